From an optimization exercise on the open Yosys and OpenROAD flow, aimed at small area and a short achievable clock period; shortcuts taken in it are not production practice.
Where RTL was checked, it was by simulation tests only, not by an equivalence proof against the original.
The runs stand in the order in which they began. Some may have run side by side, so a run need not build on the results above it, and the first need not be the original design.
The series may have gaps, and a smaller design here may also do less where the tests do not look.
Function not checked in run 2: the RTL went through the layout flow alone.

**design/flow/run.sh**
```bash
#!/bin/bash
# synth_recipe.tcl (not shown) runs the flow's synth.tcl, then flattens the netlist and writes it again
# the make line also repeats each setting of config.mk as NAME=value (left out here)
make -C /OpenROAD-flow-scripts/flow DESIGN_CONFIG=/design/flow/config.mk WORK_HOME=/design/flow/orfs CLKGATE_MAP_FILE= SYNTH_SCRIPT=/design/flow/synth_recipe.tcl finish
```
**design/flow/config.mk**
```make
export PLATFORM = sky130hd
export DESIGN_NAME = sym4_dec_fir_fp32
export DESIGN_NICKNAME = sym4_dec_fir_fp32
export VERILOG_FILES = /design/flow/design.v
export SDC_FILE = /design/flow/constraint.sdc
export NUM_CORES = 4
export LEC_CHECK = 0
export CAP_MARGIN = 20
export CORE_MARGIN = 2
export CORE_UTILIZATION = 30
export PLACE_DENSITY = 0.42
export SLEW_MARGIN = 20
```
**design/flow/constraint.sdc**
```tcl
create_clock -name core_clock -period 10.0 [get_ports {clk}]
set_input_delay 2.0000 -clock core_clock [delete_from_list [all_inputs] [get_ports {clk}]]
set_output_delay 2.0000 -clock core_clock [all_outputs]
set_load 0.01 [all_outputs]
```
**design/flow/design.v**
```verilog
module fp32_mult(
    input clk,
    input rstn,
    input [31:0] dina,
    input [31:0] dinb,
    input valid_din,
    output [31:0] result,
    output valid_out
);
    reg [31:0] dina_r1, dinb_r1;
    reg valid_r1;
    reg sign_a1, sign_b1;
    reg signed [8:0] exp_a1, exp_b1;
    reg [23:0] man_a1, man_b1;
    always @(posedge clk or negedge rstn) begin
        if (!rstn) begin
            valid_r1 <= 1'b0;
        end else begin
            valid_r1 <= valid_din;
            dina_r1 <= dina; dinb_r1 <= dinb;
            sign_a1 <= dina[31]; sign_b1 <= dinb[31];
            exp_a1  <= {1'b0,dina[30:23]}; exp_b1  <= {1'b0,dinb[30:23]};
            man_a1  <= (dina[30:23] == 8'h0) ? {1'b0,dina[22:0]} : {1'b1, dina[22:0]};
            man_b1  <= (dinb[30:23] == 8'h0) ? {1'b0,dinb[22:0]} : {1'b1, dinb[22:0]};
        end
    end
    reg valid_r2;
    reg sign_r2;
    reg signed [9:0] exp_sum2;
    reg [47:0] man_prod2;
    reg [31:0] dina_r2, dinb_r2;
    always @(posedge clk or negedge rstn) begin
        if (!rstn) valid_r2 <= 1'b0;
        else begin
            valid_r2  <= valid_r1;
            sign_r2   <= sign_a1 ^ sign_b1;
            exp_sum2  <= exp_a1 + exp_b1 - 8'd127;
            man_prod2 <= man_a1 * man_b1;
            dina_r2   <= dina_r1; dinb_r2 <= dinb_r1;
        end
    end
    reg valid_r3;
    reg sign_r3;
    reg signed[9:0] exp_norm3;
    reg [23:0] man_norm3;  
    reg sticky3;
    reg round3;
    reg [31:0] dina_r3, dinb_r3;
    always @(posedge clk or negedge rstn) begin
        if (!rstn) valid_r3 <= 1'b0;
        else begin
            valid_r3 <= valid_r2;
            sign_r3  <= sign_r2;
            dina_r3  <= dina_r2; dinb_r3 <= dinb_r2;
            if (man_prod2[47]) begin
                exp_norm3 <= exp_sum2 + 1'b1;
                man_norm3 <= man_prod2[47:24];
                round3    <= man_prod2[23];
                sticky3   <= |man_prod2[22:0];
            end else begin
                exp_norm3 <= exp_sum2;
                man_norm3 <= man_prod2[46:23];
                round3    <= man_prod2[22];
                sticky3   <= |man_prod2[21:0];
            end
        end
    end
    reg valid_r4;
    reg [31:0] result_pre4;
    reg signed [9:0] exp_final4;
    reg sign_r4;
    reg [31:0] dina_r4, dinb_r4;
    wire round_en = sticky3 && (round3);  
    always @(posedge clk or negedge rstn) begin
        if (!rstn) valid_r4 <= 1'b0;
        else begin
            valid_r4 <= valid_r3;
            sign_r4  <= sign_r3;
            dina_r4  <= dina_r3; dinb_r4 <= dinb_r3;
            if (round_en) begin
                if (man_norm3 == 24'hFFFFFF) begin  
                    result_pre4[22:0] <= 23'h0; 
                    exp_final4 <= exp_norm3 + 1'b1;
                end else begin
                    result_pre4[22:0] <= man_norm3[22:0] + 1'b1;
                    exp_final4 <= exp_norm3;
                end
            end else begin
                result_pre4[22:0] <= man_norm3[22:0];
                exp_final4 <= exp_norm3;
            end
        end
    end
    reg [31:0] final_result;
    reg final_valid;
    wire is_zero=(~|dina_r4[30:0]) || (~|dinb_r4[30:0]);
    wire is_inf=(&dina_r4[30:23] && ~|dina_r4[22:0]) || (&dinb_r4[30:23] && ~|dinb_r4[22:0]);
    wire is_nan=(&dina_r4[30:23] && |dina_r4[22:0]) || (&dinb_r4[30:23] && |dinb_r4[22:0]);
    always @(posedge clk or negedge rstn) 
        if (!rstn) begin
            final_result <= 32'h0;
            final_valid  <= 1'b0;
        end else begin
            final_valid <= valid_r4;
            if(is_nan) begin
                final_result <= 32'h7fc00000;  
            end else if(is_inf) begin
                if(is_zero)  
                    final_result <= 32'h7fc00000;  
                else
                    final_result <= {sign_r4, 8'hff, 23'h0};  
            end
            else if(is_zero) begin
                final_result <= {sign_r4, 31'h0};  
            end
            else if (exp_final4>= 255) begin
                final_result <= {sign_r4, 8'hFF, 23'h0};  
            end else if(exp_final4 <= 0) begin
                final_result <= {sign_r4, 31'h0};  
            end else
            begin
                final_result <= {sign_r4, exp_final4[7:0], result_pre4[22:0]};
            end
        end
    assign result = final_result;
    assign valid_out = final_valid;
endmodule
module fp32_add_sub (
    input clk,
    input rstn,
    input [31:0]dina,
    input [31:0]dinb,
    input op,          
    input valid_in,
    output [31:0]result,
    output valid_out
);
    reg [31:0] dina_r1, dinb_r1;
    reg op_r1, valid_r1;
    reg sign_a1, sign_b1;
    reg [7:0] exp_a1, exp_b1;
    reg [23:0] man_a1, man_b1;   
    reg is_zero_a1, is_zero_b1;
    reg is_inf_a1, is_inf_b1;
    reg is_nan_a1, is_nan_b1;
    always @(posedge clk or negedge rstn) begin
        if (!rstn) begin
            is_zero_a1 <= 1'b0;
            is_zero_b1 <= 1'b0;
            is_inf_a1 <= 1'b0;
            is_inf_b1 <= 1'b0;
            is_nan_a1 <= 1'b0;
            is_nan_b1 <= 1'b0;
            dina_r1 <= 32'h0;
            dinb_r1 <= 32'h0;
            op_r1 <= 1'b0;
            valid_r1 <= 1'b0;
            sign_a1 <= 1'b0;
            exp_a1 <= 8'h0;
            man_a1 <= 24'h0;
            sign_b1 <= 1'b0;
            exp_b1 <= 8'h0;
            man_b1 <= 24'h0;
        end else begin
            dina_r1 <= dina;
            dinb_r1 <= dinb;
            op_r1 <= op;
            valid_r1 <= valid_in;
            sign_a1 <= dina[31];
            exp_a1 <= dina[30:23];
            man_a1 <= {(dina[30:23] != 8'h0), dina[22:0]};   
            sign_b1 <= dinb[31];
            exp_b1 <= dinb[30:23];
            man_b1 <= {(dinb[30:23] != 8'h0), dinb[22:0]};   
            is_zero_a1 <= (dina[30:0] == 31'h0);
            is_zero_b1 <= (dinb[30:0] == 31'h0);
            is_inf_a1 <= (dina[30:23] == 8'hFF) && (dina[22:0] == 23'h0);
            is_inf_b1 <= (dinb[30:23] == 8'hFF) && (dinb[22:0] == 23'h0);
            is_nan_a1 <= (dina[30:23] == 8'hFF) && (dina[22:0] != 23'h0);
            is_nan_b1 <= (dinb[30:23] == 8'hFF) && (dinb[22:0] != 23'h0);
        end
    end
    reg [7:0] exp_aligned2;
    reg [47:0] man_a2, man_b2;
    reg sign_a2, sign_b2_adj;
    reg [31:0] dina_r2, dinb_r2;
    reg valid_r2;
    reg is_zero_a2, is_zero_b2;
    reg is_inf_a2, is_inf_b2;
    reg is_nan_a2,is_nan_b2;
    always @(posedge clk or negedge rstn) begin
        if (!rstn) begin
            exp_aligned2 <= 8'h0;
            man_a2 <= 48'h0;
            man_b2 <= 48'h0;
            sign_a2 <= 1'b0;
            sign_b2_adj <= 1'b0;
            dina_r2 <= 32'h0;
            dinb_r2 <= 32'h0;
            valid_r2 <= 1'b0;
            is_zero_a2 <= 1'b0;
            is_zero_b2 <= 1'b0;
            is_inf_a2 <= 1'b0;
            is_inf_b2 <= 1'b0;
            is_nan_a2 <= 1'b0;
            is_nan_b2 <= 1'b0;
        end else begin
            is_zero_a2 <= is_zero_a1;
            is_zero_b2 <= is_zero_b1;
            is_inf_a2 <= is_inf_a1;
            is_inf_b2 <= is_inf_b1;
            is_nan_a2 <= is_nan_a1;
            is_nan_b2 <= is_nan_b1;
            dina_r2 <= dina_r1;
            dinb_r2 <= dinb_r1;
            valid_r2 <= valid_r1;
            sign_b2_adj <= (op_r1) ? ~sign_b1 : sign_b1;
            sign_a2 <= sign_a1;
            if (exp_a1 >= exp_b1) begin
                exp_aligned2 <= exp_a1;
                man_a2 <= {man_a1, 24'h0};
                man_b2 <= {man_b1, 24'h0} >> (exp_a1 - exp_b1);
            end else begin
                exp_aligned2 <= exp_b1;
                man_b2 <= {man_b1, 24'h0};
                man_a2 <= {man_a1, 24'h0} >> (exp_b1 - exp_a1);
            end
        end
    end
    reg [48:0] man_result3;
    reg [7:0] exp_result3;
    reg sign_result3;
    reg valid_r3;
    reg sign_a3, sign_b3_adj;
    reg is_zero_a3, is_zero_b3;
    reg is_inf_a3, is_inf_b3;
    reg is_nan_a3, is_nan_b3;
        always @(posedge clk or negedge rstn) begin
            if (!rstn) begin
                is_zero_a3 <= 1'b0;
                is_zero_b3 <= 1'b0;
                is_inf_a3 <= 1'b0;
                is_inf_b3 <= 1'b0;
                is_nan_a3 <= 1'b0;
                is_nan_b3 <= 1'b0;
                sign_a3 <= 1'b0;
                sign_b3_adj <= 1'b0;
            end else begin
                is_zero_a3 <= is_zero_a2;
                is_zero_b3 <= is_zero_b2;
                is_inf_a3 <= is_inf_a2;
                is_inf_b3 <= is_inf_b2;
                is_nan_a3 <= is_nan_a2;
                is_nan_b3 <= is_nan_b2;
                sign_a3 <= sign_a2;
                sign_b3_adj <= sign_b2_adj;
            end
        end
    always @(posedge clk or negedge rstn) begin
        if (!rstn) begin
            man_result3 <= 49'h0;
            exp_result3 <= 8'h0;
            sign_result3 <= 1'b0;
            valid_r3 <= 1'b0;
        end else begin
            exp_result3 <= exp_aligned2;
            valid_r3 <= valid_r2;
            if (sign_a2 == sign_b2_adj) begin
                man_result3 <= {1'b0, man_a2} + {1'b0, man_b2};
                sign_result3 <= sign_a2;
            end else begin
                if (man_a2 >= man_b2) begin
                    man_result3 <= {1'b0, man_a2} - {1'b0, man_b2};
                    sign_result3 <= sign_a2;
                end else begin
                    man_result3 <= {1'b0, man_b2} - {1'b0, man_a2};
                    sign_result3 <= sign_b2_adj;
                end
            end
        end
    end
    wire [5:0] clz;   
    assign clz = 
        (man_result3[48]) ? 6'd0  :
        (man_result3[47]) ? 6'd1  :
        (man_result3[46]) ? 6'd2  :
        (man_result3[45]) ? 6'd3  :
        (man_result3[44]) ? 6'd4  :
        (man_result3[43]) ? 6'd5  :
        (man_result3[42]) ? 6'd6  :
        (man_result3[41]) ? 6'd7  :
        (man_result3[40]) ? 6'd8  :
        (man_result3[39]) ? 6'd9  :
        (man_result3[38]) ? 6'd10 :
        (man_result3[37]) ? 6'd11 :
        (man_result3[36]) ? 6'd12 :
        (man_result3[35]) ? 6'd13 :
        (man_result3[34]) ? 6'd14 :
        (man_result3[33]) ? 6'd15 :
        (man_result3[32]) ? 6'd16 :
        (man_result3[31]) ? 6'd17 :
        (man_result3[30]) ? 6'd18 :
        (man_result3[29]) ? 6'd19 :
        (man_result3[28]) ? 6'd20 :
        (man_result3[27]) ? 6'd21 :
        (man_result3[26]) ? 6'd22 :
        (man_result3[25]) ? 6'd23 :
        (man_result3[24]) ? 6'd24 :
        (man_result3[23]) ? 6'd25 :
        (man_result3[22]) ? 6'd26 :
        (man_result3[21]) ? 6'd27 :
        (man_result3[20]) ? 6'd28 :
        (man_result3[19]) ? 6'd29 :
        (man_result3[18]) ? 6'd30 :
        (man_result3[17]) ? 6'd31 :
        (man_result3[16]) ? 6'd32 :
        (man_result3[15]) ? 6'd33 :
        (man_result3[14]) ? 6'd34 :
        (man_result3[13]) ? 6'd35 :
        (man_result3[12]) ? 6'd36 :
        (man_result3[11]) ? 6'd37 :
        (man_result3[10]) ? 6'd38 :
        (man_result3[9])  ? 6'd39 :
        (man_result3[8])  ? 6'd40 :
        (man_result3[7])  ? 6'd41 :
        (man_result3[6])  ? 6'd42 :
        (man_result3[5])  ? 6'd43 :
        (man_result3[4])  ? 6'd44 :
        (man_result3[3])  ? 6'd45 :
        (man_result3[2])  ? 6'd46 :
        (man_result3[1])  ? 6'd47 :
        (man_result3[0])  ? 6'd48 :
        6'd49;   
    wire [7:0] shift_amount;
    wire signed [8:0] exp_adjusted;
    wire [23:0] mantissa_normalized;
    assign shift_amount = (clz == 6'd0) ? 6'd0 : (clz - 6'd1);
    assign exp_adjusted = (clz == 6'd0) ? (exp_result3 + 8'd1) : (exp_result3 - {{2{shift_amount[5]}},shift_amount[5:0]});
    assign mantissa_normalized =
        (clz == 6'd0)  ? man_result3[47:25] :    
        (clz == 6'd1)  ? man_result3[46:24] :    
        (clz == 6'd2)  ? man_result3[45:23] :    
        (clz == 6'd3)  ? man_result3[44:22] :    
        (clz == 6'd4)  ? man_result3[43:21] :    
        (clz == 6'd5)  ? man_result3[42:20] :    
        (clz == 6'd6)  ? man_result3[41:19] :    
        (clz == 6'd7)  ? man_result3[40:18] :
        (clz == 6'd8)  ? man_result3[39:17] :
        (clz == 6'd9)  ? man_result3[38:16] :
        (clz == 6'd10) ? man_result3[37:15] :
        (clz == 6'd11) ? man_result3[36:14] :
        (clz == 6'd12) ? man_result3[35:13] :
        (clz == 6'd13) ? man_result3[34:12] :
        (clz == 6'd14) ? man_result3[33:11] :
        (clz == 6'd15) ? man_result3[32:10] :
        (clz == 6'd16) ? man_result3[31:9]  :
        (clz == 6'd17) ? man_result3[30:8]  :
        (clz == 6'd18) ? man_result3[29:7]  :
        (clz == 6'd19) ? man_result3[28:6]  :
        (clz == 6'd20) ? man_result3[27:5]  :
        (clz == 6'd21) ? man_result3[26:4]  :
        (clz == 6'd22) ? man_result3[25:3]  :
        (clz == 6'd23) ? man_result3[24:2]  :
        (clz == 6'd24) ? man_result3[23:1]  :
        24'h0;   
    reg [31:0] result_r4;
    reg valid_r4;
always @(posedge clk or negedge rstn) begin
        if (!rstn) begin
            result_r4 <= 32'h0;
            valid_r4 <= 1'b0;
        end else begin
            valid_r4 <= valid_r3;
            if(is_nan_a3 || is_nan_b3) begin
                result_r4 <= 32'h7FC00000;
            end 
            else if (is_inf_a3 || is_inf_b3) begin
                if (is_inf_a3 && is_inf_b3) begin
                    result_r4 <= (sign_a3 == sign_b3_adj) ? {sign_a3, 8'hFF, 23'h0} : 32'h7FC00000;
                end else if (is_inf_a3) begin
                    result_r4 <= {sign_a3, 8'hFF, 23'h0};
                end else begin
                    result_r4 <= {sign_b3_adj, 8'hFF, 23'h0};
                end
            end
            else if (is_zero_a3 && is_zero_b3) begin
                result_r4 <= (op_r1) ? {sign_a3 & sign_b3_adj, 31'h0} : {sign_a3 | sign_b3_adj, 31'h0};
            end 
            else begin
                if (man_result3 == 49'h0 || clz > 6'd24) begin
                    result_r4 <= 32'h0;  
                end else if (exp_adjusted <= 8'd0) begin
                    result_r4 <= 32'h0;  
                end else if (exp_adjusted >= 9'd255) begin
                    result_r4 <= {sign_result3, 8'hFF, 23'h0};  
                end else begin
                    result_r4 <= {sign_result3, exp_adjusted[7:0], mantissa_normalized[22:0]};
                end
            end
        end
    end
    assign result = result_r4;
    assign valid_out = valid_r4;
endmodule
module sym4_dec_fir_fp32 #(
    parameter [31:0] DEC_H0 = 32'hbd9b2b0e,  
    parameter [31:0] DEC_H1 = 32'hbcf2c635,  
    parameter [31:0] DEC_H2 = 32'h3efec7e0,  
    parameter [31:0] DEC_H3 = 32'h3f4dc1d3,  
    parameter [31:0] DEC_H4 = 32'h3e9880d1,  
    parameter [31:0] DEC_H5 = 32'hbdcb339e,  
    parameter [31:0] DEC_H6 = 32'hbc4e80df,  
    parameter [31:0] DEC_H7 = 32'h3d03fc5f   
)(
    input             clk,
    input             rstn,
    input             din_valid,
    input      [31:0] din,
    output reg        dout_valid,
    output reg [31:0] dout
);
reg [31:0] x_hist_temp [0:6];
reg        phase;
always @(posedge clk or negedge rstn) begin
    if (!rstn) begin
        x_hist_temp[0] <= 32'h0; x_hist_temp[1] <= 32'h0;
        x_hist_temp[2] <= 32'h0; x_hist_temp[3] <= 32'h0;
        x_hist_temp[4] <= 32'h0; x_hist_temp[5] <= 32'h0;
        x_hist_temp[6] <= 32'h0;
        phase <= 1'b0;
    end else if (din_valid) begin
        x_hist_temp[0] <= din;
        x_hist_temp[1] <= x_hist_temp[0];
        x_hist_temp[2] <= x_hist_temp[1];
        x_hist_temp[3] <= x_hist_temp[2];
        x_hist_temp[4] <= x_hist_temp[3];
        x_hist_temp[5] <= x_hist_temp[4];
        x_hist_temp[6] <= x_hist_temp[5];
        phase <= ~phase;
    end
end
reg        mult_valid_in;
reg [31:0] curr_din;
reg [31:0] x_hist [0:6];
integer i, j;
always @(posedge clk or negedge rstn) begin
    if (!rstn)
        mult_valid_in <= 1'b0;
    else
        mult_valid_in <= din_valid & phase;
end
always @(posedge clk) begin
    curr_din <= din;
    for (i = 0; i < 7; i = i + 1)
        x_hist[i] <= x_hist_temp[i];
end
wire [31:0] product [0:7];
wire mult_valid_out;
fp32_mult fp32_mult_0(clk, rstn, curr_din,  DEC_H0, mult_valid_in, product[0], mult_valid_out);
fp32_mult fp32_mult_1(clk, rstn, x_hist[0], DEC_H1, mult_valid_in, product[1], );
fp32_mult fp32_mult_2(clk, rstn, x_hist[1], DEC_H2, mult_valid_in, product[2], );
fp32_mult fp32_mult_3(clk, rstn, x_hist[2], DEC_H3, mult_valid_in, product[3], );
fp32_mult fp32_mult_4(clk, rstn, x_hist[3], DEC_H4, mult_valid_in, product[4], );
fp32_mult fp32_mult_5(clk, rstn, x_hist[4], DEC_H5, mult_valid_in, product[5], );
fp32_mult fp32_mult_6(clk, rstn, x_hist[5], DEC_H6, mult_valid_in, product[6], );
fp32_mult fp32_mult_7(clk, rstn, x_hist[6], DEC_H7, mult_valid_in, product[7], );
reg        mult_valid_out_d1;
reg [31:0] product_d1 [0:7];
always @(posedge clk or negedge rstn) begin
    if (!rstn) mult_valid_out_d1 <= 1'b0;
    else       mult_valid_out_d1 <= mult_valid_out;
end
always @(posedge clk)
    for (j = 0; j < 8; j = j + 1)
        product_d1[j] <= product[j];
wire        add_valid_out_0;
wire [31:0] sum0 [0:3];
fp32_add_sub fp32_add_0_0(clk, rstn, product_d1[0], product_d1[1], 1'b0, mult_valid_out_d1, sum0[0], add_valid_out_0);
fp32_add_sub fp32_add_0_1(clk, rstn, product_d1[2], product_d1[3], 1'b0, mult_valid_out_d1, sum0[1], );
fp32_add_sub fp32_add_0_2(clk, rstn, product_d1[4], product_d1[5], 1'b0, mult_valid_out_d1, sum0[2], );
fp32_add_sub fp32_add_0_3(clk, rstn, product_d1[6], product_d1[7], 1'b0, mult_valid_out_d1, sum0[3], );
reg        add_valid_out_0_d1;
reg [31:0] sum0_d1 [0:3];
always @(posedge clk or negedge rstn) begin
    if (!rstn) add_valid_out_0_d1 <= 1'b0;
    else       add_valid_out_0_d1 <= add_valid_out_0;
end
always @(posedge clk)
    for (j = 0; j < 4; j = j + 1)
        sum0_d1[j] <= sum0[j];
wire        add_valid_out_1;
wire [31:0] sum1 [0:1];
fp32_add_sub fp32_add_1_0(clk, rstn, sum0_d1[0], sum0_d1[1], 1'b0, add_valid_out_0_d1, sum1[0], add_valid_out_1);
fp32_add_sub fp32_add_1_1(clk, rstn, sum0_d1[2], sum0_d1[3], 1'b0, add_valid_out_0_d1, sum1[1], );
reg        add_valid_out_1_d1;
reg [31:0] sum1_d1 [0:1];
always @(posedge clk or negedge rstn) begin
    if (!rstn) add_valid_out_1_d1 <= 1'b0;
    else       add_valid_out_1_d1 <= add_valid_out_1;
end
always @(posedge clk) begin
    sum1_d1[0] <= sum1[0];
    sum1_d1[1] <= sum1[1];
end
wire        add_valid_out_2;
wire [31:0] sum2;
fp32_add_sub fp32_add_2_0(clk, rstn, sum1_d1[0], sum1_d1[1], 1'b0, add_valid_out_1_d1, sum2, add_valid_out_2);
always @(posedge clk or negedge rstn) begin
    if (!rstn) dout_valid <= 1'b0;
    else       dout_valid <= add_valid_out_2;
end
always @(posedge clk)
    dout <= sum2;
endmodule
```
==> results of run 1 <==
[cells by family (layout without fill, tap and decap cells)]
group,Yosys count,after routing
xor gates and xnor gates,1247,1247
adders and majority gates,4783,4783
DFF,5237,5237
AOI/OAI and AO/OA,10100,10100
other,0,20
buffers and inverters,5990,5824
muxes,1087,1087
and+or+nand+nor,9583,9583
[registers in the layout, summed over array words and instances (netlist names), 49 cells and up]
signal / cells
fp32_add_1_1.man_result3: 49
sum1_d1: 64
x_hist: 224
fp32_add_0_2.man_result3: 49
x_hist_temp: 224
fp32_add_2_0.man_result3: 49
fp32_add_0_3.man_result3: 49
fp32_add_0_1.man_result3: 49
sum0_d1: 128
fp32_add_1_0.man_result3: 49
product_d1: 256
fp32_add_0_0.man_result3: 49
[final cells by class]
class / count / area, um^2 / share of cell area (%)
multi-input combinational: 26800 / 207000 / 50.9
sequential: 5237 / 137000 / 33.8
antenna: 20 / 50.0 / 0.0123
clock inverter: 312 / 3520 / 0.866
tap: 16100 / 20100 / 4.94
clock buffer: 851 / 18000 / 4.42
timing repair buffer: 720 / 5840 / 1.44
inverter: 3941 / 14800 / 3.63
[cell usage in the layout, fill, tap and decap left out, types with 159 or more instances in the layout]
cell and n:
dfxtp_1 736, o22ai_1 351, a211oi_1 444, o221ai_1 251, edfxtp_1 2024, o21bai_1 467, nand2_1 2670, nand2b_1 171
a221o_1 201, o21ai_0 2202, nor2b_1 159, clkbuf_16 653, mux2_2 572, nor4_1 448, nand3_1 665, nor3_1 853
mux2i_1 394, xor2_1 324, buf_4 630, o211ai_1 269, nor2_1 2976, a21oi_1 2933, o31ai_1 169, a21o_1 479
and2_1 296, ha_1 3088, o21a_1 179, nand4_1 505, dfrtp_1 2477, a22oi_1 206, inv_1 3924, a221oi_1 422
xnor2_1 845, fa_1 1688, a31oi_1 327, and3_1 229
[through the flow]
stage	instances	hold slack, ns	worst slack [ns]	utilization (%)	cell area [um^2]
finish	53900	0.294	1.49	33.5	407000
global route	53900	0.290	1.00	33.5	407000
CTS	53900	0.275	1.49	33.5	407000
detailed placement	52800	0.320	1.46	31.7	385000
global placement	52800	0.322	1.23	31.7	385000
floorplan	38000	0.316	2.82	-	366000
[worst max-delay path: cells and delay by family, from the launching register on]
| family | cells | cell delay, ns |
|---|---|---|
| AO/OA/AOI/OAI | 9 | 3.44 |
| AND/OR/NAND/NOR | 3 | 0.61 |
| XOR/XNOR | 1 | 0.15 |
| buffers and inverters | 6 | 0.35 |
| adder cells (fa/ha/maj) | 8 | 3.24 |
| flip-flops | 1 | 0.49 |
[metal layers]
layer	vias up	share of wire, %
met5	-	0.0026
met4	6	3.1
met3	1961	5.4
met2	10400	44
met1	144000	47
li1	134000	-
[how the worst max path moves through the flow]
stage                                                     end  cells past startpoint                              from  slack (ns)
final                     fp32_mult_5.man_prod2[46]$_DFFE_PP_                     27  fp32_mult_5.dina_r1[6]$_DFFE_PP_        1.49
after CTS                 fp32_mult_5.man_prod2[46]$_DFFE_PP_                     27  fp32_mult_5.dina_r1[7]$_DFFE_PP_        1.49
after floorplan           fp32_mult_5.man_prod2[46]$_DFFE_PP_                     27  fp32_mult_5.dina_r1[6]$_DFFE_PP_        2.82
after global placement    fp32_mult_5.man_prod2[46]$_DFFE_PP_                     27  fp32_mult_5.dina_r1[7]$_DFFE_PP_        1.23
after global routing      fp32_mult_5.man_prod2[46]$_DFFE_PP_                     27  fp32_mult_5.dina_r1[7]$_DFFE_PP_         1.0
after detailed placement  fp32_mult_5.man_prod2[46]$_DFFE_PP_                     27  fp32_mult_5.dina_r1[7]$_DFFE_PP_        1.46
==> impl_metrics.env, run 1 <==
export IMPL_final_nets=42100
export IMPL_drt_iter0_drc=27000
export IMPL_ys_ff_latch=5237
export IMPL_crit_type="reg -> reg"
export IMPL_antenna_found_initial=79
export IMPL_reg2reg_depth=27
export IMPL_r2r_end="fp32_mult_5.man_prod2[46]$_DFFE_PP_"
export IMPL_synth_top_family_by_area="adder cells"
export IMPL_synth_cell_types=102
export IMPL_yosys_warnings=13
export IMPL_synth_compound_area_share_pct=17.8
export IMPL_slew_violations=0
export IMPL_outcome="complete, no violations"
export IMPL_hpwlAfterDp_um=1000000
export IMPL_met2_usage_pct=32.0
export IMPL_avgRoutedWirePerCell_um=24.3
export IMPL_syn_area_mm2=0.366
export IMPL_synthTopCellsByArea="dfrtp_1, edfxtp_1, ha_1, fa_1, dfxtp_1"
export IMPL_io_pins=68
export IMPL_grt_overflow_total=0
export IMPL_worst_pin_slew_ns=1.28
export IMPL_cts_tree="done"
export IMPL_synth_fa_ha_area_share_pct=19.8
export IMPL_synth_ff_type="dfrtp_1"
export IMPL_slew_limit_headroom_pct=14.0
export IMPL_firstDrtPassIters=9
export IMPL_numCtsBuffers=628
export IMPL_cp_slowest_cell="a2111oi_0"
export IMPL_cts_sinks=5237
export IMPL_path_max_fanout=5
export IMPL_cts_path_max_buffers=5
export IMPL_wirelength_um=1310000
export IMPL_ant_nets=0
export IMPL_io_buffers=67
export IMPL_r2r_start="fp32_mult_5.dina_r1[6]$_DFFE_PP_"
export IMPL_synth_top_area_share_pct=16.9
export IMPL_synth_most_common_cell="inv_1"
export IMPL_critPathMaxStageDelay_ns=1.02
export IMPL_grt_pass1_vias=290000
export IMPL_synth_xor_area_share_pct=2.98
export IMPL_synth_edf_count=2024
export IMPL_grt_max_degree=179
export IMPL_syn_inst=38000
export IMPL_layout_worst_path_cycle_share_pct=85.1
export IMPL_r2r_setup_slack_ns=1.49
export IMPL_required_ns=10.87
export IMPL_insertion_delay_ns=1.11
export IMPL_cts_hold_buf=0
export IMPL_die_x_um=1110
export IMPL_arrival_ns=9.38
export IMPL_grt_use_met1_pct=30.3
export IMPL_holdPathStages=0
export IMPL_critPathLaunchType="flop"
export IMPL_post_cts_buffers=0
export IMPL_finalSetupViolCount=0
export IMPL_met3_usage_pct=2.23
export IMPL_drcViolationCount=0
export IMPL_async_flop_share_pct=47.3
export IMPL_start_util_pct=30.1
export IMPL_rsz0062_at_grt="no"
export IMPL_via_per_inst=5.38
export IMPL_hp_class="reg -> reg"
export IMPL_path_clk_slew_ns=0.06
export IMPL_synthMuxAreaShare_pct=3.58
export IMPL_grt_use_total_pct=20.6
export IMPL_skew_ns=0.0861
export IMPL_die_h_um=1110
export IMPL_ctsResizeCount=0
export IMPL_gr_max_usage_layer="met2"
export IMPL_finalHoldViolCount=0
export IMPL_max_freq_mhz=117
export IMPL_ys_top_cells_by_count="inv_1, ha_1, nor2_1"
export IMPL_htreeDepth=6
export IMPL_die_area_mm2=1.23
export IMPL_fillerInstances=124000
export IMPL_cap_violations=0
export IMPL_min_to="product_d1[3][11]$_DFF_P_"
export IMPL_period_needed_ns=8.51
export IMPL_synth_simple_area_share_pct=12.1
export IMPL_cp_common_cell="inv_1"
export IMPL_min_delay_start="fp32_mult_3.final_result[11]$_DFF_PN0_"
export IMPL_syn_to_final_growth_pct=11.2
export IMPL_drive_above_1_share_pct=7.29
export IMPL_root_buffer="clkbuf_16"
export IMPL_rows=405
export IMPL_place_congestion=0.923
export IMPL_core_area_mm2=1.22
export IMPL_finalSetupTns_ns=0
export IMPL_synth_fp_nets=42800
export IMPL_vias=290000
export IMPL_critPathCaptureType="flop"
export IMPL_grt_pass1_wl_um=1960000
export IMPL_yosys_area_top_type="dfrtp_1"
export IMPL_seq_area_frac_synth_pct=37.6
export IMPL_syn_avg_cell_area_um2=9.63
Power of run 1 is not shown: default switching activity piles up to over one toggle a cycle in this logic, so the estimate is an artifact.
==> inputs of run 2 (changes only) <==
==> design/flow/design.v (replaced) <==
module mulc0 #(parameter R1 = 1, parameter R2 = 1) (
    input         clk,
    input  [31:0] x,
    input         sel,
    output [31:0] y
);
    wire [23:0] m  = {(x[30:23] != 8'h0), x[22:0]};
    wire [23:0] mn = ~m;
    wire [23:0] z  = 24'h0;
    wire [47:0] r0 = {24'h0, (mn & {24{~sel}})} << 0;
    wire [47:0] r1 = {24'h0, m} << 1;
    wire [47:0] r2 = {24'h0, (sel ? mn : m)} << 2;
    wire [47:0] r3 = {24'h0, m} << 4;
    wire [47:0] r4 = {24'h0, (m & {24{~sel}})} << 5;
    wire [47:0] r5 = {24'h0, (m & {24{sel}})} << 8;
    wire [47:0] r6 = {24'h0, (sel ? m : mn)} << 9;
    wire [47:0] r7 = {24'h0, m} << 11;
    wire [47:0] r8 = {24'h0, (m & {24{sel}})} << 13;
    wire [47:0] r9 = {24'h0, (mn & {24{~sel}})} << 14;
    wire [47:0] r10 = {24'h0, m} << 16;
    wire [47:0] r11 = {24'h0, m} << 17;
    wire [47:0] r12 = {24'h0, (m & {24{sel}})} << 19;
    wire [47:0] r13 = {24'h0, (sel ? m : mn)} << 20;
    wire [47:0] r14 = {24'h0, (mn & {24{sel}})} << 23;
    wire [47:0] r15 = {24'h0, m} << 24;
    wire [47:0] kc = {~sel, 1'b1, 1'b1, sel, 1'b1, 1'b1, 1'b1, 1'b1, 1'b1, sel, 1'b1, 1'b1, 1'b1, 1'b1, sel, 1'b1, 1'b1, 1'b1, 1'b1, 1'b1, 1'b1, 1'b1, ~sel, ~sel, sel, 1'b0, 1'b0, ~sel, 1'b0, 1'b0, 1'b0, 1'b0, 1'b0, ~sel, 1'b0, 1'b0, 1'b0, 1'b0, ~sel, 1'b0, 1'b0, 1'b0, 1'b0, 1'b0, 1'b0, sel, 1'b0, ~sel};
    wire [47:0] p = r0 + r1 + r2 + r3 + r4 + r5 + r6 + r7 + r8 + r9 + r10 + r11 + r12 + r13 + r14 + r15 + kc;
    wire st47 = sel ? (|m[21:0]) : (|m[22:0]);
    wire st46 = sel ? (|m[20:0]) : (|m[21:0]);
    wire [9:0] eh = sel ? 10'd123 : 10'd121;
    wire sgn = x[31] ^ (sel ? 1'b1 : 1'b1);
    wire nan  = (&x[30:23]) & (|x[22:0]);
    wire inf  = (&x[30:23]) & ~(|x[22:0]);
    wire zero = ~(|x[30:0]);
    wire [9:0] es = {2'b0, x[30:23]} + eh - 10'd127;
    wire [25:0] p1; wire s47_1, s46_1, sgn1, nan1, inf1, zero1; wire [9:0] es1;
    pipe #(.W(26+6+10), .EN(R1)) u_p1(clk, {p[47:22], st47, st46, sgn, nan, inf, zero, es},
                                        {p1, s47_1, s46_1, sgn1, nan1, inf1, zero1, es1});
    wire        hi  = p1[25];
    wire [23:0] mn3 = hi ? p1[25:2] : p1[24:1];
    wire        rnd = hi ? (p1[1] & s47_1) : (p1[0] & s46_1);
    wire [24:0] mr  = {1'b0, mn3} + rnd;
    wire [9:0]  ef  = es1 + hi + mr[24];
    wire [31:0] res = nan1 ? 32'h7fc00000 :
                      inf1 ? {sgn1, 8'hff, 23'h0} :
                      zero1 ? {sgn1, 31'h0} :
                      ($signed(ef) >= 255) ? {sgn1, 8'hff, 23'h0} :
                      ($signed(ef) <= 0) ? {sgn1, 31'h0} :
                      {sgn1, ef[7:0], mr[22:0]};
    pipe #(.W(32), .EN(R2)) u_p2(clk, res, y);
endmodule
module mulc1 #(parameter R1 = 1, parameter R2 = 1) (
    input         clk,
    input  [31:0] x,
    input         sel,
    output [31:0] y
);
    wire [23:0] m  = {(x[30:23] != 8'h0), x[22:0]};
    wire [23:0] mn = ~m;
    wire [23:0] z  = 24'h0;
    wire [47:0] r0 = {24'h0, (m & {24{~sel}})} << 0;
    wire [47:0] r1 = {24'h0, (m & {24{~sel}})} << 1;
    wire [47:0] r2 = {24'h0, (mn & {24{~sel}})} << 4;
    wire [47:0] r3 = {24'h0, mn} << 5;
    wire [47:0] r4 = {24'h0, (m & {24{~sel}})} << 9;
    wire [47:0] r5 = {24'h0, (m & {24{sel}})} << 11;
    wire [47:0] r6 = {24'h0, m} << 14;
    wire [47:0] r7 = {24'h0, (sel ? m : mn)} << 15;
    wire [47:0] r8 = {24'h0, mn} << 17;
    wire [47:0] r9 = {24'h0, (m & {24{~sel}})} << 20;
    wire [47:0] r10 = {24'h0, (mn & {24{~sel}})} << 22;
    wire [47:0] r11 = {24'h0, m} << 24;
    wire [47:0] kc = {1'b1, sel, 1'b1, 1'b1, 1'b1, 1'b1, 1'b0, 1'b1, sel, 1'b1, 1'b1, 1'b1, 1'b1, 1'b1, 1'b1, 1'b1, 1'b1, 1'b1, sel, ~sel, 1'b0, 1'b0, 1'b0, 1'b0, 1'b0, ~sel, 1'b0, 1'b0, 1'b0, 1'b0, 1'b1, 1'b0, ~sel, 1'b0, 1'b0, 1'b0, 1'b0, 1'b0, 1'b0, 1'b0, 1'b0, 1'b0, 1'b1, ~sel, 1'b0, 1'b0, 1'b0, 1'b0};
    wire [47:0] p = r0 + r1 + r2 + r3 + r4 + r5 + r6 + r7 + r8 + r9 + r10 + r11 + kc;
    wire st47 = sel ? (|m[17:0]) : (|m[22:0]);
    wire st46 = sel ? (|m[16:0]) : (|m[21:0]);
    wire [9:0] eh = sel ? 10'd125 : 10'd126;
    wire sgn = x[31] ^ (sel ? 1'b0 : 1'b0);
    wire nan  = (&x[30:23]) & (|x[22:0]);
    wire inf  = (&x[30:23]) & ~(|x[22:0]);
    wire zero = ~(|x[30:0]);
    wire [9:0] es = {2'b0, x[30:23]} + eh - 10'd127;
    wire [25:0] p1; wire s47_1, s46_1, sgn1, nan1, inf1, zero1; wire [9:0] es1;
    pipe #(.W(26+6+10), .EN(R1)) u_p1(clk, {p[47:22], st47, st46, sgn, nan, inf, zero, es},
                                        {p1, s47_1, s46_1, sgn1, nan1, inf1, zero1, es1});
    wire        hi  = p1[25];
    wire [23:0] mn3 = hi ? p1[25:2] : p1[24:1];
    wire        rnd = hi ? (p1[1] & s47_1) : (p1[0] & s46_1);
    wire [24:0] mr  = {1'b0, mn3} + rnd;
    wire [9:0]  ef  = es1 + hi + mr[24];
    wire [31:0] res = nan1 ? 32'h7fc00000 :
                      inf1 ? {sgn1, 8'hff, 23'h0} :
                      zero1 ? {sgn1, 31'h0} :
                      ($signed(ef) >= 255) ? {sgn1, 8'hff, 23'h0} :
                      ($signed(ef) <= 0) ? {sgn1, 31'h0} :
                      {sgn1, ef[7:0], mr[22:0]};
    pipe #(.W(32), .EN(R2)) u_p2(clk, res, y);
endmodule
module mulc2 #(parameter R1 = 1, parameter R2 = 1) (
    input         clk,
    input  [31:0] x,
    input         sel,
    output [31:0] y
);
    wire [23:0] m  = {(x[30:23] != 8'h0), x[22:0]};
    wire [23:0] mn = ~m;
    wire [23:0] z  = 24'h0;
    wire [47:0] r0 = {24'h0, (m & {24{sel}})} << 0;
    wire [47:0] r1 = {24'h0, (mn & {24{~sel}})} << 1;
    wire [47:0] r2 = {24'h0, (m & {24{sel}})} << 4;
    wire [47:0] r3 = {24'h0, (mn & {24{~sel}})} << 5;
    wire [47:0] r4 = {24'h0, m} << 6;
    wire [47:0] r5 = {24'h0, (sel ? m : mn)} << 7;
    wire [47:0] r6 = {24'h0, (m & {24{~sel}})} << 10;
    wire [47:0] r7 = {24'h0, (mn & {24{~sel}})} << 12;
    wire [47:0] r8 = {24'h0, (mn & {24{~sel}})} << 14;
    wire [47:0] r9 = {24'h0, (sel ? m : mn)} << 15;
    wire [47:0] r10 = {24'h0, (m & {24{~sel}})} << 18;
    wire [47:0] r11 = {24'h0, m} << 19;
    wire [47:0] r12 = {24'h0, (m & {24{sel}})} << 20;
    wire [47:0] r13 = {24'h0, (m & {24{~sel}})} << 22;
    wire [47:0] r14 = {24'h0, m} << 23;
    wire [47:0] kc = {~sel, ~sel, ~sel, ~sel, ~sel, ~sel, ~sel, ~sel, 1'b0, 1'b0, ~sel, 1'b0, ~sel, ~sel, ~sel, ~sel, 1'b0, ~sel, 1'b0, ~sel, ~sel, ~sel, ~sel, 1'b0, 1'b0, 1'b0, 1'b0, 1'b0, 1'b0, 1'b0, 1'b0, 1'b0, ~sel, ~sel, 1'b0, ~sel, 1'b0, 1'b0, 1'b0, 1'b0, ~sel, 1'b0, ~sel, 1'b0, 1'b0, 1'b0, ~sel, 1'b0};
    wire [47:0] p = r0 + r1 + r2 + r3 + r4 + r5 + r6 + r7 + r8 + r9 + r10 + r11 + r12 + r13 + r14 + kc;
    wire st47 = sel ? (|m[22:0]) : (|m[21:0]);
    wire st46 = sel ? (|m[21:0]) : (|m[20:0]);
    wire [9:0] eh = sel ? 10'd125 : 10'd123;
    wire sgn = x[31] ^ (sel ? 1'b0 : 1'b1);
    wire nan  = (&x[30:23]) & (|x[22:0]);
    wire inf  = (&x[30:23]) & ~(|x[22:0]);
    wire zero = ~(|x[30:0]);
    wire [9:0] es = {2'b0, x[30:23]} + eh - 10'd127;
    wire [25:0] p1; wire s47_1, s46_1, sgn1, nan1, inf1, zero1; wire [9:0] es1;
    pipe #(.W(26+6+10), .EN(R1)) u_p1(clk, {p[47:22], st47, st46, sgn, nan, inf, zero, es},
                                        {p1, s47_1, s46_1, sgn1, nan1, inf1, zero1, es1});
    wire        hi  = p1[25];
    wire [23:0] mn3 = hi ? p1[25:2] : p1[24:1];
    wire        rnd = hi ? (p1[1] & s47_1) : (p1[0] & s46_1);
    wire [24:0] mr  = {1'b0, mn3} + rnd;
    wire [9:0]  ef  = es1 + hi + mr[24];
    wire [31:0] res = nan1 ? 32'h7fc00000 :
                      inf1 ? {sgn1, 8'hff, 23'h0} :
                      zero1 ? {sgn1, 31'h0} :
                      ($signed(ef) >= 255) ? {sgn1, 8'hff, 23'h0} :
                      ($signed(ef) <= 0) ? {sgn1, 31'h0} :
                      {sgn1, ef[7:0], mr[22:0]};
    pipe #(.W(32), .EN(R2)) u_p2(clk, res, y);
endmodule
module mulc3 #(parameter R1 = 1, parameter R2 = 1) (
    input         clk,
    input  [31:0] x,
    input         sel,
    output [31:0] y
);
    wire [23:0] m  = {(x[30:23] != 8'h0), x[22:0]};
    wire [23:0] mn = ~m;
    wire [23:0] z  = 24'h0;
    wire [47:0] r0 = {24'h0, mn} << 0;
    wire [47:0] r1 = {24'h0, m} << 5;
    wire [47:0] r2 = {24'h0, m} << 6;
    wire [47:0] r3 = {24'h0, (m & {24{sel}})} << 7;
    wire [47:0] r4 = {24'h0, (mn & {24{~sel}})} << 10;
    wire [47:0] r5 = {24'h0, (m & {24{sel}})} << 15;
    wire [47:0] r6 = {24'h0, (m & {24{sel}})} << 17;
    wire [47:0] r7 = {24'h0, m} << 18;
    wire [47:0] r8 = {24'h0, (m & {24{sel}})} << 19;
    wire [47:0] r9 = {24'h0, (m & {24{sel}})} << 22;
    wire [47:0] r10 = {24'h0, m} << 23;
    wire [47:0] kc = {1'b1, 1'b1, 1'b1, 1'b1, 1'b1, 1'b1, 1'b1, 1'b1, 1'b1, 1'b1, 1'b1, 1'b1, 1'b1, sel, 1'b1, 1'b1, 1'b1, 1'b1, 1'b1, 1'b1, 1'b1, 1'b1, 1'b1, 1'b1, 1'b0, 1'b0, 1'b0, 1'b0, 1'b0, 1'b0, 1'b0, 1'b0, 1'b0, 1'b0, 1'b0, 1'b0, 1'b0, ~sel, 1'b0, 1'b0, 1'b0, 1'b0, 1'b0, 1'b0, 1'b0, 1'b0, 1'b0, 1'b1};
    wire [47:0] p = r0 + r1 + r2 + r3 + r4 + r5 + r6 + r7 + r8 + r9 + r10 + kc;
    wire st47 = sel ? (|m[22:0]) : (|m[22:0]);
    wire st46 = sel ? (|m[21:0]) : (|m[21:0]);
    wire [9:0] eh = sel ? 10'd120 : 10'd122;
    wire sgn = x[31] ^ (sel ? 1'b1 : 1'b0);
    wire nan  = (&x[30:23]) & (|x[22:0]);
    wire inf  = (&x[30:23]) & ~(|x[22:0]);
    wire zero = ~(|x[30:0]);
    wire [9:0] es = {2'b0, x[30:23]} + eh - 10'd127;
    wire [25:0] p1; wire s47_1, s46_1, sgn1, nan1, inf1, zero1; wire [9:0] es1;
    pipe #(.W(26+6+10), .EN(R1)) u_p1(clk, {p[47:22], st47, st46, sgn, nan, inf, zero, es},
                                        {p1, s47_1, s46_1, sgn1, nan1, inf1, zero1, es1});
    wire        hi  = p1[25];
    wire [23:0] mn3 = hi ? p1[25:2] : p1[24:1];
    wire        rnd = hi ? (p1[1] & s47_1) : (p1[0] & s46_1);
    wire [24:0] mr  = {1'b0, mn3} + rnd;
    wire [9:0]  ef  = es1 + hi + mr[24];
    wire [31:0] res = nan1 ? 32'h7fc00000 :
                      inf1 ? {sgn1, 8'hff, 23'h0} :
                      zero1 ? {sgn1, 31'h0} :
                      ($signed(ef) >= 255) ? {sgn1, 8'hff, 23'h0} :
                      ($signed(ef) <= 0) ? {sgn1, 31'h0} :
                      {sgn1, ef[7:0], mr[22:0]};
    pipe #(.W(32), .EN(R2)) u_p2(clk, res, y);
endmodule
module pipe #(parameter W = 1, parameter EN = 1) (
    input          clk,
    input  [W-1:0] d,
    output [W-1:0] q
);
    generate
        if (EN) begin : g_reg
            reg [W-1:0] r;
            always @(posedge clk) r <= d;
            assign q = r;
        end else begin : g_wire
            assign q = d;
        end
    endgenerate
endmodule
module fadd #(parameter R1 = 1, parameter R2 = 1, parameter R3 = 1) (
    input         clk,
    input  [31:0] a,
    input  [31:0] b,
    output [31:0] y
);
    wire        swap = a[30:0] < b[30:0];
    wire [31:0] big  = swap ? b : a;
    wire [31:0] sml  = swap ? a : b;
    wire [7:0]  eb   = big[30:23];
    wire [7:0]  es   = sml[30:23];
    wire [23:0] mb   = {(eb != 8'h0), big[22:0]};
    wire [23:0] ms   = {(es != 8'h0), sml[22:0]};
    wire [7:0]  sh   = eb - es;
    wire [25:0] t    = {ms, 2'b00} >> sh;
    reg st;
    integer j;
    always @* begin
        st = 1'b0;
        for (j = 0; j < 24; j = j + 1)
            if (ms[j] && sh >= j + 3 && sh <= j + 24) st = 1'b1;
    end
    wire        sub  = a[31] ^ b[31];
    wire nan_a = (&a[30:23]) & (|a[22:0]);
    wire nan_b = (&b[30:23]) & (|b[22:0]);
    wire inf_a = (&a[30:23]) & ~(|a[22:0]);
    wire inf_b = (&b[30:23]) & ~(|b[22:0]);
    wire zz    = ~(|a[30:0]) & ~(|b[30:0]);
    wire nanr  = nan_a | nan_b | (inf_a & inf_b & (a[31] ^ b[31]));
    wire infr  = inf_a | inf_b;
    wire sgn   = zz ? (a[31] | b[31]) : big[31];
    wire [23:0] mb1; wire [25:0] t1; wire st1, sub1, sgn1, nan1, inf1, zz1; wire [7:0] eb1;
    pipe #(.W(24+26+6+8), .EN(R1)) u_p1(clk, {mb, t, st, sub, sgn, nanr, infr, zz, eb},
                                        {mb1, t1, st1, sub1, sgn1, nan1, inf1, zz1, eb1});
    wire [26:0] r = sub1 ? ({1'b0, mb1, 2'b00} - {1'b0, t1} - st1)
                         : ({1'b0, mb1, 2'b00} + {1'b0, t1});
    wire [26:0] r2; wire sgn2, nan2, inf2, zz2; wire [7:0] eb2;
    pipe #(.W(27+4+8), .EN(R2)) u_p2(clk, {r, sgn1, nan1, inf1, zz1, eb1}, {r2, sgn2, nan2, inf2, zz2, eb2});
    reg [4:0] lz;
    integer i;
    always @* begin
        lz = 5'd26;
        for (i = 0; i <= 26; i = i + 1)
            if (r2[i]) lz = 26 - i;
    end
    wire [26:0] rn   = r2 << lz;
    wire        zr   = (r2[26:2] == 25'h0);             
    wire [8:0]  e9   = {1'b0, eb2} + 9'd1 - {4'h0, lz};    
    wire [31:0] res  = nan2 ? 32'h7fc00000 :
                       inf2 ? {sgn2, 8'hff, 23'h0} :
                       zz2 ? {sgn2, 31'h0} :
                       zr ? 32'h0 :
                       (e9 == 9'd0) ? 32'h0 :
                       (e9 >= 9'd255) ? {sgn2, 8'hff, 23'h0} :
                       {sgn2, e9[7:0], rn[25:3]};
    pipe #(.W(32), .EN(R3)) u_p3(clk, res, y);
endmodule
module sym4_dec_fir_fp32 #(
    parameter [31:0] DEC_H0 = 32'hbd9b2b0e,  
    parameter [31:0] DEC_H1 = 32'hbcf2c635,  
    parameter [31:0] DEC_H2 = 32'h3efec7e0,  
    parameter [31:0] DEC_H3 = 32'h3f4dc1d3,  
    parameter [31:0] DEC_H4 = 32'h3e9880d1,  
    parameter [31:0] DEC_H5 = 32'hbdcb339e,  
    parameter [31:0] DEC_H6 = 32'hbc4e80df,  
    parameter [31:0] DEC_H7 = 32'h3d03fc5f   
)(
    input         clk,
    input         rstn,
    input         din_valid,
    input  [31:0] din,
    output        dout_valid,
    output [31:0] dout
);
localparam M1 = 1, M2 = 1;                
localparam A1 = 1, A2 = 1, A3 = 1;        
localparam LM = M1 + M2;
localparam LA = A1 + A2 + A3;
localparam [31:0] P1_INIT  = 32'h00000000;    
localparam [31:0] P3_INIT  = 32'h80000000;    
localparam [31:0] S23_INIT = 32'h80000000;    
reg        phase;
reg        v0;
reg        par0;
reg [31:0] x0;
always @(posedge clk or negedge rstn) begin
    if (!rstn) begin
        phase <= 1'b0;
        v0    <= 1'b0;
    end else begin
        v0 <= din_valid;
        if (din_valid) phase <= ~phase;
    end
end
always @(posedge clk) begin
    x0   <= din;
    par0 <= phase;
end
wire [31:0] q0, q1, q2, q3;
mulc0 #(.R1(M1), .R2(M2)) u_m0(clk, x0, par0, q0);
mulc1 #(.R1(M1), .R2(M2)) u_m1(clk, x0, par0, q1);
mulc2 #(.R1(M1), .R2(M2)) u_m2(clk, x0, par0, q2);
mulc3 #(.R1(M1), .R2(M2)) u_m3(clk, x0, par0, q3);
wire vm, pm;
vdelay #(.N(LM)) u_vm(clk, rstn, v0 & par0, vm);       
wire ve;
vdelay #(.N(LM)) u_ve(clk, rstn, v0 & ~par0, ve);      
reg [31:0] e0, e1, e2, e3;
always @(posedge clk)
    if (ve) begin
        e0 <= q0; e1 <= q1; e2 <= q2; e3 <= q3;
    end
wire [31:0] pr0, pr1, pr2, pr3;
fadd #(.R1(A1), .R2(A2), .R3(A3)) u_a0(clk, q0, e0, pr0);
fadd #(.R1(A1), .R2(A2), .R3(A3)) u_a1(clk, q1, e1, pr1);
fadd #(.R1(A1), .R2(A2), .R3(A3)) u_a2(clk, q2, e2, pr2);
fadd #(.R1(A1), .R2(A2), .R3(A3)) u_a3(clk, q3, e3, pr3);
wire va;
vdelay #(.N(LA)) u_va(clk, rstn, vm, va);
reg [31:0] p1h, p3h;
always @(posedge clk or negedge rstn)
    if (!rstn) begin
        p1h <= P1_INIT;
        p3h <= P3_INIT;
    end else if (va) begin
        p1h <= pr1;
        p3h <= pr3;
    end
wire [31:0] s01, s23;
fadd #(.R1(A1), .R2(A2), .R3(A3)) u_b0(clk, pr0, p1h, s01);
fadd #(.R1(A1), .R2(A2), .R3(A3)) u_b1(clk, pr2, p3h, s23);
wire vb;
vdelay #(.N(LA)) u_vb(clk, rstn, va, vb);
reg [31:0] s23a, s23b;
always @(posedge clk or negedge rstn)
    if (!rstn) begin
        s23a <= S23_INIT;
        s23b <= S23_INIT;
    end else if (vb) begin
        s23a <= s23;
        s23b <= s23a;
    end
fadd #(.R1(A1), .R2(A2), .R3(A3)) u_c0(clk, s01, s23b, dout);
vdelay #(.N(LA)) u_vc(clk, rstn, vb, dout_valid);
endmodule
module vdelay #(parameter N = 1) (
    input  clk,
    input  rstn,
    input  d,
    output q
);
    generate
        if (N == 0) begin : g_wire
            assign q = d;
        end else begin : g_reg
            reg [N-1:0] r;
            always @(posedge clk or negedge rstn)
                if (!rstn) r <= {N{1'b0}};
                else       r <= (r << 1) | d;
            assign q = r[N-1];
        end
    endgenerate
endmodule
==> run 2 against run 1 <==
Effect of this change: clock-buffer cell count is 596 lower; clock skew up 0.042 ns; largest cell class unchanged; critical path depth rose by 11; worst hold slack gained 0.013 ns; highest routed layer unchanged; cell count shrank 59%; core utilization rose by 0.32 points.
==> impl_metrics.env, run 2 <==
export IMPL_drive_above_1_share_pct=7.43
export IMPL_rsz0062_at_grt="yes"
export IMPL_die_h_um=680
export IMPL_rows=248
export IMPL_yosys_warnings=8
export IMPL_max_freq_mhz=102
export IMPL_period_needed_ns=9.76
export IMPL_setup_ws_ns=0.243
export IMPL_antenna_found_initial=14
export IMPL_path_max_fanout=7
export IMPL_ys_top_cells_by_count="inv_1, ha_1, nor2_1"
export IMPL_mostFrequentLayoutCells="inv_1, ha_1, nor2_1"
export IMPL_syn_to_final_growth_pct=12.2
export IMPL_seq_area_frac_synth_pct=23.8
export IMPL_via_per_inst=5.06
export IMPL_root_buffer="clkbuf_16"
export IMPL_die_x_um=680
export IMPL_grt_use_total_pct=20.7
export IMPL_grt_pass1_vias=113000
export IMPL_skew_ns=0.128
export IMPL_synth_top_area_share_pct=18.4
export IMPL_io_pins=68
export IMPL_vias=112000
export IMPL_die_area_mm2=0.463
export IMPL_synth_cell_types=113
export IMPL_grt_max_degree=90
export IMPL_cap_violations=0
export IMPL_grt_overflow_total=0
export IMPL_place_congestion=0.958
export IMPL_synth_most_common_cell="inv_1"
export IMPL_finalSetupTns_ns=0
export IMPL_wirelength_um=488000
export IMPL_synthTopCellsByArea="dfxtp_1, ha_1, fa_1, inv_1, mux2i_1"
export IMPL_arrival_ns=10.57
export IMPL_fin_hold_ws_ns=0.307
export IMPL_dp_slack_ns=0.0906
export IMPL_ant_nets=0
export IMPL_cts_tree="done"
export IMPL_crit_type="reg -> reg"
export IMPL_final_util_pct=33.8
export IMPL_drt_iter0_drc=7297
export IMPL_layout_worst_path_cycle_share_pct=97.6
export IMPL_hpwlAfterDp_um=395000
export IMPL_final_nets=18500
export IMPL_syn_avg_cell_area_um2=8.67
export IMPL_syn_area_mm2=0.137
export IMPL_synth_fp_nets=18400
export IMPL_worst_pin_slew_ns=1.09
export IMPL_cts_path_max_buffers=4
export IMPL_required_ns=10.81
export IMPL_drcViolationCount=0
export IMPL_cp_slowest_cell="fa_2"
export IMPL_grt_pass1_wl_um=736000
export IMPL_ys_ff_latch=1535
export IMPL_cts_sinks=1535
export IMPL_path_clk_slew_ns=0.07
export IMPL_critPathMaxStageDelay_ns=0.55
export IMPL_yosys_area_top_type="dfxtp_1"
export IMPL_slew_violations=0
export IMPL_firstDrtPassIters=7
export IMPL_avgRoutedWirePerCell_um=22.0
export IMPL_critPathCaptureType="flop"
export IMPL_async_flop_share_pct=9.32
export IMPL_outcome="complete, no violations"
export IMPL_synth_ff_type="dfxtp_1"
export IMPL_slew_limit_headroom_pct=25.0
export IMPL_critPathLaunchType="flop"
export IMPL_syn_inst=15800
export IMPL_core_area_mm2=0.456
export IMPL_numCtsBuffers=193
export IMPL_start_util_pct=30.1
export IMPL_finalSetupViolCount=0
export IMPL_insertion_delay_ns=0.98
export IMPL_finalHoldViolCount=0
export IMPL_synth_edf_count=128
export IMPL_final_common_cell="inv_1"
export IMPL_io_buffers=67
export IMPL_fillerInstances=47700
export IMPL_htreeDepth=4
export IMPL_hp_class="reg -> reg"
-- run 2: cell count changes after synthesis, moves of 1439 or more --
cell,delta
inv_1,-1950
nor2_1,-1690
clkbuf_1,-1451
dfrtp_1,-2337
a21oi_1,-1882
ha_1,-1464
edfxtp_1,-1896
nand2_1,-1439
-- run 2: path summary, 6_finish.rpt --
| kind | startpoint | endpoint | slack, ns | cells past startpoint |
|---|---|---|---|---|
| max in group asynchronous | rstn | p1h[7]$_DFFE_PN0P_ | 7.61 | 2 |
| worst min register to register | u_ve.g_reg.r[0]$_DFF_PN0_ | u_ve.g_reg.r[1]$_DFF_PN0_ | 0.31 | 0 |
| worst min-delay path | u_ve.g_reg.r[0]$_DFF_PN0_ | u_ve.g_reg.r[1]$_DFF_PN0_ | 0.31 | 0 |
| min in group asynchronous | rstn | u_vc.g_reg.r[2]$_DFF_PN0_ | 0.98 | 1 |
| worst max-delay path | par0$_DFF_P_ | u_m1.u_p1.g_reg.r[39]$_DFF_P_ | 0.24 | 38 |
| worst max register to register | par0$_DFF_P_ | u_m1.u_p1.g_reg.r[39]$_DFF_P_ | 0.24 | 38 |
-- run 2: worst max-delay path, delay by kind of cell (launching register included) --
family	cells	cell delay, ns
buffers and inverters	4	0.40
and+or+nand+nor	4	0.90
DFF	1	0.40
xor gates and xnor gates	2	0.25
AOI/OAI and AO/OA	20	4.62
adders and majority gates	8	3.10
-- run 2: cells by family (layout without fill, tap and decap cells) --
| kind of cell | Yosys count | in the layout | synth area share [%] |
|---|---|---|---|
| simple gates | 4256 | 4256 | 14.3 |
| compound gates | 3442 | 3442 | 15.8 |
| fa+ha+maj | 2510 | 2510 | 27.7 |
| buf+inv | 2507 | 2785 | 6.91 |
| flops | 1535 | 1535 | 23.8 |
| mux | 869 | 869 | 6.99 |
| xor+xnor | 705 | 705 | 4.51 |
| other cells | 0 | 26 | 0 |
-- run 2: final cells by class --
type                            instances  area [um^2]  share of cell area, %
Timing Repair Buffer                  440         3570                   2.32
Inverter                             1988         7470                   4.85
Clock buffer                          255         5530                   3.59
Clock inverter                        102         1220                  0.792
Multi-Input combinational cell      11800        95900                   62.3
Antenna cell                           26         65.1                 0.0422
Tap cell                             6000         7510                   4.87
Sequential cell                      1535        32800                   21.3
-- run 2: timing repair --
| action | CTS | global route |
|---|---|---|
| endpoints found under the hold margin | 0 | 0 |
| setup buffers | 0 | 22 |
| endpoints found under the setup margin | 0 | 24 |
| hold buffers | 0 | 0 |
| gates resized for setup | 0 | 66 |
-- run 2: stage by stage --
step | instance area (um^2) | instances
after floorplan | 138000 | 15800
after global placement | 147000 | 21700
after detailed placement | 147000 | 21700
after CTS | 153000 | 22100
after global routing | 154000 | 22100
final | 154000 | 22100
-- run 2: routing by layer --
metal	GRT usage, %	share of wire [%]
met1	27.9	46
met2	34.6	46
met3	2.18	4.3
met4	6.62	3.7
met5	0	0.0027
Power of run 2 is left out for the same reason.
## Run 3: large edit since run 2, in outline
design/flow/design.v: 372 -> 1463 lines; modules unchanged: 2
  mulc0: edited, 51 -> 375 lines, shown in part
  mulc1: edited, 47 -> 341 lines, not shown
  mulc2: edited, 50 -> 257 lines, not shown
  mulc3: edited, 46 -> 285 lines
  fadd: edited, 57 -> 66 lines
  sym4_dec_fir_fp32: edited, 88 -> 106 lines
==> module mulc0, changes in run 3, first 33 of 407 lines <==
@@ -1,51 +1,375 @@
-module mulc0 #(parameter R1 = 1, parameter R2 = 1) (
+module mulc0 #(parameter R0 = 0, parameter R1 = 1, parameter R2 = 1) (
     input         clk,
     input  [31:0] x,
+    input  [25:0] m3,
     input         sel,
     output [31:0] y
 );
-    wire [23:0] m  = {(x[30:23] != 8'h0), x[22:0]};
-    wire [23:0] mn = ~m;
-    wire [23:0] z  = 24'h0;
-    wire [47:0] r0 = {24'h0, (mn & {24{~sel}})} << 0;
-    wire [47:0] r1 = {24'h0, m} << 1;
-    wire [47:0] r2 = {24'h0, (sel ? mn : m)} << 2;
-    wire [47:0] r3 = {24'h0, m} << 4;
-    wire [47:0] r4 = {24'h0, (m & {24{~sel}})} << 5;
-    wire [47:0] r5 = {24'h0, (m & {24{sel}})} << 8;
-    wire [47:0] r6 = {24'h0, (sel ? m : mn)} << 9;
-    wire [47:0] r7 = {24'h0, m} << 11;
-    wire [47:0] r8 = {24'h0, (m & {24{sel}})} << 13;
-    wire [47:0] r9 = {24'h0, (mn & {24{~sel}})} << 14;
-    wire [47:0] r10 = {24'h0, m} << 16;
-    wire [47:0] r11 = {24'h0, m} << 17;
-    wire [47:0] r12 = {24'h0, (m & {24{sel}})} << 19;
-    wire [47:0] r13 = {24'h0, (sel ? m : mn)} << 20;
-    wire [47:0] r14 = {24'h0, (mn & {24{sel}})} << 23;
-    wire [47:0] r15 = {24'h0, m} << 24;
-    wire [47:0] kc = {~sel, 1'b1, 1'b1, sel, 1'b1, 1'b1, 1'b1, 1'b1, 1'b1, sel, 1'b1, 1'b1, 1'b1, 1'b1, sel, 1'b1, 1'b1, 1'b1, 1'b1, 1'b1, 1'b1, 1'b1, ~sel, ~sel, sel, 1'b0, 1'b0, ~sel, 1'b0, 1'b0, 1'b0, 1'b0, 1'b0, ~sel, 1'b0, 1'b0, 1'b0, 1'b0, ~sel, 1'b0, 1'b0, 1'b0, 1'b0, 1'b0, 1'b0, sel, 1'b0, ~sel};
-    wire [47:0] p = r0 + r1 + r2 + r3 + r4 + r5 + r6 + r7 + r8 + r9 + r10 + r11 + r12 + r13 + r14 + r15 + kc;
+    wire [23:0] m = {(x[30:23] != 8'h0), x[22:0]};
+    wire t1 = (sel ? m[14] : m[15]) ^ (sel ? m3[13] : m[13]);
+    wire t2 = (sel ? m[14] : m[15]) & (sel ? m3[13] : m[13]);
==> module mulc3 as of run 3 <==
module mulc3 #(parameter R0 = 0, parameter R1 = 1, parameter R2 = 1) (
    input         clk,
    input  [31:0] x,
    input  [25:0] m3,
    input         sel,
    output [31:0] y
);
    wire [23:0] m = {(x[30:23] != 8'h0), x[22:0]};
    wire t1 = ~m[15] ^ (sel ? m[10] : m3[10]);
    wire t2 = ~m[15] & (sel ? m[10] : m3[10]);
    wire t3 = ~m[16] ^ (sel ? m[11] : m3[11]);
    wire t4 = ~m[16] & (sel ? m[11] : m3[11]);
    wire t5 = ~m[17] ^ (sel ? m[12] : m3[12]);
    wire t6 = ~m[17] & (sel ? m[12] : m3[12]);
    wire t7 = ~m[18] ^ (sel ? m[13] : m3[13]);
    wire t8 = ~m[18] & (sel ? m[13] : m3[13]);
    wire t9 = ~m[19] ^ (sel ? m[14] : m3[14]);
    wire t10 = ~m[19] & (sel ? m[14] : m3[14]);
    wire t11 = ~m[20] ^ (sel ? m[15] : m3[15]) ^ (sel ? m3[14] : ~m[10]);
    wire t12 = (~m[20] & (sel ? m[15] : m3[15])) | (~m[20] & (sel ? m3[14] : ~m[10])) | ((sel ? m[15] : m3[15]) & (sel ? m3[14] : ~m[10]));
    wire t13 = ~m[21] ^ (sel ? m[16] : m3[16]) ^ (sel ? m3[15] : ~m[11]);
    wire t14 = (~m[21] & (sel ? m[16] : m3[16])) | (~m[21] & (sel ? m3[15] : ~m[11])) | ((sel ? m[16] : m3[16]) & (sel ? m3[15] : ~m[11]));
    wire t15 = ~m[22] ^ (sel ? m[17] : m3[17]) ^ (sel ? m3[16] : ~m[12]);
    wire t16 = (~m[22] & (sel ? m[17] : m3[17])) | (~m[22] & (sel ? m3[16] : ~m[12])) | ((sel ? m[17] : m3[17]) & (sel ? m3[16] : ~m[12]));
    wire t17 = (sel ? ~m3[7] : m[4]) ^ (sel & m[2]);
    wire t18 = (sel ? ~m3[7] : m[4]) & (sel & m[2]);
    wire t19 = ~m[23] ^ (sel ? m[18] : m3[18]) ^ (sel ? m3[17] : ~m[13]);
    wire t20 = (~m[23] & (sel ? m[18] : m3[18])) | (~m[23] & (sel ? m3[17] : ~m[13])) | ((sel ? m[18] : m3[18]) & (sel ? m3[17] : ~m[13]));
    wire t21 = (sel ? ~m3[8] : m[5]) ^ (sel ? m[3] : m[0]) ^ (sel & m3[1]);
    wire t22 = ((sel ? ~m3[8] : m[5]) & (sel ? m[3] : m[0])) | ((sel ? ~m3[8] : m[5]) & (sel & m3[1])) | ((sel ? m[3] : m[0]) & (sel & m3[1]));
    wire t23 = (sel ? m[19] : m3[19]) ^ (sel ? m3[18] : ~m[14]) ^ (sel ? ~m3[9] : m[6]);
    wire t24 = ((sel ? m[19] : m3[19]) & (sel ? m3[18] : ~m[14])) | ((sel ? m[19] : m3[19]) & (sel ? ~m3[9] : m[6])) | ((sel ? m3[18] : ~m[14]) & (sel ? ~m3[9] : m[6]));
    wire t25 = (sel ? m[4] : m[1]) ^ (sel & m3[2]) ^ 1'b1;
    wire t26 = ((sel ? m[4] : m[1]) & (sel & m3[2])) | ((sel ? m[4] : m[1]) & 1'b1) | ((sel & m3[2]) & 1'b1);
    wire t27 = (sel ? m[20] : m3[20]) ^ (sel ? m3[19] : ~m[15]) ^ (sel ? ~m3[10] : m[7]);
    wire t28 = ((sel ? m[20] : m3[20]) & (sel ? m3[19] : ~m[15])) | ((sel ? m[20] : m3[20]) & (sel ? ~m3[10] : m[7])) | ((sel ? m3[19] : ~m[15]) & (sel ? ~m3[10] : m[7]));
    wire t29 = (sel ? m[5] : m[2]) ^ (sel & m3[3]) ^ 1'b1;
    wire t30 = ((sel ? m[5] : m[2]) & (sel & m3[3])) | ((sel ? m[5] : m[2]) & 1'b1) | ((sel & m3[3]) & 1'b1);
    wire t31 = (sel ? m[21] : m3[21]) ^ (sel ? m3[20] : ~m[16]) ^ (sel ? ~m3[11] : m[8]);
    wire t32 = ((sel ? m[21] : m3[21]) & (sel ? m3[20] : ~m[16])) | ((sel ? m[21] : m3[21]) & (sel ? ~m3[11] : m[8])) | ((sel ? m3[20] : ~m[16]) & (sel ? ~m3[11] : m[8]));
    wire t33 = (sel ? m[6] : m[3]) ^ (sel & m3[4]) ^ 1'b1;
    wire t34 = ((sel ? m[6] : m[3]) & (sel & m3[4])) | ((sel ? m[6] : m[3]) & 1'b1) | ((sel & m3[4]) & 1'b1);
    wire t35 = (sel ? m[22] : m3[22]) ^ (sel ? m3[21] : ~m[17]) ^ (sel ? ~m3[12] : m[9]);
    wire t36 = ((sel ? m[22] : m3[22]) & (sel ? m3[21] : ~m[17])) | ((sel ? m[22] : m3[22]) & (sel ? ~m3[12] : m[9])) | ((sel ? m3[21] : ~m[17]) & (sel ? ~m3[12] : m[9]));
    wire t37 = (sel ? m[7] : m[4]) ^ (sel & m3[5]) ^ 1'b1;
    wire t38 = ((sel ? m[7] : m[4]) & (sel & m3[5])) | ((sel ? m[7] : m[4]) & 1'b1) | ((sel & m3[5]) & 1'b1);
    wire t39 = (sel ? m[23] : m3[23]) ^ (sel ? m3[22] : ~m[18]) ^ (sel ? ~m3[13] : m[10]);
    wire t40 = ((sel ? m[23] : m3[23]) & (sel ? m3[22] : ~m[18])) | ((sel ? m[23] : m3[23]) & (sel ? ~m3[13] : m[10])) | ((sel ? m3[22] : ~m[18]) & (sel ? ~m3[13] : m[10]));
    wire t41 = (sel ? m[8] : m[5]) ^ (sel & m3[6]) ^ 1'b1;
    wire t42 = ((sel ? m[8] : m[5]) & (sel & m3[6])) | ((sel ? m[8] : m[5]) & 1'b1) | ((sel & m3[6]) & 1'b1);
    wire t43 = (~sel & m3[24]) ^ (sel ? m3[23] : ~m[19]) ^ (sel ? ~m3[14] : m[11]);
    wire t44 = ((~sel & m3[24]) & (sel ? m3[23] : ~m[19])) | ((~sel & m3[24]) & (sel ? ~m3[14] : m[11])) | ((sel ? m3[23] : ~m[19]) & (sel ? ~m3[14] : m[11]));
    wire t45 = (sel ? m[9] : m[6]) ^ (sel & m3[7]) ^ 1'b1;
    wire t46 = ((sel ? m[9] : m[6]) & (sel & m3[7])) | ((sel ? m[9] : m[6]) & 1'b1) | ((sel & m3[7]) & 1'b1);
    wire t47 = (~sel & m3[25]) ^ (sel ? m3[24] : ~m[20]) ^ (sel ? ~m3[15] : m[12]);
    wire t48 = ((~sel & m3[25]) & (sel ? m3[24] : ~m[20])) | ((~sel & m3[25]) & (sel ? ~m3[15] : m[12])) | ((sel ? m3[24] : ~m[20]) & (sel ? ~m3[15] : m[12]));
    wire t49 = (sel ? m[10] : m[7]) ^ (sel & m3[8]) ^ 1'b1;
    wire t50 = ((sel ? m[10] : m[7]) & (sel & m3[8])) | ((sel ? m[10] : m[7]) & 1'b1) | ((sel & m3[8]) & 1'b1);
    wire t51 = (sel ? m3[25] : ~m[21]) ^ (sel ? ~m3[16] : m[13]) ^ (sel ? m[11] : m[8]);
    wire t52 = ((sel ? m3[25] : ~m[21]) & (sel ? ~m3[16] : m[13])) | ((sel ? m3[25] : ~m[21]) & (sel ? m[11] : m[8])) | ((sel ? ~m3[16] : m[13]) & (sel ? m[11] : m[8]));
    wire t53 = (sel & m3[9]) ^ 1'b1;
    wire t54 = (sel & m3[9]) & 1'b1;
    wire t55 = (~sel & ~m[22]) ^ (sel ? ~m3[17] : m[14]) ^ (sel ? m[12] : m[9]);
    wire t56 = ((~sel & ~m[22]) & (sel ? ~m3[17] : m[14])) | ((~sel & ~m[22]) & (sel ? m[12] : m[9])) | ((sel ? ~m3[17] : m[14]) & (sel ? m[12] : m[9]));
    wire t57 = (sel & m3[10]) ^ 1'b1;
    wire t58 = (sel & m3[10]) & 1'b1;
    wire t59 = (~sel & ~m[23]) ^ (sel ? ~m3[18] : m[15]) ^ (sel ? m[13] : m[10]);
    wire t60 = ((~sel & ~m[23]) & (sel ? ~m3[18] : m[15])) | ((~sel & ~m[23]) & (sel ? m[13] : m[10])) | ((sel ? ~m3[18] : m[15]) & (sel ? m[13] : m[10]));
    wire t61 = (sel & m3[11]) ^ 1'b1;
    wire t62 = (sel & m3[11]) & 1'b1;
    wire t63 = (sel ? ~m3[19] : m[16]) ^ (sel ? m[14] : m[11]) ^ (sel & m3[12]);
    wire t64 = ((sel ? ~m3[19] : m[16]) & (sel ? m[14] : m[11])) | ((sel ? ~m3[19] : m[16]) & (sel & m3[12])) | ((sel ? m[14] : m[11]) & (sel & m3[12]));
    wire t65 = (sel ? ~m3[20] : m[17]) ^ (sel ? m[15] : m[12]);
    wire t66 = (sel ? ~m3[20] : m[17]) & (sel ? m[15] : m[12]);
    wire t67 = (sel ? ~m3[21] : m[18]) ^ (sel ? m[16] : m[13]);
    wire t68 = (sel ? ~m3[21] : m[18]) & (sel ? m[16] : m[13]);
    wire t69 = (sel ? ~m3[22] : m[19]) ^ (sel ? m[17] : m[14]);
    wire t70 = (sel ? ~m3[22] : m[19]) & (sel ? m[17] : m[14]);
    wire t71 = (sel ? ~m3[23] : m[20]) ^ (sel ? m[18] : m[15]);
    wire t72 = (sel ? ~m3[23] : m[20]) & (sel ? m[18] : m[15]);
    wire t73 = (sel ? ~m3[24] : m[21]) ^ (sel ? m[19] : m[16]);
    wire t74 = (sel ? ~m3[24] : m[21]) & (sel ? m[19] : m[16]);
    wire t75 = (sel ? ~m3[25] : m[22]) ^ (sel ? m[20] : m[17]);
    wire t76 = (sel ? ~m3[25] : m[22]) & (sel ? m[20] : m[17]);
    wire t77 = (~sel & m[23]) ^ (sel ? m[21] : m[18]);
    wire t78 = (~sel & m[23]) & (sel ? m[21] : m[18]);
    wire t79 = ~m[10] ^ (sel ? m[5] : m3[5]);
    wire t80 = ~m[10] & (sel ? m[5] : m3[5]);
    wire t81 = ~m[11] ^ (sel ? m[6] : m3[6]);
    wire t82 = ~m[11] & (sel ? m[6] : m3[6]);
    wire t83 = ~m[12] ^ (sel ? m[7] : m3[7]);
    wire t84 = ~m[12] & (sel ? m[7] : m3[7]);
    wire t85 = ~m[13] ^ (sel ? m[8] : m3[8]);
    wire t86 = ~m[13] & (sel ? m[8] : m3[8]);
    wire t87 = ~m[14] ^ (sel ? m[9] : m3[9]);
    wire t88 = ~m[14] & (sel ? m[9] : m3[9]);
    wire t89 = t1 ^ (sel ? m3[9] : ~m[5]) ^ (sel & ~m3[0]);
    wire t90 = (t1 & (sel ? m3[9] : ~m[5])) | (t1 & (sel & ~m3[0])) | ((sel ? m3[9] : ~m[5]) & (sel & ~m3[0]));
    wire t91 = t2 ^ t3 ^ (sel ? m3[10] : ~m[6]);
    wire t92 = (t2 & t3) | (t2 & (sel ? m3[10] : ~m[6])) | (t3 & (sel ? m3[10] : ~m[6]));
    wire t93 = t4 ^ t5 ^ (sel ? m3[11] : ~m[7]);
    wire t94 = (t4 & t5) | (t4 & (sel ? m3[11] : ~m[7])) | (t5 & (sel ? m3[11] : ~m[7]));
    wire t95 = t6 ^ t7 ^ (sel ? m3[12] : ~m[8]);
    wire t96 = (t6 & t7) | (t6 & (sel ? m3[12] : ~m[8])) | (t7 & (sel ? m3[12] : ~m[8]));
    wire t97 = t8 ^ t9 ^ (sel ? m3[13] : ~m[9]);
    wire t98 = (t8 & t9) | (t8 & (sel ? m3[13] : ~m[9])) | (t9 & (sel ? m3[13] : ~m[9]));
    wire t99 = t10 ^ t11 ^ (sel ? ~m3[5] : m[2]);
    wire t100 = (t10 & t11) | (t10 & (sel ? ~m3[5] : m[2])) | (t11 & (sel ? ~m3[5] : m[2]));
    wire t101 = t12 ^ t13 ^ (sel ? ~m3[6] : m[3]);
    wire t102 = (t12 & t13) | (t12 & (sel ? ~m3[6] : m[3])) | (t13 & (sel ? ~m3[6] : m[3]));
    wire t103 = t14 ^ t15 ^ t17;
    wire t104 = (t14 & t15) | (t14 & t17) | (t15 & t17);
    wire t105 = t16 ^ t18 ^ t19;
    wire t106 = (t16 & t18) | (t16 & t19) | (t18 & t19);
    wire t107 = t20 ^ t22 ^ t23;
    wire t108 = (t20 & t22) | (t20 & t23) | (t22 & t23);
    wire t109 = t24 ^ t26 ^ t27;
    wire t110 = (t24 & t26) | (t24 & t27) | (t26 & t27);
    wire t111 = t28 ^ t30 ^ t31;
    wire t112 = (t28 & t30) | (t28 & t31) | (t30 & t31);
    wire t113 = t32 ^ t34 ^ t35;
    wire t114 = (t32 & t34) | (t32 & t35) | (t34 & t35);
    wire t115 = t36 ^ t38 ^ t39;
    wire t116 = (t36 & t38) | (t36 & t39) | (t38 & t39);
    wire t117 = t40 ^ t42 ^ t43;
    wire t118 = (t40 & t42) | (t40 & t43) | (t42 & t43);
    wire t119 = t44 ^ t46 ^ t47;
    wire t120 = (t44 & t46) | (t44 & t47) | (t46 & t47);
    wire t121 = t48 ^ t50 ^ t51;
    wire t122 = (t48 & t50) | (t48 & t51) | (t50 & t51);
    wire t123 = t52 ^ t54 ^ t55;
    wire t124 = (t52 & t54) | (t52 & t55) | (t54 & t55);
    wire t125 = t56 ^ t58 ^ t59;
    wire t126 = (t56 & t58) | (t56 & t59) | (t58 & t59);
    wire t127 = t60 ^ t62 ^ t63;
    wire t128 = (t60 & t62) | (t60 & t63) | (t62 & t63);
    wire t129 = t64 ^ t65 ^ (sel & m3[13]);
    wire t130 = (t64 & t65) | (t64 & (sel & m3[13])) | (t65 & (sel & m3[13]));
    wire t131 = t66 ^ t67 ^ (sel & m3[14]);
    wire t132 = (t66 & t67) | (t66 & (sel & m3[14])) | (t67 & (sel & m3[14]));
    wire t133 = t68 ^ t69 ^ (sel & m3[15]);
    wire t134 = (t68 & t69) | (t68 & (sel & m3[15])) | (t69 & (sel & m3[15]));
    wire t135 = t70 ^ t71 ^ (sel & m3[16]);
    wire t136 = (t70 & t71) | (t70 & (sel & m3[16])) | (t71 & (sel & m3[16]));
    wire t137 = t72 ^ t73 ^ (sel & m3[17]);
    wire t138 = (t72 & t73) | (t72 & (sel & m3[17])) | (t73 & (sel & m3[17]));
    wire t139 = t74 ^ t75 ^ (sel & m3[18]);
    wire t140 = (t74 & t75) | (t74 & (sel & m3[18])) | (t75 & (sel & m3[18]));
    wire t141 = t76 ^ t77 ^ (sel & m3[19]);
    wire t142 = (t76 & t77) | (t76 & (sel & m3[19])) | (t77 & (sel & m3[19]));
    wire t143 = t78 ^ (sel ? m[22] : m[19]) ^ (sel & m3[20]);
    wire t144 = (t78 & (sel ? m[22] : m[19])) | (t78 & (sel & m3[20])) | ((sel ? m[22] : m[19]) & (sel & m3[20]));
    wire t145 = (sel ? m[23] : m[20]) ^ (sel & m3[21]);
    wire t146 = (sel ? m[23] : m[20]) & (sel & m3[21]);
    wire t147 = (~sel & m[21]) ^ (sel & m3[22]);
    wire t148 = (~sel & m[21]) & (sel & m3[22]);
    wire t149 = (~sel & m[22]) ^ (sel & m3[23]);
    wire t150 = (~sel & m[22]) & (sel & m3[23]);
    wire t151 = (~sel & m[23]) ^ (sel & m3[24]);
    wire t152 = (~sel & m[23]) & (sel & m3[24]);
    wire t153 = ~m[6] ^ (sel ? m[1] : m3[1]);
    wire t154 = ~m[6] & (sel ? m[1] : m3[1]);
    wire t155 = ~m[7] ^ (sel ? m[2] : m3[2]) ^ (sel & m3[1]);
    wire t156 = (~m[7] & (sel ? m[2] : m3[2])) | (~m[7] & (sel & m3[1])) | ((sel ? m[2] : m3[2]) & (sel & m3[1]));
    wire t157 = ~m[8] ^ (sel ? m[3] : m3[3]) ^ (sel & m3[2]);
    wire t158 = (~m[8] & (sel ? m[3] : m3[3])) | (~m[8] & (sel & m3[2])) | ((sel ? m[3] : m3[3]) & (sel & m3[2]));
    wire t159 = ~m[9] ^ (sel ? m[4] : m3[4]) ^ (sel & m3[3]);
    wire t160 = (~m[9] & (sel ? m[4] : m3[4])) | (~m[9] & (sel & m3[3])) | ((sel ? m[4] : m3[4]) & (sel & m3[3]));
    wire t161 = t79 ^ (sel ? m3[4] : ~m[0]) ^ ~sel;
    wire t162 = (t79 & (sel ? m3[4] : ~m[0])) | (t79 & ~sel) | ((sel ? m3[4] : ~m[0]) & ~sel);
    wire t163 = t80 ^ t81 ^ (sel ? m3[5] : ~m[1]);
    wire t164 = (t80 & t81) | (t80 & (sel ? m3[5] : ~m[1])) | (t81 & (sel ? m3[5] : ~m[1]));
    wire t165 = t82 ^ t83 ^ (sel ? m3[6] : ~m[2]);
    wire t166 = (t82 & t83) | (t82 & (sel ? m3[6] : ~m[2])) | (t83 & (sel ? m3[6] : ~m[2]));
    wire t167 = t84 ^ t85 ^ (sel ? m3[7] : ~m[3]);
    wire t168 = (t84 & t85) | (t84 & (sel ? m3[7] : ~m[3])) | (t85 & (sel ? m3[7] : ~m[3]));
    wire t169 = t86 ^ t87 ^ (sel ? m3[8] : ~m[4]);
    wire t170 = (t86 & t87) | (t86 & (sel ? m3[8] : ~m[4])) | (t87 & (sel ? m3[8] : ~m[4]));
    wire t171 = t88 ^ t89 ^ sel;
    wire t172 = (t88 & t89) | (t88 & sel) | (t89 & sel);
    wire t173 = t90 ^ t91 ^ (sel & ~m3[1]);
    wire t174 = (t90 & t91) | (t90 & (sel & ~m3[1])) | (t91 & (sel & ~m3[1]));
    wire t175 = t92 ^ t93 ^ (sel & ~m3[2]);
    wire t176 = (t92 & t93) | (t92 & (sel & ~m3[2])) | (t93 & (sel & ~m3[2]));
    wire t177 = t94 ^ t95 ^ (sel ? ~m3[3] : m[0]);
    wire t178 = (t94 & t95) | (t94 & (sel ? ~m3[3] : m[0])) | (t95 & (sel ? ~m3[3] : m[0]));
    wire t179 = t96 ^ t97 ^ (sel ? ~m3[4] : m[1]);
    wire t180 = (t96 & t97) | (t96 & (sel ? ~m3[4] : m[1])) | (t97 & (sel ? ~m3[4] : m[1]));
    wire t181 = t98 ^ t99 ^ (sel & m[0]);
    wire t182 = (t98 & t99) | (t98 & (sel & m[0])) | (t99 & (sel & m[0]));
    wire t183 = t100 ^ t101 ^ (sel & m[1]);
    wire t184 = (t100 & t101) | (t100 & (sel & m[1])) | (t101 & (sel & m[1]));
    wire t185 = t102 ^ t103 ^ (sel & m3[0]);
    wire t186 = (t102 & t103) | (t102 & (sel & m3[0])) | (t103 & (sel & m3[0]));
    wire t187 = t104 ^ t105 ^ t21;
    wire t188 = (t104 & t105) | (t104 & t21) | (t105 & t21);
    wire t189 = t106 ^ t107 ^ t25;
    wire t190 = (t106 & t107) | (t106 & t25) | (t107 & t25);
    wire t191 = t108 ^ t109 ^ t29;
    wire t192 = (t108 & t109) | (t108 & t29) | (t109 & t29);
    wire t193 = t110 ^ t111 ^ t33;
    wire t194 = (t110 & t111) | (t110 & t33) | (t111 & t33);
    wire t195 = t112 ^ t113 ^ t37;
    wire t196 = (t112 & t113) | (t112 & t37) | (t113 & t37);
    wire t197 = t114 ^ t115 ^ t41;
    wire t198 = (t114 & t115) | (t114 & t41) | (t115 & t41);
    wire t199 = t116 ^ t117 ^ t45;
    wire t200 = (t116 & t117) | (t116 & t45) | (t117 & t45);
    wire t201 = t118 ^ t119 ^ t49;
    wire t202 = (t118 & t119) | (t118 & t49) | (t119 & t49);
    wire t203 = t120 ^ t121 ^ t53;
    wire t204 = (t120 & t121) | (t120 & t53) | (t121 & t53);
    wire t205 = t122 ^ t123 ^ t57;
    wire t206 = (t122 & t123) | (t122 & t57) | (t123 & t57);
    wire t207 = t124 ^ t125 ^ t61;
    wire t208 = (t124 & t125) | (t124 & t61) | (t125 & t61);
    wire t209 = t126 ^ t127 ^ sel;
    wire t210 = (t126 & t127) | (t126 & sel) | (t127 & sel);
    wire t211 = t128 ^ t129 ^ 1'b1;
    wire t212 = (t128 & t129) | (t128 & 1'b1) | (t129 & 1'b1);
    wire t213 = t130 ^ t131 ^ 1'b1;
    wire t214 = (t130 & t131) | (t130 & 1'b1) | (t131 & 1'b1);
    wire t215 = t132 ^ t133 ^ 1'b1;
    wire t216 = (t132 & t133) | (t132 & 1'b1) | (t133 & 1'b1);
    wire t217 = t134 ^ t135 ^ 1'b1;
    wire t218 = (t134 & t135) | (t134 & 1'b1) | (t135 & 1'b1);
    wire t219 = t136 ^ t137 ^ 1'b1;
    wire t220 = (t136 & t137) | (t136 & 1'b1) | (t137 & 1'b1);
    wire t221 = t138 ^ t139 ^ 1'b1;
    wire t222 = (t138 & t139) | (t138 & 1'b1) | (t139 & 1'b1);
    wire t223 = t140 ^ t141 ^ ~sel;
    wire t224 = (t140 & t141) | (t140 & ~sel) | (t141 & ~sel);
    wire t225 = t142 ^ t143 ^ 1'b1;
    wire t226 = (t142 & t143) | (t142 & 1'b1) | (t143 & 1'b1);
    wire t227 = t144 ^ t145 ^ 1'b1;
    wire t228 = (t144 & t145) | (t144 & 1'b1) | (t145 & 1'b1);
    wire t229 = t146 ^ t147 ^ 1'b1;
    wire t230 = (t146 & t147) | (t146 & 1'b1) | (t147 & 1'b1);
    wire t231 = t148 ^ t149 ^ 1'b1;
    wire t232 = (t148 & t149) | (t148 & 1'b1) | (t149 & 1'b1);
    wire t233 = t150 ^ t151 ^ 1'b1;
    wire t234 = (t150 & t151) | (t150 & 1'b1) | (t151 & 1'b1);
    wire t235 = t152 ^ (sel & m3[25]) ^ 1'b1;
    wire t236 = (t152 & (sel & m3[25])) | (t152 & 1'b1) | ((sel & m3[25]) & 1'b1);
    wire [47:0] px = {t234, t232, t230, t228, t226, t224, t222, t220, t218, t216, t214, t212, t210, t208, t206, t204, t202, t200, t198, t196, t194, t192, t190, t188, t186, t184, t182, t180, t178, t176, t174, t172, t170, t168, t166, t164, t162, t160, t158, t156, t154, t153, ~m[5], ~m[4], ~m[3], ~m[2], ~m[1], ~m[0]};
    wire [47:0] py = {t235, t233, t231, t229, t227, t225, t223, t221, t219, t217, t215, t213, t211, t209, t207, t205, t203, t201, t199, t197, t195, t193, t191, t189, t187, t185, t183, t181, t179, t177, t175, t173, t171, t169, t167, t165, t163, t161, t159, t157, t155, (sel & m3[0]), (sel ? m[0] : m3[0]), 1'b0, 1'b0, 1'b0, 1'b0, 1'b1};
    wire st47 = sel ? (|m[22:0]) : (|m[22:0]);
    wire st46 = sel ? (|m[21:0]) : (|m[21:0]);
    wire [9:0] eh = sel ? 10'd1017 : 10'd1019;    
    wire sgn = x[31] ^ (sel ? 1'b1 : 1'b0);
    wire nan  = (&x[30:23]) & (|x[22:0]);
    wire inf  = (&x[30:23]) & ~(|x[22:0]);
    wire zero = ~(|x[30:0]);
    wire [9:0] es  = {2'b0, x[30:23]} + eh;
    wire [9:0] es1 = es + 10'd1;
    wire [9:0] es2 = es + 10'd2;
    wire [5:0] rng = {(~es2[9] & (es2[8:0] >= 9'd255)), (es2[9] | (es2 == 10'd0)),
                      (~es1[9] & (es1[8:0] >= 9'd255)), (es1[9] | (es1 == 10'd0)),
                      (~es[9]  & (es[8:0]  >= 9'd255)), (es[9]  | (es  == 10'd0))};
    localparam FW = 6 + 8 + 6;
    wire [FW-1:0] fl = {st47, st46, sgn, nan, inf, zero, es[7:0], rng};
    wire [47:0] px0, py0; wire [FW-1:0] fl0;
    pipe #(.W(96+FW), .EN(R0)) u_p0(clk, {px, py, fl}, {px0, py0, fl0});
    wire [47:0] p = px0 + py0;
    wire [25:0] p1; wire [FW-1:0] fl1;
    pipe #(.W(26+FW), .EN(R1)) u_p1(clk, {p[47:22], fl0}, {p1, fl1});
    wire s47_1 = fl1[19], s46_1 = fl1[18], sgn1 = fl1[17], nan1 = fl1[16], inf1 = fl1[15], zero1 = fl1[14];
    wire [7:0] e8 = fl1[13:6];
    wire [5:0] rg = fl1[5:0];
    wire        hi  = p1[25];
    wire [23:0] mn3 = hi ? p1[25:2] : p1[24:1];
    wire        rnd = hi ? (p1[1] & s47_1) : (p1[0] & s46_1);
    wire [24:0] mr  = {1'b0, mn3} + rnd;
    wire [1:0]  inc = {1'b0, hi} + {1'b0, mr[24]};
    wire [7:0]  ef  = e8 + {6'h0, inc};
    wire        ovf = inc[1] ? rg[5] : inc[0] ? rg[3] : rg[1];
    wire        unf = inc[1] ? rg[4] : inc[0] ? rg[2] : rg[0];
    wire [31:0] res = nan1 ? 32'h7fc00000 :
                      inf1 ? {sgn1, 8'hff, 23'h0} :
                      zero1 ? {sgn1, 31'h0} :
                      ovf ? {sgn1, 8'hff, 23'h0} :
                      unf ? {sgn1, 31'h0} :
                      {sgn1, ef, mr[22:0]};
    pipe #(.W(32), .EN(R2)) u_p2(clk, res, y);
endmodule
==> module fadd as of run 3 <==
module fadd #(parameter R1 = 1, parameter R2 = 1, parameter R3 = 1) (
    input         clk,
    input  [31:0] a,
    input  [31:0] b,
    output [31:0] y
);
    wire        swap = a[30:0] < b[30:0];
    wire [7:0]  dab  = a[30:23] - b[30:23];
    wire [7:0]  dba  = b[30:23] - a[30:23];
    wire [31:0] big  = swap ? b : a;
    wire [31:0] sml  = swap ? a : b;
    wire [7:0]  sh   = swap ? dba : dab;
    wire [7:0]  eb   = big[30:23];
    wire [23:0] mb   = {(eb != 8'h0), big[22:0]};
    wire [23:0] ms   = {(sml[30:23] != 8'h0), sml[22:0]};
    wire [25:0] t    = {ms, 2'b00} >> sh;
    reg st;
    integer j;
    always @* begin
        st = 1'b0;
        for (j = 0; j < 24; j = j + 1)
            if (ms[j] && sh >= j + 3 && sh <= j + 24) st = 1'b1;
    end
    wire        sub  = a[31] ^ b[31];
    wire nan_a = (&a[30:23]) & (|a[22:0]);
    wire nan_b = (&b[30:23]) & (|b[22:0]);
    wire inf_a = (&a[30:23]) & ~(|a[22:0]);
    wire inf_b = (&b[30:23]) & ~(|b[22:0]);
    wire zz    = ~(|a[30:0]) & ~(|b[30:0]);
    wire nanr  = nan_a | nan_b | (inf_a & inf_b & (a[31] ^ b[31]));
    wire infr  = inf_a | inf_b;
    wire sgn   = zz ? (a[31] | b[31]) : big[31];
    wire [25:0] tt   = sub ? ~t : t;
    wire        ci   = sub & ~st;
    wire [23:0] mb1; wire [25:0] tt1; wire ci1, sub1, sgn1, nan1, inf1, zz1; wire [7:0] eb1;
    pipe #(.W(24+26+6+8), .EN(R1)) u_p1(clk, {mb, tt, ci, sub, sgn, nanr, infr, zz, eb},
                                        {mb1, tt1, ci1, sub1, sgn1, nan1, inf1, zz1, eb1});
    wire [27:0] rs = {1'b0, mb1, 2'b00, ci1} + {1'b0, {1'b0, tt1} | {sub1, 26'h0}, ci1};
    wire [26:0] r  = rs[27:1];
    wire [8:0]  ep = {1'b0, eb1} + 9'd1;
    wire [26:0] r2; wire sgn2, nan2, inf2, zz2; wire [8:0] ep2;
    pipe #(.W(27+4+9), .EN(R2)) u_p2(clk, {r, sgn1, nan1, inf1, zz1, ep}, {r2, sgn2, nan2, inf2, zz2, ep2});
    wire        z4 = ~(|r2[26:11]);
    wire [26:0] n4 = z4 ? {r2[10:0], 16'h0} : r2;
    wire        z3 = ~(|n4[26:19]);
    wire [26:0] n3 = z3 ? {n4[18:0], 8'h0} : n4;
    wire        z2 = ~(|n3[26:23]);
    wire [26:0] n2 = z2 ? {n3[22:0], 4'h0} : n3;
    wire        z1 = ~(|n2[26:25]);
    wire [26:0] n1 = z1 ? {n2[24:0], 2'h0} : n2;
    wire        z0 = ~n1[26];
    wire [26:0] rn = z0 ? {n1[25:0], 1'h0} : n1;
    wire [4:0]  lz = {z4, z3, z2, z1, z0};
    wire        zr = (r2[26:2] == 25'h0);               
    wire [7:0]  e8   = ep2[7:0] - {3'h0, lz};
    wire        ez   = (ep2 == {4'h0, lz});
    wire        eo   = ({4'h0, lz} > ep2) | ((ep2 == 9'd255) & (lz == 5'd0));
    wire [31:0] res  = nan2 ? 32'h7fc00000 :
                       inf2 ? {sgn2, 8'hff, 23'h0} :
                       zz2 ? {sgn2, 31'h0} :
                       zr ? 32'h0 :
                       ez ? 32'h0 :
                       eo ? {sgn2, 8'hff, 23'h0} :
                       {sgn2, e8, rn[25:3]};
    pipe #(.W(32), .EN(R3)) u_p3(clk, res, y);
endmodule
==> module sym4_dec_fir_fp32 as of run 3 <==
module sym4_dec_fir_fp32 #(
    parameter [31:0] DEC_H0 = 32'hbd9b2b0e,  
    parameter [31:0] DEC_H1 = 32'hbcf2c635,  
    parameter [31:0] DEC_H2 = 32'h3efec7e0,  
    parameter [31:0] DEC_H3 = 32'h3f4dc1d3,  
    parameter [31:0] DEC_H4 = 32'h3e9880d1,  
    parameter [31:0] DEC_H5 = 32'hbdcb339e,  
    parameter [31:0] DEC_H6 = 32'hbc4e80df,  
    parameter [31:0] DEC_H7 = 32'h3d03fc5f   
)(
    input         clk,
    input         rstn,
    input         din_valid,
    input  [31:0] din,
    output        dout_valid,
    output [31:0] dout
);
localparam M0 = 1, M1 = 1, M2 = 1;        
localparam A1 = 1, A2 = 1, A3 = 1;        
localparam LM = M0 + M1 + M2;
localparam LA = A1 + A2 + A3;
localparam [31:0] P1_INIT  = 32'h00000000;    
localparam [31:0] P2_INIT  = 32'h80000000;    
localparam [31:0] P3_INIT  = 32'h80000000;    
localparam [31:0] S23_INIT = 32'h80000000;    
reg        phase;
reg        v0;
reg        par0;
reg [31:0] x0;
reg [25:0] m30;                            
wire [23:0] din_m = {(din[30:23] != 8'h0), din[22:0]};
always @(posedge clk or negedge rstn) begin
    if (!rstn) begin
        phase <= 1'b0;
        v0    <= 1'b0;
    end else begin
        v0 <= din_valid;
        if (din_valid) phase <= ~phase;
    end
end
reg [3:0] sel0;                            
always @(posedge clk) begin
    sel0 <= {4{phase}};
    x0   <= din;
    m30  <= {2'b00, din_m} + {1'b0, din_m, 1'b0};
    par0 <= phase;
end
wire [31:0] q0, q1, q2, q3;
mulc0 #(.R0(M0), .R1(M1), .R2(M2)) u_m0(clk, x0, m30, sel0[0], q0);
mulc1 #(.R0(M0), .R1(M1), .R2(M2)) u_m1(clk, x0, m30, sel0[1], q1);
mulc2 #(.R0(M0), .R1(M1), .R2(M2)) u_m2(clk, x0, m30, sel0[2], q2);
mulc3 #(.R0(M0), .R1(M1), .R2(M2)) u_m3(clk, x0, m30, sel0[3], q3);
wire vm, pm;
vdelay #(.N(LM)) u_vm(clk, rstn, v0 & par0, vm);       
wire ve;
vdelay #(.N(LM)) u_ve(clk, rstn, v0 & ~par0, ve);      
reg [31:0] e0, e1, e2, e3;
always @(posedge clk)
    if (ve) begin
        e0 <= q0; e1 <= q1; e2 <= q2; e3 <= q3;
    end
wire [31:0] pr0, pr1, pr2, pr3;
fadd #(.R1(A1), .R2(A2), .R3(A3)) u_a0(clk, q0, e0, pr0);
fadd #(.R1(A1), .R2(A2), .R3(A3)) u_a1(clk, q1, e1, pr1);
fadd #(.R1(A1), .R2(A2), .R3(0))  u_a2(clk, q2, e2, pr2);
fadd #(.R1(A1), .R2(A2), .R3(0))  u_a3(clk, q3, e3, pr3);
wire va, vap;
vdelay #(.N(LA)) u_va(clk, rstn, vm, va);
vdelay #(.N(LA-A3)) u_vap(clk, rstn, vm, vap);
reg [31:0] p1h, p2h, p3h, p3hh;
always @(posedge clk or negedge rstn)
    if (!rstn)
        p1h <= P1_INIT;
    else if (va)
        p1h <= pr1;
always @(posedge clk or negedge rstn)
    if (!rstn) begin
        p2h  <= P2_INIT;
        p3h  <= P3_INIT;
        p3hh <= P3_INIT;
    end else if (vap) begin
        p2h  <= pr2;
        p3h  <= pr3;
        p3hh <= p3h;
    end
wire vs;                                      
vdelay #(.N(LA-1)) u_vs(clk, rstn, vm, vs);
wire [31:0] b_a = vs ? p2h  : pr0;
wire [31:0] b_b = vs ? p3hh : p1h;
wire [31:0] bs;
fadd #(.R1(A1), .R2(A2), .R3(A3)) u_b0(clk, b_a, b_b, bs);
wire vs23, vb;
vdelay #(.N(LA)) u_vs23(clk, rstn, vs, vs23);    
vdelay #(.N(LA)) u_vb(clk, rstn, va, vb);        
reg [31:0] s23a, s23b;
always @(posedge clk or negedge rstn)
    if (!rstn) begin
        s23a <= S23_INIT;
        s23b <= S23_INIT;
    end else if (vs23) begin
        s23a <= bs;
        s23b <= s23a;
    end
fadd #(.R1(A1), .R2(A2), .R3(A3)) u_c0(clk, bs, s23b, dout);
vdelay #(.N(LA)) u_vc(clk, rstn, vb, dout_valid);
endmodule
--- a/design/flow/config.mk
+++ b/design/flow/config.mk
@@ -7,6 +7,7 @@
 export LEC_CHECK = 0
 export CAP_MARGIN = 20
 export CORE_MARGIN = 2
-export CORE_UTILIZATION = 30
-export PLACE_DENSITY = 0.42
+export CORE_UTILIZATION = 40
+export PLACE_DENSITY = 0.55
+export SETUP_SLACK_MARGIN = 5
 export SLEW_MARGIN = 20
==> run 3 against run 2 <==
Effect of this change: clock-buffer cell count up 42; worst hold slack better by 0.0082 ns; cell count down 23%; worst setup slack better by 4.8 ns; sequential share of layout area up 8.9 points; synthesized cell count down 18%; clock skew down 0.057 ns; still clean; largest cell class unchanged.
==> impl_metrics.env, run 3 <==
export IMPL_outcome="complete, no violations"
export IMPL_io_buffers=67
export IMPL_critPathCaptureType="flop"
export IMPL_synthTopCellsByArea="dfxtp_1, ha_1, fa_1, mux2i_1, dfrtp_1"
export IMPL_critPathLaunchType="flop"
export IMPL_seqCellArea_mm2=0.0400
export IMPL_avgRoutedWirePerCell_um=24.4
export IMPL_grt_use_total_pct=27.3
export IMPL_firstDrtPassIters=8
export IMPL_via_per_inst=5.69
export IMPL_grt_pass1_wl_um=615000
export IMPL_slew_limit_headroom_pct=20.3
export IMPL_cap_violations=0
export IMPL_period_needed_ns=4.98
export IMPL_hp_class="reg -> reg"
export IMPL_syn_inst=12900
export IMPL_synth_most_common_cell="dfxtp_1"
export IMPL_die_h_um=541
export IMPL_async_flop_share_pct=11.1
export IMPL_required_ns=10.76
export IMPL_path_max_fanout=12
export IMPL_cts_tree="done"
export IMPL_finalHoldViolCount=0
export IMPL_syn_avg_cell_area_um2=8.95
export IMPL_max_freq_mhz=201
export IMPL_rows=197
export IMPL_yosys_area_top_type="dfxtp_1"
export IMPL_fillerInstances=27600
export IMPL_hpwlAfterDp_um=320000
export IMPL_drcViolationCount=0
export IMPL_ys_ff_latch=1878
export IMPL_ant_nets=0
export IMPL_multiInputGateArea_mm2=0.0717
export IMPL_syn_area_mm2=0.116
export IMPL_arrival_ns=5.74
export IMPL_finalSetupViolCount=0
export IMPL_drive_above_1_share_pct=11.7
export IMPL_largest_reg_flops=111
export IMPL_final_common_cell="dfxtp_1"
export IMPL_io_pins=68
export IMPL_die_x_um=541
export IMPL_dp_slack_ns=2.02
export IMPL_grt_pass1_vias=95700
export IMPL_place_congestion=0.986
export IMPL_grt_overflow_total=0
export IMPL_skew_ns=0.0707
export IMPL_numCtsBuffers=210
export IMPL_die_area_mm2=0.293
export IMPL_insertion_delay_ns=0.93
export IMPL_synth_edf_count=128
export IMPL_start_util_pct=40.2
export IMPL_finalSetupTns_ns=0
export IMPL_mostFrequentLayoutCells="dfxtp_1, nand2_1, inv_1"
export IMPL_synth_top_area_share_pct=26.7
export IMPL_layout_worst_path_cycle_share_pct=49.8
export IMPL_synth_cell_types=101
export IMPL_root_buffer="clkbuf_16"
export IMPL_vias=96900
export IMPL_htreeDepth=4
export IMPL_synth_ff_type="dfxtp_1"
export IMPL_cts_path_max_buffers=4
export IMPL_seq_area_frac_synth_pct=34.6
export IMPL_final_nets=14400
export IMPL_slew_violations=0
export IMPL_ys_top_cells_by_count="dfxtp_1, nand2_1, inv_1"
export IMPL_synth_fp_nets=14200
export IMPL_rsz0062_at_grt="yes"
export IMPL_antenna_found_initial=27
export IMPL_core_area_mm2=0.288
export IMPL_drt_iter0_drc=8230
export IMPL_grt_max_degree=160
export IMPL_syn_to_final_growth_pct=14.9
export IMPL_fin_hold_ws_ns=0.315
export IMPL_wirelength_um=416000
export IMPL_top_regs="u_m2.u_p0.g_reg.r (111), u_m3.u_p0.g_reg.r (107), u_m0.u_p0.g_reg.r (106)"
export IMPL_cts_hold_buf=0
export IMPL_regMostFlops="u_m2.u_p0.g_reg.r"
export IMPL_path_clk_slew_ns=0.06
export IMPL_cts_sinks=1878
export IMPL_crit_type="reg -> reg"
export IMPL_yosys_warnings=10
export IMPL_worst_pin_slew_ns=1.18
export IMPL_setup_ws_ns=5.02
## run 3: critical path: stages (launching register included)
cell and delay [ns]:
edfxtp_1 0.44, inv_1 0.22, ha_1 0.31, nand4_1 0.25, nor2_1 0.12, a211oi_2 0.30
o21ai_2 0.20, a2111o_1 0.46, buf_4 0.19, a22oi_1 0.26, or2_4 0.30, nor2_1 0.18
and2_1 0.22, a311oi_2 0.36, a211oi_1 0.08, or4_1 0.57, o31ai_2 0.38
## run 3: kinds of logic after synthesis
logic type                 Yosys count  share of synthesized area, %
xor gates and xnor gates           680                          5.16
AOI/OAI and AO/OA                 2786                          15.1
buffers and inverters             1668                          5.49
DFF                               1878                          34.6
muxes                              830                          7.90
adders and majority gates         1296                          16.8
and+or+nand+nor                   3762                          15.1
## run 3: path summary, 6_finish.rpt
check | slack (ns) | endpoint | from | cells past startpoint
max in group asynchronous | 7.37 | p2h[9]$_DFFE_PN0P_ | rstn | 2
min | 0.32 | u_m1.u_p1.g_reg.r[3]$_DFF_P_ | u_m1.u_p0.g_reg.r[3]$_DFF_P_ | 0
min in group asynchronous | 1.18 | u_vb.g_reg.r[2]$_DFF_PN0_ | rstn | 1
min reg2reg | 0.32 | u_m1.u_p1.g_reg.r[3]$_DFF_P_ | u_m1.u_p0.g_reg.r[3]$_DFF_P_ | 0
max | 5.02 | u_a2.u_p1.g_reg.r[13]$_DFF_P_ | e2[14]$_DFFE_PP_ | 16
max reg2reg | 5.02 | u_a2.u_p1.g_reg.r[13]$_DFF_P_ | e2[14]$_DFFE_PP_ | 16
## run 3: cell type report
type	instances	share of cell area [%]
Antenna cell	5	0.00943
Multi-Input combinational cell	9368	54.0
Sequential cell	1878	30.1
Clock buffer	297	4.58
Tap cell	3781	3.56
Clock inverter	95	0.898
Inverter	1163	3.40
Timing Repair Buffer	431	3.36
Timing Repair inverter	7	0.0330
## run 3: metrics by stage
stage | utilization, % | instances | cell area (um^2)
after floorplan | - | 12900 | 116000
after global placement | 41.8 | 16400 | 120000
after detailed placement | 41.8 | 16400 | 120000
after CTS | 45.2 | 16900 | 130000
after global routing | 46.1 | 17000 | 133000
final | 46.1 | 17000 | 133000
## run 3: per-layer routing
layer	track usage, %	routed length, um
met1	36.7	181000
met2	43.5	185000
met3	3.73	26100
met4	12.6	22600
met5	0	56
## run 3: timing repair
item                       in CTS  in global routing
buffers inserted               95                102
pin swaps                      36                 65
setup endpoints to repair     465                358
cloned                         22                 23
gates resized for setup       336                320
Power of run 3 is left out for the same reason.
==> inputs of run 4 (changes only) <==
--- a/design/flow/design.v
+++ b/design/flow/design.v
@@ -1,11 +1,15 @@
 module mulc0 #(parameter R0 = 0, parameter R1 = 1, parameter R2 = 1) (
     input         clk,
     input  [31:0] x,
+    input         xh,        
+    input         xnan,      
+    input         xinf,      
+    input         xzero,     
     input  [25:0] m3,
     input         sel,
     output [31:0] y
 );
-    wire [23:0] m = {(x[30:23] != 8'h0), x[22:0]};
+    wire [23:0] m = {xh, x[22:0]};
     wire t1 = (sel ? m[14] : m[15]) ^ (sel ? m3[13] : m[13]);
     wire t2 = (sel ? m[14] : m[15]) & (sel ? m3[13] : m[13]);
     wire t3 = (sel ? m[15] : m[16]) ^ (sel ? m3[14] : m[14]);
@@ -338,9 +342,9 @@
     wire st46 = sel ? (|m[20:0]) : (|m[21:0]);
     wire [9:0] eh = sel ? 10'd1020 : 10'd1018;    
     wire sgn = x[31] ^ (sel ? 1'b1 : 1'b1);
-    wire nan  = (&x[30:23]) & (|x[22:0]);
-    wire inf  = (&x[30:23]) & ~(|x[22:0]);
-    wire zero = ~(|x[30:0]);
+    wire nan  = xnan;
+    wire inf  = xinf;
+    wire zero = xzero;
     wire [9:0] es  = {2'b0, x[30:23]} + eh;
     wire [9:0] es1 = es + 10'd1;
     wire [9:0] es2 = es + 10'd2;
@@ -349,11 +353,12 @@
                       (~es[9]  & (es[8:0]  >= 9'd255)), (es[9]  | (es  == 10'd0))};
     localparam FW = 6 + 8 + 6;
     wire [FW-1:0] fl = {st47, st46, sgn, nan, inf, zero, es[7:0], rng};
-    wire [47:0] px0, py0; wire [FW-1:0] fl0;
-    pipe #(.W(96+FW), .EN(R0)) u_p0(clk, {px, py, fl}, {px0, py0, fl0});
-    wire [47:0] p = px0 + py0;
+    wire [22:0] lo = {1'b0, px[21:0]} + {1'b0, py[21:0]};
+    wire [25:0] px0, py0; wire c0; wire [FW-1:0] fl0;
+    pipe #(.W(53+FW), .EN(R0)) u_p0(clk, {px[47:22], py[47:22], lo[22], fl}, {px0, py0, c0, fl0});
+    wire [26:0] ps = {px0, c0} + {py0, c0};
     wire [25:0] p1; wire [FW-1:0] fl1;
-    pipe #(.W(26+FW), .EN(R1)) u_p1(clk, {p[47:22], fl0}, {p1, fl1});
+    pipe #(.W(26+FW), .EN(R1)) u_p1(clk, {ps[26:1], fl0}, {p1, fl1});
     wire s47_1 = fl1[19], s46_1 = fl1[18], sgn1 = fl1[17], nan1 = fl1[16], inf1 = fl1[15], zero1 = fl1[14];
     wire [7:0] e8 = fl1[13:6];
     wire [5:0] rg = fl1[5:0];
@@ -376,11 +381,15 @@
 module mulc1 #(parameter R0 = 0, parameter R1 = 1, parameter R2 = 1) (
     input         clk,
     input  [31:0] x,
+    input         xh,        
+    input         xnan,      
+    input         xinf,      
+    input         xzero,     
     input  [25:0] m3,
     input         sel,
     output [31:0] y
 );
-    wire [23:0] m = {(x[30:23] != 8'h0), x[22:0]};
+    wire [23:0] m = {xh, x[22:0]};
     wire t1 = (sel ? ~m[17] : m3[22]) ^ (sel ? m[11] : ~m3[18]);
     wire t2 = (sel ? ~m[17] : m3[22]) & (sel ? m[11] : ~m3[18]);
     wire t3 = (sel ? ~m[18] : m3[23]) ^ (sel ? m[12] : ~m3[19]) ^ (sel ? m[9] : m[14]);
@@ -679,9 +688,9 @@
     wire st46 = sel ? (|m[16:0]) : (|m[21:0]);
     wire [9:0] eh = sel ? 10'd1022 : 10'd1023;    
     wire sgn = x[31] ^ (sel ? 1'b0 : 1'b0);
-    wire nan  = (&x[30:23]) & (|x[22:0]);
-    wire inf  = (&x[30:23]) & ~(|x[22:0]);
-    wire zero = ~(|x[30:0]);
+    wire nan  = xnan;
+    wire inf  = xinf;
+    wire zero = xzero;
     wire [9:0] es  = {2'b0, x[30:23]} + eh;
     wire [9:0] es1 = es + 10'd1;
     wire [9:0] es2 = es + 10'd2;
@@ -690,11 +699,12 @@
                       (~es[9]  & (es[8:0]  >= 9'd255)), (es[9]  | (es  == 10'd0))};
     localparam FW = 6 + 8 + 6;
     wire [FW-1:0] fl = {st47, st46, sgn, nan, inf, zero, es[7:0], rng};
-    wire [47:0] px0, py0; wire [FW-1:0] fl0;
-    pipe #(.W(96+FW), .EN(R0)) u_p0(clk, {px, py, fl}, {px0, py0, fl0});
-    wire [47:0] p = px0 + py0;
+    wire [22:0] lo = {1'b0, px[21:0]} + {1'b0, py[21:0]};
+    wire [25:0] px0, py0; wire c0; wire [FW-1:0] fl0;
+    pipe #(.W(53+FW), .EN(R0)) u_p0(clk, {px[47:22], py[47:22], lo[22], fl}, {px0, py0, c0, fl0});
+    wire [26:0] ps = {px0, c0} + {py0, c0};
     wire [25:0] p1; wire [FW-1:0] fl1;
-    pipe #(.W(26+FW), .EN(R1)) u_p1(clk, {p[47:22], fl0}, {p1, fl1});
+    pipe #(.W(26+FW), .EN(R1)) u_p1(clk, {ps[26:1], fl0}, {p1, fl1});
     wire s47_1 = fl1[19], s46_1 = fl1[18], sgn1 = fl1[17], nan1 = fl1[16], inf1 = fl1[15], zero1 = fl1[14];
     wire [7:0] e8 = fl1[13:6];
     wire [5:0] rg = fl1[5:0];
@@ -717,11 +727,15 @@
 module mulc2 #(parameter R0 = 0, parameter R1 = 1, parameter R2 = 1) (
     input         clk,
     input  [31:0] x,
+    input         xh,        
+    input         xnan,      
+    input         xinf,      
+    input         xzero,     
     input  [25:0] m3,
     input         sel,
     output [31:0] y
 );
-    wire [23:0] m = {(x[30:23] != 8'h0), x[22:0]};
+    wire [23:0] m = {xh, x[22:0]};
     wire t1 = (sel ? m[14] : ~m[13]) ^ (sel ? m[10] : ~m3[9]);
     wire t2 = (sel ? m[14] : ~m[13]) & (sel ? m[10] : ~m3[9]);
     wire t3 = (sel ? m[15] : ~m[14]) ^ (sel ? m[11] : ~m3[10]);
@@ -936,9 +950,9 @@
     wire st46 = sel ? (|m[21:0]) : (|m[20:0]);
     wire [9:0] eh = sel ? 10'd1022 : 10'd1020;    
     wire sgn = x[31] ^ (sel ? 1'b0 : 1'b1);
-    wire nan  = (&x[30:23]) & (|x[22:0]);
-    wire inf  = (&x[30:23]) & ~(|x[22:0]);
-    wire zero = ~(|x[30:0]);
+    wire nan  = xnan;
+    wire inf  = xinf;
+    wire zero = xzero;
     wire [9:0] es  = {2'b0, x[30:23]} + eh;
     wire [9:0] es1 = es + 10'd1;
     wire [9:0] es2 = es + 10'd2;
@@ -947,11 +961,12 @@
                       (~es[9]  & (es[8:0]  >= 9'd255)), (es[9]  | (es  == 10'd0))};
     localparam FW = 6 + 8 + 6;
     wire [FW-1:0] fl = {st47, st46, sgn, nan, inf, zero, es[7:0], rng};
-    wire [47:0] px0, py0; wire [FW-1:0] fl0;
-    pipe #(.W(96+FW), .EN(R0)) u_p0(clk, {px, py, fl}, {px0, py0, fl0});
-    wire [47:0] p = px0 + py0;
+    wire [22:0] lo = {1'b0, px[21:0]} + {1'b0, py[21:0]};
+    wire [25:0] px0, py0; wire c0; wire [FW-1:0] fl0;
+    pipe #(.W(53+FW), .EN(R0)) u_p0(clk, {px[47:22], py[47:22], lo[22], fl}, {px0, py0, c0, fl0});
+    wire [26:0] ps = {px0, c0} + {py0, c0};
     wire [25:0] p1; wire [FW-1:0] fl1;
-    pipe #(.W(26+FW), .EN(R1)) u_p1(clk, {p[47:22], fl0}, {p1, fl1});
+    pipe #(.W(26+FW), .EN(R1)) u_p1(clk, {ps[26:1], fl0}, {p1, fl1});
     wire s47_1 = fl1[19], s46_1 = fl1[18], sgn1 = fl1[17], nan1 = fl1[16], inf1 = fl1[15], zero1 = fl1[14];
     wire [7:0] e8 = fl1[13:6];
     wire [5:0] rg = fl1[5:0];
@@ -974,11 +989,15 @@
 module mulc3 #(parameter R0 = 0, parameter R1 = 1, parameter R2 = 1) (
     input         clk,
     input  [31:0] x,
+    input         xh,        
+    input         xnan,      
+    input         xinf,      
+    input         xzero,     
     input  [25:0] m3,
     input         sel,
     output [31:0] y
 );
-    wire [23:0] m = {(x[30:23] != 8'h0), x[22:0]};
+    wire [23:0] m = {xh, x[22:0]};
     wire t1 = ~m[15] ^ (sel ? m[10] : m3[10]);
     wire t2 = ~m[15] & (sel ? m[10] : m3[10]);
     wire t3 = ~m[16] ^ (sel ? m[11] : m3[11]);
@@ -1221,9 +1240,9 @@
     wire st46 = sel ? (|m[21:0]) : (|m[21:0]);
     wire [9:0] eh = sel ? 10'd1017 : 10'd1019;    
     wire sgn = x[31] ^ (sel ? 1'b1 : 1'b0);
-    wire nan  = (&x[30:23]) & (|x[22:0]);
-    wire inf  = (&x[30:23]) & ~(|x[22:0]);
-    wire zero = ~(|x[30:0]);
+    wire nan  = xnan;
+    wire inf  = xinf;
+    wire zero = xzero;
     wire [9:0] es  = {2'b0, x[30:23]} + eh;
     wire [9:0] es1 = es + 10'd1;
     wire [9:0] es2 = es + 10'd2;
@@ -1232,11 +1251,12 @@
                       (~es[9]  & (es[8:0]  >= 9'd255)), (es[9]  | (es  == 10'd0))};
     localparam FW = 6 + 8 + 6;
     wire [FW-1:0] fl = {st47, st46, sgn, nan, inf, zero, es[7:0], rng};
-    wire [47:0] px0, py0; wire [FW-1:0] fl0;
-    pipe #(.W(96+FW), .EN(R0)) u_p0(clk, {px, py, fl}, {px0, py0, fl0});
-    wire [47:0] p = px0 + py0;
+    wire [22:0] lo = {1'b0, px[21:0]} + {1'b0, py[21:0]};
+    wire [25:0] px0, py0; wire c0; wire [FW-1:0] fl0;
+    pipe #(.W(53+FW), .EN(R0)) u_p0(clk, {px[47:22], py[47:22], lo[22], fl}, {px0, py0, c0, fl0});
+    wire [26:0] ps = {px0, c0} + {py0, c0};
     wire [25:0] p1; wire [FW-1:0] fl1;
-    pipe #(.W(26+FW), .EN(R1)) u_p1(clk, {p[47:22], fl0}, {p1, fl1});
+    pipe #(.W(26+FW), .EN(R1)) u_p1(clk, {ps[26:1], fl0}, {p1, fl1});
     wire s47_1 = fl1[19], s46_1 = fl1[18], sgn1 = fl1[17], nan1 = fl1[16], inf1 = fl1[15], zero1 = fl1[14];
     wire [7:0] e8 = fl1[13:6];
     wire [5:0] rg = fl1[5:0];
@@ -1367,6 +1387,7 @@
 reg        par0;
 reg [31:0] x0;
 reg [25:0] m30;                            
+reg        xh0, xnan0, xinf0, xzero0;      
 wire [23:0] din_m = {(din[30:23] != 8'h0), din[22:0]};
 always @(posedge clk or negedge rstn) begin
     if (!rstn) begin
@@ -1382,13 +1403,17 @@
     sel0 <= {4{phase}};
     x0   <= din;
     m30  <= {2'b00, din_m} + {1'b0, din_m, 1'b0};
+    xh0    <= din_m[23];
+    xnan0  <= (&din[30:23]) & (|din[22:0]);
+    xinf0  <= (&din[30:23]) & ~(|din[22:0]);
+    xzero0 <= ~(|din[30:0]);
     par0 <= phase;
 end
 wire [31:0] q0, q1, q2, q3;
-mulc0 #(.R0(M0), .R1(M1), .R2(M2)) u_m0(clk, x0, m30, sel0[0], q0);
-mulc1 #(.R0(M0), .R1(M1), .R2(M2)) u_m1(clk, x0, m30, sel0[1], q1);
-mulc2 #(.R0(M0), .R1(M1), .R2(M2)) u_m2(clk, x0, m30, sel0[2], q2);
-mulc3 #(.R0(M0), .R1(M1), .R2(M2)) u_m3(clk, x0, m30, sel0[3], q3);
+mulc0 #(.R0(M0), .R1(M1), .R2(M2)) u_m0(clk, x0, xh0, xnan0, xinf0, xzero0, m30, sel0[0], q0);
+mulc1 #(.R0(M0), .R1(M1), .R2(M2)) u_m1(clk, x0, xh0, xnan0, xinf0, xzero0, m30, sel0[1], q1);
+mulc2 #(.R0(M0), .R1(M1), .R2(M2)) u_m2(clk, x0, xh0, xnan0, xinf0, xzero0, m30, sel0[2], q2);
+mulc3 #(.R0(M0), .R1(M1), .R2(M2)) u_m3(clk, x0, xh0, xnan0, xinf0, xzero0, m30, sel0[3], q3);
 wire vm, pm;
 vdelay #(.N(LM)) u_vm(clk, rstn, v0 & par0, vm);       
 wire ve;
==> run 4 against run 3 <==
Effect of this change: still clean; cell count hardly changed; fmax is 2.0% lower; worst hold slack worse by 0.054 ns; global-route usage is 0.67 points higher; via count is 0.17% lower; synthesized cell count is 0.16% higher; clock-buffer cell count is 40 lower; critical path depth is 5 lower; die area is 1.3% lower; worst setup slack worse by 0.10 ns; largest cell class unchanged; highest routed layer unchanged.
==> impl_metrics.env, run 4 <==
export IMPL_period_needed_ns=5.08
export IMPL_syn_to_final_growth_pct=15.3
export IMPL_synth_edf_count=128
export IMPL_r2r_setup_slack_ns=4.92
export IMPL_ant_nets=0
export IMPL_syn_inst=12900
export IMPL_crit_type="reg -> reg"
export IMPL_grt_pass1_vias=95300
export IMPL_synthTopCellsByArea="dfxtp_1, ha_1, fa_1, mux2i_1, dfrtp_1"
export IMPL_async_flop_share_pct=12.0
export IMPL_yosys_warnings=10
export IMPL_synthMuxAreaShare_pct=8.09
export IMPL_cts_tree="done"
export IMPL_io_pins=68
export IMPL_regMostFlops="u_m3.u_p0.g_reg.r"
export IMPL_critPathLaunch="m30[12]$_DFF_P_"
export IMPL_r2r_start="m30[12]$_DFF_P_"
export IMPL_slew_limit_headroom_pct=20.2
export IMPL_syn_area_mm2=0.114
export IMPL_synth_fa_ha_area_share_pct=17.2
export IMPL_dp_cells=16400
export IMPL_synth_top_area_share_pct=24.6
export IMPL_synth_compound_area_share_pct=15.5
export IMPL_fin_area_mm2=0.131
export IMPL_path_clk_slew_ns=0.06
export IMPL_synth_cell_types=112
export IMPL_final_nets=14400
export IMPL_skew_ns=0.0803
export IMPL_firstDrtPassIters=8
export IMPL_grt_pass1_wl_um=617000
export IMPL_layout_worst_path_cycle_share_pct=50.8
export IMPL_hp_class="reg -> reg"
export IMPL_drt_iter0_drc=8439
export IMPL_finalSetupViolCount=0
export IMPL_cap_violations=0
export IMPL_critPathLaunchType="flop"
export IMPL_yosys_area_top_type="dfxtp_1"
export IMPL_numCtsBuffers=200
export IMPL_mostFrequentLayoutCells="dfxtp_1, inv_1, nand2_1"
export IMPL_synth_xor_area_share_pct=5.25
export IMPL_grt_overflow_total=0
export IMPL_max_freq_mhz=197
export IMPL_die_area_mm2=0.289
export IMPL_finalSetupTns_ns=0
export IMPL_core_area_mm2=0.283
export IMPL_io_buffers=67
export IMPL_rows=195
export IMPL_stdcell_count=17000
export IMPL_seq_area_frac_synth_pct=32.5
export IMPL_root_buffer="clkbuf_16"
export IMPL_syn_avg_cell_area_um2=8.82
export IMPL_place_area_mm2=0.119
export IMPL_top_regs="u_m3.u_p0.g_reg.r (73), u_m1.u_p0.g_reg.r (70), u_m2.u_p0.g_reg.r (70)"
export IMPL_cts_sinks=1735
export IMPL_seqCellArea_mm2=0.0371
export IMPL_synth_fp_nets=14300
export IMPL_die_h_um=538
export IMPL_largest_reg_flops=73
export IMPL_rsz0062_at_grt="yes"
export IMPL_insertion_delay_ns=0.93
export IMPL_outcome="complete, no violations"
export IMPL_antenna_found_initial=18
export IMPL_grt_max_degree=125
export IMPL_htreeDepth=4
export IMPL_avgRoutedWirePerCell_um=24.7
export IMPL_required_ns=10.74
export IMPL_critPathCaptureType="flop"
export IMPL_vias=96700
export IMPL_die_x_um=538
export IMPL_ys_ff_latch=1735
export IMPL_r2r_end="u_m0.u_p0.g_reg.r[20]$_DFF_P_"
export IMPL_crit_end="u_m0.u_p0.g_reg.r[20]$_DFF_P_"
export IMPL_drcViolationCount=0
export IMPL_reg2reg_depth=11
export IMPL_synth_most_common_cell="dfxtp_1"
export IMPL_hpwlAfterDp_um=317000
export IMPL_path_max_fanout=10
export IMPL_finalHoldViolCount=0
export IMPL_synth_simple_area_share_pct=15.7
export IMPL_via_per_inst=5.68
export IMPL_final_common_cell="dfxtp_1"
export IMPL_worst_pin_slew_ns=1.19
export IMPL_ys_top_cells_by_count="dfxtp_1, inv_1, nand2_1"
export IMPL_start_util_pct=40.3
export IMPL_arrival_ns=5.82
export IMPL_fillerInstances=27100
export IMPL_place_congestion=1.06
export IMPL_multiInputGateArea_mm2=0.0731
export IMPL_grt_use_total_pct=28.0
export IMPL_drive_above_1_share_pct=12.0
export IMPL_wirelength_um=420000
export IMPL_synth_ff_type="dfxtp_1"
export IMPL_cts_path_max_buffers=4
export IMPL_slew_violations=0
export IMPL_synth_top_family_by_area="adder cells"
==> run 4: worst min-delay path by stage <==
stage	startpoint	end	slack, ns	depth (start not counted)
4_1_cts	u_m2.u_p0.g_reg.r[17]$_DFF_P_	u_m2.u_p1.g_reg.r[17]$_DFF_P_	0.24	0
3_5_place_dp	u_m1.u_p0.g_reg.r[1]$_DFF_P_	u_m1.u_p1.g_reg.r[1]$_DFF_P_	0.31	0
2_1_floorplan	u_a0.u_p1.g_reg.r[9]$_DFF_P_	u_a0.u_p2.g_reg.r[10]$_DFF_P_	0.31	0
5_1_grt	u_m2.u_p0.g_reg.r[17]$_DFF_P_	u_m2.u_p1.g_reg.r[17]$_DFF_P_	0.24	0
6_report	u_m2.u_p0.g_reg.r[17]$_DFF_P_	u_m2.u_p1.g_reg.r[17]$_DFF_P_	0.26	0
3_3_place_gp	u_m2.u_p0.g_reg.r[6]$_DFF_P_	u_m2.u_p1.g_reg.r[6]$_DFF_P_	0.31	0
==> run 4: timing repair <==
action,CTS,global route
pin swaps,33,95
cloned,31,27
hold buffers,0,0
buffers inserted,81,147
gates resized for setup,325,355
setup endpoints to repair,453,379
==> run 4: kinds of logic (layout without fill, tap and decap cells) <==
| family | after synthesis | count (layout) |
|---|---|---|
| compound gates | 2812 | 2815 |
| fa+ha+maj | 1313 | 1313 |
| simple gates | 3814 | 3827 |
| flops | 1735 | 1735 |
| buf+inv | 1702 | 2033 |
| other cells | 0 | 9 |
| mux | 861 | 864 |
| xor+xnor | 683 | 683 |
==> run 4: cell type report <==
cell class	count	share of cell area, %
clock inverter	115	1.14
clock buffer	257	4.26
inverter	1185	3.52
multi-input combinational	9502	55.6
tap	3743	3.57
sequential	1735	28.2
antenna	9	0.0171
timing repair inverter	9	0.0391
timing repair buffer	467	3.60
==> run 4: stage by stage <==
stage	hold slack, ns	setup slack (ns)	util, %
floorplan	0.310	4.90	-
global placement	0.310	2.59	41.9
detailed placement	0.312	2.47	41.9
CTS	0.237	4.96	45.3
global route	0.242	4.88	46.4
finish	0.262	4.92	46.5
==> run 4: metal layers <==
metal  vias to the layer above  global-route usage, %  share of wire [%]
met5                         -                      0             0.0031
met4                         2                   15.1                6.4
met3                       938                   3.74                5.7
met2                      3406                   45.0                 45
met1                     47000                   36.5                 43
li1                      45400                      -                  -
==> run 4: worst max-delay path: stages (launching register included) <==
cell	delay [ns]
dfxtp_1	0.97
nor2b_1	0.60
nor2_1	0.16
fa_1	0.53
inv_1	0.06
fa_2	0.35
fa_1	0.60
ha_4	0.21
a211o_1	0.31
or4_4	0.56
a2111oi_4	0.46
o31ai_2	0.12
Power of run 4 is left out for the same reason.
==> inputs of run 5 (changes only) <==
--- a/design/flow/design.v
+++ b/design/flow/design.v
@@ -2,9 +2,8 @@
     input         clk,
     input  [31:0] x,
     input         xh,        
-    input         xnan,      
-    input         xinf,      
-    input         xzero,     
+    input  [8:0]  md,        
+    input  [4:0]  lt,        
     input  [25:0] m3,
     input         sel,
     output [31:0] y
@@ -340,28 +339,21 @@
     wire [47:0] py = {t325, t323, t321, t319, t317, t315, t313, t311, t309, t307, t305, t303, t301, t299, t297, t295, t293, t291, t289, t287, t285, t283, t281, t279, t277, t275, t273, t271, t269, t267, t265, t263, t261, t259, t257, t255, t253, t251, t249, t247, t245, t243, t241, (~sel & m3[0]), (sel ? m3[1] : m[1]), (sel ? m3[0] : m[0]), 1'b0, 1'b0};
     wire st47 = sel ? (|m[21:0]) : (|m[22:0]);
     wire st46 = sel ? (|m[20:0]) : (|m[21:0]);
-    wire [9:0] eh = sel ? 10'd1020 : 10'd1018;    
-    wire sgn = x[31] ^ (sel ? 1'b1 : 1'b1);
-    wire nan  = xnan;
-    wire inf  = xinf;
-    wire zero = xzero;
-    wire [9:0] es  = {2'b0, x[30:23]} + eh;
+    wire [22:0] lo = {1'b0, px[21:0]} + {1'b0, py[21:0]};
+    wire [25:0] px0, py0; wire c0, s47_0, s46_0;
+    pipe #(.W(55), .EN(R0)) u_p0(clk, {px[47:22], py[47:22], lo[22], st47, st46}, {px0, py0, c0, s47_0, s46_0});
+    wire [26:0] ps = {px0, c0} + {py0, c0};
+    wire [9:0] eh = md[0] ? 10'd1020 : 10'd1018;    
+    wire [9:0] es  = {2'b0, md[8:1]} + eh;
     wire [9:0] es1 = es + 10'd1;
     wire [9:0] es2 = es + 10'd2;
     wire [5:0] rng = {(~es2[9] & (es2[8:0] >= 9'd255)), (es2[9] | (es2 == 10'd0)),
                       (~es1[9] & (es1[8:0] >= 9'd255)), (es1[9] | (es1 == 10'd0)),
                       (~es[9]  & (es[8:0]  >= 9'd255)), (es[9]  | (es  == 10'd0))};
-    localparam FW = 6 + 8 + 6;
-    wire [FW-1:0] fl = {st47, st46, sgn, nan, inf, zero, es[7:0], rng};
-    wire [22:0] lo = {1'b0, px[21:0]} + {1'b0, py[21:0]};
-    wire [25:0] px0, py0; wire c0; wire [FW-1:0] fl0;
-    pipe #(.W(53+FW), .EN(R0)) u_p0(clk, {px[47:22], py[47:22], lo[22], fl}, {px0, py0, c0, fl0});
-    wire [26:0] ps = {px0, c0} + {py0, c0};
-    wire [25:0] p1; wire [FW-1:0] fl1;
-    pipe #(.W(26+FW), .EN(R1)) u_p1(clk, {ps[26:1], fl0}, {p1, fl1});
-    wire s47_1 = fl1[19], s46_1 = fl1[18], sgn1 = fl1[17], nan1 = fl1[16], inf1 = fl1[15], zero1 = fl1[14];
-    wire [7:0] e8 = fl1[13:6];
-    wire [5:0] rg = fl1[5:0];
+    wire [25:0] p1; wire s47_1, s46_1; wire [7:0] e8; wire [5:0] rg;
+    pipe #(.W(26+2+8+6), .EN(R1)) u_p1(clk, {ps[26:1], s47_0, s46_0, es[7:0], rng}, {p1, s47_1, s46_1, e8, rg});
+    wire sgn1 = lt[4] ^ (lt[0] ? 1'b1 : 1'b1);
+    wire nan1 = lt[3], inf1 = lt[2], zero1 = lt[1];
     wire        hi  = p1[25];
     wire [23:0] mn3 = hi ? p1[25:2] : p1[24:1];
     wire        rnd = hi ? (p1[1] & s47_1) : (p1[0] & s46_1);
@@ -382,9 +374,8 @@
     input         clk,
     input  [31:0] x,
     input         xh,        
-    input         xnan,      
-    input         xinf,      
-    input         xzero,     
+    input  [8:0]  md,        
+    input  [4:0]  lt,        
     input  [25:0] m3,
     input         sel,
     output [31:0] y
@@ -686,28 +677,21 @@
     wire [47:0] py = {t291, t289, t287, t285, t283, t281, t279, t277, t275, t273, t271, t269, t267, t265, t263, t261, t259, t257, t255, t253, t251, t249, t247, t245, t243, t241, t239, t237, t235, t233, t231, t229, t227, t225, t223, t221, t219, t217, t215, t213, t211, t209, t207, ~sel, 1'b0, 1'b0, 1'b0, 1'b0};
     wire st47 = sel ? (|m[17:0]) : (|m[22:0]);
     wire st46 = sel ? (|m[16:0]) : (|m[21:0]);
-    wire [9:0] eh = sel ? 10'd1022 : 10'd1023;    
-    wire sgn = x[31] ^ (sel ? 1'b0 : 1'b0);
-    wire nan  = xnan;
-    wire inf  = xinf;
-    wire zero = xzero;
-    wire [9:0] es  = {2'b0, x[30:23]} + eh;
+    wire [22:0] lo = {1'b0, px[21:0]} + {1'b0, py[21:0]};
+    wire [25:0] px0, py0; wire c0, s47_0, s46_0;
+    pipe #(.W(55), .EN(R0)) u_p0(clk, {px[47:22], py[47:22], lo[22], st47, st46}, {px0, py0, c0, s47_0, s46_0});
+    wire [26:0] ps = {px0, c0} + {py0, c0};
+    wire [9:0] eh = md[0] ? 10'd1022 : 10'd1023;    
+    wire [9:0] es  = {2'b0, md[8:1]} + eh;
     wire [9:0] es1 = es + 10'd1;
     wire [9:0] es2 = es + 10'd2;
     wire [5:0] rng = {(~es2[9] & (es2[8:0] >= 9'd255)), (es2[9] | (es2 == 10'd0)),
                       (~es1[9] & (es1[8:0] >= 9'd255)), (es1[9] | (es1 == 10'd0)),
                       (~es[9]  & (es[8:0]  >= 9'd255)), (es[9]  | (es  == 10'd0))};
-    localparam FW = 6 + 8 + 6;
-    wire [FW-1:0] fl = {st47, st46, sgn, nan, inf, zero, es[7:0], rng};
-    wire [22:0] lo = {1'b0, px[21:0]} + {1'b0, py[21:0]};
-    wire [25:0] px0, py0; wire c0; wire [FW-1:0] fl0;
-    pipe #(.W(53+FW), .EN(R0)) u_p0(clk, {px[47:22], py[47:22], lo[22], fl}, {px0, py0, c0, fl0});
-    wire [26:0] ps = {px0, c0} + {py0, c0};
-    wire [25:0] p1; wire [FW-1:0] fl1;
-    pipe #(.W(26+FW), .EN(R1)) u_p1(clk, {ps[26:1], fl0}, {p1, fl1});
-    wire s47_1 = fl1[19], s46_1 = fl1[18], sgn1 = fl1[17], nan1 = fl1[16], inf1 = fl1[15], zero1 = fl1[14];
-    wire [7:0] e8 = fl1[13:6];
-    wire [5:0] rg = fl1[5:0];
+    wire [25:0] p1; wire s47_1, s46_1; wire [7:0] e8; wire [5:0] rg;
+    pipe #(.W(26+2+8+6), .EN(R1)) u_p1(clk, {ps[26:1], s47_0, s46_0, es[7:0], rng}, {p1, s47_1, s46_1, e8, rg});
+    wire sgn1 = lt[4] ^ (lt[0] ? 1'b0 : 1'b0);
+    wire nan1 = lt[3], inf1 = lt[2], zero1 = lt[1];
     wire        hi  = p1[25];
     wire [23:0] mn3 = hi ? p1[25:2] : p1[24:1];
     wire        rnd = hi ? (p1[1] & s47_1) : (p1[0] & s46_1);
@@ -728,9 +712,8 @@
     input         clk,
     input  [31:0] x,
     input         xh,        
-    input         xnan,      
-    input         xinf,      
-    input         xzero,     
+    input  [8:0]  md,        
+    input  [4:0]  lt,        
     input  [25:0] m3,
     input         sel,
     output [31:0] y
@@ -948,28 +931,21 @@
     wire [47:0] py = {t207, t205, t203, t201, t199, t197, t195, t193, t191, t189, t187, t185, t183, t181, t179, t177, t175, t173, t171, t169, t167, t165, t163, t161, t159, t157, t155, t153, t151, t149, t147, t145, t143, t141, t139, t137, t135, t133, t131, t129, t127, t125, ~sel, (sel & m[0]), 1'b0, 1'b0, ~sel, 1'b0};
     wire st47 = sel ? (|m[22:0]) : (|m[21:0]);
     wire st46 = sel ? (|m[21:0]) : (|m[20:0]);
-    wire [9:0] eh = sel ? 10'd1022 : 10'd1020;    
-    wire sgn = x[31] ^ (sel ? 1'b0 : 1'b1);
-    wire nan  = xnan;
-    wire inf  = xinf;
-    wire zero = xzero;
-    wire [9:0] es  = {2'b0, x[30:23]} + eh;
+    wire [22:0] lo = {1'b0, px[21:0]} + {1'b0, py[21:0]};
+    wire [25:0] px0, py0; wire c0, s47_0, s46_0;
+    pipe #(.W(55), .EN(R0)) u_p0(clk, {px[47:22], py[47:22], lo[22], st47, st46}, {px0, py0, c0, s47_0, s46_0});
+    wire [26:0] ps = {px0, c0} + {py0, c0};
+    wire [9:0] eh = md[0] ? 10'd1022 : 10'd1020;    
+    wire [9:0] es  = {2'b0, md[8:1]} + eh;
     wire [9:0] es1 = es + 10'd1;
     wire [9:0] es2 = es + 10'd2;
     wire [5:0] rng = {(~es2[9] & (es2[8:0] >= 9'd255)), (es2[9] | (es2 == 10'd0)),
                       (~es1[9] & (es1[8:0] >= 9'd255)), (es1[9] | (es1 == 10'd0)),
                       (~es[9]  & (es[8:0]  >= 9'd255)), (es[9]  | (es  == 10'd0))};
-    localparam FW = 6 + 8 + 6;
-    wire [FW-1:0] fl = {st47, st46, sgn, nan, inf, zero, es[7:0], rng};
-    wire [22:0] lo = {1'b0, px[21:0]} + {1'b0, py[21:0]};
-    wire [25:0] px0, py0; wire c0; wire [FW-1:0] fl0;
-    pipe #(.W(53+FW), .EN(R0)) u_p0(clk, {px[47:22], py[47:22], lo[22], fl}, {px0, py0, c0, fl0});
-    wire [26:0] ps = {px0, c0} + {py0, c0};
-    wire [25:0] p1; wire [FW-1:0] fl1;
-    pipe #(.W(26+FW), .EN(R1)) u_p1(clk, {ps[26:1], fl0}, {p1, fl1});
-    wire s47_1 = fl1[19], s46_1 = fl1[18], sgn1 = fl1[17], nan1 = fl1[16], inf1 = fl1[15], zero1 = fl1[14];
-    wire [7:0] e8 = fl1[13:6];
-    wire [5:0] rg = fl1[5:0];
+    wire [25:0] p1; wire s47_1, s46_1; wire [7:0] e8; wire [5:0] rg;
+    pipe #(.W(26+2+8+6), .EN(R1)) u_p1(clk, {ps[26:1], s47_0, s46_0, es[7:0], rng}, {p1, s47_1, s46_1, e8, rg});
+    wire sgn1 = lt[4] ^ (lt[0] ? 1'b0 : 1'b1);
+    wire nan1 = lt[3], inf1 = lt[2], zero1 = lt[1];
     wire        hi  = p1[25];
     wire [23:0] mn3 = hi ? p1[25:2] : p1[24:1];
     wire        rnd = hi ? (p1[1] & s47_1) : (p1[0] & s46_1);
@@ -990,9 +966,8 @@
     input         clk,
     input  [31:0] x,
     input         xh,        
-    input         xnan,      
-    input         xinf,      
-    input         xzero,     
+    input  [8:0]  md,        
+    input  [4:0]  lt,        
     input  [25:0] m3,
     input         sel,
     output [31:0] y
@@ -1238,28 +1213,21 @@
     wire [47:0] py = {t235, t233, t231, t229, t227, t225, t223, t221, t219, t217, t215, t213, t211, t209, t207, t205, t203, t201, t199, t197, t195, t193, t191, t189, t187, t185, t183, t181, t179, t177, t175, t173, t171, t169, t167, t165, t163, t161, t159, t157, t155, (sel & m3[0]), (sel ? m[0] : m3[0]), 1'b0, 1'b0, 1'b0, 1'b0, 1'b1};
     wire st47 = sel ? (|m[22:0]) : (|m[22:0]);
     wire st46 = sel ? (|m[21:0]) : (|m[21:0]);
-    wire [9:0] eh = sel ? 10'd1017 : 10'd1019;    
-    wire sgn = x[31] ^ (sel ? 1'b1 : 1'b0);
-    wire nan  = xnan;
-    wire inf  = xinf;
-    wire zero = xzero;
-    wire [9:0] es  = {2'b0, x[30:23]} + eh;
+    wire [22:0] lo = {1'b0, px[21:0]} + {1'b0, py[21:0]};
+    wire [25:0] px0, py0; wire c0, s47_0, s46_0;
+    pipe #(.W(55), .EN(R0)) u_p0(clk, {px[47:22], py[47:22], lo[22], st47, st46}, {px0, py0, c0, s47_0, s46_0});
+    wire [26:0] ps = {px0, c0} + {py0, c0};
+    wire [9:0] eh = md[0] ? 10'd1017 : 10'd1019;    
+    wire [9:0] es  = {2'b0, md[8:1]} + eh;
     wire [9:0] es1 = es + 10'd1;
     wire [9:0] es2 = es + 10'd2;
     wire [5:0] rng = {(~es2[9] & (es2[8:0] >= 9'd255)), (es2[9] | (es2 == 10'd0)),
                       (~es1[9] & (es1[8:0] >= 9'd255)), (es1[9] | (es1 == 10'd0)),
                       (~es[9]  & (es[8:0]  >= 9'd255)), (es[9]  | (es  == 10'd0))};
-    localparam FW = 6 + 8 + 6;
-    wire [FW-1:0] fl = {st47, st46, sgn, nan, inf, zero, es[7:0], rng};
-    wire [22:0] lo = {1'b0, px[21:0]} + {1'b0, py[21:0]};
-    wire [25:0] px0, py0; wire c0; wire [FW-1:0] fl0;
-    pipe #(.W(53+FW), .EN(R0)) u_p0(clk, {px[47:22], py[47:22], lo[22], fl}, {px0, py0, c0, fl0});
-    wire [26:0] ps = {px0, c0} + {py0, c0};
-    wire [25:0] p1; wire [FW-1:0] fl1;
-    pipe #(.W(26+FW), .EN(R1)) u_p1(clk, {ps[26:1], fl0}, {p1, fl1});
-    wire s47_1 = fl1[19], s46_1 = fl1[18], sgn1 = fl1[17], nan1 = fl1[16], inf1 = fl1[15], zero1 = fl1[14];
-    wire [7:0] e8 = fl1[13:6];
-    wire [5:0] rg = fl1[5:0];
+    wire [25:0] p1; wire s47_1, s46_1; wire [7:0] e8; wire [5:0] rg;
+    pipe #(.W(26+2+8+6), .EN(R1)) u_p1(clk, {ps[26:1], s47_0, s46_0, es[7:0], rng}, {p1, s47_1, s46_1, e8, rg});
+    wire sgn1 = lt[4] ^ (lt[0] ? 1'b1 : 1'b0);
+    wire nan1 = lt[3], inf1 = lt[2], zero1 = lt[1];
     wire        hi  = p1[25];
     wire [23:0] mn3 = hi ? p1[25:2] : p1[24:1];
     wire        rnd = hi ? (p1[1] & s47_1) : (p1[0] & s46_1);
@@ -1306,14 +1274,6 @@
     wire [7:0]  eb   = big[30:23];
     wire [23:0] mb   = {(eb != 8'h0), big[22:0]};
     wire [23:0] ms   = {(sml[30:23] != 8'h0), sml[22:0]};
-    wire [25:0] t    = {ms, 2'b00} >> sh;
-    reg st;
-    integer j;
-    always @* begin
-        st = 1'b0;
-        for (j = 0; j < 24; j = j + 1)
-            if (ms[j] && sh >= j + 3 && sh <= j + 24) st = 1'b1;
-    end
     wire        sub  = a[31] ^ b[31];
     wire nan_a = (&a[30:23]) & (|a[22:0]);
     wire nan_b = (&b[30:23]) & (|b[22:0]);
@@ -1323,11 +1283,19 @@
     wire nanr  = nan_a | nan_b | (inf_a & inf_b & (a[31] ^ b[31]));
     wire infr  = inf_a | inf_b;
     wire sgn   = zz ? (a[31] | b[31]) : big[31];
-    wire [25:0] tt   = sub ? ~t : t;
-    wire        ci   = sub & ~st;
-    wire [23:0] mb1; wire [25:0] tt1; wire ci1, sub1, sgn1, nan1, inf1, zz1; wire [7:0] eb1;
-    pipe #(.W(24+26+6+8), .EN(R1)) u_p1(clk, {mb, tt, ci, sub, sgn, nanr, infr, zz, eb},
-                                        {mb1, tt1, ci1, sub1, sgn1, nan1, inf1, zz1, eb1});
+    wire [23:0] mb1, ms1; wire [7:0] sh1; wire sub1, sgn1, nan1, inf1, zz1; wire [7:0] eb1;
+    pipe #(.W(24+24+8+5+8), .EN(R1)) u_p1(clk, {mb, ms, sh, sub, sgn, nanr, infr, zz, eb},
+                                          {mb1, ms1, sh1, sub1, sgn1, nan1, inf1, zz1, eb1});
+    wire [25:0] t    = {ms1, 2'b00} >> sh1;
+    reg st;
+    integer j;
+    always @* begin
+        st = 1'b0;
+        for (j = 0; j < 24; j = j + 1)
+            if (ms1[j] && sh1 >= j + 3 && sh1 <= j + 24) st = 1'b1;
+    end
+    wire [25:0] tt1  = sub1 ? ~t : t;
+    wire        ci1  = sub1 & ~st;
     wire [27:0] rs = {1'b0, mb1, 2'b00, ci1} + {1'b0, {1'b0, tt1} | {sub1, 26'h0}, ci1};
     wire [26:0] r  = rs[27:1];
     wire [8:0]  ep = {1'b0, eb1} + 9'd1;
@@ -1409,11 +1377,16 @@
     xzero0 <= ~(|din[30:0]);
     par0 <= phase;
 end
+wire [8:0] md;
+pipe #(.W(9), .EN(M0)) u_md(clk, {x0[30:23], par0}, md);
+wire [4:0] lt1, lt;
+pipe #(.W(5), .EN(M0)) u_lt1(clk, {x0[31], xnan0, xinf0, xzero0, par0}, lt1);
+pipe #(.W(5), .EN(M1)) u_lt(clk, lt1, lt);
 wire [31:0] q0, q1, q2, q3;
-mulc0 #(.R0(M0), .R1(M1), .R2(M2)) u_m0(clk, x0, xh0, xnan0, xinf0, xzero0, m30, sel0[0], q0);
-mulc1 #(.R0(M0), .R1(M1), .R2(M2)) u_m1(clk, x0, xh0, xnan0, xinf0, xzero0, m30, sel0[1], q1);
-mulc2 #(.R0(M0), .R1(M1), .R2(M2)) u_m2(clk, x0, xh0, xnan0, xinf0, xzero0, m30, sel0[2], q2);
-mulc3 #(.R0(M0), .R1(M1), .R2(M2)) u_m3(clk, x0, xh0, xnan0, xinf0, xzero0, m30, sel0[3], q3);
+mulc0 #(.R0(M0), .R1(M1), .R2(M2)) u_m0(clk, x0, xh0, md, lt, m30, sel0[0], q0);
+mulc1 #(.R0(M0), .R1(M1), .R2(M2)) u_m1(clk, x0, xh0, md, lt, m30, sel0[1], q1);
+mulc2 #(.R0(M0), .R1(M1), .R2(M2)) u_m2(clk, x0, xh0, md, lt, m30, sel0[2], q2);
+mulc3 #(.R0(M0), .R1(M1), .R2(M2)) u_m3(clk, x0, xh0, md, lt, m30, sel0[3], q3);
 wire vm, pm;
 vdelay #(.N(LM)) u_vm(clk, rstn, v0 & par0, vm);       
 wire ve;
--- a/design/flow/config.mk
+++ b/design/flow/config.mk
@@ -7,7 +7,9 @@
 export LEC_CHECK = 0
 export CAP_MARGIN = 20
 export CORE_MARGIN = 2
-export CORE_UTILIZATION = 40
-export PLACE_DENSITY = 0.55
+export CORE_UTILIZATION = 55
+export CTS_CLUSTER_DIAMETER = 100
+export CTS_CLUSTER_SIZE = 20
+export PLACE_DENSITY = 0.7
 export SETUP_SLACK_MARGIN = 5
 export SLEW_MARGIN = 20
==> run 5 against run 4 <==
Effect of this change: still clean on timing, DRC and antenna; routed wire length down 12%; cell count fell by 8.1%; fmax rose by 2.5%; clock-buffer cell count decreased by 100; sequential share of layout area grew 1.5 points; cell area decreased by 5.9%; flip-flop and latch count decreased by 21; register-to-register slack gained 0.13 ns; die area fell by 27%; critical endpoint is now u_m0.u_p0.g_reg.r[2]$_DFF_P_; largest cell class unchanged.
==> impl_metrics.env, run 5 <==
export IMPL_multiInputGateArea_mm2=0.0723
export IMPL_hpwlAfterDp_um=285000
export IMPL_finalSetupViolCount=0
export IMPL_dp_cells=15300
export IMPL_crit_type="reg -> reg"
export IMPL_ys_ff_latch=1714
export IMPL_final_common_cell="dfxtp_1"
export IMPL_htreeDepth=3
export IMPL_stdcell_count=15600
export IMPL_holdPathStages=0
export IMPL_synthTopCellsByArea="dfxtp_1, ha_1, fa_1, dfrtp_1, inv_1"
export IMPL_ys_top_cells_by_count="dfxtp_1, inv_1, nand2_1"
export IMPL_vias=95000
export IMPL_path_clk_slew_ns=0.09
export IMPL_synth_fp_nets=14300
export IMPL_synth_compound_area_share_pct=15.7
export IMPL_async_flop_share_pct=12.2
export IMPL_wirelength_um=370000
export IMPL_path_max_fanout=132
export IMPL_start_util_pct=55.3
export IMPL_numCtsBuffers=104
export IMPL_io_buffers=67
export IMPL_fillerInstances=18300
export IMPL_die_h_um=460
export IMPL_final_nets=14100
export IMPL_worst_pin_slew_ns=1.03
export IMPL_ant_nets=0
export IMPL_cp_slowest_cell="dfxtp_4"
export IMPL_rsz0062_at_grt="yes"
export IMPL_insertion_delay_ns=0.80
export IMPL_synth_cell_types=135
export IMPL_slew_limit_headroom_pct=30.8
export IMPL_cts_tree="done"
export IMPL_finalHoldViolCount=0
export IMPL_synth_top_family_by_area="adder cells"
export IMPL_grt_use_met1_pct=47.1
export IMPL_synth_ff_type="dfxtp_1"
export IMPL_synth_fa_ha_area_share_pct=17.1
export IMPL_core_area_mm2=0.207
export IMPL_synth_most_common_cell="dfxtp_1"
export IMPL_critPathLaunchType="flop"
export IMPL_yosys_area_top_type="dfxtp_1"
export IMPL_syn_inst=12900
export IMPL_syn_avg_cell_area_um2=8.86
export IMPL_syn_to_final_growth_pct=7.99
export IMPL_io_pins=68
export IMPL_fin_area_mm2=0.124
export IMPL_critPathCaptureType="flop"
export IMPL_slew_violations=0
export IMPL_outcome="complete, no violations"
export IMPL_period_needed_ns=4.95
export IMPL_avgRoutedWirePerCell_um=23.7
export IMPL_grt_overflow_total=0
export IMPL_required_ns=10.67
export IMPL_yosys_warnings=12
export IMPL_cap_violations=0
export IMPL_mostFrequentLayoutCells="dfxtp_1, inv_1, nand2_1"
export IMPL_max_freq_mhz=202
export IMPL_gr_max_usage_layer="met2"
export IMPL_antenna_found_initial=15
export IMPL_grt_max_degree=133
export IMPL_place_congestion=1.00
export IMPL_met2_usage_pct=53.7
export IMPL_hp_class="reg -> reg"
export IMPL_setup_ws_ns=5.05
export IMPL_die_area_mm2=0.212
export IMPL_rows=167
export IMPL_grt_use_total_pct=34.0
export IMPL_syn_area_mm2=0.114
export IMPL_root_buffer="clkbuf_16"
export IMPL_via_per_inst=6.07
export IMPL_cts_sinks=1714
export IMPL_grt_pass1_vias=91200
export IMPL_drive_above_1_share_pct=9.71
export IMPL_synth_xor_area_share_pct=5.25
export IMPL_layout_worst_path_cycle_share_pct=49.5
export IMPL_synthMuxAreaShare_pct=8.36
export IMPL_cts_path_max_buffers=3
export IMPL_synth_top_area_share_pct=24.1
export IMPL_skew_ns=0.0509
export IMPL_reg2reg_depth=13
export IMPL_path_cells="buf_16 -> nand2_2 -> nand2_1 -> fa_1 -> fa_1 -> inv_1 -> fa_1 -> fa_1 -> inv_1 -> ha_1 -> or3_1 -> o21ai_0 -> a21oi_1"
export IMPL_synth_edf_count=128
export IMPL_drcViolationCount=0
export IMPL_seqCellArea_mm2=0.0367
export IMPL_grt_pass1_wl_um=559000
export IMPL_cp_common_cell="fa_1"
export IMPL_drt_iter0_drc=9983
export IMPL_met3_usage_pct=4.99
export IMPL_arrival_ns=5.62
export IMPL_die_x_um=460
export IMPL_finalSetupTns_ns=0
export IMPL_dp_slack_ns=2.79
export IMPL_firstDrtPassIters=7
export IMPL_seq_area_frac_synth_pct=32.0
export IMPL_place_area_mm2=0.117
export IMPL_critPathMaxStageDelay_ns=0.64
export IMPL_synth_simple_area_share_pct=15.4
-- run 5: path summary, 6_finish.rpt --
kind / startpoint / endpoint / slack, ns
max in group asynchronous: rstn / u_vb.g_reg.r[1]$_DFF_PN0_ / 6.57
max: par0$_DFF_P_ / u_m0.u_p0.g_reg.r[2]$_DFF_P_ / 5.05
max reg2reg: par0$_DFF_P_ / u_m0.u_p0.g_reg.r[2]$_DFF_P_ / 5.05
min reg2reg: u_lt1.g_reg.r[3]$_DFF_P_ / u_lt.g_reg.r[3]$_DFF_P_ / 0.33
min in group asynchronous: rstn / p2h[0]$_DFFE_PN0P_ / 1.25
min: u_lt1.g_reg.r[3]$_DFF_P_ / u_lt.g_reg.r[3]$_DFF_P_ / 0.33
-- run 5: worst max-delay path: cells and delay by family, from the launching register on --
kind | cells | cell delay (ns)
flops | 1 | 0.64
simple gates | 3 | 1.08
fa+ha+maj | 5 | 2.17
buf+inv | 3 | 0.54
compound gates | 2 | 0.19
-- run 5: layer usage --
layer,part of all wire (%),wire (um),vias to the layer above
met4,4.5,16600,12
met5,0.024,89,-
met2,45,166000,3836
met3,7.3,26900,775
li1,-,-,44500
met1,43,161000,45900
-- run 5: cell families after synthesis --
kind of cell / count (synthesis)
AND/OR/NAND/NOR: 3781
AO/OA/AOI/OAI: 2830
buffers and inverters: 1782
flip-flops: 1714
adder cells (fa/ha/maj): 1312
multiplexers: 814
XOR/XNOR: 686
-- run 5: cell type report --
type                            count  area share, %
Multi-Input combinational cell   9433           58.5
Sequential cell                  1714           29.7
Inverter                         1206           3.79
Tap cell                         2788           2.82
Timing Repair Buffer              313           2.57
Clock buffer                      157           2.36
Clock inverter                     23          0.263
Timing Repair inverter              3         0.0121
Antenna cell                        4        0.00810
-- run 5: stage by stage --
stage                     util [%]  hold WS (ns)
after floorplan                  -         0.310
after global placement        56.6         0.311
after detailed placement      56.6         0.312
after CTS                     58.8         0.330
after global routing          59.7         0.336
final                         59.7         0.327
-- run 5: repair_timing --
| item | 4_1_cts | 5_1_grt |
|---|---|---|
| endpoints found under the hold margin | 0 | 0 |
| cloned | 14 | 16 |
| setup endpoints to repair | 341 | 306 |
| hold buffers | 0 | 0 |
| setup buffers | 31 | 77 |
| pin swaps | 16 | 62 |
| resized for setup | 197 | 257 |
Power of run 5 is left out for the same reason.
==> inputs of run 6 (changes only) <==
==> design/flow/flow/run.sh (new file) <==
#!/bin/bash
set -euo pipefail
bash standard.sh SETUP_SLACK_MARGIN=5.5 finish > flow_make.log 2>&1
==> design/flow/standard.sh (new file) <==
#!/bin/bash
# synth_recipe.tcl (not shown) runs the flow's synth.tcl, then flattens the netlist and writes it again
# the make line also repeats each setting of config.mk as NAME=value (left out here)
make -C /OpenROAD-flow-scripts/flow DESIGN_CONFIG=/design/flow/config.mk WORK_HOME=/design/flow/orfs CLKGATE_MAP_FILE= SYNTH_SCRIPT=/design/flow/synth_recipe.tcl "${@:-finish}"
--- a/design/flow/config.mk
+++ b/design/flow/config.mk
@@ -11,5 +11,4 @@
 export CTS_CLUSTER_DIAMETER = 100
 export CTS_CLUSTER_SIZE = 20
 export PLACE_DENSITY = 0.7
-export SETUP_SLACK_MARGIN = 5
 export SLEW_MARGIN = 20
removed: design/flow/run.sh
==> run 6 against run 5 <==
Effect of this change: first-iteration DRC count shrank 2.1%; die area did not move; critical path type unchanged; worst hold slack lost 0.0032 ns; cell area increased by 4.0%; worst setup slack improved by 0.32 ns; still clean on timing, DRC and antenna; non-clock buffer count increased by 259; critical path depth increased by 5.
==> impl_metrics.env, run 6 <==
export IMPL_core_area_mm2=0.207
export IMPL_critPathMaxStageDelay_ns=0.53
export IMPL_drt_iter0_drc=9777
export IMPL_max_freq_mhz=216
export IMPL_cap_violations=0
export IMPL_required_ns=10.67
export IMPL_mostFrequentLayoutCells="dfxtp_1, inv_1, nand2_1"
export IMPL_grt_pass1_wl_um=570000
export IMPL_syn_to_final_growth_pct=12.3
export IMPL_io_buffers=67
export IMPL_outcome="complete, no violations"
export IMPL_path_max_fanout=6
export IMPL_grt_max_degree=104
export IMPL_ys_top_cells_by_count="dfxtp_1, inv_1, nand2_1"
export IMPL_grt_pass1_vias=93600
export IMPL_syn_inst=12900
export IMPL_synth_top_area_share_pct=24.1
export IMPL_worst_pin_slew_ns=1.03
export IMPL_finalHoldViolCount=0
export IMPL_path_cells="buf_12 -> buf_4 -> mux4_1 -> mux2_4 -> a32o_1 -> and2_1 -> xor2_1 -> ha_1 -> a21o_1 -> a211o_1 -> a211oi_4 -> o41ai_2 -> a21oi_2 -> o21ai_2 -> o41a_1 -> a211o_1 -> a21o_1 -> xor2_1"
export IMPL_avgRoutedWirePerCell_um=24.0
export IMPL_die_h_um=460
export IMPL_finalSetupTns_ns=0
export IMPL_fillerInstances=17700
export IMPL_final_nets=14400
export IMPL_firstDrtPassIters=13
export IMPL_ys_ff_latch=1714
export IMPL_skew_ns=0.0616
export IMPL_fin_area_mm2=0.129
export IMPL_synth_ff_type="dfxtp_1"
export IMPL_die_x_um=460
export IMPL_yosys_warnings=12
export IMPL_slew_limit_headroom_pct=30.4
export IMPL_htreeDepth=3
export IMPL_final_common_cell="dfxtp_1"
export IMPL_layout_worst_path_cycle_share_pct=46.4
export IMPL_synth_most_common_cell="dfxtp_1"
export IMPL_wirelength_um=382000
export IMPL_hp_class="reg -> reg"
export IMPL_root_buffer="clkbuf_16"
export IMPL_crit_type="reg -> reg"
export IMPL_cp_slowest_cell="mux4_1"
export IMPL_place_area_mm2=0.118
export IMPL_finalSetupViolCount=0
export IMPL_hpwlAfterDp_um=284000
export IMPL_io_pins=68
export IMPL_start_util_pct=55.3
export IMPL_place_congestion=0.999
export IMPL_drive_above_1_share_pct=13.7
export IMPL_synthTopCellsByArea="dfxtp_1, ha_1, fa_1, dfrtp_1, inv_1"
export IMPL_cts_sinks=1714
export IMPL_synth_edf_count=128
export IMPL_rsz0062_at_grt="yes"
export IMPL_path_clk_slew_ns=0.09
export IMPL_async_flop_share_pct=12.2
export IMPL_cts_path_max_buffers=3
export IMPL_rows=167
export IMPL_syn_area_mm2=0.114
export IMPL_vias=98000
export IMPL_numCtsBuffers=101
export IMPL_period_needed_ns=4.64
export IMPL_seq_area_frac_synth_pct=32.0
export IMPL_ant_nets=0
export IMPL_drcViolationCount=0
export IMPL_yosys_area_top_type="dfxtp_1"
export IMPL_r2r_setup_slack_ns=5.36
export IMPL_arrival_ns=5.30
export IMPL_cts_hold_buf=0
export IMPL_antenna_found_initial=13
export IMPL_via_per_inst=6.16
export IMPL_grt_use_total_pct=34.6
export IMPL_slew_violations=0
export IMPL_die_area_mm2=0.212
export IMPL_critPathLaunchType="flop"
export IMPL_grt_overflow_total=0
export IMPL_synth_fp_nets=14300
export IMPL_critPathCaptureType="flop"
export IMPL_cts_tree="done"
export IMPL_syn_avg_cell_area_um2=8.86
export IMPL_insertion_delay_ns=0.81
export IMPL_synth_cell_types=135
-- run 6: logic make-up (layout without fill, tap and decap cells) --
kind of cell	count (synthesis)	after routing	share of synthesized area [%]
other	0	5	0
DFF	1714	1714	32.0
adders and majority gates	1312	1312	17.1
AOI/OAI and AO/OA	2830	2833	15.7
and+or+nand+nor	3781	3795	15.4
xor gates and xnor gates	686	686	5.25
buffers and inverters	1782	1954	6.14
muxes	814	814	8.36
-- run 6: final cells by class --
cell class                 count  area, um^2  area share (%)
antenna                        5        12.5         0.00973
inverter                    1206        4770            3.71
multi-input combinational   9440       74200            57.7
clock buffer                 151        2780            2.16
tap                         2788        3490            2.71
timing repair inverter         6        40.0          0.0311
clock inverter                19         285           0.222
timing repair buffer         572        6250            4.86
sequential                  1714       36800            28.6
-- run 6: repair_timing --
action                                  in CTS  in global routing
resized for setup                          464                449
endpoints found under the setup margin     566                349
cloned                                      38                 35
setup buffers                              166                184
pin swaps                                  112                219
-- run 6: metrics by stage --
stage          setup slack (ns)  hold slack (ns)  instances  utilization, %
2_1_floorplan              5.37            0.310      12900               -
4_1_cts                    5.38            0.327      15700            60.2
5_1_grt                    5.16            0.336      15900            62.1
6_report                   5.36            0.324      15900            62.1
3_5_place_dp               3.55            0.312      15300            56.8
3_3_place_gp               3.67            0.312      15300            56.8
-- run 6: routing by layer --
metal	vias to the layer above	share of wire (%)	wire (um)	track usage [%]
met4	18	4.7	18100	13.2
met5	-	0.032	123	0
met1	47600	43	163000	47.9
li1	45000	-	-	-
met2	4412	45	171000	54.7
met3	948	7.8	29700	4.96
-- run 6: final timing paths --
| check | from | endpoint | cells past startpoint |
|---|---|---|---|
| min | x0[26]$_DFF_P_ | u_md.g_reg.r[4]$_DFF_P_ | 0 |
| max reg2reg | u_a1.u_p1.g_reg.r[13]$_DFF_P_ | u_a1.u_p2.g_reg.r[39]$_DFF_P_ | 18 |
| min reg2reg | x0[26]$_DFF_P_ | u_md.g_reg.r[4]$_DFF_P_ | 0 |
| min in group asynchronous | rstn | p2h[27]$_DFFE_PN0P_ | 1 |
| max | u_a1.u_p1.g_reg.r[13]$_DFF_P_ | u_a1.u_p2.g_reg.r[39]$_DFF_P_ | 18 |
| max in group asynchronous | rstn | u_vc.g_reg.r[2]$_DFF_PN0_ | 2 |
-- run 6: worst max-delay path: cells and delay by family (launching register included) --
| kind | cells | cell delay [ns] |
|---|---|---|
| muxes | 2 | 0.83 |
| and+or+nand+nor | 1 | 0.16 |
| xor gates and xnor gates | 2 | 0.29 |
| buffers and inverters | 2 | 0.27 |
| adders and majority gates | 1 | 0.32 |
| DFF | 1 | 0.41 |
| AOI/OAI and AO/OA | 10 | 2.24 |
Power of run 6 is left out for the same reason.
==> inputs of run 7 (changes only) <==
==> design/flow/flow/run.sh (replaced) <==
#!/bin/bash
set -euo pipefail
bash standard.sh SETUP_SLACK_MARGIN=6 finish > flow_make.log 2>&1
==> run 7 against run 6 <==
Effect of this change: first-iteration DRC count rose by 6.3%; critical endpoint is now u_a3.u_p2.g_reg.r[39]$_DFF_P_; global-route usage increased by 2.1 points; worst hold slack better by 0.00074 ns; highest routed layer unchanged; flip-flop and latch count is the same; register-to-register slack worse by 0.05 ns; synthesized cell count did not move; via count rose by 3.2%; sequential share of layout area decreased by 1.5 points; critical path depth is 3 higher; still clean on timing, DRC and antenna; cell area increased by 5.7%; die area unchanged.
==> impl_metrics.env, run 7 <==
export IMPL_grt_overflow_total=0
export IMPL_grt_use_met1_pct=47.4
export IMPL_syn_inst=12900
export IMPL_mostFrequentLayoutCells="dfxtp_1, inv_1, nand2_1"
export IMPL_finalHoldViolCount=0
export IMPL_max_freq_mhz=213
export IMPL_ant_nets=0
export IMPL_synth_ff_type="dfxtp_1"
export IMPL_syn_to_final_growth_pct=18.7
export IMPL_gr_max_usage_layer="met2"
export IMPL_crit_end="u_a3.u_p2.g_reg.r[39]$_DFF_P_"
export IMPL_seq_area_frac_synth_pct=32.0
export IMPL_grt_pass1_vias=98500
export IMPL_critPathCaptureType="flop"
export IMPL_drive_above_1_share_pct=20.0
export IMPL_crit_type="reg -> reg"
export IMPL_outcome="complete, no violations"
export IMPL_cap_violations=0
export IMPL_place_congestion=1.06
export IMPL_drt_iter0_drc=10400
export IMPL_rsz0062_at_grt="yes"
export IMPL_fillerInstances=16800
export IMPL_syn_avg_cell_area_um2=8.86
export IMPL_critPathLaunch="u_a3.u_p1.g_reg.r[13]$_DFF_P_"
export IMPL_syn_area_mm2=0.114
export IMPL_grt_use_total_pct=36.7
export IMPL_die_h_um=460
export IMPL_start_util_pct=55.3
export IMPL_arrival_ns=5.37
export IMPL_layout_worst_path_cycle_share_pct=46.9
export IMPL_period_needed_ns=4.69
export IMPL_path_max_fanout=6
export IMPL_synth_most_common_cell="dfxtp_1"
export IMPL_firstDrtPassIters=7
export IMPL_final_common_cell="dfxtp_1"
export IMPL_met3_usage_pct=6.83
export IMPL_final_nets=14800
export IMPL_antenna_found_initial=22
export IMPL_htreeDepth=3
export IMPL_slew_violations=0
export IMPL_die_area_mm2=0.212
export IMPL_synthTopCellsByArea="dfxtp_1, ha_1, fa_1, dfrtp_1, inv_1"
export IMPL_hp_class="reg -> reg"
export IMPL_r2r_start="u_a3.u_p1.g_reg.r[13]$_DFF_P_"
export IMPL_grt_max_degree=99
export IMPL_core_area_mm2=0.207
export IMPL_vias=101000
export IMPL_via_per_inst=6.21
export IMPL_synth_fp_nets=14300
export IMPL_io_buffers=67
export IMPL_slew_limit_headroom_pct=27.0
export IMPL_required_ns=10.69
export IMPL_path_clk_slew_ns=0.10
export IMPL_synth_top_area_share_pct=24.1
export IMPL_cts_path_max_buffers=3
export IMPL_synth_edf_count=128
export IMPL_critPathLaunchType="flop"
export IMPL_ys_ff_latch=1714
export IMPL_ys_top_cells_by_count="dfxtp_1, inv_1, nand2_1"
export IMPL_yosys_warnings=12
export IMPL_holdPathStages=0
export IMPL_synth_cell_types=135
export IMPL_grt_pass1_wl_um=601000
export IMPL_yosys_area_top_type="dfxtp_1"
export IMPL_skew_ns=0.0385
export IMPL_final_util_pct=65.6
export IMPL_avgRoutedWirePerCell_um=24.9
export IMPL_hpwlAfterDp_um=289000
export IMPL_worst_pin_slew_ns=1.09
export IMPL_cts_tree="done"
export IMPL_drcViolationCount=0
export IMPL_cts_sinks=1714
export IMPL_r2r_setup_slack_ns=5.31
export IMPL_io_pins=68
export IMPL_die_x_um=460
export IMPL_met2_usage_pct=59.1
export IMPL_async_flop_share_pct=12.2
export IMPL_rows=167
export IMPL_reg2reg_depth=21
export IMPL_cts_hold_buf=0
export IMPL_r2r_end="u_a3.u_p2.g_reg.r[39]$_DFF_P_"
export IMPL_finalSetupTns_ns=0
export IMPL_wirelength_um=405000
export IMPL_numCtsBuffers=101
export IMPL_insertion_delay_ns=0.80
export IMPL_finalSetupViolCount=0
export IMPL_root_buffer="clkbuf_16"
-- run 7: per-layer routing --
| layer | vias up | share of wire, % |
|---|---|---|
| met2 | 5037 | 45 |
| met1 | 49000 | 40 |
| met3 | 1219 | 8.6 |
| li1 | 45900 | - |
| met5 | - | 0.033 |
| met4 | 18 | 6.0 |
-- run 7: worst min path at each step --
stage	start	endpoint	slack, ns
detailed placement	u_a3.u_p1.g_reg.r[9]$_DFF_P_	u_a3.u_p2.g_reg.r[10]$_DFF_P_	0.31
global route	u_a3.u_p1.g_reg.r[10]$_DFF_P_	u_a3.u_p2.g_reg.r[11]$_DFF_P_	0.33
floorplan	u_a0.u_p1.g_reg.r[9]$_DFF_P_	u_a0.u_p2.g_reg.r[10]$_DFF_P_	0.31
CTS	u_lt1.g_reg.r[4]$_DFF_P_	u_lt.g_reg.r[4]$_DFF_P_	0.32
finish	u_c0.u_p1.g_reg.r[10]$_DFF_P_	u_c0.u_p2.g_reg.r[11]$_DFF_P_	0.33
global placement	x0[23]$_DFF_P_	u_md.g_reg.r[1]$_DFF_P_	0.31
-- run 7: final cells by class --
class | instances | area, um^2 | area share [%]
Timing Repair inverter | 10 | 73.8 | 0.0543
Clock buffer | 154 | 2830 | 2.08
Sequential cell | 1714 | 36800 | 27.1
Timing Repair Buffer | 929 | 9990 | 7.35
Clock inverter | 17 | 198 | 0.145
Tap cell | 2788 | 3490 | 2.57
Multi-Input combinational cell | 9453 | 77700 | 57.2
Inverter | 1206 | 4820 | 3.54
Antenna cell | 15 | 37.5 | 0.0276
-- run 7: repair_timing --
| action | in CTS | in global routing |
|---|---|---|
| gates cloned | 92 | 16 |
| endpoints found under the hold margin | 0 | 0 |
| gates resized for setup | 962 | 588 |
| pin swaps | 398 | 426 |
| setup buffers | 459 | 227 |
| endpoints found under the setup margin | 761 | 497 |
-- run 7: cell families after synthesis --
logic type / synth area share [%]
multiplexers: 8.36
flip-flops: 32.0
buffers and inverters: 6.14
adder cells (fa/ha/maj): 17.1
AO/OA/AOI/OAI: 15.7
XOR/XNOR: 5.25
AND/OR/NAND/NOR: 15.4
-- run 7: per-stage QoR --
stage / hold WS [ns] / worst slack [ns] / cells / cell area (um^2)
6_report: 0.325 / 5.31 / 16300 / 136000
3_5_place_dp: 0.312 / 3.62 / 15300 / 119000
5_1_grt: 0.333 / 5.11 / 16300 / 136000
4_1_cts: 0.322 / 5.36 / 16000 / 131000
2_1_floorplan: 0.310 / 5.37 / 12900 / 118000
3_3_place_gp: 0.310 / 3.74 / 15300 / 119000
-- run 7: critical path, cell delays in order, from the launching register on --
cell and delay (ns):
dfxtp_4 0.42, buf_12 0.14, mux4_2 0.52, mux4_2 0.51, a32oi_2 0.18, nor2_1 0.08, xor2_1 0.16, ha_1 0.33
a21o_1 0.20, a21o_1 0.17, a21o_1 0.15, a21o_1 0.17, a21oi_2 0.20, a211oi_2 0.05, buf_4 0.18, a31oi_4 0.23
a21oi_4 0.10, a211oi_2 0.26, nor2_2 0.09, a31oi_2 0.23, nand3_1 0.11, o311ai_1 0.10
Power of run 7 is left out for the same reason.
==> inputs of run 8 (changes only) <==
--- a/design/flow/design.v
+++ b/design/flow/design.v
@@ -1283,35 +1283,56 @@
     wire nanr  = nan_a | nan_b | (inf_a & inf_b & (a[31] ^ b[31]));
     wire infr  = inf_a | inf_b;
     wire sgn   = zz ? (a[31] | b[31]) : big[31];
-    wire [23:0] mb1, ms1; wire [7:0] sh1; wire sub1, sgn1, nan1, inf1, zz1; wire [7:0] eb1;
-    pipe #(.W(24+24+8+5+8), .EN(R1)) u_p1(clk, {mb, ms, sh, sub, sgn, nanr, infr, zz, eb},
-                                          {mb1, ms1, sh1, sub1, sgn1, nan1, inf1, zz1, eb1});
-    wire [25:0] t    = {ms1, 2'b00} >> sh1;
     reg st;
     integer j;
     always @* begin
         st = 1'b0;
         for (j = 0; j < 24; j = j + 1)
-            if (ms1[j] && sh1 >= j + 3 && sh1 <= j + 24) st = 1'b1;
+            if (ms[j] && sh >= j + 3 && sh <= j + 24) st = 1'b1;
     end
+    wire [25:0] t8   = {ms, 2'b00} >> {sh[7:3], 3'b000};
+    wire [23:0] mb1; wire [25:0] t81; wire [2:0] sh1; wire st1, sub1, sgn1, nan1, inf1, zz1; wire [7:0] eb1;
+    pipe #(.W(24+26+3+6+8), .EN(R1)) u_p1(clk, {mb, t8, sh[2:0], st, sub, sgn, nanr, infr, zz, eb},
+                                          {mb1, t81, sh1, st1, sub1, sgn1, nan1, inf1, zz1, eb1});
+    wire [25:0] t    = t81 >> sh1;
     wire [25:0] tt1  = sub1 ? ~t : t;
-    wire        ci1  = sub1 & ~st;
+    wire        ci1  = sub1 & ~st1;
     wire [27:0] rs = {1'b0, mb1, 2'b00, ci1} + {1'b0, {1'b0, tt1} | {sub1, 26'h0}, ci1};
     wire [26:0] r  = rs[27:1];
     wire [8:0]  ep = {1'b0, eb1} + 9'd1;
     wire [26:0] r2; wire sgn2, nan2, inf2, zz2; wire [8:0] ep2;
     pipe #(.W(27+4+9), .EN(R2)) u_p2(clk, {r, sgn1, nan1, inf1, zz1, ep}, {r2, sgn2, nan2, inf2, zz2, ep2});
-    wire        z4 = ~(|r2[26:11]);
+    wire [31:0] v   = {r2, 5'h0};
+    wire [15:0] g2;
+    wire [7:0]  g4;
+    wire [3:0]  g8;
+    wire [1:0]  g16;
+    genvar gi;
+    generate
+        for (gi = 0; gi < 16; gi = gi + 1) begin : g_or2
+            assign g2[gi] = v[2*gi+1] | v[2*gi];
+        end
+        for (gi = 0; gi < 8; gi = gi + 1) begin : g_or4
+            assign g4[gi] = g2[2*gi+1] | g2[2*gi];
+        end
+        for (gi = 0; gi < 4; gi = gi + 1) begin : g_or8
+            assign g8[gi] = g4[2*gi+1] | g4[2*gi];
+        end
+        for (gi = 0; gi < 2; gi = gi + 1) begin : g_or16
+            assign g16[gi] = g8[2*gi+1] | g8[2*gi];
+        end
+    endgenerate
+    wire        z4 = ~g16[1];
+    wire        z3 = ~g8[{~z4, 1'b1}];
+    wire        z2 = ~g4[{~z4, ~z3, 1'b1}];
+    wire        z1 = ~g2[{~z4, ~z3, ~z2, 1'b1}];
+    wire        z0 = ~v[{~z4, ~z3, ~z2, ~z1, 1'b1}];
+    wire [4:0]  lz = {z4, z3, z2, z1, z0};
     wire [26:0] n4 = z4 ? {r2[10:0], 16'h0} : r2;
-    wire        z3 = ~(|n4[26:19]);
     wire [26:0] n3 = z3 ? {n4[18:0], 8'h0} : n4;
-    wire        z2 = ~(|n3[26:23]);
     wire [26:0] n2 = z2 ? {n3[22:0], 4'h0} : n3;
-    wire        z1 = ~(|n2[26:25]);
     wire [26:0] n1 = z1 ? {n2[24:0], 2'h0} : n2;
-    wire        z0 = ~n1[26];
     wire [26:0] rn = z0 ? {n1[25:0], 1'h0} : n1;
-    wire [4:0]  lz = {z4, z3, z2, z1, z0};
     wire        zr = (r2[26:2] == 25'h0);               
     wire [7:0]  e8   = ep2[7:0] - {3'h0, lz};
     wire        ez   = (ep2 == {4'h0, lz});
==> design/flow/flow/run.sh (replaced) <==
#!/bin/bash
set -euo pipefail
bash standard.sh SETUP_SLACK_MARGIN=5.5 finish > flow_make.log 2>&1
==> run 8 against run 7 <==
Effect of this change: still clean on timing, DRC and antenna; synthesized cell count up 0.63%; die area down 0.10%; fmax down 2.6%; routed wire length down 1.8%; first-iteration DRC count up 0.63%; worst hold slack better by 0.0022 ns; critical path type unchanged; highest routed layer unchanged.
==> impl_metrics.env, run 8 <==
export IMPL_cp_common_cell="o21ai_2"
export IMPL_core_area_mm2=0.207
export IMPL_critPathLaunchType="flop"
export IMPL_wirelength_um=398000
export IMPL_syn_to_final_growth_pct=15.0
export IMPL_finalSetupViolCount=0
export IMPL_cts_tree="done"
export IMPL_path_max_fanout=6
export IMPL_yosys_warnings=12
export IMPL_finalHoldViolCount=0
export IMPL_synth_fp_nets=14300
export IMPL_fillerInstances=17300
export IMPL_root_buffer="clkbuf_16"
export IMPL_io_buffers=67
export IMPL_slew_limit_headroom_pct=24.3
export IMPL_drt_iter0_drc=10500
export IMPL_synth_top_area_share_pct=23.9
export IMPL_mostFrequentLayoutCells="dfxtp_1, nand2_1, nor2_1"
export IMPL_multiInputGateArea_mm2=0.0768
export IMPL_antenna_found_initial=12
export IMPL_seq_area_frac_synth_pct=31.8
export IMPL_cap_violations=0
export IMPL_skew_ns=0.0304
export IMPL_path_clk_slew_ns=0.08
export IMPL_final_common_cell="dfxtp_1"
export IMPL_hp_class="reg -> reg"
export IMPL_final_nets=14600
export IMPL_cts_path_max_buffers=3
export IMPL_cp_num_buf_inv=3
export IMPL_path_cells="or4_4 -> a21boi_2 -> nand2b_4 -> o21a_4 -> clkinv_8 -> nand2_2 -> o311ai_1 -> a222oi_1 -> bufbuf_16 -> mux2i_4 -> mux2_4 -> o21ai_2 -> a221o_1 -> buf_12 -> ha_4 -> nor2b_1 -> o21a_1 -> o21ai_2 -> nand2b_1 -> a21oi_2 -> nor3b_1 -> a31o_2 -> or3_4 -> a2111oi_4"
export IMPL_synth_most_common_cell="dfxtp_1"
export IMPL_slew_violations=0
export IMPL_ys_top_cells_by_count="dfxtp_1, nor2_1, nand2_1"
export IMPL_drive_above_1_share_pct=14.9
export IMPL_synthTopCellsByArea="dfxtp_1, ha_1, fa_1, mux2i_1, dfrtp_1"
export IMPL_cp_slowest_cell="or4_4"
export IMPL_layout_worst_path_cycle_share_pct=48.1
export IMPL_die_area_mm2=0.212
export IMPL_die_h_um=460
export IMPL_crit_type="reg -> reg"
export IMPL_crit_family="compound AO/OA/AOI/OAI gates"
export IMPL_dp_cells=15400
export IMPL_vias=100000
export IMPL_critPathCaptureType="flop"
export IMPL_ant_nets=0
export IMPL_start_util_pct=55.3
export IMPL_grt_max_degree=97
export IMPL_arrival_ns=5.50
export IMPL_synth_ff_type="dfxtp_1"
export IMPL_grt_overflow_total=0
export IMPL_syn_area_mm2=0.114
export IMPL_io_pins=68
export IMPL_finalSetupTns_ns=0
export IMPL_via_per_inst=6.24
export IMPL_seqCellArea_mm2=0.0366
export IMPL_synth_edf_count=128
export IMPL_place_congestion=1.03
export IMPL_cts_hold_buf=0
export IMPL_firstDrtPassIters=7
export IMPL_worst_pin_slew_ns=1.13
export IMPL_rsz0062_at_grt="yes"
export IMPL_max_freq_mhz=208
export IMPL_required_ns=10.69
export IMPL_grt_pass1_vias=96500
export IMPL_ys_ff_latch=1702
export IMPL_stdcell_count=16000
export IMPL_yosys_area_top_type="dfxtp_1"
export IMPL_grt_use_total_pct=36.0
export IMPL_grt_pass1_wl_um=589000
export IMPL_insertion_delay_ns=0.81
export IMPL_period_needed_ns=4.81
export IMPL_die_x_um=460
export IMPL_htreeDepth=3
export IMPL_synth_cell_types=112
export IMPL_async_flop_share_pct=12.3
export IMPL_hpwlAfterDp_um=296000
export IMPL_avgRoutedWirePerCell_um=24.8
export IMPL_critPathMaxStageDelay_ns=0.54
export IMPL_syn_inst=13000
export IMPL_numCtsBuffers=100
export IMPL_syn_avg_cell_area_um2=8.80
export IMPL_rows=167
export IMPL_drcViolationCount=0
export IMPL_cts_sinks=1702
export IMPL_outcome="complete, no violations"
[run 8: changes by cell type after synthesis, moves of 32 or more]
cell,before,now
buf_2,80,34
nand4_1,149,116
mux2i_1,401,538
nand2_1,1154,1225
o21a_1,53,107
a21o_1,261,148
mux2_2,333,207
o21ai_0,725,784
nor2_1,1139,1233
nand3_1,277,226
nor4_1,127,159
inv_1,1186,1148
[run 8: per-stage QoR]
stage	hold slack, ns	cell area [um^2]	utilization, %	worst slack [ns]
6_report	0.327	131000	63.6	5.19
5_1_grt	0.335	131000	63.6	4.98
4_1_cts	0.327	127000	61.5	5.29
3_5_place_dp	0.312	118000	57.1	3.02
3_3_place_gp	0.311	118000	57.1	3.06
2_1_floorplan	0.310	115000	-	5.40
[run 8: cells by family (layout without fill, tap and decap cells)]
logic type,Yosys count,after routing,share of synthesized area [%]
AO/OA/AOI/OAI,2869,2873,15.8
XOR/XNOR,661,661,5.06
adder cells (fa/ha/maj),1311,1311,17.1
buffers and inverters,1686,1983,5.59
flip-flops,1702,1702,31.8
multiplexers,843,843,8.68
other,0,11,0
AND/OR/NAND/NOR,3928,3959,15.9
[run 8: final timing paths]
kind	slack, ns	end	depth (start not counted)	startpoint
max	5.19	u_b0.u_p3.g_reg.r[0]$_SDFF_PP0_	24	u_b0.u_p2.g_reg.r[26]$_DFF_P_
min	0.33	u_a1.u_p2.g_reg.r[11]$_DFF_P_	0	u_a1.u_p1.g_reg.r[10]$_DFF_P_
max reg2reg	5.19	u_b0.u_p3.g_reg.r[0]$_SDFF_PP0_	24	u_b0.u_p2.g_reg.r[26]$_DFF_P_
min reg2reg	0.33	u_a1.u_p2.g_reg.r[11]$_DFF_P_	0	u_a1.u_p1.g_reg.r[10]$_DFF_P_
max in group asynchronous	7.34	s23a[22]$_DFFE_PN0P_	2	rstn
min in group asynchronous	1.17	s23b[27]$_DFFE_PN0P_	1	rstn
[run 8: area by class of cell]
type / instances / share of cell area, %
diodes: 11 / 0.0209
clock buffers: 144 / 2.07
clock inverters: 19 / 0.206
inverters: 1175 / 3.51
multi-input cells: 9647 / 58.4
flip-flops and latches: 1702 / 27.8
well taps: 2704 / 2.57
repair buffers: 637 / 5.29
repair inverters: 8 / 0.0533
[run 8: metal layers]
layer / GRT usage, % / routed length [um] / part of all wire (%) / vias to the layer above
met5: 0 / 39 / 0.0098 / -
met4: 18.9 / 25400 / 6.4 / 6
met3: 5.19 / 29900 / 7.5 / 1118
met2: 57.7 / 180000 / 45 / 4509
met1: 47.1 / 163000 / 41 / 48600
li1: - / - / - / 45800
[run 8: what timing repair did]
action                                  CTS  global route
cloned                                   61            32
setup buffers                           233           173
resized for setup                       765           559
pin swaps                               180           220
endpoints found under the setup margin  555           379
Power of run 8 is left out for the same reason.
==> inputs of run 9 (changes only) <==
==> design/flow/design.v: back to that of run 5 <==
==> design/flow/flow/run.sh (replaced) <==
#!/bin/bash
set -euo pipefail
bash standard.sh SETUP_SLACK_MARGIN=5.75 finish > flow_make.log 2>&1
==> run 9 against run 8 <==
Effect of this change: clock skew grew 0.013 ns; clock-buffer cell count grew 11; global-route usage decreased by 0.60 points; synthesized cell count down 0.62%; worst setup slack better by 0.14 ns; routed wire length shrank 1.7%; via count fell by 0.45%; fmax rose by 3.0%; critical path depth down 3; worst hold slack got worse by 0.0029 ns; still clean on timing, DRC and antenna; first-iteration DRC count fell by 3.4%.
==> impl_metrics.env, run 9 <==
export IMPL_seq_area_frac_synth_pct=32.0
export IMPL_grt_max_degree=104
export IMPL_path_cells="buf_12 -> mux2_4 -> mux4_2 -> a21oi_2 -> a211oi_2 -> a21oi_1 -> nor2_1 -> xor2_1 -> ha_2 -> o21ai_1 -> or2b_4 -> buf_4 -> nand3_2 -> o21bai_4 -> a211oi_2 -> or4_4 -> a311oi_2 -> o21a_1 -> o21a_1 -> o41ai_2 -> xnor2_1"
export IMPL_worst_pin_slew_ns=1.08
export IMPL_holdPathStages=0
export IMPL_yosys_warnings=12
export IMPL_syn_avg_cell_area_um2=8.86
export IMPL_min_to="u_lt1.g_reg.r[1]$_DFF_P_"
export IMPL_core_area_mm2=0.207
export IMPL_drive_above_1_share_pct=17.5
export IMPL_grt_overflow_total=0
export IMPL_root_buffer="clkbuf_16"
export IMPL_required_ns=10.69
export IMPL_antenna_found_initial=18
export IMPL_cts_path_max_buffers=3
export IMPL_ys_ff_latch=1714
export IMPL_synth_top_area_share_pct=24.1
export IMPL_outcome="complete, no violations"
export IMPL_critPathLaunchType="flop"
export IMPL_final_nets=14600
export IMPL_crit_type="reg -> reg"
export IMPL_drt_iter0_drc=10100
export IMPL_wirelength_um=391000
export IMPL_r2r_start="u_a1.u_p1.g_reg.r[13]$_DFF_P_"
export IMPL_slew_limit_headroom_pct=27.8
export IMPL_io_buffers=67
export IMPL_synth_edf_count=128
export IMPL_grt_pass1_wl_um=583000
export IMPL_io_pins=68
export IMPL_rows=167
export IMPL_drcViolationCount=0
export IMPL_arrival_ns=5.36
export IMPL_synth_fp_nets=14300
export IMPL_ys_top_cells_by_count="dfxtp_1, inv_1, nand2_1"
export IMPL_min_delay_start="xzero0$_DFF_P_"
export IMPL_hp_class="reg -> reg"
export IMPL_final_util_pct=64.2
export IMPL_cp_num_buf_inv=2
export IMPL_reg2reg_depth=21
export IMPL_firstDrtPassIters=9
export IMPL_die_h_um=460
export IMPL_layout_worst_path_cycle_share_pct=46.7
export IMPL_rsz0062_at_grt="yes"
export IMPL_via_per_inst=6.17
export IMPL_die_area_mm2=0.212
export IMPL_synth_ff_type="dfxtp_1"
export IMPL_ant_nets=0
export IMPL_crit_family="compound AO/OA/AOI/OAI gates"
export IMPL_r2r_end="u_a1.u_p2.g_reg.r[38]$_DFF_P_"
export IMPL_vias=99600
export IMPL_die_x_um=460
export IMPL_dp_slack_ns=3.36
export IMPL_synth_cell_types=135
export IMPL_synthTopCellsByArea="dfxtp_1, ha_1, fa_1, dfrtp_1, inv_1"
export IMPL_hpwlAfterDp_um=283000
export IMPL_finalSetupViolCount=0
export IMPL_slew_violations=0
export IMPL_yosys_area_top_type="dfxtp_1"
export IMPL_critPathMaxStageDelay_ns=0.52
export IMPL_insertion_delay_ns=0.78
export IMPL_setup_ws_ns=5.33
export IMPL_skew_ns=0.0434
export IMPL_async_flop_share_pct=12.2
export IMPL_cts_tree="done"
export IMPL_max_freq_mhz=214
export IMPL_synth_most_common_cell="dfxtp_1"
export IMPL_cts_sinks=1714
export IMPL_syn_inst=12900
export IMPL_r2r_setup_slack_ns=5.33
export IMPL_mostFrequentLayoutCells="dfxtp_1, inv_1, nand2_1"
export IMPL_grt_use_total_pct=35.4
export IMPL_period_needed_ns=4.67
export IMPL_final_common_cell="dfxtp_1"
export IMPL_fin_hold_ws_ns=0.324
export IMPL_htreeDepth=3
export IMPL_syn_area_mm2=0.114
export IMPL_grt_pass1_vias=95900
export IMPL_path_clk_slew_ns=0.08
export IMPL_syn_to_final_growth_pct=16.1
export IMPL_avgRoutedWirePerCell_um=24.2
export IMPL_cap_violations=0
export IMPL_numCtsBuffers=101
export IMPL_place_congestion=1.01
export IMPL_start_util_pct=55.3
export IMPL_cp_slowest_cell="or4_4"
export IMPL_finalSetupTns_ns=0
export IMPL_finalHoldViolCount=0
export IMPL_path_max_fanout=6
export IMPL_critPathCaptureType="flop"
[run 9: what timing repair did]
| item | CTS | global route |
|---|---|---|
| setup buffers | 300 | 262 |
| gates cloned | 66 | 32 |
| setup endpoints to repair | 689 | 380 |
| pin swaps | 257 | 406 |
| hold buffers | 0 | 0 |
| gates resized for setup | 678 | 635 |
| hold endpoints to repair | 0 | 0 |
[run 9: how the worst max path moves through the flow]
stage	end	from	depth (start not counted)	slack (ns)
2_1_floorplan	u_a1.u_p2.g_reg.r[39]$_DFF_P_	u_a1.u_p1.g_reg.r[13]$_DFF_P_	25	5.37
3_3_place_gp	p2h[0]$_DFFE_PN0P_	u_a2.u_p2.g_reg.r[34]$_DFF_P_	18	3.44
3_5_place_dp	p2h[0]$_DFFE_PN0P_	u_a2.u_p2.g_reg.r[34]$_DFF_P_	18	3.36
4_1_cts	u_a1.u_p2.g_reg.r[39]$_DFF_P_	u_a1.u_p1.g_reg.r[13]$_DFF_P_	22	5.39
5_1_grt	u_a1.u_p2.g_reg.r[39]$_DFF_P_	u_a1.u_p1.g_reg.r[13]$_DFF_P_	20	5.11
6_report	u_a1.u_p2.g_reg.r[38]$_DFF_P_	u_a1.u_p1.g_reg.r[13]$_DFF_P_	21	5.33
[run 9: layout make-up]
class | count | area [um^2]
Antenna cell | 3 | 7.51
Timing Repair Buffer | 795 | 8600
Timing Repair inverter | 8 | 57.6
Fill cell | 17200 | 74100
Clock buffer | 155 | 2810
Multi-Input combinational cell | 9449 | 76100
Inverter | 1206 | 4820
Tap cell | 2788 | 3490
Sequential cell | 1714 | 36800
Clock inverter | 20 | 205
[run 9: logic make-up after synthesis]
| family | Yosys count | synth area share, % |
|---|---|---|
| compound gates | 2830 | 15.7 |
| flops | 1714 | 32.0 |
| simple gates | 3781 | 15.4 |
| mux | 814 | 8.36 |
| xor+xnor | 686 | 5.25 |
| buf+inv | 1782 | 6.14 |
| fa+ha+maj | 1312 | 17.1 |
[run 9: stage by stage]
stage,area [um^2],std cells
finish,133000,16100
global route,133000,16100
CTS,128000,15800
detailed placement,118000,15300
global placement,118000,15300
floorplan,116000,12900
[run 9: metal layers]
layer / GRT usage, % / vias to the layer above / part of all wire [%]
li1: - / 45500 / -
met1: 47.4 / 48000 / 41
met2: 56.1 / 4845 / 45
met3: 5.71 / 1212 / 8.4
met4: 16.1 / 20 / 5.8
met5: 0 / - / 0.037
[run 9: worst reg2reg max path: cells and delay by family (launching register included)]
family | cells | cell delay [ns]
compound gates | 10 | 1.47
xor+xnor | 2 | 0.36
fa+ha+maj | 1 | 0.36
buf+inv | 2 | 0.27
flops | 1 | 0.44
mux | 2 | 0.79
simple gates | 4 | 0.90
Power of run 9 is left out for the same reason.
==> inputs of run 10 (changes only) <==
==> design/flow/flow/run.sh (replaced) <==
#!/bin/bash
set -euo pipefail
bash standard.sh SETUP_SLACK_MARGIN=5.25 finish > flow_make.log 2>&1
==> run 10 against run 9 <==
Effect of this change: critical endpoint is now u_a1.u_p2.g_reg.r[39]$_DFF_P_; area after synthesis stayed put; first-iteration DRC count decreased by 5.0%; highest routed layer unchanged; cell count down 2.2%; flip-flop and latch count stayed put; largest cell class unchanged; clock skew grew 0.012 ns.
==> impl_metrics.env, run 10 <==
export IMPL_min_to="u_c0.u_p2.g_reg.r[11]$_DFF_P_"
export IMPL_wirelength_um=375000
export IMPL_yosys_warnings=12
export IMPL_cts_path_max_buffers=3
export IMPL_ys_top_cells_by_count="dfxtp_1, inv_1, nand2_1"
export IMPL_synth_edf_count=128
export IMPL_syn_inst=12900
export IMPL_path_cells="buf_12 -> mux2_4 -> mux4_2 -> a21oi_2 -> a211oi_2 -> a21oi_1 -> nor2_1 -> xor2_1 -> ha_1 -> o21ai_2 -> or2b_4 -> nand4_1 -> nor2_2 -> a211oi_4 -> o41ai_4 -> a21oi_2 -> o21ai_2 -> o41a_1 -> a211o_1 -> a21o_1 -> xor2_2"
export IMPL_skew_ns=0.0558
export IMPL_holdPathStages=0
export IMPL_fillerInstances=18000
export IMPL_core_area_mm2=0.207
export IMPL_layout_worst_path_cycle_share_pct=47.5
export IMPL_cap_violations=0
export IMPL_met2_usage_pct=54.3
export IMPL_seq_area_frac_synth_pct=32.0
export IMPL_grt_use_total_pct=34.2
export IMPL_final_nets=14300
export IMPL_cts_hold_buf=0
export IMPL_start_util_pct=55.3
export IMPL_reg2reg_depth=21
export IMPL_arrival_ns=5.38
export IMPL_synth_fp_nets=14300
export IMPL_via_per_inst=6.11
export IMPL_root_buffer="clkbuf_16"
export IMPL_critPathMaxStageDelay_ns=0.47
export IMPL_cts_sinks=1714
export IMPL_final_util_pct=60.8
export IMPL_mostFrequentLayoutCells="dfxtp_1, inv_1, nand2_1"
export IMPL_finalSetupTns_ns=0
export IMPL_critPathLaunchType="flop"
export IMPL_r2r_end="u_a1.u_p2.g_reg.r[39]$_DFF_P_"
export IMPL_grt_pass1_wl_um=563000
export IMPL_io_buffers=67
export IMPL_drive_above_1_share_pct=11.6
export IMPL_ys_ff_latch=1714
export IMPL_insertion_delay_ns=0.80
export IMPL_io_pins=68
export IMPL_hpwlAfterDp_um=284000
export IMPL_die_area_mm2=0.212
export IMPL_synthTopCellsByArea="dfxtp_1, ha_1, fa_1, dfrtp_1, inv_1"
export IMPL_hp_class="reg -> reg"
export IMPL_finalHoldViolCount=0
export IMPL_crit_type="reg -> reg"
export IMPL_async_flop_share_pct=12.2
export IMPL_rows=167
export IMPL_yosys_area_top_type="dfxtp_1"
export IMPL_max_freq_mhz=211
export IMPL_vias=96400
export IMPL_outcome="complete, no violations"
export IMPL_period_needed_ns=4.75
export IMPL_synth_most_common_cell="dfxtp_1"
export IMPL_die_x_um=460
export IMPL_synth_ff_type="dfxtp_1"
export IMPL_path_max_fanout=6
export IMPL_firstDrtPassIters=7
export IMPL_r2r_start="u_a1.u_p1.g_reg.r[13]$_DFF_P_"
export IMPL_worst_pin_slew_ns=1.06
export IMPL_grt_overflow_total=0
export IMPL_final_common_cell="dfxtp_1"
export IMPL_required_ns=10.63
export IMPL_synth_cell_types=135
export IMPL_slew_limit_headroom_pct=29.0
export IMPL_ant_nets=0
export IMPL_finalSetupViolCount=0
export IMPL_rsz0062_at_grt="yes"
export IMPL_synth_top_area_share_pct=24.1
export IMPL_cts_tree="done"
export IMPL_met3_usage_pct=4.98
export IMPL_r2r_setup_slack_ns=5.25
export IMPL_die_h_um=460
export IMPL_syn_area_mm2=0.114
export IMPL_min_delay_start="u_c0.u_p1.g_reg.r[10]$_DFF_P_"
export IMPL_syn_to_final_growth_pct=9.91
export IMPL_critPathCaptureType="flop"
export IMPL_avgRoutedWirePerCell_um=23.8
export IMPL_drcViolationCount=0
export IMPL_syn_avg_cell_area_um2=8.86
export IMPL_drt_iter0_drc=9603
export IMPL_grt_max_degree=169
export IMPL_slew_violations=0
export IMPL_htreeDepth=3
export IMPL_place_congestion=1.00
export IMPL_path_clk_slew_ns=0.09
export IMPL_gr_max_usage_layer="met2"
export IMPL_numCtsBuffers=103
export IMPL_grt_use_met1_pct=46.8
export IMPL_antenna_found_initial=18
export IMPL_cp_slowest_cell="mux4_2"
export IMPL_grt_pass1_vias=92600
[run 10: cells by family (layout without fill, tap and decap cells)]
kind of cell	after synthesis	in the layout	synth area share [%]
and+or+nand+nor	3781	3791	15.4
AOI/OAI and AO/OA	2830	2834	15.7
buffers and inverters	1782	1835	6.14
DFF	1714	1714	32.0
adders and majority gates	1312	1312	17.1
muxes	814	814	8.36
xor gates and xnor gates	686	686	5.25
other	0	3	0
[run 10: how the worst max path moves through the flow]
stage	startpoint	slack (ns)	endpoint
3_5_place_dp	u_a2.u_p2.g_reg.r[33]$_DFF_P_	2.92	p2h[0]$_DFFE_PN0P_
4_1_cts	u_a1.u_p2.g_reg.r[25]$_DFF_P_	5.25	u_a1.u_p3.g_reg.r[6]$_SDFF_PP0_
6_report	u_a1.u_p1.g_reg.r[13]$_DFF_P_	5.25	u_a1.u_p2.g_reg.r[39]$_DFF_P_
2_1_floorplan	par0$_DFF_P_	5.15	u_m1.u_p0.g_reg.r[2]$_DFF_P_
3_3_place_gp	u_a0.u_p2.g_reg.r[25]$_DFF_P_	3.10	u_a0.u_p3.g_reg.r[0]$_SDFF_PP0_
5_1_grt	u_a3.u_p1.g_reg.r[13]$_DFF_P_	5.06	u_a3.u_p2.g_reg.r[39]$_DFF_P_
[run 10: cell type report]
cell class	count	area, um^2	area share (%)
diodes	3	7.51	0.00597
clock buffers	156	2880	2.29
clock inverters	24	270	0.215
inverters	1206	4710	3.74
multi-input cells	9437	73100	58.1
flip-flops and latches	1714	36700	29.2
well taps	2788	3490	2.77
repair buffers	445	4600	3.66
repair inverters	4	23.8	0.0189
[run 10: worst max-delay path: cells and delay by family, from the launching register on]
kind | cells | cell delay [ns]
AO/OA/AOI/OAI | 11 | 1.95
adder cells (fa/ha/maj) | 1 | 0.32
buffers and inverters | 1 | 0.16
flip-flops | 1 | 0.44
multiplexers | 2 | 0.78
AND/OR/NAND/NOR | 4 | 0.62
XOR/XNOR | 2 | 0.32
[run 10: routing by layer]
metal / share of wire (%) / up-vias
met5: 0.016 / -
met4: 5.0 / 10
met3: 7.3 / 893
met2: 45 / 3941
met1: 43 / 46800
li1: - / 44800
[run 10: through the flow]
| stage | cells | hold slack (ns) | setup WS [ns] | instance area (um^2) |
|---|---|---|---|---|
| after floorplan | 12900 | 0.310 | 5.15 | 115000 |
| after global routing | 15800 | 0.334 | 5.06 | 126000 |
| final | 15800 | 0.320 | 5.25 | 126000 |
| after CTS | 15600 | 0.325 | 5.25 | 123000 |
| after global placement | 15300 | 0.310 | 3.10 | 117000 |
| after detailed placement | 15300 | 0.312 | 2.92 | 117000 |
[run 10: what timing repair did]
action / in CTS / in global routing
setup endpoints to repair: 441 / 351
gates resized for setup: 301 / 339
cloned: 27 / 25
pin swaps: 60 / 144
buffers inserted: 77 / 162
Power of run 10 is left out for the same reason.
==> inputs of run 11 (changes only) <==
==> design/flow/flow/run.sh (replaced) <==
#!/bin/bash
set -euo pipefail
bash standard.sh SETUP_SLACK_MARGIN=5.5 finish > flow_make.log 2>&1
--- a/design/flow/config.mk
+++ b/design/flow/config.mk
@@ -7,8 +7,8 @@
 export LEC_CHECK = 0
 export CAP_MARGIN = 20
 export CORE_MARGIN = 2
-export CORE_UTILIZATION = 55
+export CORE_UTILIZATION = 60
 export CTS_CLUSTER_DIAMETER = 100
 export CTS_CLUSTER_SIZE = 20
-export PLACE_DENSITY = 0.7
+export PLACE_DENSITY = 0.75
 export SLEW_MARGIN = 20
==> run 11 against run 10 <==
Effect of this change: via count is 2.8% higher; area after synthesis stayed put; synthesized cell count stayed put; core utilization is 7.0 points higher; largest cell class unchanged.
==> impl_metrics.env, run 11 <==
export IMPL_outcome="complete, no violations"
export IMPL_required_ns=10.65
export IMPL_synth_ff_type="dfxtp_1"
export IMPL_place_congestion=1.04
export IMPL_hpwlAfterDp_um=278000
export IMPL_worst_pin_slew_ns=1.37
export IMPL_drive_above_1_share_pct=14.2
export IMPL_cp_slowest_cell="dfxtp_4"
export IMPL_cap_violations=0
export IMPL_ys_ff_latch=1714
export IMPL_place_area_mm2=0.117
export IMPL_rsz0062_at_grt="yes"
export IMPL_firstDrtPassIters=6
export IMPL_yosys_warnings=12
export IMPL_fin_area_mm2=0.129
export IMPL_insertion_delay_ns=0.79
export IMPL_root_buffer="clkbuf_16"
export IMPL_die_area_mm2=0.194
export IMPL_synth_cell_types=135
export IMPL_critPathCaptureType="flop"
export IMPL_syn_avg_cell_area_um2=8.86
export IMPL_antenna_found_initial=18
export IMPL_ant_nets=0
export IMPL_crit_type="reg -> reg"
export IMPL_dp_slack_ns=3.02
export IMPL_io_buffers=67
export IMPL_syn_to_final_growth_pct=12.4
export IMPL_wirelength_um=377000
export IMPL_critPathMaxStageDelay_ns=0.44
export IMPL_syn_inst=12900
export IMPL_core_area_mm2=0.190
export IMPL_ys_top_cells_by_count="dfxtp_1, inv_1, nand2_1"
export IMPL_synthTopCellsByArea="dfxtp_1, ha_1, fa_1, dfrtp_1, inv_1"
export IMPL_start_util_pct=60.3
export IMPL_period_needed_ns=4.68
export IMPL_finalSetupTns_ns=0
export IMPL_hp_class="reg -> reg"
export IMPL_final_common_cell="dfxtp_1"
export IMPL_grt_use_total_pct=37.0
export IMPL_drt_iter0_drc=10500
export IMPL_path_cells="buf_12 -> mux2_4 -> nor2_1 -> a21oi_1 -> mux2_4 -> a21oi_2 -> o32a_1 -> a21oi_1 -> xor2_1 -> ha_1 -> o21ai_1 -> or2b_4 -> nand4_1 -> nor2_2 -> a211oi_4 -> o41ai_2 -> a21oi_2 -> o21ai_2 -> o41a_1 -> a211o_1 -> a21o_1 -> xor2_1"
export IMPL_die_x_um=441
export IMPL_finalHoldViolCount=0
export IMPL_rows=160
export IMPL_syn_area_mm2=0.114
export IMPL_setup_ws_ns=5.32
export IMPL_synth_top_area_share_pct=24.1
export IMPL_numCtsBuffers=102
export IMPL_drcViolationCount=0
export IMPL_grt_overflow_total=0
export IMPL_slew_limit_headroom_pct=7.57
export IMPL_layout_worst_path_cycle_share_pct=46.8
export IMPL_synth_fp_nets=14300
export IMPL_synth_edf_count=128
export IMPL_vias=99100
export IMPL_multiInputGateArea_mm2=0.0743
export IMPL_htreeDepth=3
export IMPL_io_pins=68
export IMPL_final_nets=14400
export IMPL_fin_hold_ws_ns=0.324
export IMPL_path_max_fanout=6
export IMPL_grt_pass1_wl_um=561000
export IMPL_fillerInstances=15100
export IMPL_grt_pass1_vias=94500
export IMPL_skew_ns=0.0406
export IMPL_slew_violations=0
export IMPL_arrival_ns=5.33
export IMPL_seq_area_frac_synth_pct=32.0
export IMPL_critPathLaunchType="flop"
export IMPL_cts_path_max_buffers=3
export IMPL_die_h_um=441
export IMPL_synth_most_common_cell="dfxtp_1"
export IMPL_mostFrequentLayoutCells="dfxtp_1, inv_1, nand2_1"
export IMPL_async_flop_share_pct=12.2
export IMPL_via_per_inst=6.32
export IMPL_max_freq_mhz=214
export IMPL_cts_hold_buf=0
export IMPL_grt_max_degree=104
export IMPL_path_clk_slew_ns=0.09
export IMPL_cts_sinks=1714
export IMPL_cts_tree="done"
export IMPL_seqCellArea_mm2=0.0368
export IMPL_finalSetupViolCount=0
export IMPL_avgRoutedWirePerCell_um=24.1
export IMPL_yosys_area_top_type="dfxtp_1"
-- run 11: cell counts after synthesis --
No cell type changed its count.
-- run 11: worst max-delay path: cells and delay by family, from the launching register on --
kind / cells / cell delay (ns)
adder cells (fa/ha/maj): 1 / 0.34
flip-flops: 1 / 0.44
buffers and inverters: 1 / 0.16
AO/OA/AOI/OAI: 12 / 2.07
multiplexers: 2 / 0.61
XOR/XNOR: 2 / 0.31
AND/OR/NAND/NOR: 4 / 0.62
-- run 11: cells by family (layout without fill, tap and decap cells) --
kind of cell,count (synthesis),count (layout),share of synthesized area [%]
buffers and inverters,1782,2009,6.14
AOI/OAI and AO/OA,2830,2836,15.7
adders and majority gates,1312,1312,17.1
and+or+nand+nor,3781,3796,15.4
DFF,1714,1714,32.0
muxes,814,814,8.36
other,0,2,0
xor gates and xnor gates,686,686,5.25
-- run 11: repair_timing --
| action | in CTS | in global routing |
|---|---|---|
| setup buffers | 168 | 239 |
| gates cloned | 42 | 33 |
| gates resized for setup | 446 | 496 |
| setup endpoints to repair | 547 | 355 |
| pin swaps | 125 | 272 |
-- run 11: metrics by stage --
stage          utilization [%]  std cells
3_3_place_gp              61.7      15000
3_5_place_dp              61.7      15000
4_1_cts                   65.4      15400
2_1_floorplan                -      12900
6_report                  67.8      15700
5_1_grt                   67.8      15700
-- run 11: routing by layer --
metal  up-vias  routed length [um]  GRT usage [%]  share of wire [%]
met5         -                 198              0              0.052
met2      5161              167000           58.1                 44
met1     47500              154000           49.6                 41
li1      45100                   -              -                  -
met4        28               22800           17.5                6.1
met3      1250               33300           6.30                8.8
-- run 11: worst paths after layout --
path                                               startpoint                            end  slack [ns]  cells after the start
worst max-delay path            u_a1.u_p1.g_reg.r[13]$_DFF_P_  u_a1.u_p2.g_reg.r[39]$_DFF_P_        5.32                     22
worst min register to register                 x0[25]$_DFF_P_        u_md.g_reg.r[3]$_DFF_P_        0.32                      0
min in group asynchronous                                rstn            p3h[17]$_DFFE_PN0P_        1.22                      1
worst min-delay path                           x0[25]$_DFF_P_        u_md.g_reg.r[3]$_DFF_P_        0.32                      0
max in group asynchronous                                rstn      u_vb.g_reg.r[1]$_DFF_PN0_        7.55                      2
worst max register to register  u_a1.u_p1.g_reg.r[13]$_DFF_P_  u_a1.u_p2.g_reg.r[39]$_DFF_P_        5.32                     22
-- run 11: layout make-up --
class / instances / share of cell area, %
antenna: 2 / 0.00389
timing repair inverter: 7 / 0.0457
multi-input combinational: 9444 / 57.8
tap: 2511 / 2.44
clock buffer: 153 / 2.18
sequential: 1714 / 28.6
clock inverter: 22 / 0.249
timing repair buffer: 621 / 5.00
inverter: 1206 / 3.73
Power of run 11 is left out for the same reason.

-- static timing again, ports no longer ideal --
No port has a modelled driver above. Below, the same layouts with a new extraction and two added sets of constraints. Step 1 assumes that a clkbuf_16 drives the clock port and a buf_2 every other input. Step 2 also shifts input and output timing later by t, the mid clock arrival at the registers, as if the neighbouring blocks saw the same clock. a / b / c = ideal ports / drivers / drivers and shift; a / b = the first two.
| run | t, ns | slack for setup (ns) | worst data-port slew with drivers (ns) |
|---|---|---|---|
| run 1 | 1.235 | 1.488 / 1.488 / 1.488 | 0.10 |
| run 2 | 1.022 | 0.243 / 0.243 / 0.243 | 0.08 |
| run 3 | 0.987 | 5.023 / 5.023 / 4.254 | 0.08 |
| run 4 | 0.991 | 4.920 / 4.920 / 4.216 | 0.09 |
| run 5 | 0.868 | 5.046 / 5.046 / 4.330 | 0.05 |
| run 6 | 0.873 | 5.365 / 5.365 / 4.792 | 0.06 |
| run 7 | 0.875 | 5.314 / 5.314 / 5.025 | 0.20 |
| run 8 | 0.883 | 5.190 / 5.190 / 4.879 | 0.08 |
| run 9 | 0.855 | 5.329 / 5.329 / 5.084 | 0.05 |
| run 10 | 0.867 | 5.252 / 5.252 / 4.580 | 0.18 |
| run 11 | 0.857 | 5.319 / 5.319 / 4.777 | 0.06 |
After both steps every run listed still meets setup and hold. For run 3, which loses most, drivers alone change the setup slack by 0.000 ns; drivers and shift together by -0.769 ns.
